From an optimization exercise on the open Yosys and OpenROAD flow, aimed at small area; shortcuts taken in it are not production practice. Function was checked by simulation only, so behaviour that the tests miss may differ from the original. Runs are listed by start time; runs that overlapped did not see each other's results, and the first one shown may already differ from the original design. The series may have gaps, and a smaller design here may also do less where the tests do not look. No activity file was given, so power comes from the tool's default toggle rates.

==> flow/design.v <==
module usb_device_controller
(
        input clk_i,
        input reset_i,
        output usbrst_o,
        output highspeed_o,
        output suspend_o,
        output online_o,
        input  [7:0]    txdat_i  ,
        input           txval_i  ,
        input  [11:0]   txdat_len_i,
        input  [3:0]    txiso_pid_i,
        input           txcork_i ,
        output          txpop_o  ,
        output          txact_o  ,
        output [7:0]    rxdat_o  ,
        output          rxval_o  ,
        input           rxrdy_i  ,
        output          rxact_o  ,
        output          rxpktval_o,
        output          txpktfin_o,
        output          setup_o,
        output [3:0]    endpt_o  ,
        output          sof_o    ,
        input  [7:0]    inf_alter_i,
        output [7:0]    inf_alter_o,
        output [7:0]    inf_sel_o,
        output          inf_set_o,
        output [15:0]   descrom_raddr_o,
        output [7:0]    desc_index_o,
        output [7:0]    desc_type_o,
        input  [7:0]    descrom_rdata_i,
        input  [15:0]    desc_dev_addr_i,
        input  [15:0]    desc_dev_len_i,
        input  [15:0]    desc_qual_addr_i,
        input  [15:0]    desc_qual_len_i,
        input  [15:0]    desc_fscfg_addr_i,
        input  [15:0]    desc_fscfg_len_i,
        input  [15:0]    desc_hscfg_addr_i,
        input  [15:0]    desc_hscfg_len_i,
        input  [15:0]    desc_oscfg_addr_i,
        input  [15:0]    desc_strlang_addr_i,
        input  [15:0]    desc_strvendor_addr_i,
        input  [15:0]    desc_strvendor_len_i,
        input  [15:0]    desc_strproduct_addr_i,
        input  [15:0]    desc_strproduct_len_i,
        input  [15:0]    desc_strserial_addr_i,
        input  [15:0]    desc_strserial_len_i,
        input           desc_have_strings_i,
        input  [15:0]    desc_hidrpt_addr_i,
        input  [15:0]    desc_hidrpt_len_i,
        output [7:0] utmi_dataout_o   ,
        output       utmi_txvalid_o   ,
        input        utmi_txready_i   ,
        input  [7:0] utmi_datain_i    ,
        input        utmi_rxactive_i  ,
        input        utmi_rxvalid_i   ,
        input        utmi_rxerror_i   ,
        input  [1:0] utmi_linestate_i ,
        output [1:0] utmi_opmode_o    ,
        output       utmi_xcvrselect_o,
        output       utmi_termselect_o,
        output       utmi_reset_o     ,
        output       ack_timeout_o    ,
        output       ack_received_o   , 
        output       ack_bad_packet_o
        ,output wire [3:0] transact_state_o
        ,output wire [3:0] crc_dbg_dataout_o
        ,input wire clk_120
        ,output wire stuck_in_2nd_or_3rd_state_o
        ,output wire [19:0] dev_controller_dbg_o
);
    parameter ENDPT_NUM = 0; 
    localparam ST_IDLE= 0;
    localparam ST_STALL= 1;
    localparam ST_NAK= 2;
    localparam ST_INSTART= 3;
    localparam ST_INSEND= 4;
    localparam ST_INDONE= 5;
    localparam ST_OUTRECV= 6;
    localparam ST_OUTNAK = 7;
    localparam ST_SETUP= 8;
    wire [7:0] txbuf_rdat;
    wire       usbi_usbrst;
    wire       usbi_highspeed;
    wire       usbi_suspend;
    wire       usbp_chirpk;
    wire       usbp_rxact;
    wire       usbp_rxrdy;
    wire       usbp_rxfin;
    wire [7:0] usbp_rxdat;
    wire       usbp_txact;
    wire       usbp_txrdy;
    wire [7:0] usbp_txdat;
    wire       usbt_in;
    wire       usbt_out;
    wire       usbt_setup;
    wire       usbt_ping;
    wire       usbt_fin;
    wire [3:0] usbt_endpt;
    wire       usbt_nak;
    wire       usbt_stall;
    wire       usbt_nyet;
    wire       usbt_send;
    wire       usbt_isync;
    wire       usbt_osync;
    wire       usbt_rxrdy;
    wire [7:0] usbt_rxdat;
    reg  [1:0] usbt_type;
    wire       usbt_txrdy;
    wire [7:0] usbt_txdat;
    wire [6:0] usbc_addr;
    wire       usbc_confd;
    wire [1:ENDPT_NUM] usbc_clr_in;
    wire [1:ENDPT_NUM] usbc_clr_out;
    wire [1:ENDPT_NUM] usbc_sethlt_in;
    wire [1:ENDPT_NUM] usbc_sethlt_out;
    wire       usbc_dscbusy;
    wire       usbc_dscrd;
    wire [7:0] usbc_dsctyp;
    wire [7:0] usbc_dscinx;
    wire [15:0] usbc_dscoff;
    reg  [15:0] descrom_raddr;
    reg  [15:0] descrom_start;
    reg  [15:0] usbc_dsclen;
    wire       usbc_selfpowered;
    wire       usbc_in;
    wire       usbc_out;
    wire       usbc_setup;
    wire       usbc_ping;
    wire       usbc_nak;
    wire       usbc_stall;
    wire       usbc_nyet;
    wire       usbc_send;
    wire       usbc_isync;
    wire [7:0] usbc_txdat;
    reg  [3:0] cur_state;
    reg  [3:0] next_state;
    reg [1:ENDPT_NUM] isync;
    reg [1:ENDPT_NUM] osync;
    reg [1:ENDPT_NUM] halt_in;
    reg [1:ENDPT_NUM] halt_out;
    reg [11 : 0] s_txbuf_stop;
    reg [11 : 0] s_bufptr;
    reg          s_isync;
    reg          s_osync;
    reg          s_halt_in;
    reg          s_halt_out;
    reg          s_endpt_rxrdy;
    reg          s_endpt_txcork;
    reg          s_endpt_tx_en;
    reg          s_nyet;
    wire         s_reset;
    wire         q_usbrst;
    wire         q_online;
    wire         q_highspeed;
    wire       usbp_txvalid_o;
    wire [1:0] usbi_opmode;
    wire [7:0] usbp_dataout_o;
    assign utmi_opmode_o = usbi_opmode;
    assign utmi_dataout_o = usbp_dataout_o;
    assign utmi_txvalid_o = usbp_txvalid_o; 
    wire [9:0] dev_packet_dbg_o;
    wire [9:0] dev_control_dbg_o;
    wire [9:0] dev_transact_dbg_o;
    assign dev_controller_dbg_o[0]  = isync[1];
    assign dev_controller_dbg_o[1]  = osync[1];
    assign dev_controller_dbg_o[2]  = usbt_fin;
    assign dev_controller_dbg_o[3]  = usbc_clr_in[1];
    assign dev_controller_dbg_o[4]  = usbc_clr_out[1];
    assign dev_controller_dbg_o[5]  = dev_control_dbg_o[0];
    assign dev_controller_dbg_o[6]  = dev_control_dbg_o[1];
    assign dev_controller_dbg_o[7]  = 1'b0;
    assign dev_controller_dbg_o[8]  = 1'b0;
    assign dev_controller_dbg_o[9]  = 1'b0;
    assign dev_controller_dbg_o[10] = 1'b0;
    assign dev_controller_dbg_o[11] = 1'b0;
    assign dev_controller_dbg_o[12] = 1'b0;
    assign dev_controller_dbg_o[13] = 1'b0;
    assign dev_controller_dbg_o[14] = 1'b0;
    assign dev_controller_dbg_o[15] = 1'b0;
    assign dev_controller_dbg_o[16] = 1'b0;
    assign dev_controller_dbg_o[17] = 1'b0;
    assign dev_controller_dbg_o[18] = 1'b0;
    assign dev_controller_dbg_o[19] = 1'b0;
    usb_init u_usb_init (
         .CLK             (clk_i            )
        ,.RESET           (s_reset          )
        ,.I_USBRST        (usbi_usbrst      )
        ,.I_HIGHSPEED     (usbi_highspeed   )
        ,.I_SUSPEND       (usbi_suspend     )
        ,.P_CHIRPK        (usbp_chirpk      )
        ,.PHY_RESET       (utmi_reset_o     )
        ,.PHY_LINESTATE   (utmi_linestate_i )
        ,.PHY_OPMODE      (usbi_opmode      )
        ,.PHY_XCVRSELECT  (utmi_xcvrselect_o)
        ,.PHY_TERMSELECT  (utmi_termselect_o)
    );  
    usb_packet u_usb_packet(
         .CLK             (clk_i            )
        ,.RESET           (usbi_usbrst      )
        ,.P_CHIRPK        (usbp_chirpk      )
        ,.P_RXACT         (usbp_rxact       )
        ,.P_RXRDY         (usbp_rxrdy       )
        ,.P_RXFIN         (usbp_rxfin       )
        ,.P_RXDAT         (usbp_rxdat       )
        ,.P_TXACT         (usbp_txact       )
        ,.P_TXRDY         (usbp_txrdy       )
        ,.P_TXDAT         (usbp_txdat       )
        ,.PHY_DATAOUT     (usbp_dataout_o   )
        ,.PHY_TXVALID     (usbp_txvalid_o   )
        ,.PHY_TXREADY     (utmi_txready_i   )
        ,.PHY_DATAIN      (utmi_datain_i    )
        ,.PHY_RXACTIVE    (utmi_rxactive_i  )
        ,.PHY_RXVALID     (utmi_rxvalid_i   )
        ,.PHY_RXERROR     (utmi_rxerror_i   )
        ,.clk_120 (clk_120) 
        ,.crc_dbg_dataout_o () 
        ,.dev_packet_dbg_o(dev_packet_dbg_o)
    );
    usb_transact usb_transact_inst(
         .CLK             (clk_i         )
        ,.RESET           (usbi_usbrst   )
        ,.T_IN            (usbt_in       )
        ,.T_OUT           (usbt_out      )
        ,.T_SOF           (sof_o         )
        ,.T_SETUP         (usbt_setup    )
        ,.T_PING          (usbt_ping     )
        ,.T_FIN           (usbt_fin      )
        ,.T_ADDR          (usbc_addr     )
        ,.T_ENDPT         (usbt_endpt    )
        ,.T_NAK           (usbt_nak      )
        ,.T_STALL         (usbt_stall    )
        ,.T_NYET          (usbt_nyet     )
        ,.T_SEND          (usbt_send     )
        ,.T_ISYNC         (usbt_isync    )
        ,.T_OSYNC         (usbt_osync    )
        ,.T_RXRDY         (usbt_rxrdy    )
        ,.T_RXDAT         (usbt_rxdat    )
        ,.T_TYPE          (usbt_type     )
        ,.T_PID_DATA      (txiso_pid_i   )
        ,.T_TXRDY         (usbt_txrdy    )
        ,.T_TXDAT         (usbt_txdat    )
        ,.I_HIGHSPEED     (usbi_highspeed)
        ,.P_RXACT         (usbp_rxact    )
        ,.P_RXRDY         (usbp_rxrdy    )
        ,.P_RXFIN         (usbp_rxfin    )
        ,.P_RXDAT         (usbp_rxdat    )
        ,.P_TXACT         (usbp_txact    )
        ,.P_TXRDY         (usbp_txrdy    )
        ,.P_TXDAT         (usbp_txdat    )
        ,.ack_timeout_o                  (ack_timeout_o )
        ,.ack_received_o                 (ack_received_o  )
        ,.ack_bad_packet_o               (ack_bad_packet_o)
        ,.transact_state_o               (transact_state_o)
        ,.stuck_in_2nd_or_3rd_state_o    (stuck_in_2nd_or_3rd_state_o)
        ,.dev_transact_dbg_o (dev_transact_dbg_o)
    );
    usb_control #(.NENDPT(ENDPT_NUM))
    usb_control_inst (
         .CLK                    (clk_i           )
        ,.RESET                  (usbi_usbrst     )
        ,.C_ADDR                 (usbc_addr       )
        ,.C_CONFD                (usbc_confd      )
        ,.C_CLRIN                (usbc_clr_in     )
        ,.C_CLROUT               (usbc_clr_out    )
        ,.C_HLTIN                (halt_in         )
        ,.C_HLTOUT               (halt_out        )
        ,.C_SHLTIN               (usbc_sethlt_in  )
        ,.C_SHLTOUT              (usbc_sethlt_out )
        ,.C_INTERFACE_ALTER_I    (inf_alter_i     )
        ,.C_INTERFACE_ALTER_O    (inf_alter_o     )
        ,.C_INTERFACE            (inf_sel_o       )
        ,.C_INTERFACE_UPDATE     (inf_set_o       )
        ,.C_DSCBUSY              (usbc_dscbusy    )
        ,.C_DSCRD                (usbc_dscrd      )
        ,.C_DSCTYP               (usbc_dsctyp     )
        ,.C_DSCINX               (usbc_dscinx     )
        ,.C_DSCOFF               (usbc_dscoff     )
        ,.C_DSCLEN               (usbc_dsclen     )
        ,.C_SELFPOWERED          (usbc_selfpowered)
        ,.T_IN                   (usbc_in         )
        ,.T_OUT                  (usbc_out        )
        ,.T_SETUP                (usbc_setup      )
        ,.T_PING                 (usbc_ping       )
        ,.T_FIN                  (usbt_fin        )
        ,.T_NAK                  (usbc_nak        )
        ,.T_STALL                (usbc_stall      )
        ,.T_NYET                 (usbc_nyet       )
        ,.T_SEND                 (usbc_send       )
        ,.T_ISYNC                (usbc_isync      )
        ,.T_OSYNC                (usbt_osync      )
        ,.T_RXRDY                (usbt_rxrdy      )
        ,.T_RXDAT                (usbt_rxdat      )
        ,.T_TXRDY                (usbt_txrdy      )
        ,.T_TXDAT                (usbc_txdat      )
        ,.dev_control_dbg_o      (dev_control_dbg_o)
    );
    assign usbrst_o      = q_usbrst;
    assign highspeed_o   = q_highspeed;
    assign suspend_o     = usbi_suspend;
    assign online_o      = q_online;
    assign usbc_in     = (usbt_endpt == 4'b0000) ? usbt_in    : 0;
    assign usbc_out    = (usbt_endpt == 4'b0000) ? usbt_out   : 0;
    assign usbc_setup  = (usbt_endpt == 4'b0000) ? usbt_setup : 0;
    assign usbc_ping   = (usbt_endpt == 4'b0000) ? usbt_ping  : 0;
    assign usbc_selfpowered = 1'b0;
    assign usbt_nak    = (usbt_endpt == 4'b0000) ? usbc_nak : (next_state == ST_NAK) ? 1 : 0;
    assign usbt_stall  = (usbt_endpt == 4'b0000) ? usbc_stall : (next_state == ST_STALL) ? 1 : 0;
    assign usbt_nyet   = (usbt_endpt == 4'b0000) ? usbc_nyet  : s_nyet;
    assign usbt_send   = (usbt_endpt == 4'b0000) ? txval_i|usbc_send  : (cur_state == ST_INSEND) ? 1 : 0;
    assign usbt_isync  = (usbt_endpt == 4'b0000) ? endpt0_isync : s_isync;
    assign usbt_txdat  = (usbt_endpt == 4'b0000 && usbc_dscbusy == 0) ? (txval_i ? txbuf_rdat : usbc_txdat) : (usbt_endpt == 4'b0000) ? descrom_rdata_i : txbuf_rdat;
    assign s_reset     = reset_i;
    assign q_online    = usbc_confd;
    assign q_usbrst    = usbi_usbrst;
    assign q_highspeed = usbi_highspeed;
    wire [ENDPT_NUM:0] endpt_in;
    wire [ENDPT_NUM:0] endpt_out;
    genvar i;
    generate
        for(i=1;i<=ENDPT_NUM;i=i+1) begin : halt_sync
            always @(posedge clk_i) begin
                if (s_reset == 1) begin
                    halt_in[i] <= 0;
                    halt_out[i] <= 0;
                end
                else if (usbi_usbrst == 1) begin
                    halt_in[i] <= 0;
                    halt_out[i] <= 0;
                end
                else begin
                    halt_in[i] <= (halt_in[i] || usbc_sethlt_in[i]) && (~usbc_clr_in[i]);
                    halt_out[i] <= (halt_out[i] || usbc_sethlt_out[i]) && (~usbc_clr_out[i]);
                end
            end
            always @(posedge clk_i) begin
                if (s_reset == 1) begin
                    isync[i] <= 0;
                    osync[i] <= 0;
                end
                else if (usbi_usbrst == 1) begin
                    isync[i] <= 0;
                    osync[i] <= 0;
                end
                else if (cur_state == ST_IDLE) begin
                    isync[i] <= isync[i] && (~usbc_clr_in[i]);
                    osync[i] <= osync[i] && (~usbc_clr_out[i]);
                end
                else if (cur_state == ST_INDONE) begin
                    if ( (usbt_endpt == i) ) begin
                        if (usbt_type == 2'd1) begin
                            isync[i] <= 1'b0;
                        end
                        else if (usbt_fin == 1) begin
                            isync[i] <= ~isync[i];
                        end
                    end
                end
                else if (cur_state == ST_OUTRECV) begin
                    if ( (usbt_endpt == i) && (usbt_fin == 1) && (usbt_osync == osync[i])) begin
                        osync[i] <= ~osync[i];
                    end
                end
            end
        end
    endgenerate
    reg endpt0_isync;
    reg endpt0_osync;
    always @(posedge clk_i) begin
        if (s_reset == 1) begin
            endpt0_isync <= 1'b1;
            endpt0_osync <= 1'b1;
        end
        else if (usbi_usbrst == 1) begin
            endpt0_isync <= 1'b1;
            endpt0_osync <= 1'b1;
        end
        else if (cur_state == ST_SETUP) begin
            endpt0_isync <= 1'b1;
            endpt0_osync <= 1'b1;
        end
        else if (cur_state == ST_INDONE) begin
            if (usbt_endpt == 4'b0000) begin
                if (usbt_fin == 1) begin
                    endpt0_isync <= ~endpt0_isync;
                end
            end
        end
        else if (cur_state == ST_OUTRECV) begin
            if ( (usbt_endpt == 4'b0000) && (usbt_fin == 1) && (usbt_osync == endpt0_osync)) begin
                endpt0_osync <= ~endpt0_osync;
            end
        end
    end
    assign crc_dbg_dataout_o[0] = endpt0_isync; 
    assign crc_dbg_dataout_o[1] = endpt0_osync; 
    assign crc_dbg_dataout_o[2] = isync[1]; 
    assign crc_dbg_dataout_o[3] = osync[1]; 
    always @(posedge clk_i) begin
        if (s_reset == 1) begin
            s_endpt_rxrdy  <= 1'b0;
            s_endpt_txcork <= 1'b0;
            s_halt_out     <= 1'b0;
            s_halt_in      <= 1'b0;
            s_osync        <= 1'b0;
            s_isync        <= 1'b0;
        end
        else begin
            s_endpt_rxrdy  <= rxrdy_i;
            s_endpt_txcork <= txcork_i;
            s_halt_out     <= (usbt_endpt >= 1 && usbt_endpt <= ENDPT_NUM) ? halt_out[usbt_endpt] : 1'b0;
            s_halt_in      <= (usbt_endpt >= 1 && usbt_endpt <= ENDPT_NUM) ? halt_in[usbt_endpt] : 1'b0;
            s_osync        <= (usbt_endpt >= 1 && usbt_endpt <= ENDPT_NUM) ? osync[usbt_endpt] : 1'b0;
            s_isync        <= (usbt_endpt >= 1 && usbt_endpt <= ENDPT_NUM) ? isync[usbt_endpt] : 1'b0;
        end
    end
    always @(posedge clk_i) begin
        if (s_reset == 1) begin
            s_txbuf_stop   <= 12'd32;
        end
        else begin
            s_txbuf_stop <= txdat_len_i;  
        end
    end
    always @(posedge clk_i) begin
        if (s_reset == 1) begin
            usbt_type <= 2'd0;
        end
        else begin
            usbt_type <= 2'b00;  
        end
    end
    generate
       for(i=0;i<=ENDPT_NUM;i=i+1) begin : set_endpt
            assign endpt_in[i]  = (usbt_endpt == i);
            assign endpt_out[i] = (usbt_endpt == i);
        end
    endgenerate
    always @(posedge clk_i) begin
        if (s_reset == 1) begin
            cur_state <= ST_IDLE;
        end
        else begin
            cur_state <= next_state;
        end
    end
    always @(*) begin
        if (s_reset == 1) begin
            next_state = ST_IDLE;
        end
        else if (usbi_usbrst == 1) begin
            next_state  = ST_IDLE;
        end
        else begin
            case (cur_state)
                ST_IDLE : begin
                    if ((usbt_out == 1)&&(|endpt_out))begin
                        if (s_halt_out == 1) begin
                            next_state = ST_STALL;
                        end
                        else if (s_endpt_rxrdy == 1) begin
                            next_state = ST_OUTRECV;
                        end
                        else begin
                            next_state = ST_OUTNAK;
                        end
                    end
                    else if (usbt_setup == 1)begin
                        next_state = ST_SETUP;
                    end
                    else if ((usbt_in == 1)&&(|endpt_in)) begin
                        if (s_halt_in == 1)
                            next_state = ST_STALL;
                        else if (s_endpt_txcork == 0) begin
                            next_state = ST_INSTART;
                        end else begin
                            next_state = ST_NAK;
                        end
                    end
                    else if ((usbt_ping == 1) && (|endpt_out)) begin
                        if (s_endpt_rxrdy == 1) begin
                            next_state = ST_IDLE;
                        end
                        else begin
                            next_state = ST_NAK;
                        end
                    end
                    else begin
                        next_state = ST_IDLE;
                    end
                end
                ST_STALL :
                    if ((usbt_in == 0) && (usbt_out == 0) && (usbt_ping == 0)) begin
                        next_state = ST_IDLE;
                    end
                    else begin
                        next_state = ST_STALL;
                    end
                ST_NAK :
                    if ((usbt_in == 0) && (usbt_out == 0) && (usbt_ping == 0)) begin
                        next_state = ST_IDLE;
                    end
                    else begin
                        next_state = ST_NAK;
                    end
                ST_INSTART : begin
                    if (usbt_in == 0)
                        next_state = ST_IDLE;
                    else if (s_bufptr == s_txbuf_stop) begin
                        next_state = ST_INDONE;
                    end
                    else begin
                        next_state = ST_INSEND;
                    end
                end
                ST_INSEND :
                    if (usbt_in == 0) begin
                        next_state = ST_IDLE;
                    end
                     else if ( usbt_txrdy == 1) begin
                        if (s_bufptr >= s_txbuf_stop) begin
                            next_state = ST_INDONE;
                        end
                        else begin
                            next_state = ST_INSEND;
                        end
                    end
                    else begin
                        next_state = ST_INSEND;
                    end
                ST_INDONE : begin
                    if (usbt_in == 0) begin
                        next_state = ST_IDLE;
                    end
                    else if ( usbt_fin == 1) begin
                        next_state = ST_IDLE;
                    end
                    else begin
                        next_state = ST_INDONE;
                    end
                end
                ST_SETUP :
                    if (usbt_setup == 0) begin
                        next_state = ST_IDLE;
                    end
                    else begin
                        next_state = ST_SETUP;
                    end
                ST_OUTRECV :
                    if (usbt_out == 0) begin
                        next_state = ST_IDLE;
                    end
                    else begin
                        next_state = ST_OUTRECV;
                    end
                ST_OUTNAK :
                    if (usbt_out == 0) begin
                        next_state = ST_IDLE;
                    end
                    else if (usbt_rxrdy == 1) begin
                        if (usbt_type == 1'b1) begin
                            next_state = ST_IDLE;
                        end
                        else if (usbt_osync == s_osync) begin
                            next_state = ST_NAK;
                        end
                        else begin
                            next_state = ST_OUTNAK;
                        end
                    end
                    else begin
                        next_state = ST_OUTNAK;
                    end
                default: next_state  = ST_IDLE;
            endcase
        end
    end
    always @(posedge clk_i) begin
        if (s_reset == 1) begin
            s_bufptr <= 0; 
            s_endpt_tx_en <= 1'b0;
            s_nyet <= 0;
        end
        else if (usbi_usbrst == 1) begin
            s_bufptr <= 0; 
            s_endpt_tx_en <= 1'b0;
            s_nyet <= 0;
        end
        else begin
            case (cur_state)
                ST_IDLE : begin
                    s_bufptr <= 0;
                    s_nyet <= 0;
                    s_endpt_tx_en <= 1'b0;
                end
                ST_INSTART : begin
                    s_bufptr <= s_bufptr + 1'b1;
                    s_endpt_tx_en <= 1'b1;
                end
                ST_INSEND :
                     if ( usbt_txrdy == 1) begin
                    s_bufptr <= s_bufptr + 1;
                    end
                ST_OUTRECV :
                    if ( usbt_rxrdy == 1) begin
                        s_nyet <= ~s_endpt_rxrdy;
                    end
                default:;
            endcase
        end
    end
reg [7:0] rxdat_d0;
reg [7:0] rxdat_d1;
reg [7:0] rxdat_d2;
reg       rxval_d0;
reg       rxval_d1;
reg       rxval_d2;
always @ (posedge clk_i, posedge reset_i) begin
    if (reset_i) begin
        rxdat_d0 <= 8'd0;
        rxdat_d1 <= 8'd0;
        rxdat_d2 <= 8'd0;
        rxval_d0 <= 1'd0;
        rxval_d1 <= 1'd0;
        rxval_d2 <= 1'd0;
    end
    else begin
        if (cur_state == ST_OUTRECV && usbt_rxrdy == 1) begin
            rxdat_d0 <= usbt_rxdat;
            rxdat_d1 <= rxdat_d0;
            rxdat_d2 <= rxdat_d1;
            rxval_d0 <= 1'b1;
            rxval_d1 <= rxval_d0;
            rxval_d2 <= rxval_d1;
        end
        else if (cur_state == ST_SETUP && usbt_rxrdy == 1) begin
            rxdat_d0 <= usbt_rxdat;
            rxdat_d1 <= rxdat_d0;
            rxdat_d2 <= rxdat_d1;
            rxval_d0 <= 1'b1;
            rxval_d1 <= rxval_d0;
            rxval_d2 <= rxval_d1;
        end
        else if (cur_state == ST_OUTRECV && usbt_out == 0) begin
            rxdat_d0 <= 8'd0;
            rxdat_d1 <= 8'd0;
            rxdat_d2 <= 8'd0;
            rxval_d0 <= 1'd0;
            rxval_d1 <= 1'd0;
            rxval_d2 <= 1'd0;
        end
        else if (cur_state == ST_SETUP && usbt_setup == 0) begin
            rxdat_d0 <= 8'd0;
            rxdat_d1 <= 8'd0;
            rxdat_d2 <= 8'd0;
            rxval_d0 <= 1'd0;
            rxval_d1 <= 1'd0;
            rxval_d2 <= 1'd0;
        end
        else begin
            rxdat_d2 <= 8'd0;
            rxval_d2 <= 1'd0;
        end
    end
end
reg rx_packet_valid;
always @ (posedge clk_i, posedge reset_i) begin
    if (reset_i) begin
        rx_packet_valid <= 1'b0;
    end
    else begin
        if (cur_state == ST_OUTRECV) begin
            if (usbt_fin == 1) begin
                if (usbt_type == 1'b1) begin
                    rx_packet_valid <= 1'b1;
                end
                else if (usbt_osync == s_osync) begin
                    rx_packet_valid <= 1'b1;
                end
                else begin
                    rx_packet_valid <= 1'b0;
                end
            end
            else begin
                rx_packet_valid <= 1'b0;
            end
        end
        else begin
            rx_packet_valid <= 1'b0;
        end
    end
end
assign txpktfin_o = (cur_state == ST_INDONE)&(usbt_fin == 1);
assign txbuf_rdat = txdat_i;
assign rxdat_o  = ((cur_state == ST_OUTRECV)|(cur_state == ST_SETUP)) ? rxdat_d2 : 0;
assign rxval_o  = ((cur_state == ST_OUTRECV)|(cur_state == ST_SETUP)) ? rxval_d2 : 0;
assign rxact_o  = (cur_state == ST_OUTRECV);
assign rxpktval_o = rx_packet_valid;
assign setup_o = (cur_state == ST_SETUP);
assign endpt_o  = usbt_endpt;
assign txpop_o  = usbt_txrdy;
assign txact_o  = s_endpt_tx_en;
    assign desc_index_o = usbc_dscinx;
    assign desc_type_o  = usbc_dsctyp;
    always @(*)  
    begin
        descrom_start <= 0;
        usbc_dsclen <= 0;
        case (usbc_dsctyp)
            8'h01 : begin    
                descrom_start <= desc_dev_addr_i;
                usbc_dsclen   <= desc_dev_len_i;
            end
            8'h02 : begin    
                if (usbc_dscinx == 0) begin
                    descrom_start <= desc_hscfg_addr_i;
                    usbc_dsclen   <= desc_hscfg_len_i;
                end
            end
            8'h03 : begin    
                case (usbc_dscinx)
                    0: begin  
                        descrom_start <= desc_strlang_addr_i;
                        usbc_dsclen <= 4;
                    end
                    default: begin  
                        descrom_start <= desc_strvendor_addr_i;
                        usbc_dsclen <= desc_strvendor_len_i;
                    end
                endcase
            end
            8'h06 : begin    
                    descrom_start <= desc_qual_addr_i;
                    usbc_dsclen   <= desc_qual_len_i;
            end
            8'h07 : begin    
                if (usbc_dscinx == 0) begin
                    descrom_start <= desc_hscfg_addr_i;
                    usbc_dsclen   <= desc_hscfg_len_i;
                end
            end
        endcase
    end
    always @(posedge clk_i) begin
        if (s_reset == 1) begin
           descrom_raddr <= 16'd0;
        end
        else if (usbc_dscrd == 1) begin
           descrom_raddr <= descrom_start + usbc_dscoff;
       end
    end
    assign descrom_raddr_o = descrom_raddr;
endmodule
`timescale 1ns / 1ps
module usb_init #(
    parameter HSSUPPORT = 1 
)
(
    input wire CLK,
    input wire RESET,
    output wire I_USBRST,
    output wire I_HIGHSPEED,
    output wire I_SUSPEND,
    output wire P_CHIRPK,
    output wire PHY_RESET,
    input wire [1 : 0] PHY_LINESTATE,
    output wire [1 : 0] PHY_OPMODE,
    output wire         PHY_XCVRSELECT,
    output wire PHY_TERMSELECT
);
    localparam TIME_SUSPEND = 20'd180000;
    localparam TIME_RESET = 16'd10000;
    localparam TIME_SUSPRST = 20'd360000;
    localparam TIME_CHIRPK  = 20'd72000;
    localparam TIME_FILT = 8'd165;
    localparam TIME_WTFS = 20'd66000;
    localparam TIME_WTRSTHS = 20'd6000;
    localparam TIME_OVERFLOW = 20'd102000;
    localparam ST_INIT        = 4'h0;
    localparam ST_FSRESET    = 4'h1;
    localparam ST_FULLSPEED    = 4'h2;
    localparam ST_SUSPEND    = 4'h3;
    localparam ST_SUSPRESET    = 4'h4;
    localparam ST_SENDCHIRP    = 4'h5;
    localparam ST_RECVCHIRP    = 4'h6;
    localparam ST_HIGHSPEED    = 4'h7;
    localparam ST_HSREVERT    = 4'h8;
    reg [3 : 0] s_state;
    reg [15 : 0] s_timer1;
    reg [19 : 0] s_timer2;
    reg [2 : 0] s_chirpcnt;
    reg s_highspeed;
    reg s_suspend;
    reg [1 : 0] s_linestate;
    reg         s_reset;
    reg [1 : 0] s_opmode;
    reg         s_xcvrselect;
    reg         s_termselect;
    reg         s_chirpk;
    reg v_clrtimer1;
    reg v_clrtimer2;
    assign I_USBRST          = s_reset;
    assign I_HIGHSPEED       = s_highspeed;
    wire phy_linestate_rst;
    assign phy_linestate_rst =  (PHY_LINESTATE != 2'b01) ? 1'b1 : 1'b0;
    assign I_SUSPEND         = s_suspend & ~phy_linestate_rst;
    assign P_CHIRPK          = s_chirpk;
    assign PHY_RESET         = s_reset;
    assign PHY_OPMODE        = s_opmode;
    assign PHY_XCVRSELECT    = s_xcvrselect;
    assign PHY_TERMSELECT    = s_termselect;
    always@(posedge CLK) begin
        v_clrtimer1 <= 1'b0;
        v_clrtimer2 <= 1'b0;
        s_linestate <= PHY_LINESTATE;
        s_reset  <= 1'b0;
        s_chirpk <= 1'b0;
        if (RESET) begin
            s_reset      <= 1'b1;
            s_opmode     <= 2'b01;
            s_xcvrselect <= 1'b1;
            s_termselect <= 1'b1;
            v_clrtimer1  <= 1'b1;
            v_clrtimer2  <= 1'b1;
            s_highspeed  <= 1'b0;
            s_state      <= ST_INIT;
            s_timer1     <= 'h0;
            s_timer2     <= 'h0;
        end
        else begin
            case(s_state)
                ST_INIT : begin
                    s_opmode     <= 2'b01;    
                    s_xcvrselect <= 1'b1;     
                    s_termselect <= 1'b1;     
                    v_clrtimer1  <= 1'b1;
                    if(s_timer2 >= TIME_OVERFLOW) begin
                        v_clrtimer2 <= 1'b1;
                        s_state     <= ST_FULLSPEED;
                    end
                end
                ST_FSRESET : begin
                    s_highspeed  <= 1'b0;
                    s_opmode     <= 2'b00;    
                    s_xcvrselect <= 1'b1;     
                    s_termselect <= 1'b1;     
                    v_clrtimer1  <= 1'b1;
                    v_clrtimer2  <= 1'b1;
                    if(s_linestate != 2'b00) begin
                        s_state  <= ST_FULLSPEED;
                    end
                end
                ST_FULLSPEED : begin
                    s_highspeed  <= 1'b0;
                    s_opmode     <= 2'b00;    
                    s_xcvrselect <= 1'b1;     
                    s_termselect <= 1'b1;     
                    if(s_linestate != 2'b00) begin
                        v_clrtimer1 <= 1'b1;
                    end
                    if(s_linestate != 2'b01) begin
                        v_clrtimer2 <= 1'b1;
                    end
                    if(s_timer1 == TIME_RESET) begin
                        s_reset <= 1'b1;
                        s_state <= ST_SENDCHIRP;
                    end
                    else if(s_timer2 == TIME_SUSPEND) begin
                        s_state <= ST_SUSPEND;
                    end
                end
                ST_SUSPEND : begin
                    s_opmode     <= 2'b00;    
                    s_xcvrselect <= 'b1;     
                    s_termselect <= 'b1;     
                    v_clrtimer1  <= 'b1;
                    v_clrtimer2  <= 'b1;
                    if(s_linestate != 'b01) begin
                            if(s_highspeed == 1'b1) begin
                                if(s_linestate == 2'b10) begin
                                    s_state <= ST_HIGHSPEED;
                                end
                                else if(s_linestate == 2'b00) begin
                                    s_state <= ST_SUSPRESET;
                                end
                            end
                            else begin
                                s_state <= ST_FULLSPEED;
                            end
                    end
                end
                ST_SUSPRESET : begin
                    s_opmode     <= 2'b00;    
                    s_xcvrselect <= 1'b1;     
                    s_termselect <= 1'b1;     
                    if(s_linestate != 2'b00) begin
                        v_clrtimer1 <= 1'b1;
                    end
                    if(s_timer1 == TIME_RESET) begin
                        s_reset     <= 1'b1;
                        v_clrtimer2 <= 1'b1;
                        s_state     <= ST_SENDCHIRP;
                    end
                    if(s_timer2 == TIME_SUSPRST) begin
                        s_state <= ST_SUSPEND;
                    end
                end
                ST_SENDCHIRP : begin
                    s_highspeed  <= 1'b0;
                    s_opmode     <= 2'b10;    
                    s_xcvrselect <= 1'b0;     
                    s_termselect <= 1'b1;     
                    s_chirpk     <= 1'b1;     
                    v_clrtimer1  <= 1'b1;
                    if(s_timer2 == TIME_CHIRPK) begin
                        v_clrtimer2 <= 1'b1;
                        s_chirpcnt  <= 3'b000;
                        s_state     <= ST_RECVCHIRP;
                    end
                end
                ST_RECVCHIRP : begin
                    s_opmode     <= 2'b10;    
                    s_xcvrselect <= 1'b0;     
                    s_termselect <= 1'b1;     
                    if((s_chirpcnt[0] == 1'b0 && s_linestate != 2'b10) || (s_chirpcnt[0] == 1'b1 && s_linestate != 2'b01)) begin
                        v_clrtimer1 <= 1'b1;
                    end
                    if(s_timer2 == TIME_WTFS) begin
                        v_clrtimer1 <= 1'b1;
                        v_clrtimer2 <= 1'b1;
                        s_state     <= ST_FSRESET;
                    end
                    else if (s_timer1 == TIME_FILT) begin
                        if(s_chirpcnt == 5) begin
                            v_clrtimer2 <= 1'b1;
                            s_state     <= ST_HIGHSPEED;
                        end
                        s_chirpcnt  <= s_chirpcnt + 1;
                        v_clrtimer1 <= 1'b1;
                    end
                end
                ST_HIGHSPEED : begin
                    s_highspeed  <= 1'b1;
                    s_opmode     <= 2'b00;    
                    s_xcvrselect <= 1'b0;     
                    s_termselect <= 1'b0;     
                    if(s_linestate != 2'b00) begin
                        v_clrtimer2 <= 1'b1;
                    end
                    if(s_timer2 == TIME_SUSPEND) begin
                        v_clrtimer2 <= 1'b1;
                        s_state     <= ST_HSREVERT;
                    end
                end
                ST_HSREVERT : begin
                    s_opmode     <= 2'b00;    
                    s_xcvrselect <= 1'b1;     
                    s_termselect <= 1'b1;     
                    if(s_timer2 == TIME_WTRSTHS) begin
                        v_clrtimer2 <= 1'b1;
                        if(s_linestate == 2'b00) begin
                            s_reset <= 1'b1;
                            s_state <= ST_SENDCHIRP;
                        end
                        else begin
                            s_state <= ST_SUSPEND;
                        end
                    end
                end
            endcase
            if(v_clrtimer1 == 1'b1) begin
                s_timer1 <= 'h0;
            end
            else begin
                s_timer1 <= s_timer1 + 1;
            end
            if(v_clrtimer2 == 1'b1) begin
                s_timer2 <= 'h0;
            end
            else begin
                s_timer2 <= s_timer2 + 1;
            end
        end
    end
    always@(posedge CLK) begin
        if(phy_linestate_rst || RESET) begin
            s_suspend <= 1'b0;
      end
        else begin
            if (s_state == ST_SUSPEND) begin
                s_suspend   <= 1'b1;
            end
        end
    end
endmodule
module usb_transact 
#(
    parameter HSSUPPORT = 1 
)
(
        input CLK,
        input RESET,
        output T_IN,
        output T_OUT,
        output T_SOF,
        output T_SETUP,  
        output T_PING,
        output T_FIN,
        input [6:0] T_ADDR,
        output [3:0] T_ENDPT,
        input T_NAK,
        input T_STALL,
        input T_NYET,
        input T_SEND,
        input T_ISYNC,
        output T_OSYNC,
        output T_RXRDY,
        input [1:0] T_TYPE,
        input [3:0] T_PID_DATA,
        output [7:0] T_RXDAT,
        output T_TXRDY,
        input [7:0] T_TXDAT,
        input I_HIGHSPEED,
        input P_RXACT,
        input P_RXRDY,
        input P_RXFIN,
        input [7:0] P_RXDAT,
        output P_TXACT,
        input P_TXRDY,
        output [7:0] P_TXDAT,
        output reg ack_timeout_o,
        output reg ack_received_o,
        output reg ack_bad_packet_o
        ,output wire [3:0] transact_state_o
        ,output wire stuck_in_2nd_or_3rd_state_o
        ,output wire [9:0] dev_transact_dbg_o
    );
    localparam pid_out   = 4'b0001;
    localparam pid_in    = 4'b1001;
    localparam pid_sof   = 4'b0101;
    localparam pid_setup = 4'b1101;
    localparam pid_ack   = 4'b0010;
    localparam pid_nak   = 4'b1010;
    localparam pid_stall = 4'b1110;
    localparam pid_nyet  = 4'b0110;
    localparam pid_ping  = 4'b0100;
    localparam pid_data  = 3'b011;
    localparam ST_IDLE      = 16'h0000;
    localparam ST_SKIP      = 16'h0001;
    localparam ST_GETTOKEN1 = 16'h0002;
    localparam ST_GETTOKEN2 = 16'h0004;
    localparam ST_GETTOKEN3 = 16'h0008;
    localparam ST_GOTTOKEN  = 16'h0010;
    localparam ST_SENDSHAKE = 16'h0020;
    localparam ST_GETDATA   = 16'h0040;
    localparam ST_GOTDATA   = 16'h0080;
    localparam ST_SENDDATA  = 16'h0100;
    localparam ST_SENDING   = 16'h0200;
    localparam ST_WAITACK   = 16'h0400;
    localparam ST_WAITSKIP  = 16'h0800;
    localparam ST_GETACK    = 16'h1000;
    reg [15:0] s_state;
    wire s_active;
    reg [3:0] transact_state;
    always @(posedge CLK) begin
        case (s_state)
            ST_IDLE     :   begin   transact_state <= 4'd0    ;end
            ST_SKIP     :   begin   transact_state <= 4'd1    ;end  
            ST_GETTOKEN1:   begin   transact_state <= 4'd2    ;end
            ST_GETTOKEN2:   begin   transact_state <= 4'd3    ;end
            ST_GETTOKEN3:   begin   transact_state <= 4'd4    ;end
            ST_GOTTOKEN :   begin   transact_state <= 4'd5    ;end
            ST_SENDSHAKE:   begin   transact_state <= 4'd6    ;end
            ST_GETDATA  :   begin   transact_state <= 4'd7    ;end
            ST_GOTDATA  :   begin   transact_state <= 4'd8    ;end
            ST_SENDDATA :   begin   transact_state <= 4'd9    ;end
            ST_SENDING  :   begin   transact_state <= 4'd10   ;end
            ST_WAITACK  :   begin   transact_state <= 4'd11   ;end
            ST_WAITSKIP :   begin   transact_state <= 4'd12   ;end
            ST_GETACK   :   begin   transact_state <= 4'd13   ;end
            default     :   begin   transact_state <= 4'd15   ;end
        endcase
    end
    assign transact_state_o = transact_state;
    wire stuck_in_2nd_or_3rd_state;
    reg [3:0] stuck_in_2nd_or_3rd_state_counter;
    assign stuck_in_2nd_or_3rd_state = (stuck_in_2nd_or_3rd_state_counter >= 4'd10) ? 1'b1 : 1'b0;
    assign stuck_in_2nd_or_3rd_state_o = stuck_in_2nd_or_3rd_state;
    reg s_in;
    reg s_out;
    reg s_sof;
    reg s_in_valid;
    reg s_out_valid;
    reg s_sof_valid;
    reg s_setup   ;
    reg s_ping;
    reg s_finished;
    reg s_prevrxact;
    reg [3:0] s_sendpid;
    wire [7:0] s_sendpid_mirrored;
    assign s_sendpid_mirrored = {~s_sendpid, s_sendpid};
    reg [3:0] s_endpt;
    reg s_osync;
    localparam wait_timeout_ls = 16'b0001111111111111;
    localparam wait_timeout_fs = 16'b0000000111111111;
    localparam wait_timeout_hs = 16'b0000000011111111;
    localparam wait_send_fs = 16'b0000000000001110;
    localparam wait_send_ls = 16'b0000000001110000;
    localparam wait_send_hs = 16'b0000000000000010;
    reg[15:0] wait_count;
    assign T_IN    = s_in_valid & s_active;   
    assign T_OUT   = s_out_valid & s_active;  
    assign T_SOF   = s_sof_valid; 
    assign T_SETUP = s_setup & s_active;
    assign T_PING  = s_ping & s_active;
    assign T_FIN   = s_finished;   
    assign T_ENDPT = s_endpt;
    assign T_OSYNC = s_osync;
    assign T_RXRDY = (s_state == ST_GETDATA) ? P_RXRDY : 0;
    assign T_RXDAT = P_RXDAT;
    assign T_TXRDY = (s_state == ST_SENDING) ? P_TXRDY : 0;
    assign P_TXACT = (s_state == ST_SENDSHAKE || s_state == ST_SENDDATA || (s_state == ST_SENDING && T_SEND == 1)) ? 1 : 0;
    assign P_TXDAT = (s_state == ST_SENDSHAKE || s_state == ST_SENDDATA) ? s_sendpid_mirrored : T_TXDAT;
    assign s_active =
                 (s_state == ST_IDLE || s_state == ST_GOTTOKEN ||
                  s_state == ST_SENDSHAKE ||
                  s_state == ST_GETDATA || s_state == ST_GOTDATA ||
                  s_state == ST_SENDDATA || s_state == ST_SENDING ||
                  s_state == ST_WAITACK || s_state == ST_WAITSKIP || s_state == ST_GETACK);
always @(posedge CLK)
    s_prevrxact     <= P_RXACT;
always @(posedge CLK  ) begin
    if(RESET) begin
        s_state         <= ST_IDLE;
        s_in            <= 0;
        s_out           <= 0;
        s_sof           <= 0;
        s_in_valid      <= 1'b0;
        s_out_valid     <= 1'b0;
        s_sof_valid     <= 0;
        s_setup         <= 0;
        s_ping          <= 0;
        s_finished      <= 0;
        s_endpt         <= 0;
        s_osync         <= 0;
        wait_count      <= 0;
        s_sendpid       <= 0;
        ack_timeout_o   <= 1'b0;
        ack_received_o  <= 1'b0;
        ack_bad_packet_o<= 1'b0;
        stuck_in_2nd_or_3rd_state_counter <= 4'b0;
    end
    else begin
        case(s_state)
            ST_IDLE: begin
                s_in            <= 0;
                s_out           <= 0;
                s_setup         <= 0;
                s_ping          <= 0;
                s_finished      <= 0;
                s_in_valid      <= 1'b0;
                s_out_valid     <= 1'b0;
                s_sof_valid     <= 0;
                ack_timeout_o   <= 1'b0;
                ack_received_o  <= 1'b0;
                ack_bad_packet_o<= 1'b0;
                stuck_in_2nd_or_3rd_state_counter <= 4'b0;
                if(P_RXRDY == 1) begin
                    case (P_RXDAT[3:0])
                        pid_out: begin
                            s_out   <= 1;
                            s_state <= ST_GETTOKEN1;
                        end
                        pid_in: begin
                            s_in    <= 1;
                            s_state <= ST_GETTOKEN1;
                        end
                        pid_sof: begin
                            s_sof   <= 1;
                            s_state <= ST_GETTOKEN1;
                        end
                        pid_setup: begin
                            s_setup <= 1;
                            s_state <= ST_GETTOKEN1;
                        end
                        pid_ping: begin
                                s_ping  <= 1;
                                s_state <= ST_GETTOKEN1;
                        end
                        default: begin
                            s_state <= ST_SKIP;
                        end
                    endcase
                end
            end
            ST_SKIP: begin
                stuck_in_2nd_or_3rd_state_counter <= 4'b0;
                if(P_RXACT == 0) begin
                    s_state <= ST_IDLE;
                end
            end
            ST_GETTOKEN1: begin
                if(P_RXACT == 0) begin
                    s_state <= ST_IDLE;
                    s_sof <= 1'b0;
                end else if(P_RXRDY == 1) begin
                    if(s_sof == 1) begin  
                        s_state <= ST_GETTOKEN2;
                    end
                    else begin
                        s_endpt[0] <= P_RXDAT[7];
                        if ((P_RXDAT[6:0] == T_ADDR)) begin
                            s_state <= ST_GETTOKEN2;
                        end
                        else begin
                            s_state <= ST_SKIP;
                        end
                    end
                end
                if (stuck_in_2nd_or_3rd_state_counter < 4'd10) stuck_in_2nd_or_3rd_state_counter <= stuck_in_2nd_or_3rd_state_counter + 1'b1;
                else stuck_in_2nd_or_3rd_state_counter <= stuck_in_2nd_or_3rd_state_counter;
            end
            ST_GETTOKEN2: begin
                if (P_RXACT == 0) begin
                    s_state <= ST_IDLE;
                    s_sof <= 1'b0;
                end
                else if (P_RXRDY == 1) begin
                    if(s_sof == 1) begin  
                        s_state <= ST_IDLE;
                        s_sof <= 1'b0;
                        s_sof_valid <= 1;
                    end
                    else begin
                        s_endpt[3:1] <= P_RXDAT[2:0];
                        s_state <= ST_GETTOKEN3;
                    end
                end
                if (stuck_in_2nd_or_3rd_state_counter < 4'd10) stuck_in_2nd_or_3rd_state_counter <= stuck_in_2nd_or_3rd_state_counter + 1'b1;
                else stuck_in_2nd_or_3rd_state_counter <= stuck_in_2nd_or_3rd_state_counter;
            end
            ST_GETTOKEN3: begin
                stuck_in_2nd_or_3rd_state_counter <= 4'b0;
                if (P_RXFIN == 1) begin
                    s_state <= ST_GOTTOKEN;
                    if (s_in) begin
                        s_in_valid <= 1'b1;
                        s_out_valid <= 1'b0;
                    end
                    else if (s_out) begin
                        s_in_valid <= 1'b0;
                        s_out_valid <= 1'b1;
                    end
                end else if(P_RXACT == 0) begin
                    s_state <= ST_IDLE;
                end
                if (s_in == 1) begin
                   if (I_HIGHSPEED == 1)
                       wait_count <= wait_send_hs;
                   else
                       wait_count <= wait_send_fs;
                end
                else if (s_ping == 1) begin
                    if (I_HIGHSPEED == 1)
                        wait_count <= wait_send_hs;
                    else
                        wait_count <= wait_send_fs;
                end
                else begin
                   if (I_HIGHSPEED == 1)
                       wait_count <= wait_timeout_hs;
                   else
                       wait_count <= wait_timeout_fs;
                end
            end
            ST_GOTTOKEN: begin
                if (P_RXACT == 1) begin
                    if (P_RXRDY == 1) begin
                        if (((s_out == 1) || (s_setup == 1)) && (P_RXDAT[2:0] == pid_data)) begin
                            s_osync <= P_RXDAT[3];
                            s_state <= ST_GETDATA;
                        end    else begin
                            s_in_valid <= 0;
                            s_out_valid <= 0;
                            s_in    <= 0;
                            s_out   <= 0;
                            s_setup <= 0;
                            s_ping  <= 0;
                            case(P_RXDAT[3:0])
                                pid_out: begin
                                    s_out <= 1;
                                    s_state <= ST_GETTOKEN1;
                                end
                                pid_in: begin
                                    s_in <= 1;
                                    s_state <= ST_GETTOKEN1;
                                end
                                pid_setup: begin
                                    s_setup <= 1;
                                    s_state <= ST_GETTOKEN1;
                                end
                                pid_ping: begin
                                        s_ping  <= 1;
                                        s_state <= ST_GETTOKEN1;
                                end
                                default: begin
                                    s_state <= ST_SKIP;
                                end
                            endcase
                        end
                    end
                end else if (s_prevrxact == 1) begin
                    s_state <= ST_IDLE;
               end else if (s_in == 1) begin
                    if (T_STALL == 1) begin
                        s_state   <= ST_SENDSHAKE;
                        s_sendpid <= pid_stall;
                    end else if (T_NAK == 1) begin
                        s_state   <= ST_SENDSHAKE;
                        s_sendpid <= pid_nak;
                    end else begin
                        if (wait_count == 0)begin
                            s_state   <= ST_SENDDATA;
                            if (T_TYPE == 2'd1) begin  
                                s_sendpid <= T_PID_DATA;
                            end
                            else begin
                                s_sendpid <= {T_ISYNC, pid_data};
                            end
                        end
                    end
                end
                else if ((s_ping == 1)) begin
                    s_state <= ST_SENDSHAKE;
                    if (T_STALL == 1)
                        s_sendpid <= pid_stall;
                    else if (T_NAK == 1)
                        s_sendpid <= pid_nak;
                    else
                        s_sendpid <= pid_ack;
                end
                else if (wait_count == 0)begin
                    s_state <= ST_IDLE;
                end
                wait_count <= wait_count - 1;
            end
            ST_SENDSHAKE: begin
                if (P_TXRDY == 1) begin
                    s_finished <= 1;
                    s_state <= ST_IDLE;
                end
            end
            ST_GETDATA: begin
                if (P_RXFIN == 1) begin
                    s_state <= ST_GOTDATA;
                end
                else if (P_RXACT == 0) begin
                    s_state <= ST_IDLE;
                end
                if (I_HIGHSPEED == 1)
                   wait_count <= wait_send_hs;
                else
                   wait_count <= wait_send_fs;
            end
            ST_GOTDATA: begin
                if (wait_count == 0) begin
                    if (T_TYPE == 2'd1) begin  
                        s_state <= ST_IDLE;
                        s_finished <= 1;
                    end
                    else begin
                        s_state <= ST_SENDSHAKE;
                    end
                    if (T_STALL == 1) begin
                        s_sendpid <= pid_stall;
                    end else if (T_NAK == 1) begin
                        s_sendpid <= pid_nak;
                    end
                    else if ((I_HIGHSPEED == 1) && (T_NYET == 1)) begin
                        s_sendpid <= pid_nyet;
                    end
                    else begin
                        s_sendpid <= pid_ack;
                    end
                end
                else begin
                    wait_count <= wait_count - 1;
                end
            end
            ST_SENDDATA: begin
                if (P_TXRDY == 1) begin
                    s_state <= ST_SENDING;
                end
            end
            ST_SENDING: begin
                if (T_SEND == 0) begin
                    if (P_RXACT == 1) begin
                        s_state <= ST_WAITSKIP;
                    end else begin
                        if (T_TYPE == 2'd1) begin  
                            s_state <= ST_IDLE;
                            s_finished <= 1;
                        end
                        else begin
                            s_state <= ST_WAITACK;
                        end
                    end
                end
                    if (I_HIGHSPEED == 1)
                       wait_count <= wait_timeout_hs;
                    else
                       wait_count <= wait_timeout_fs;
            end
            ST_WAITACK: begin
                if (P_RXACT == 1) begin
                    if (P_RXRDY == 1) begin
                        case (P_RXDAT[3:0])
                            pid_ack: begin
                                s_state <= ST_GETACK;
                            end
                            pid_out: begin
                                s_in_valid <= 0;
                                s_in    <= 0;
                                s_out   <= 1;
                                s_state <= ST_GETTOKEN1;
                            end
                            pid_in: begin
                                s_in    <= 1;
                                s_state <= ST_GETTOKEN1;
                            end
                            pid_setup: begin
                                s_in_valid <= 0;
                                s_in    <= 0;
                                s_setup <= 1;
                                s_state <= ST_GETTOKEN1;
                            end
                            pid_ping: begin
                                        s_in_valid <= 0;
                                    s_in    <= 0;
                                    s_ping  <= 1;
                                    s_state <= ST_GETTOKEN1;
                            end
                            default: begin
                                s_state <= ST_WAITSKIP;
                            end
                        endcase
                    end
                end else if (s_prevrxact == 1) begin
                        ack_bad_packet_o <= 1'b1;
                        s_state <= ST_IDLE;
                end else if (wait_count == 0) begin
                    ack_timeout_o <= 1'b1;
                    s_state <= ST_IDLE;
                end
                    wait_count <= wait_count - 1;
            end
            ST_WAITSKIP: begin
                if (wait_count == 0) begin
                    s_state <= ST_SKIP;
                end else if (P_RXACT == 0) begin
                    if (T_TYPE == 2'd1) begin  
                        s_state <= ST_IDLE;
                        s_finished <= 1;
                    end
                    else begin
                        s_state <= ST_WAITACK;
                    end
                end
                wait_count <= wait_count - 1;
            end
            ST_GETACK: begin
                if (P_RXFIN == 1) begin
                    ack_received_o <= 1'b1;
                    s_finished <= 1;
                    s_state <= ST_IDLE;
                end
                else if (P_RXACT == 0) begin
                    s_state <= ST_IDLE;
                end
            end
        endcase
    end
end
endmodule
module usb_packet (
    input wire CLK,
    input wire RESET,
    input wire P_CHIRPK,
    output wire P_RXACT,
    output wire P_RXRDY,
    output wire P_RXFIN,
    output wire [7 : 0] P_RXDAT,
    input wire P_TXACT,
    output wire P_TXRDY,
    input wire [7 : 0] P_TXDAT,
    input wire [7 : 0] PHY_DATAIN,
    output reg [7 : 0] PHY_DATAOUT,
    output reg PHY_TXVALID,
    input wire PHY_TXREADY,
    input wire PHY_RXACTIVE,
    input PHY_RXVALID,
    input wire PHY_RXERROR
    ,input wire clk_120
    ,output reg [3:0] crc_dbg_dataout_o
    ,output wire [9 : 0] dev_packet_dbg_o
);
    localparam ST_NONE        = 12'h000;
    localparam ST_CHIRPK    = 12'h001;
    localparam ST_RWAIT        = 12'h002;
    localparam ST_RTOKEN    = 12'h004;
    localparam ST_RDATA        = 12'h008;
    localparam ST_RSHAKE    = 12'h010;
    localparam ST_TSTART    = 12'h020;
    localparam ST_TDATA        = 12'h040;
    localparam ST_TCRC1        = 12'h080;
    localparam ST_TCRC2        = 12'h100;
    reg [11 : 0] s_state;
    reg s_txfirst;
    reg s_rxactive;
    reg s_rxvalid;
    reg s_rxerror;
    reg [7 : 0] s_datain;
    reg s_txready;
    reg [7 : 0] s_dataout;
    reg s_rxgoodpacket;
    localparam crc5_gen  = 5'b00101;
    localparam crc5_res  = 5'b01100;
    localparam crc16_gen = 16'b1000000000000101;
    localparam crc16_res = 16'b1000000000001101;
    reg [4 : 0] crc5_buf ;
    reg [15 : 0]  crc16_buf;
    reg [7 : 0] v_dataout;
    reg v_txvalid;
    reg v_crc_upd;
    reg [7 : 0] v_crc_data;
    reg [4 : 0] v_crc5_new;
    reg [15 : 0] v_crc16_new;
    integer i;
    function [4 : 0] crc5_upd;
        input  [4 : 0] c;
        input  [7 : 0] b;
        reg [4 : 0] t;
        begin
             t = {b[0] ^ c[4],
                        b[1] ^ c[3],
                        b[2] ^ c[2],
                        b[3] ^ c[1],
                        b[4] ^ c[0]};
         crc5_upd = {b[5] ^ t[1] ^ t[2],
                        b[6] ^ t[0] ^ t[1] ^ t[4],
                        b[5] ^ b[7] ^ t[0] ^ t[3] ^ t[4],
                        b[6] ^ t[1] ^ t[3] ^ t[4],
                        b[7] ^ t[0] ^ t[2] ^ t[3] };
        end
    endfunction
    function [15:0] crc16_upd;
        input  [15 : 0] c;
        input  [ 7 : 0] b;
        reg [7 : 0] t;
        begin
             t = {b[0] ^ c[15],
                        b[1] ^ c[14],
                        b[2] ^ c[13],
                        b[3] ^ c[12],
                        b[4] ^ c[11],
                        b[5] ^ c[10],
                        b[6] ^ c[9],
                        b[7] ^ c[8] };
             crc16_upd = {c[7] ^ t[0] ^ t[1] ^ t[2] ^ t[3] ^ t[4] ^ t[5] ^ t[6] ^ t[7],
                        c[6], c[5], c[4], c[3], c[2],
                        c[1] ^ t[7],
                        c[0] ^ t[6] ^ t[7],
                        t[5] ^ t[6],
                        t[4] ^ t[5],
                        t[3] ^ t[4],
                        t[2] ^ t[3],
                        t[1] ^ t[2],
                        t[0] ^ t[1],
                        t[1] ^ t[2] ^ t[3] ^ t[4] ^ t[5] ^ t[6] ^ t[7],
                        t[0] ^ t[1] ^ t[2] ^ t[3] ^ t[4] ^ t[5] ^ t[6] ^ t[7] };
        end
    endfunction
    assign P_RXACT = s_rxactive;
    assign P_RXFIN = ~s_rxactive & ~s_rxerror & s_rxgoodpacket;
    assign P_RXRDY = s_rxactive & s_rxvalid;
    assign P_RXDAT = s_datain;
    assign P_TXRDY = (s_state == ST_TSTART) ? 1'b1 : ((s_state == ST_TDATA)&P_TXACT) ? (s_txfirst | s_txready) : 1'b0;
    always@(posedge CLK) begin
        v_dataout   = s_dataout;
        v_txvalid   = 1'b0;
        v_crc_upd   = 1'b0;
        v_crc_data  = 8'h00;
        v_crc5_new  = 5'h00;
        v_crc16_new = 16'h0000;
        s_txfirst <= 1'b0;
        s_rxactive <= PHY_RXACTIVE;
        s_rxvalid  <= PHY_RXVALID;
        s_rxerror  <= PHY_RXERROR;
        s_datain   <= PHY_DATAIN;
        s_txready  <= PHY_TXREADY;
        if(RESET) begin
            s_state        <= ST_NONE;
            s_rxgoodpacket <= 1'b0;
        end
        else begin
            case(s_state)
                ST_NONE : begin
                    crc5_buf       <= 5'h1F;
                    crc16_buf      <= 16'hFFFF;
                    s_rxgoodpacket <= 1'b0;
                    if(P_CHIRPK) begin
                        s_state <= ST_CHIRPK;
                    end    else if(s_rxactive) begin
                        if(s_rxerror) begin
                            s_state <= ST_RWAIT;
                        end    else if(s_rxvalid) begin
                            if (s_datain[3:0] ==  ~s_datain[7:4]) begin
                                case (s_datain[1:0])
                                    2'b01 : begin  
                                        s_state <= ST_RTOKEN;
                                    end
                                    2'b11 : begin  
                                        s_state <= ST_RDATA;
                                    end
                                    2'b10 : begin  
                                        s_state        <= ST_RSHAKE;
                                        s_rxgoodpacket <= 1'b1;
                                    end
                                    default : begin  
                                        s_state <= ST_RTOKEN;
                                    end
                                endcase
                            end    else begin
                                s_state <= ST_RWAIT;
                            end
                        end
                    end    else if (P_TXACT) begin
                        v_txvalid = 1'b1;
                        v_dataout = P_TXDAT;
                        s_state   <= ST_TSTART;
                    end
                end
                ST_CHIRPK : begin
                    if (!P_CHIRPK) begin
                        s_state <= ST_NONE;
                    end
                end
                ST_RTOKEN : begin
                    if(!s_rxactive) begin
                        s_rxgoodpacket <= 1'b0;
                        s_state        <= ST_NONE;
                    end    else if(s_rxerror) begin
                        s_rxgoodpacket <= 1'b0;
                        s_state <= ST_RWAIT;
                    end    else if(s_rxvalid) begin
                        v_crc5_new = crc5_upd(crc5_buf, s_datain);
                        crc5_buf   <= v_crc5_new;
                        if(v_crc5_new == crc5_res) begin
                            s_rxgoodpacket <= 1'b1;
                        end    else begin
                            s_rxgoodpacket <= 1'b0;
                        end
                    end
                end
                ST_RDATA : begin
                    if(!s_rxactive) begin
                        s_rxgoodpacket <= 1'b0;
                        s_state        <= ST_NONE;
                    end    else if(s_rxerror) begin
                        s_rxgoodpacket <= 1'b0;
                        s_state        <= ST_RWAIT;
                    end else if(s_rxvalid) begin
                        v_crc_upd  = 1'b1;
                        v_crc_data = s_datain;
                    end
                end
                ST_RWAIT : begin
                    if (!s_rxactive) begin
                        s_state <= ST_NONE;
                    end
                end
                ST_RSHAKE : begin
                    if(!s_rxactive) begin
                        s_rxgoodpacket <= 1'b0;
                        s_state        <= ST_NONE;
                    end    else if(s_rxerror | s_rxvalid) begin
                        s_rxgoodpacket <= 1'b0;
                        s_state        <= ST_RWAIT;
                    end
                end
                ST_TSTART : begin
                    v_txvalid = 1'b1;
                    case(P_TXDAT[1:0])
                        2'b11 : begin  
                            s_state   <= ST_TDATA;
                            s_txfirst <= 1'b1;
                        end
                        2'b10 : begin  
                            s_state <= ST_RWAIT;
                        end
                        default : begin  
                        end
                    endcase
                end
                ST_TDATA : begin
                    v_txvalid = 1'b1;
                    if(s_txready | s_txfirst) begin
                        if(!P_TXACT) begin
                            for(i=0; i<=7; i=i+1) begin
                                v_dataout[i] = ~crc16_buf[15-i];
                            end
                            s_state <= ST_TCRC1;
                        end    else begin
                            v_dataout = P_TXDAT;
                            v_crc_upd  = 1'b1;
                            v_crc_data = P_TXDAT;
                        end
                    end
                end
                ST_TCRC1 : begin
                    v_txvalid = 1'b1;
                    if(s_txready) begin
                        for(i=0; i<=7; i=i+1) begin
                            v_dataout[i] = ~crc16_buf[7-i];
                        end
                        s_state <= ST_TCRC2;
                    end
                end
                ST_TCRC2 : begin
                    if(s_txready) begin
                        s_state <= ST_RWAIT;
                    end
                    else begin
                        v_txvalid = 1'b1;
                    end
                end
            endcase
        end
        if(v_crc_upd) begin
            v_crc16_new = crc16_upd(crc16_buf, v_crc_data);
            crc16_buf   <= v_crc16_new;
            if(s_state == ST_RDATA && v_crc16_new == crc16_res) begin
                s_rxgoodpacket <= 1'b1;
            end    else begin
                s_rxgoodpacket <= 1'b0;
            end
        end
        if(RESET) begin
            PHY_TXVALID <= 1'b0;
            PHY_DATAOUT <= 8'h00;
        end    else if(s_state == ST_CHIRPK) begin
            PHY_TXVALID <= P_CHIRPK;
            PHY_DATAOUT <= 8'h00;
        end    else if((PHY_TXREADY==1'b1) || (s_state == ST_NONE && P_TXACT == 1'b1)) begin
            PHY_TXVALID <= v_txvalid;
            PHY_DATAOUT <= v_dataout;
        end
        s_dataout <= v_dataout;
    end
endmodule
`timescale 1ns / 1ps
module usb_control #(
    parameter NENDPT = 4'h0
)(
    input wire CLK,
    input wire RESET,
    output wire [6 : 0] C_ADDR,
    output wire C_CONFD,
    output reg [1 : NENDPT] C_CLRIN,
    output reg [1 : NENDPT] C_CLROUT,
    input wire [1 : NENDPT] C_HLTIN,
    input wire [1 : NENDPT] C_HLTOUT,
    output reg [1 : NENDPT] C_SHLTIN,
    output reg [1 : NENDPT] C_SHLTOUT,
    input      [7 : 0] C_INTERFACE_ALTER_I,
    output     [7 : 0] C_INTERFACE_ALTER_O,
    output     [7 : 0] C_INTERFACE,
    output             C_INTERFACE_UPDATE,
    output wire C_DSCBUSY,
    output wire C_DSCRD,
    output wire [7 : 0] C_DSCTYP,
    output wire [7 : 0] C_DSCINX,
    output wire [15 : 0] C_DSCOFF,
    input wire [15 : 0] C_DSCLEN,
    input wire C_SELFPOWERED,
    input wire T_IN,
    input wire T_OUT,
    input wire T_SETUP,
    input wire T_PING,
    input wire T_FIN,
    output wire T_NAK,
    output wire T_STALL,
    output wire T_NYET,
    output wire T_SEND,
    output wire T_ISYNC,
    input wire T_OSYNC,
    input wire T_RXRDY,
    input wire [7 : 0] T_RXDAT,
    input wire T_TXRDY,
    output wire [7 : 0] T_TXDAT
    ,output reg [9 : 0] dev_control_dbg_o
);
    localparam req_getstatus    = 4'b0000;
    localparam req_clearfeature = 4'b0001;
    localparam req_setfeature   = 4'b0011;
    localparam req_setaddress   = 4'b0101;
    localparam req_getdesc      = 4'b0110;
    localparam req_getconf      = 4'b1000;
    localparam req_setconf      = 4'b1001;
    localparam req_getiface     = 4'b1010;
    localparam req_setinterface = 4'b1011;
    localparam ST_IDLE            = 12'h000;
    localparam ST_STALL           = 12'h001;
    localparam ST_SETUP           = 12'h002;
    localparam ST_SETUPERR        = 12'h004;
    localparam ST_NONSTANDARD     = 12'h008;
    localparam ST_ENDSETUP        = 12'h010;
    localparam ST_WAITIN          = 12'h020;
    localparam ST_SENDRESP        = 12'h040;
    localparam ST_STARTDESC       = 12'h080;
    localparam ST_SENDDESC        = 12'h100;
    localparam ST_DONESEND        = 12'h200;
    reg [11 : 0] s_state;
    reg [ 3:0] s_ctlrequest;
    reg [ 7:0] s_ctlparam;
    reg [ 7:0] s_desctyp;
    reg [15:0] s_answerlen;
    reg [ 7:0] s_sendbyte;
    reg [ 7:0] s_interface_alter;
    reg [ 7:0] s_interface;
    reg        s_interface_set;
    reg [ 6:0] s_addr;
    reg        s_confd;
    reg [ 2:0] s_setupptr;
    reg [15:0] s_answerptr;
    reg        s_nak;
    assign dev_control_dbg_o[1] = T_STALL;
   assign C_INTERFACE_ALTER_O  = s_interface_alter;
   assign C_INTERFACE          = s_interface;
   assign C_INTERFACE_UPDATE  = s_interface_set;
    assign C_ADDR  = s_addr;
    assign C_CONFD = s_confd;
    assign C_DSCBUSY = (s_state == ST_WAITIN) ? T_IN : (s_state == ST_STARTDESC || s_state == ST_SENDDESC) ? 1'b1 : 1'b0;
    assign C_DSCRD   = (s_state == ST_STARTDESC) ? 1'b1 : T_TXRDY;
    assign C_DSCTYP  = s_desctyp;
    assign C_DSCINX  = s_ctlparam;
    assign C_DSCOFF  = s_answerptr;
    assign T_NAK   = 1'b0;
    assign T_STALL = (s_state == ST_STALL) ? 1'b1 : 1'b0;
    assign T_NYET  = 1'b0;
    assign T_SEND  = ((s_state == ST_SENDRESP) || (s_state == ST_SENDDESC)) ? 1'b1 : 1'b0;
        assign T_ISYNC = ~s_answerptr[6];
    assign T_TXDAT = s_sendbyte;
integer i;
    always@(posedge CLK) begin
        if(RESET) begin
            s_state <= ST_IDLE;
            s_addr  <= 'h0;
            s_confd <= 'b0;
            C_CLRIN  <= ~0;
            C_CLROUT <= ~0;
            C_SHLTIN  <= 'h0;
            C_SHLTOUT <= 'h0;
            s_interface_alter <= 'd0;
            s_interface <= 'd0;
            s_interface_set <= 'd0;
            dev_control_dbg_o[0] <= 1'b0;
        end
        else begin
            case(s_state)
                ST_IDLE : begin
                    s_answerptr <= 'h0;
                    s_interface_set <= 'd0;
                    if(T_SETUP == 1'b1) begin
                        s_state <= ST_SETUP;
                        s_setupptr <= 'h0;
                        C_CLRIN   <= 'h0;
                        C_CLROUT  <= 'h0;
                        C_SHLTIN  <= 'h0;
                        C_SHLTOUT <= 'h0;
                    end
                    dev_control_dbg_o[0] <= 1'b0;
                end
                ST_STALL : begin
                    if(T_SETUP == 1'b1) begin
                        s_state <= ST_SETUP;
                        s_setupptr <= 'h0;
                    end
                end
                ST_SETUP : begin
                    s_answerptr <= 'h0;
                    if (T_RXRDY == 1'b1) begin
                        case (s_setupptr)
                            3'b000 : begin
                                s_ctlparam <= T_RXDAT;
                                if (T_RXDAT[6:5] != 2'b00) begin
                                    s_state <= ST_NONSTANDARD;
                                end
                            end
                            3'b001 : begin
                                s_ctlrequest <= T_RXDAT[3:0];
                                if (T_RXDAT[7:4] != 4'b0000) begin
                                    s_state <= ST_SETUPERR;
                                end
                            end
                            3'b010 : begin
                                if(s_ctlrequest != req_getstatus) begin
                                    s_ctlparam <= T_RXDAT;
                                    s_interface_alter <= T_RXDAT;
                                end
                            end
                            3'b011 : begin
                                s_desctyp <= T_RXDAT[7:0];
                            end
                            3'b100 : begin
                                case (s_ctlrequest)
                                    req_clearfeature : begin
                                        if (s_ctlparam == 8'h0) begin
                                            s_ctlparam <= T_RXDAT;
                                        end
                                        else begin
                                            s_ctlparam <= 0;
                                        end
                                    end
                                    req_setfeature : begin
                                        if(s_ctlparam == 8'h0) begin
                                            s_ctlparam <= T_RXDAT;
                                        end
                                        else begin
                                            s_state <= ST_SETUPERR;
                                        end
                                    end
                                    req_getiface : begin
                                        s_interface <= T_RXDAT;
                                    end
                                    req_setinterface : begin
                                        s_interface <= T_RXDAT;
                                    end
                                    req_getstatus : begin
                                        if(s_ctlparam[1:0] == 2'b00) begin
                                            s_sendbyte <= {7'h0, C_SELFPOWERED};
                                            s_ctlparam <= 8'h0;
                                        end
                                        else if(s_ctlparam[1:0] == 2'b10) begin
                                            s_sendbyte <= 8'h0;
                                            s_ctlparam <= T_RXDAT;
                                        end
                                        else begin
                                            s_sendbyte <= 8'h0;
                                            s_ctlparam <= 8'h0;
                                        end
                                    end
                                    default : begin
                                    end
                                endcase
                            end
                            3'b101 : begin
                                if (s_ctlrequest == req_setfeature) begin
                                end
                            end
                            3'b110 : begin
                                s_answerlen[7:0] <= T_RXDAT;
                            end
                            3'b111 : begin
                                s_answerlen[15:8] <= T_RXDAT;
                                s_state <= ST_ENDSETUP;
                            end
                            default : begin
                            end
                        endcase
                        s_setupptr <= s_setupptr + 1;
                    end
                    else if(T_FIN == 1'b1) begin
                        s_state <= ST_STALL;
                    end
                    else if(T_SETUP == 1'b0) begin
                        s_state <= ST_IDLE;
                    end
                end
                ST_SETUPERR : begin
                    if(T_FIN == 1'b1) begin
                        s_state <= ST_STALL;
                    end
                    else if(T_SETUP == 1'b0) begin
                        s_state <= ST_IDLE;
                    end
                end
                ST_NONSTANDARD : begin
                    if(T_SETUP == 1'b0) begin
                        s_state <= ST_IDLE;
                    end
                end
                ST_ENDSETUP : begin
                    if(T_FIN == 1'b1) begin
                        case (s_ctlrequest)
                            req_getstatus : begin
                                for(i=1; i<=NENDPT; i=i+1) begin
                                    if(s_ctlparam[3:0] == i) begin
                                        if(s_ctlparam[7] == 1'b1) begin
                                            s_sendbyte <= {7'h0, C_HLTIN[i]};
                                        end
                                        else begin
                                            s_sendbyte <= {7'h0, C_HLTOUT[i]};
                                        end
                                    end
                                end
                               s_state <= ST_WAITIN;
                            end
                            req_clearfeature : begin
                                dev_control_dbg_o[0] <= 1'b1;
                                for(i=1; i<=NENDPT; i=i+1) begin
                                    if(s_ctlparam[3:0] == i) begin
                                        if(s_ctlparam[7] == 1'b1) begin
                                            C_CLRIN[i] <= 1'b1;
                                        end
                                        else begin
                                            C_CLROUT[i] <= 1'b1;
                                        end
                                    end
                                end
                                s_state <= ST_IDLE;
                            end
                            req_setfeature : begin
                                    for(i=1; i<=NENDPT; i=i+1) begin
                                        if(s_ctlparam[3:0] == i) begin
                                            if(s_ctlparam[7] == 1'b1) begin
                                                C_SHLTIN[i] <= 1'b1;
                                            end
                                            else begin
                                                C_SHLTOUT[i] <= 1'b1;
                                            end
                                        end
                                    end
                                    s_state <= ST_IDLE;
                            end
                            req_setinterface : begin
                                s_interface_set <= 1'b1;
                            end
                            req_setaddress : begin
                                s_state <= ST_WAITIN;
                            end
                            req_getdesc : begin
                                s_state <= ST_WAITIN;
                            end
                            req_getconf : begin
                                s_state <= ST_WAITIN;
                            end
                            req_setconf : begin
                                if(s_ctlparam[7:1] == 7'h0) begin
                                    s_confd  <= s_ctlparam[0];
                                    s_state  <= ST_IDLE;
                                    C_CLRIN  <= ~0;
                                    C_CLROUT <= ~0;
                                end
                                else begin
                                    s_state <= ST_STALL;
                                end
                            end
                            req_setinterface : begin
                                s_state <= ST_IDLE;
                            end
                            req_getiface : begin
                                s_state <= ST_WAITIN;
                            end
                            default : begin
                                s_state <= ST_STALL;
                            end
                        endcase
                    end
                    else if(T_SETUP == 1'b0) begin
                        s_state <= ST_IDLE;
                    end
                end
                ST_WAITIN : begin
                        s_answerptr[5:0] <= 6'd0;
                    if(T_SETUP == 1'b1) begin
                        s_state    <= ST_SETUP;
                        s_setupptr <= 'h0;
                    end
                    else if(T_IN == 1'b1) begin
                        case(s_ctlrequest)
                            req_getstatus : begin
                                s_state <= ST_SENDRESP;
                            end
                            req_setaddress : begin
                                s_addr  <= s_ctlparam[6:0];
                                s_state <= ST_IDLE;
                            end
                            req_getdesc : begin
                                s_state <= ST_STARTDESC;
                            end
                            req_getconf : begin
                                s_sendbyte <= {7'h0, s_confd};
                                s_state <= ST_SENDRESP;
                            end
                            req_getiface : begin
                                s_sendbyte <= C_INTERFACE_ALTER_I;
                                s_state <= ST_SENDRESP;
                            end
                            req_setfeature : begin
                                s_state <= ST_STALL;
                            end
                            default : begin
                            end
                        endcase
                    end
                end
                ST_SENDRESP : begin
                    if(T_IN == 1'b0) begin
                        s_state <= ST_WAITIN;
                    end
                    else if(T_TXRDY == 1'b1) begin
                        s_sendbyte <= 8'h0;
                        if(s_answerptr[0] | s_answerlen[0]) begin
                            s_state <= ST_DONESEND;
                        end
                            s_answerptr[5:0] <= s_answerptr[5:0] + 1'b1;
                    end
                end
                ST_STARTDESC : begin
                    if(T_IN == 1'b0) begin
                        s_state <= ST_WAITIN;
                    end
                    else if(C_DSCLEN == 'h0) begin
                        s_state <= ST_STALL;
                    end
                    else if((s_answerptr == C_DSCLEN) || (s_answerptr == s_answerlen)) begin
                        s_state <= ST_DONESEND;
                    end
                    else begin
                        s_state <= ST_SENDDESC;
                    end
                        s_answerptr[5:0] <= s_answerptr[5:0] + 1'b1;
                end
                ST_SENDDESC : begin
                    if(T_IN == 1'b0) begin
                        s_state <= ST_WAITIN;
                    end    else if(T_TXRDY == 1'b1) begin
                            if((s_answerptr[5:0] == 0) || (s_answerptr == C_DSCLEN) || (s_answerptr == s_answerlen)) begin
                            s_state <= ST_DONESEND;
                        end
                        else begin
                                s_answerptr[5:0] <= s_answerptr[5:0] + 1'b1;
                        end
                    end
                end
                ST_DONESEND : begin
                    if(T_FIN == 1'b1) begin
                            if(s_answerptr[5:0] == 0) begin
                            s_state <= ST_WAITIN;
                        end    else begin
                            s_state <= ST_IDLE;
                        end
                            s_answerptr <= s_answerptr + 64;
                    end    else if(T_IN == 1'b0) begin
                        s_state <= ST_WAITIN;
                    end
                end
            endcase
        end
    end
endmodule
module USB_Device_Controller_Top
(
    input clk_i         ,
    input reset_i       ,
    output usbrst_o      ,
    output highspeed_o   ,
    output suspend_o     ,
    output online_o      ,
    input  [7:0]    txdat_i  ,
    input           txval_i  ,
    input  [11:0]   txdat_len_i  ,
    input  [3:0]    txiso_pid_i  ,
    input           txcork_i ,
    output          txpop_o  ,
    output          txact_o  ,
    output          txpktfin_o  ,
    output [7:0]    rxdat_o  ,
    output          rxval_o  ,
    input           rxrdy_i  ,
    output          rxact_o  ,
    output          rxpktval_o  ,
    output          setup_o,
    output [3:0]    endpt_o  ,
    output          sof_o    ,
    input  [7:0]    inf_alter_i,
    output [7:0]    inf_alter_o,
    output [7:0]    inf_sel_o,
    output          inf_set_o,
    output [9:0]    descrom_raddr_o,         
    input  [7:0]    descrom_rdata_i,         
    input  [9:0]    desc_dev_addr_i,         
    input  [7:0]    desc_dev_len_i,          
    input  [9:0]    desc_qual_addr_i,        
    input  [7:0]    desc_qual_len_i,         
    input  [9:0]    desc_fscfg_addr_i,       
    input  [7:0]    desc_fscfg_len_i,        
    input  [9:0]    desc_hscfg_addr_i,       
    input  [7:0]    desc_hscfg_len_i,        
    input  [9:0]    desc_oscfg_addr_i,       
    input  [9:0]    desc_strlang_addr_i,     
    input  [9:0]    desc_strvendor_addr_i,   
    input  [7:0]    desc_strvendor_len_i,    
    input  [9:0]    desc_strproduct_addr_i,  
    input  [7:0]    desc_strproduct_len_i,   
    input  [9:0]    desc_strserial_addr_i,   
    input  [7:0]    desc_strserial_len_i,    
    input           desc_have_strings_i,     
    output [7:0] utmi_dataout_o   ,
    output       utmi_txvalid_o   ,
    input        utmi_txready_i   ,
    input  [7:0] utmi_datain_i    ,
    input        utmi_rxactive_i  ,
    input        utmi_rxvalid_i   ,
    input        utmi_rxerror_i   ,
    input  [1:0] utmi_linestate_i ,
    output [1:0] utmi_opmode_o    ,
    output       utmi_xcvrselect_o,
    output       utmi_termselect_o,
    output       utmi_reset_o
);
    usb_device_controller #(.ENDPT_NUM(1))
    u_usb_device_controller (
         .clk_i                 (clk_i               )
        ,.reset_i               (reset_i             )
        ,.usbrst_o              (usbrst_o            )
        ,.highspeed_o           (highspeed_o         )
        ,.suspend_o             (suspend_o           )
        ,.online_o              (online_o            )
        ,.txdat_i               (txdat_i             )
        ,.txval_i               (txval_i             )
        ,.txdat_len_i           (txdat_len_i         )
        ,.txiso_pid_i           (txiso_pid_i         )
        ,.txcork_i              (txcork_i            )
        ,.txpop_o               (txpop_o             )
        ,.txact_o               (txact_o             )
        ,.txpktfin_o            (txpktfin_o          )
        ,.rxdat_o               (rxdat_o             )
        ,.rxval_o               (rxval_o             )
        ,.rxact_o               (rxact_o             )
        ,.rxrdy_i               (rxrdy_i             )
        ,.rxpktval_o            (rxpktval_o          )
        ,.setup_o               (setup_o             )
        ,.endpt_o               (endpt_o             )
        ,.sof_o                 (sof_o               )
        ,.inf_alter_i           (inf_alter_i         )
        ,.inf_alter_o           (inf_alter_o         )
        ,.inf_sel_o             (inf_sel_o           )
        ,.inf_set_o             (inf_set_o           )
        ,.descrom_rdata_i       (descrom_rdata_i     )
        ,.descrom_raddr_o       (descrom_raddr_o     )
        ,.desc_dev_addr_i       (desc_dev_addr_i       )
        ,.desc_dev_len_i        (desc_dev_len_i        )
        ,.desc_qual_addr_i      (desc_qual_addr_i      )
        ,.desc_qual_len_i       (desc_qual_len_i       )
        ,.desc_fscfg_addr_i     (desc_fscfg_addr_i     )
        ,.desc_fscfg_len_i      (desc_fscfg_len_i      )
        ,.desc_hscfg_addr_i     (desc_hscfg_addr_i     )
        ,.desc_hscfg_len_i      (desc_hscfg_len_i      )
        ,.desc_oscfg_addr_i     (desc_oscfg_addr_i     )
        ,.desc_strlang_addr_i   (desc_strlang_addr_i   )
        ,.desc_strvendor_addr_i (desc_strvendor_addr_i )
        ,.desc_strvendor_len_i  (desc_strvendor_len_i  )
        ,.desc_strproduct_addr_i(desc_strproduct_addr_i)
        ,.desc_strproduct_len_i (desc_strproduct_len_i )
        ,.desc_strserial_addr_i (desc_strserial_addr_i )
        ,.desc_strserial_len_i  (desc_strserial_len_i  )
        ,.desc_have_strings_i   (desc_have_strings_i   )
        ,.utmi_dataout_o        (utmi_dataout_o      )
        ,.utmi_txvalid_o        (utmi_txvalid_o      )
        ,.utmi_txready_i        (utmi_txready_i      )
        ,.utmi_datain_i         (utmi_datain_i       )
        ,.utmi_rxactive_i       (utmi_rxactive_i     )
        ,.utmi_rxvalid_i        (utmi_rxvalid_i      )
        ,.utmi_rxerror_i        (utmi_rxerror_i      )
        ,.utmi_linestate_i      (utmi_linestate_i    )
        ,.utmi_opmode_o         (utmi_opmode_o       )
        ,.utmi_xcvrselect_o     (utmi_xcvrselect_o   )
        ,.utmi_termselect_o     (utmi_termselect_o   )
        ,.utmi_reset_o          (utmi_reset_o        )
        ,.ack_timeout_o         (                    )
        ,.ack_received_o        (                    )
        ,.ack_bad_packet_o      (                    )
        ,.transact_state_o              ()
        ,.clk_120                       (1'b0)
        ,.crc_dbg_dataout_o             ()
        ,.stuck_in_2nd_or_3rd_state_o   ()
        ,.dev_controller_dbg_o          ()
    );
endmodule
==> flow/run.sh <==
#!/bin/bash
# synth_recipe.tcl (not shown) runs the flow's synth.tcl, then flattens the netlist and writes it again
# the make line also repeats each setting of config.mk as NAME=value (left out here)
make -C /OpenROAD-flow-scripts/flow DESIGN_CONFIG=/design/flow/config.mk WORK_HOME=/design/flow/orfs CLKGATE_MAP_FILE= SYNTH_SCRIPT=/design/flow/synth_recipe.tcl finish
==> flow/config.mk <==
export PLATFORM = sky130hd
export DESIGN_NAME = USB_Device_Controller_Top
export DESIGN_NICKNAME = USB_Device_Controller_Top
export VERILOG_FILES = /design/flow/design.v
export SDC_FILE = /design/flow/constraint.sdc
export NUM_CORES = 4
export LEC_CHECK = 0
export CAP_MARGIN = 20
export CORE_MARGIN = 2
export CORE_UTILIZATION = 40
export PLACE_DENSITY = 0.6
export SLEW_MARGIN = 20
==> flow/constraint.sdc <==
create_clock -name core_clock -period 10.0 [get_ports {clk_i}]
set_input_delay 2.0000 -clock core_clock [delete_from_list [all_inputs] [get_ports {clk_i}]]
set_output_delay 2.0000 -clock core_clock [all_outputs]
set_load 0.01 [all_outputs]
==> flow_summary.json, run 1 <==
{
  "setup_viol": 0,
  "reg2reg_slack_ns": 4.78,
  "syn_area_um2": 19800,
  "relSlewSlack": 0.303,
  "grt_antenna_before_repair": 2,
  "clockBufferDepth": 3,
  "postCtsSetupRepairBufs": 0,
  "finClkSkew_ns": 0.0151,
  "cp-start-kind": "input port",
  "areaGrowthSynthToFinish_pct": 20.4,
  "synth_seq_area_share": 0.405,
  "fp.dieW_um": 227,
  "ys_seq_elements": 350,
  "finalNetCount": 2737,
  "wl_per_cell_um": 19.3,
  "required_ns": 8.00,
  "hold_viol_final": 0,
  "drcViolationCount": 0,
  "antenna_cells": 0,
  "synth_top_area_frac": 0.236,
  "drv_cap": 0,
  "firstDrtPassIters": 5,
  "fmax_ghz": 0.150,
  "initial_core_util": 0.405,
  "status": "no timing/DRC/antenna violations",
  "ctsResizeCount": 0,
  "syn_inst": 2343,
  "grt_util_all_layers": 0.235,
  "num_rows": 81,
  "dieHeight_um": 227,
  "slew_violations": 0,
  "cts_buffers": 41,
  "hp-class": "reg2reg",
  "final_core_util": 0.488,
  "powerDensity_nw_per_um2": 172,
  "ctsHoldBuffers": 0,
  "synth_largest_area_cell": "dfxtp_1",
  "dieArea_um2": 51400,
  "arrival_ns": 4.65,
  "io_buffers": 201,
  "vias_per_cell": 5.71,
  "synth_ff_type": "dfxtp_1",
  "ir_worst_vdd_v": 0.000103,
  "clk_latency_ns": 0.57,
  "finalCriticalPeriod_ns": 6.65,
  "rr_worst_depth": 13,
  "synth_area_leaders": "dfxtp_1 (24%), edfxtp_1 (13%), nor2_1 (5.8%)",
  "grt_pass1_wl_um": 95500,
  "finalCritPeriodShare": 0.665,
  "synth.avg_cell_area_um2": 8.47,
  "crit_fanout": 12,
  "yosysUniqueCellTypes": 94,
  "gp_congestion": 0.916,
  "synth_edf_count": 88,
  "hold_depth": 1,
  "cts_sinks": 350,
  "hpwl_um": 45100,
  "grt-ovfl-total": 0,
  "final_common_cell": "nor2_1",
  "rsz0062_at_grt": "false",
  "mostFrequentLayoutCells": "nor2_1 (308), nand2_1 (237), dfxtp_1 (233)",
  "crit_type": "in2out",
  "fin_cells": 3185,
  "io_pins": 271,
  "async_reset_ff_frac": 0.0800,
  "power_uw": 4100,
  "htree_levels": 2,
  "cp-end-kind": "primary output",
  "layout-drive-gt1-share": 0.0583,
  "dr.first_iter.drc_count": 1544,
  "ys_warn_count": 23,
  "cts_tree": "yes",
  "core_um2": 49000,
  "placed_cells": 3109,
  "dr_total_vias": 18200,
  "leakagePower_uw": 0.00869,
  "route.antenna.remaining_nets": 0,
  "path_clk_slew_ns": 0.06,
  "final.setup.tns_ns": 0,
  "worst_pin_slew_ns": 1.03,
  "grt_pass1_vias": 17400,
  "cts.root.buffer_cell": "clkbuf_16",
  "grt_max_degree": 42,
  "drt_wl_total_um": 61500,
  "min_to": "u_usb_device_controller.halt_in"
}
-- flip-flops by register name, indices dropped and copies added, names as in the netlist, 9 cells and up --
register / count
u_usb_device_controller.usb_transact_inst.wait_count: 16
u_usb_device_controller.usb_control_inst.s_state: 12
u_usb_device_controller.descrom_raddr: 10
u_usb_device_controller.u_usb_packet.crc16_buf: 16
u_usb_device_controller.u_usb_packet.s_state: 9
u_usb_device_controller.u_usb_init.s_timer2: 20
u_usb_device_controller.usb_control_inst.s_answerlen: 16
u_usb_device_controller.usb_control_inst.s_answerptr: 16
u_usb_device_controller.usb_transact_inst.s_state: 16
u_usb_device_controller.s_txbuf_stop: 12
u_usb_device_controller.u_usb_init.s_timer1: 16
u_usb_device_controller.s_bufptr: 12
-- worst max path at each step --
stage,slack [ns],to,startpoint,cells past startpoint
floorplan,5.20,txpop_o,txval_i,6
global placement,3.37,txpop_o,txval_i,8
detailed placement,3.32,txpop_o,txval_i,8
CTS,3.32,txpop_o,txval_i,8
global route,3.24,txpop_o,txval_i,8
finish,3.35,txpop_o,txval_i,8
-- cell type report --
cell class / instances / area, um^2
Tap cell: 664 / 831
Inverter: 74 / 278
Fill cell: 4686 / 25100
Clock inverter: 19 / 280
Sequential cell: 350 / 8030
Timing Repair Buffer: 226 / 2200
Clock buffer: 57 / 1170
Multi-Input combinational cell: 1795 / 11100
-- cell usage after synthesis, types with 9 or more instances --
master and number:
nor2_1 308, nand2_1 237, dfxtp_1 234, a21oi_1 124, o21ai_0 115, clkbuf_1 109, edfxtp_1 88, nor3_1 82
xor2_1 77, inv_1 73, xnor2_1 73, nand3_1 70, mux2i_1 64, nor2b_1 62, ha_1 42, and3_1 40
nand4_1 39, and2_1 34, nor4_1 31, dfrtp_1 28, or3_1 27, nand2b_1 26, a31oi_1 22, a211oi_1 17
a22oi_1 17, o211ai_1 16, o21a_1 14, o31ai_1 14, nor3b_1 13, mux2_2 12, a222oi_1 11, or2_2 11
a21o_1 10, a22o_1 9, and4_1 9, buf_1 9
-- routing by layer --
metal | wire [um] | global-route usage | vias up
li1 | - | - | 8698
met1 | 26700 | 0.308 | 8753
met2 | 28800 | 0.387 | 594
met3 | 3910 | 0.0390 | 136
met4 | 2080 | 0.0893 | 4
met5 | 24 | 0 | -
-- through the flow --
step | hold slack (ns) | cell area, um^2 | setup WS (ns)
final | 0.439 | 23900 | 3.35
after global routing | 0.459 | 23900 | 3.24
after CTS | 0.438 | 23900 | 3.32
after detailed placement | 0.420 | 22400 | 3.32
after global placement | 0.415 | 22400 | 3.37
after floorplan | 0.358 | 19800 | 5.20
-- where the power goes --
| group | internal [uW] | switching, uW |
|---|---|---|
| Clock | 1000 | 618 |
| Sequential | 1540 | 107 |
| Combinational | 332 | 509 |
-- critical path, stage by stage --
cell	delay, ns
clkdlybuf4s50_1	0.82
nor2_1	0.13
o31a_1	0.21
o21a_1	0.21
o21ai_1	0.31
nand2_1	0.31
inv_1	0.11
clkdlybuf4s50_1	0.53
-- logic make-up after synthesis --
| kind of cell | after synthesis | share of synthesized area |
|---|---|---|
| mux | 76 | 0.0391 |
| compound gates | 479 | 0.160 |
| flops | 350 | 0.405 |
| buf+inv | 198 | 0.0385 |
| simple gates | 1044 | 0.261 |
| fa+ha+maj | 43 | 0.0275 |
| xor+xnor | 153 | 0.0694 |
==> inputs of run 2 (changes only) <==
--- a/flow/design.v
+++ b/flow/design.v
@@ -106,7 +106,7 @@
     wire       usbt_osync;
     wire       usbt_rxrdy;
     wire [7:0] usbt_rxdat;
-    reg  [1:0] usbt_type;
+    wire [1:0] usbt_type = 2'd0;  
     wire       usbt_txrdy;
     wire [7:0] usbt_txdat;
     wire [6:0] usbc_addr;
@@ -423,14 +423,6 @@
             s_txbuf_stop <= txdat_len_i;  
         end
     end
-    always @(posedge clk_i) begin
-        if (s_reset == 1) begin
-            usbt_type <= 2'd0;
-        end
-        else begin
-            usbt_type <= 2'b00;  
-        end
-    end
     generate
        for(i=0;i<=ENDPT_NUM;i=i+1) begin : set_endpt
             assign endpt_in[i]  = (usbt_endpt == i);
@@ -703,7 +695,7 @@
 assign txact_o  = s_endpt_tx_en;
     assign desc_index_o = usbc_dscinx;
     assign desc_type_o  = usbc_dsctyp;
-    always @(*)  
+    always @(*) 
     begin
         descrom_start <= 0;
         usbc_dsclen <= 0;
@@ -787,8 +779,8 @@
     localparam ST_HIGHSPEED    = 4'h7;
     localparam ST_HSREVERT    = 4'h8;
     reg [3 : 0] s_state;
-    reg [15 : 0] s_timer1;
-    reg [19 : 0] s_timer2;
+    reg [13 : 0] s_timer1;
+    reg [18 : 0] s_timer2;
     reg [2 : 0] s_chirpcnt;
     reg s_highspeed;
     reg s_suspend;
@@ -1046,21 +1038,21 @@
     localparam pid_nyet  = 4'b0110;
     localparam pid_ping  = 4'b0100;
     localparam pid_data  = 3'b011;
-    localparam ST_IDLE      = 16'h0000;
-    localparam ST_SKIP      = 16'h0001;
-    localparam ST_GETTOKEN1 = 16'h0002;
-    localparam ST_GETTOKEN2 = 16'h0004;
-    localparam ST_GETTOKEN3 = 16'h0008;
-    localparam ST_GOTTOKEN  = 16'h0010;
-    localparam ST_SENDSHAKE = 16'h0020;
-    localparam ST_GETDATA   = 16'h0040;
-    localparam ST_GOTDATA   = 16'h0080;
-    localparam ST_SENDDATA  = 16'h0100;
-    localparam ST_SENDING   = 16'h0200;
-    localparam ST_WAITACK   = 16'h0400;
-    localparam ST_WAITSKIP  = 16'h0800;
-    localparam ST_GETACK    = 16'h1000;
-    reg [15:0] s_state;
+    localparam ST_IDLE = 4'd0;
+    localparam ST_SKIP = 4'd1;
+    localparam ST_GETTOKEN1 = 4'd2;
+    localparam ST_GETTOKEN2 = 4'd3;
+    localparam ST_GETTOKEN3 = 4'd4;
+    localparam ST_GOTTOKEN = 4'd5;
+    localparam ST_SENDSHAKE = 4'd6;
+    localparam ST_GETDATA = 4'd7;
+    localparam ST_GOTDATA = 4'd8;
+    localparam ST_SENDDATA = 4'd9;
+    localparam ST_SENDING = 4'd10;
+    localparam ST_WAITACK = 4'd11;
+    localparam ST_WAITSKIP = 4'd12;
+    localparam ST_GETACK = 4'd13;
+    reg [3:0] s_state;
     wire s_active;
     reg [3:0] transact_state;
     always @(posedge CLK) begin
@@ -1097,7 +1089,9 @@
     reg s_ping;
     reg s_finished;
     reg s_prevrxact;
-    reg [3:0] s_sendpid;
+    reg s_sendpid3;
+    reg s_sendpid2;
+    wire [3:0] s_sendpid = (s_state == ST_SENDDATA) ? {s_sendpid3, 3'b011} : {s_sendpid3, s_sendpid2, 2'b10};
     wire [7:0] s_sendpid_mirrored;
     assign s_sendpid_mirrored = {~s_sendpid, s_sendpid};
     reg [3:0] s_endpt;
@@ -1145,7 +1139,6 @@
         s_endpt         <= 0;
         s_osync         <= 0;
         wait_count      <= 0;
-        s_sendpid       <= 0;
         ack_timeout_o   <= 1'b0;
         ack_received_o  <= 1'b0;
         ack_bad_packet_o<= 1'b0;
@@ -1315,30 +1308,23 @@
                end else if (s_in == 1) begin
                     if (T_STALL == 1) begin
                         s_state   <= ST_SENDSHAKE;
-                        s_sendpid <= pid_stall;
+                        s_sendpid3 <= 1'b1;
+                        s_sendpid2 <= 1'b1;
                     end else if (T_NAK == 1) begin
                         s_state   <= ST_SENDSHAKE;
-                        s_sendpid <= pid_nak;
+                        s_sendpid3 <= 1'b1;
+                        s_sendpid2 <= 1'b0;
                     end else begin
                         if (wait_count == 0)begin
                             s_state   <= ST_SENDDATA;
-                            if (T_TYPE == 2'd1) begin  
-                                s_sendpid <= T_PID_DATA;
-                            end
-                            else begin
-                                s_sendpid <= {T_ISYNC, pid_data};
-                            end
+                            s_sendpid3 <= T_ISYNC;
                         end
                     end
                 end
                 else if ((s_ping == 1)) begin
                     s_state <= ST_SENDSHAKE;
-                    if (T_STALL == 1)
-                        s_sendpid <= pid_stall;
-                    else if (T_NAK == 1)
-                        s_sendpid <= pid_nak;
-                    else
-                        s_sendpid <= pid_ack;
+                    s_sendpid3 <= T_STALL | T_NAK;
+                    s_sendpid2 <= T_STALL;
                 end
                 else if (wait_count == 0)begin
                     s_state <= ST_IDLE;
@@ -1365,24 +1351,9 @@
             end
             ST_GOTDATA: begin
                 if (wait_count == 0) begin
-                    if (T_TYPE == 2'd1) begin  
-                        s_state <= ST_IDLE;
-                        s_finished <= 1;
-                    end
-                    else begin
-                        s_state <= ST_SENDSHAKE;
-                    end
-                    if (T_STALL == 1) begin
-                        s_sendpid <= pid_stall;
-                    end else if (T_NAK == 1) begin
-                        s_sendpid <= pid_nak;
-                    end
-                    else if ((I_HIGHSPEED == 1) && (T_NYET == 1)) begin
-                        s_sendpid <= pid_nyet;
-                    end
-                    else begin
-                        s_sendpid <= pid_ack;
-                    end
+                    s_state <= ST_SENDSHAKE;
+                    s_sendpid3 <= T_STALL | T_NAK;
+                    s_sendpid2 <= T_STALL | (~T_NAK & I_HIGHSPEED & T_NYET);
                 end
                 else begin
                     wait_count <= wait_count - 1;
@@ -1505,17 +1476,17 @@
     ,output reg [3:0] crc_dbg_dataout_o
     ,output wire [9 : 0] dev_packet_dbg_o
 );
-    localparam ST_NONE        = 12'h000;
-    localparam ST_CHIRPK    = 12'h001;
-    localparam ST_RWAIT        = 12'h002;
-    localparam ST_RTOKEN    = 12'h004;
-    localparam ST_RDATA        = 12'h008;
-    localparam ST_RSHAKE    = 12'h010;
-    localparam ST_TSTART    = 12'h020;
-    localparam ST_TDATA        = 12'h040;
-    localparam ST_TCRC1        = 12'h080;
-    localparam ST_TCRC2        = 12'h100;
-    reg [11 : 0] s_state;
+    localparam ST_NONE = 4'd0;
+    localparam ST_CHIRPK = 4'd1;
+    localparam ST_RWAIT = 4'd2;
+    localparam ST_RTOKEN = 4'd3;
+    localparam ST_RDATA = 4'd4;
+    localparam ST_RSHAKE = 4'd5;
+    localparam ST_TSTART = 4'd6;
+    localparam ST_TDATA = 4'd7;
+    localparam ST_TCRC1 = 4'd8;
+    localparam ST_TCRC2 = 4'd9;
+    reg [3 : 0] s_state;
     reg s_txfirst;
     reg s_rxactive;
     reg s_rxvalid;
@@ -1606,7 +1577,6 @@
         else begin
             case(s_state)
                 ST_NONE : begin
-                    crc5_buf       <= 5'h1F;
                     crc16_buf      <= 16'hFFFF;
                     s_rxgoodpacket <= 1'b0;
                     if(P_CHIRPK) begin
@@ -1654,8 +1624,8 @@
                         s_rxgoodpacket <= 1'b0;
                         s_state <= ST_RWAIT;
                     end    else if(s_rxvalid) begin
-                        v_crc5_new = crc5_upd(crc5_buf, s_datain);
-                        crc5_buf   <= v_crc5_new;
+                        v_crc5_new = crc5_upd(crc16_buf[4:0], s_datain);
+                        crc16_buf[4:0] <= v_crc5_new;
                         if(v_crc5_new == crc5_res) begin
                             s_rxgoodpacket <= 1'b1;
                         end    else begin
@@ -1810,18 +1780,18 @@
     localparam req_setconf      = 4'b1001;
     localparam req_getiface     = 4'b1010;
     localparam req_setinterface = 4'b1011;
-    localparam ST_IDLE            = 12'h000;
-    localparam ST_STALL           = 12'h001;
-    localparam ST_SETUP           = 12'h002;
-    localparam ST_SETUPERR        = 12'h004;
-    localparam ST_NONSTANDARD     = 12'h008;
-    localparam ST_ENDSETUP        = 12'h010;
-    localparam ST_WAITIN          = 12'h020;
-    localparam ST_SENDRESP        = 12'h040;
-    localparam ST_STARTDESC       = 12'h080;
-    localparam ST_SENDDESC        = 12'h100;
-    localparam ST_DONESEND        = 12'h200;
-    reg [11 : 0] s_state;
+    localparam ST_IDLE = 4'd0;
+    localparam ST_STALL = 4'd1;
+    localparam ST_SETUP = 4'd2;
+    localparam ST_SETUPERR = 4'd3;
+    localparam ST_NONSTANDARD = 4'd4;
+    localparam ST_ENDSETUP = 4'd5;
+    localparam ST_WAITIN = 4'd6;
+    localparam ST_SENDRESP = 4'd7;
+    localparam ST_STARTDESC = 4'd8;
+    localparam ST_SENDDESC = 4'd9;
+    localparam ST_DONESEND = 4'd10;
+    reg [3 : 0] s_state;
     reg [ 3:0] s_ctlrequest;
     reg [ 7:0] s_ctlparam;
     reg [ 7:0] s_desctyp;
==> flow/flow/run.sh (new file) <==
#!/bin/bash
# Own layout flow: the standard flow (standard.sh, unchanged synthesis) with
# plain buf_1 port buffers and a clock tree built without dummy loads.
set -uo pipefail
export BUFFER_PORTS_ARGS="-buffer_cell sky130_fd_sc_hd__buf_1"
export CTS_ARGS="-sink_clustering_enable -repair_clock_nets -dont_use_dummy_load"
bash standard.sh finish > flow_make.log 2>&1
==> flow/standard.sh (new file) <==
#!/bin/bash
# synth_recipe.tcl (not shown) runs the flow's synth.tcl, then flattens the netlist and writes it again
# the make line also repeats each setting of config.mk as NAME=value (left out here)
make -C /OpenROAD-flow-scripts/flow DESIGN_CONFIG=/design/flow/config.mk WORK_HOME=/design/flow/orfs CLKGATE_MAP_FILE= SYNTH_SCRIPT=/design/flow/synth_recipe.tcl "${@:-finish}"
removed: flow/run.sh
==> run 2 against run 1 <==
Compared with the run above:
- hold slack improved by 0.020 ns
- synthesized cell count fell by 7.4%
- combinational power rose by 43%
- global-route usage fell by 1.5 points
- register-to-register slack improved by 0.66 ns
- setup slack improved by 0.034 ns
- via count fell by 8.8%
- largest cell class unchanged
- largest power group unchanged
- highest routed layer is now met4
==> flow_summary.json, run 2 <==
{
  "drv_cap": 0,
  "firstDrtPassIters": 6,
  "vias_per_cell": 5.72,
  "crit_type": "in2out",
  "slowest_delay_ns": 0.54,
  "final.setup.tns_ns": 0,
  "synth_area_leaders": "dfxtp_1 (22%), edfxtp_1 (14%), nor2_1 (6.0%)",
  "async_reset_ff_frac": 0.0889,
  "fmax_ghz": 0.151,
  "finish.instance_area_um2": 20600,
  "relSlewSlack": 0.324,
  "syn_area_um2": 18400,
  "required_ns": 8.00,
  "finClkSkew_ns": 0.0470,
  "arrival_ns": 4.61,
  "mostFrequentLayoutCells": "nor2_1 (294), nand2_1 (203), dfxtp_1 (201)",
  "nFillCells": 4456,
  "clk_latency_ns": 0.56,
  "cts_sinks": 315,
  "endpoint": "txpop_o",
  "grt_max_degree": 54,
  "clockBufferDepth": 3,
  "fin_ws_ns": 3.39,
  "worst_pin_slew_ns": 1.01,
  "slew_violations": 0,
  "whs_ns": 0.460,
  "synth.avg_cell_area_um2": 8.48,
  "ctsHoldBuffers": 0,
  "yosysUniqueCellTypes": 111,
  "io_pins": 271,
  "grt-ovfl-total": 0,
  "synth_largest_area_cell": "dfxtp_1",
  "grt_pass1_wl_um": 84000,
  "dr.first_iter.drc_count": 1542,
  "rsz0062_at_grt": "false",
  "hpwl_um": 39200,
  "leakagePower_uw": 0.00728,
  "finalCriticalPeriod_ns": 6.61,
  "rr_worst_depth": 19,
  "grt_util_all_layers": 0.220,
  "crit_fanout": 18,
  "dieHeight_um": 218,
  "cts_buffers": 38,
  "dieArea_um2": 47700,
  "drt_wl_total_um": 54100,
  "r2r_end": "u_usb_device_controller.descrom_raddr[9]",
  "drcViolationCount": 0,
  "cp-start-kind": "input port",
  "final_common_cell": "nor2_1",
  "crit_chain": "buf_1 > or4b_1 > o32ai_2 > o21ai_4 > a21oi_1 > or2_1 > inv_1 > buf_1",
  "synth_top_area_frac": 0.220,
  "hp-class": "reg2reg",
  "fp.dieW_um": 218,
  "postCtsSetupRepairBufs": 0,
  "num_rows": 78,
  "setup_viol": 0,
  "path_clk_slew_ns": 0.04,
  "hold_viol_final": 0,
  "finalCritPeriodShare": 0.661,
  "largest-register": "u_usb_device_controller.u_usb_init.s_timer2",
  "ys_warn_count": 23,
  "synth_most_common_cell": "nor2_1",
  "synth_seq_area_share": 0.397,
  "seq_area_um2": 7300,
  "multi_input_comb_area_um2": 10400,
  "cts_tree": "yes",
  "io_buffers": 201,
  "cts.root.buffer_cell": "clkbuf_16",
  "ys_seq_elements": 315,
  "reg2reg_slack_ns": 5.44,
  "synth_edf_count": 85,
  "cp-end-kind": "primary output",
  "grt_antenna_before_repair": 0,
  "ir_worst_vdd_v": 0.0000798,
  "layout-drive-gt1-share": 0.0570,
  "largest_register_ffs": 19,
  "finalNetCount": 2552,
  "powerDensity_nw_per_um2": 192,
  "wl_per_cell_um": 18.6,
  "core_um2": 45400,
  "synthTopCellsByCount": "nor2_1 (295), nand2_1 (203), dfxtp_1 (202)",
  "placed_cells": 2862,
  "crit_top_cell": "buf_1",
  "ctsResizeCount": 0,
  "route.antenna.remaining_nets": 0,
  "syn_inst": 2169,
  "areaGrowthSynthToFinish_pct": 11.7,
  "critPathSlowestCell": "or4b_1",
  "dr_total_vias": 16600,
  "dpl_worst_slack_ns": 3.45,
  "initial_core_util": 0.405,
  "antenna_cells": 0,
  "placed_cell_area_um2": 19600,
  "grt_pass1_vias": 15700,
  "gp_congestion": 0.913,
  "htree_levels": 2,
  "synth_ff_type": "dfxtp_1",
  "fin_cells": 2900,
  "status": "no timing/DRC/antenna violations",
  "crit_start": "txval_i"
}
run 2: changes by cell type in the layout (fill, tap and decap cells not counted), moves of 12 or more:
cell	change
clkdlybuf4s50_1	-201
buf_1	+200
nand2_1	-34
dfxtp_1	-32
and3_1	-27
mux2i_1	-23
o21ai_0	-22
a21oi_1	+17
nand4_1	-17
nor2_1	-14
nor3_1	-13
a31oi_1	-12
run 2: layer usage:
layer	vias to the layer above	part of all wire	GRT usage
met5	-	0	0
met1	7891	0.43	0.280
met4	0	0.032	0.0884
met2	592	0.47	0.370
met3	90	0.065	0.0349
li1	8008	-	-
run 2: logic make-up (layout without fill, tap and decap cells):
| logic type | Yosys count | after routing | synth area share |
|---|---|---|---|
| muxes | 55 | 55 | 0.0311 |
| adders and majority gates | 44 | 44 | 0.0303 |
| AOI/OAI and AO/OA | 485 | 485 | 0.180 |
| DFF | 315 | 315 | 0.397 |
| buffers and inverters | 200 | 331 | 0.0428 |
| xor gates and xnor gates | 138 | 138 | 0.0698 |
| and+or+nand+nor | 932 | 932 | 0.249 |
run 2: where the power goes:
part / total [uW] / internal, uW / switching [uW]
logic: 1200 / 435 / 761
clock network: 1160 / 665 / 490
registers: 1600 / 1440 / 163
run 2: critical path, delay by kind of cell:
family | cells | cell delay [ns]
AND/OR/NAND/NOR | 2 | 0.98
buffers and inverters | 3 | 0.58
AO/OA/AOI/OAI | 3 | 1.05
run 2: how the worst min path moves through the flow:
stage                     slack (ns)                                             end  cells past startpoint                                             from
after floorplan                 0.40                                       flip-flop                      0  u_usb_device_controller.u_usb_packet.s_rxactive
after global placement          0.44  u_usb_device_controller.u_usb_init.s_timer2[0]                      1   u_usb_device_controller.u_usb_init.s_timer2[0]
after detailed placement        0.45                                       flip-flop                      2                                        flip-flop
after CTS                       0.46                 u_usb_device_controller.s_isync                      2                    u_usb_device_controller.isync
after global routing            0.48                 u_usb_device_controller.s_isync                      2                    u_usb_device_controller.isync
final                           0.46  u_usb_device_controller.u_usb_init.s_timer2[0]                      1   u_usb_device_controller.u_usb_init.s_timer2[0]
run 2: cell type report:
type,count,area share
clock buffer,38,0.0463
tap,600,0.0365
sequential,315,0.355
multi-input combinational,1654,0.504
inverter,66,0.0121
timing repair buffer,227,0.0463
run 2: per-stage QoR:
step	power (uW)	util
after floorplan	2470	-
after global placement	2780	0.431
after detailed placement	2800	0.431
after CTS	3970	0.452
after global routing	4180	0.453
final	3950	0.453
==> inputs of run 3 (changes only) <==
--- a/flow/design.v
+++ b/flow/design.v
@@ -62,7 +62,7 @@
         output       utmi_termselect_o,
         output       utmi_reset_o     ,
         output       ack_timeout_o    ,
-        output       ack_received_o   , 
+        output       ack_received_o   ,
         output       ack_bad_packet_o
         ,output wire [3:0] transact_state_o
         ,output wire [3:0] crc_dbg_dataout_o
@@ -70,7 +70,7 @@
         ,output wire stuck_in_2nd_or_3rd_state_o
         ,output wire [19:0] dev_controller_dbg_o
 );
-    parameter ENDPT_NUM = 0; 
+    parameter ENDPT_NUM = 0;
     localparam ST_IDLE= 0;
     localparam ST_STALL= 1;
     localparam ST_NAK= 2;
@@ -140,7 +140,6 @@
     reg [1:ENDPT_NUM] osync;
     reg [1:ENDPT_NUM] halt_in;
     reg [1:ENDPT_NUM] halt_out;
-    reg [11 : 0] s_txbuf_stop;
     reg [11 : 0] s_bufptr;
     reg          s_isync;
     reg          s_osync;
@@ -159,7 +158,7 @@
     wire [7:0] usbp_dataout_o;
     assign utmi_opmode_o = usbi_opmode;
     assign utmi_dataout_o = usbp_dataout_o;
-    assign utmi_txvalid_o = usbp_txvalid_o; 
+    assign utmi_txvalid_o = usbp_txvalid_o;
     wire [9:0] dev_packet_dbg_o;
     wire [9:0] dev_control_dbg_o;
     wire [9:0] dev_transact_dbg_o;
@@ -195,7 +194,7 @@
         ,.PHY_OPMODE      (usbi_opmode      )
         ,.PHY_XCVRSELECT  (utmi_xcvrselect_o)
         ,.PHY_TERMSELECT  (utmi_termselect_o)
-    );  
+    );
     usb_packet u_usb_packet(
          .CLK             (clk_i            )
         ,.RESET           (usbi_usbrst      )
@@ -214,7 +213,7 @@
         ,.PHY_RXACTIVE    (utmi_rxactive_i  )
         ,.PHY_RXVALID     (utmi_rxvalid_i   )
         ,.PHY_RXERROR     (utmi_rxerror_i   )
-        ,.clk_120 (clk_120) 
+        ,.clk_120 (clk_120)
         ,.crc_dbg_dataout_o () 
         ,.dev_packet_dbg_o(dev_packet_dbg_o)
     );
@@ -393,10 +392,10 @@
             end
         end
     end
-    assign crc_dbg_dataout_o[0] = endpt0_isync; 
-    assign crc_dbg_dataout_o[1] = endpt0_osync; 
-    assign crc_dbg_dataout_o[2] = isync[1]; 
-    assign crc_dbg_dataout_o[3] = osync[1]; 
+    assign crc_dbg_dataout_o[0] = endpt0_isync;
+    assign crc_dbg_dataout_o[1] = endpt0_osync;
+    assign crc_dbg_dataout_o[2] = isync[1];
+    assign crc_dbg_dataout_o[3] = osync[1];
     always @(posedge clk_i) begin
         if (s_reset == 1) begin
             s_endpt_rxrdy  <= 1'b0;
@@ -415,12 +414,26 @@
             s_isync        <= (usbt_endpt >= 1 && usbt_endpt <= ENDPT_NUM) ? isync[usbt_endpt] : 1'b0;
         end
     end
+    reg [11:0] bufptr_d;
+    always @(*) begin
+        if (s_reset == 1 || usbi_usbrst == 1 || cur_state == ST_IDLE)
+            bufptr_d = 12'd0;
+        else if (cur_state == ST_INSTART || (cur_state == ST_INSEND && usbt_txrdy == 1))
+            bufptr_d = s_bufptr + 1'b1;
+        else
+            bufptr_d = s_bufptr;
+    end
+    reg s_bufptr_eq_stop;
+    reg s_bufptr_ge_stop;
     always @(posedge clk_i) begin
+        s_bufptr <= bufptr_d;
         if (s_reset == 1) begin
-            s_txbuf_stop   <= 12'd32;
+            s_bufptr_eq_stop <= 1'b0;
+            s_bufptr_ge_stop <= 1'b0;
         end
         else begin
-            s_txbuf_stop <= txdat_len_i;  
+            s_bufptr_eq_stop <= (bufptr_d == txdat_len_i);
+            s_bufptr_ge_stop <= (bufptr_d >= txdat_len_i);
         end
     end
     generate
@@ -499,7 +512,7 @@
                 ST_INSTART : begin
                     if (usbt_in == 0)
                         next_state = ST_IDLE;
-                    else if (s_bufptr == s_txbuf_stop) begin
+                    else if (s_bufptr_eq_stop) begin
                         next_state = ST_INDONE;
                     end
                     else begin
@@ -511,7 +524,7 @@
                         next_state = ST_IDLE;
                     end
                      else if ( usbt_txrdy == 1) begin
-                        if (s_bufptr >= s_txbuf_stop) begin
+                        if (s_bufptr_ge_stop) begin
                             next_state = ST_INDONE;
                         end
                         else begin
@@ -570,30 +583,22 @@
     end
     always @(posedge clk_i) begin
         if (s_reset == 1) begin
-            s_bufptr <= 0; 
             s_endpt_tx_en <= 1'b0;
             s_nyet <= 0;
         end
         else if (usbi_usbrst == 1) begin
-            s_bufptr <= 0; 
             s_endpt_tx_en <= 1'b0;
             s_nyet <= 0;
         end
         else begin
             case (cur_state)
                 ST_IDLE : begin
-                    s_bufptr <= 0;
                     s_nyet <= 0;
                     s_endpt_tx_en <= 1'b0;
                 end
                 ST_INSTART : begin
-                    s_bufptr <= s_bufptr + 1'b1;
                     s_endpt_tx_en <= 1'b1;
                 end
-                ST_INSEND :
-                     if ( usbt_txrdy == 1) begin
-                    s_bufptr <= s_bufptr + 1;
-                    end
                 ST_OUTRECV :
                     if ( usbt_rxrdy == 1) begin
                         s_nyet <= ~s_endpt_rxrdy;
@@ -608,7 +613,7 @@
 reg       rxval_d0;
 reg       rxval_d1;
 reg       rxval_d2;
-always @ (posedge clk_i, posedge reset_i) begin
+always @ (posedge clk_i) begin
     if (reset_i) begin
         rxdat_d0 <= 8'd0;
         rxdat_d1 <= 8'd0;
@@ -657,7 +662,7 @@
     end
 end
 reg rx_packet_valid;
-always @ (posedge clk_i, posedge reset_i) begin
+always @ (posedge clk_i) begin
     if (reset_i) begin
         rx_packet_valid <= 1'b0;
     end
@@ -746,7 +751,7 @@
 endmodule
 `timescale 1ns / 1ps
 module usb_init #(
-    parameter HSSUPPORT = 1 
+    parameter HSSUPPORT = 1
 )
 (
     input wire CLK,
@@ -827,7 +832,7 @@
                     s_xcvrselect <= 1'b1;     
                     s_termselect <= 1'b1;     
                     v_clrtimer1  <= 1'b1;
-                    if(s_timer2 >= TIME_OVERFLOW) begin
+                    if(s_timer2 == TIME_OVERFLOW) begin
                         v_clrtimer2 <= 1'b1;
                         s_state     <= ST_FULLSPEED;
                     end
@@ -986,9 +991,9 @@
         end
     end
 endmodule
-module usb_transact 
+module usb_transact
 #(
-    parameter HSSUPPORT = 1 
+    parameter HSSUPPORT = 1
 )
 (
         input CLK,
@@ -996,7 +1001,7 @@
         output T_IN,
         output T_OUT,
         output T_SOF,
-        output T_SETUP,  
+        output T_SETUP,
         output T_PING,
         output T_FIN,
         input [6:0] T_ADDR,
@@ -1058,7 +1063,7 @@
     always @(posedge CLK) begin
         case (s_state)
             ST_IDLE     :   begin   transact_state <= 4'd0    ;end
-            ST_SKIP     :   begin   transact_state <= 4'd1    ;end  
+            ST_SKIP     :   begin   transact_state <= 4'd1    ;end
             ST_GETTOKEN1:   begin   transact_state <= 4'd2    ;end
             ST_GETTOKEN2:   begin   transact_state <= 4'd3    ;end
             ST_GETTOKEN3:   begin   transact_state <= 4'd4    ;end
@@ -1081,11 +1086,11 @@
     assign stuck_in_2nd_or_3rd_state_o = stuck_in_2nd_or_3rd_state;
     reg s_in;
     reg s_out;
-    reg s_sof;
+    wire s_sof = ~(s_in | s_out | s_setup | s_ping);
     reg s_in_valid;
     reg s_out_valid;
     reg s_sof_valid;
-    reg s_setup   ;
+    reg s_setup  ;
     reg s_ping;
     reg s_finished;
     reg s_prevrxact;
@@ -1124,12 +1129,11 @@
                   s_state == ST_WAITACK || s_state == ST_WAITSKIP || s_state == ST_GETACK);
 always @(posedge CLK)
     s_prevrxact     <= P_RXACT;
-always @(posedge CLK  ) begin
+always @(posedge CLK ) begin
     if(RESET) begin
         s_state         <= ST_IDLE;
         s_in            <= 0;
         s_out           <= 0;
-        s_sof           <= 0;
         s_in_valid      <= 1'b0;
         s_out_valid     <= 1'b0;
         s_sof_valid     <= 0;
@@ -1170,7 +1174,6 @@
                             s_state <= ST_GETTOKEN1;
                         end
                         pid_sof: begin
-                            s_sof   <= 1;
                             s_state <= ST_GETTOKEN1;
                         end
                         pid_setup: begin
@@ -1196,7 +1199,6 @@
             ST_GETTOKEN1: begin
                 if(P_RXACT == 0) begin
                     s_state <= ST_IDLE;
-                    s_sof <= 1'b0;
                 end else if(P_RXRDY == 1) begin
                     if(s_sof == 1) begin  
                         s_state <= ST_GETTOKEN2;
@@ -1217,12 +1219,10 @@
             ST_GETTOKEN2: begin
                 if (P_RXACT == 0) begin
                     s_state <= ST_IDLE;
-                    s_sof <= 1'b0;
                 end
                 else if (P_RXRDY == 1) begin
                     if(s_sof == 1) begin  
                         s_state <= ST_IDLE;
-                        s_sof <= 1'b0;
                         s_sof_valid <= 1;
                     end
                     else begin
==> flow/flow/run.sh (replaced) <==
#!/bin/bash
# Own layout flow: the standard flow (standard.sh, unchanged synthesis) with
#  - plain buf_1 cells as the input/output port buffers,
#  - synthesis buffers removed at floorplan instead of timing-driven placement,
#  - a clock tree of clkbuf_4 cells over clusters of at most 10 flip-flops, without dummy loads.
# All tool output goes to the ORFS logs under orfs/logs and to flow_make.log here.
set -uo pipefail
export BUFFER_PORTS_ARGS="-buffer_cell sky130_fd_sc_hd__buf_1"
export CTS_ARGS="-sink_clustering_enable -repair_clock_nets -dont_use_dummy_load -buf_list {sky130_fd_sc_hd__clkbuf_4} -sink_clustering_size 10 -sink_clustering_max_diameter 50"
export REMOVE_ABC_BUFFERS=1
bash standard.sh finish > flow_make.log 2>&1
--- a/flow/config.mk
+++ b/flow/config.mk
@@ -5,8 +5,10 @@
 export SDC_FILE = /design/flow/constraint.sdc
 export NUM_CORES = 4
 export LEC_CHECK = 0
+export ABC_AREA = 1
 export CAP_MARGIN = 20
 export CORE_MARGIN = 2
 export CORE_UTILIZATION = 40
+export GPL_TIMING_DRIVEN = 0
 export PLACE_DENSITY = 0.6
 export SLEW_MARGIN = 20
==> run 3 against run 2 <==
Compared with the run above:
- total power down 28%
- global-route usage grew 1.8 points
- synthesized cell count up 18%
- combinational power fell by 34%
- highest routed layer unchanged
- non-clock buffer count decreased by 21
- area after synthesis down 2.4%
- still clean on timing, DRC and antenna
- critical path depth up 2
==> flow_summary.json, run 3 <==
{
  "synthTopCellsByCount": "nand2_1 (476), nor2_1 (371), inv_1 (349)",
  "grt_use_met1": 0.310,
  "syn_area_um2": 18000,
  "ctsHoldBuffers": 0,
  "worst_pin_slew_ns": 1.18,
  "synth_ff_type": "dfxtp_1",
  "synth_most_common_cell": "nand2_1",
  "drv_cap": 0,
  "clockBufferDepth": 3,
  "largest-register": "u_usb_device_controller.u_usb_init.s_timer2",
  "finalCriticalPeriod_ns": 5.76,
  "synth.avg_cell_area_um2": 7.02,
  "leakagePower_uw": 0.00764,
  "hp-class": "reg2reg",
  "fp.dieW_um": 216,
  "grt_util_all_layers": 0.238,
  "hpwl_um": 43500,
  "ctsResizeCount": 0,
  "synth_edf_count": 85,
  "mostFrequentLayoutCells": "nand2_1 (476), nor2_1 (371), inv_1 (348)",
  "syn_inst": 2559,
  "cts.root.buffer_cell": "clkbuf_4",
  "dr_total_vias": 18000,
  "use_met2": 0.393,
  "route.antenna.remaining_nets": 0,
  "gp_congestion": 0.939,
  "ys_warn_count": 23,
  "dr.first_iter.drc_count": 1347,
  "fin_ws_ns": 4.24,
  "async_reset_ff_frac": 0,
  "cp-end-kind": "primary output",
  "firstDrtPassIters": 6,
  "grt_pass1_vias": 16700,
  "vias_per_cell": 5.38,
  "synth_area_leaders": "dfxtp_1 (24%), edfxtp_1 (14%), nand2_1 (9.9%)",
  "crit_type": "in2out",
  "num_rows": 77,
  "final_core_util": 0.443,
  "whs_ns": 0.432,
  "synth_top_area_frac": 0.244,
  "powerDensity_nw_per_um2": 145,
  "dieHeight_um": 216,
  "cts_sinks": 304,
  "setup_viol": 0,
  "finClkSkew_ns": 0.131,
  "grt_max_degree": 68,
  "slew_violations": 0,
  "use_met3": 0.0471,
  "ir_worst_vdd_v": 0.0000554,
  "yosysUniqueCellTypes": 70,
  "dieArea_um2": 46600,
  "finalNetCount": 3005,
  "top_usage_layer": "met2",
  "grt_pass1_wl_um": 88700,
  "areaGrowthSynthToFinish_pct": 9.41,
  "synth_seq_area_share": 0.386,
  "final.setup.tns_ns": 0,
  "final_common_cell": "nand2_1",
  "crit_fanout": 15,
  "cts_tree": "yes",
  "ys_seq_elements": 304,
  "core_um2": 44300,
  "io_pins": 271,
  "arrival_ns": 3.76,
  "layout-drive-gt1-share": 0.0545,
  "required_ns": 8.00,
  "initial_core_util": 0.405,
  "cts_buffers": 43,
  "grt-ovfl-total": 0,
  "hold_viol_final": 0,
  "path_clk_slew_ns": 0.10,
  "dpl_worst_slack_ns": 4.26,
  "rsz0062_at_grt": "false",
  "synth_largest_area_cell": "dfxtp_1",
  "postCtsSetupRepairBufs": 0,
  "wl_per_cell_um": 17.1,
  "cp-start-kind": "input port",
  "fmax_ghz": 0.173,
  "relSlewSlack": 0.209,
  "htree_levels": 2,
  "clk_latency_ns": 0.80,
  "drt_wl_total_um": 57100,
  "grt_antenna_before_repair": 1,
  "status": "no timing/DRC/antenna violations",
  "finalCritPeriodShare": 0.576,
  "largest_register_ffs": 19,
  "io_buffers": 201,
  "drcViolationCount": 0
}
-- run 3: final cells by class --
type                       count  area, um^2
antenna                        1        2.50
clock buffer                  43         323
fill                        4752       24700
inverter                     376        1410
multi-input combinational   1825        9430
sequential                   304        6940
tap                          592         741
timing repair buffer         206         811
-- run 3: kinds of logic (layout without fill, tap and decap cells) --
logic type,after synthesis,after routing,synth area share
simple gates,1205,1205,0.295
flops,304,304,0.386
compound gates,511,511,0.165
fa+ha+maj,43,43,0.0304
other cells,0,1,0
xor+xnor,66,66,0.0322
buf+inv,430,625,0.0914
-- run 3: report_power, final --
part	switching [uW]	total [uW]	leakage, uW	internal, uW
Sequential	88.4	1440	0.00252	1350
Combinational	553	794	0.00492	241
Clock	424	621	0.000198	197
Total	1070	2860	0.00764	1790
-- run 3: layer usage --
layer | part of all wire | vias to the layer above
li1 | - | 8918
met5 | 0 | -
met2 | 0.46 | 643
met4 | 0.032 | 0
met3 | 0.069 | 97
met1 | 0.44 | 8335
-- run 3: metrics by stage --
stage	instance area, um^2	instances	total power, uW
floorplan	17700	2505	1990
global placement	19200	3298	2230
detailed placement	19300	3303	2240
CTS	19600	3346	2870
global route	19700	3347	3040
finish	19700	3347	2860
-- run 3: path summary, 6_finish.rpt --
check	startpoint	endpoint	slack (ns)	cells past startpoint
max	txval_i	txpop_o	4.24	10
max reg2reg	flip-flop	u_usb_device_controller.s_bufptr_ge_stop	5.26	25
min reg2reg	u_usb_device_controller.rxdat_d1[6]	u_usb_device_controller.rxdat_d2[6]	0.43	2
min	u_usb_device_controller.rxdat_d1[6]	u_usb_device_controller.rxdat_d2[6]	0.43	2
-- run 3: worst max-delay path, cell delays in order --
cell     delay [ns]
buf_1          0.45
nor2_1         0.14
nand2_1        0.13
nand2_2        0.08
nand2_4        0.19
nand3_4        0.12
nand2_2        0.11
inv_2          0.05
nor2_4         0.27
buf_1          0.20
==> inputs of run 4 (changes only) <==
--- a/flow/design.v
+++ b/flow/design.v
@@ -613,52 +613,33 @@
 reg       rxval_d0;
 reg       rxval_d1;
 reg       rxval_d2;
+wire rx_shift = (cur_state == ST_OUTRECV || cur_state == ST_SETUP) && usbt_rxrdy == 1;
+wire rx_clear = (cur_state == ST_OUTRECV && usbt_out == 0) || (cur_state == ST_SETUP && usbt_setup == 0);
+always @ (posedge clk_i) begin
+    if (rx_shift) begin
+        rxdat_d0 <= usbt_rxdat;
+        rxdat_d1 <= rxdat_d0;
+    end
+    rxdat_d2 <= (rx_shift && rxval_d1) ? rxdat_d1 : 8'd0;
+end
 always @ (posedge clk_i) begin
     if (reset_i) begin
-        rxdat_d0 <= 8'd0;
-        rxdat_d1 <= 8'd0;
-        rxdat_d2 <= 8'd0;
+        rxval_d0 <= 1'd0;
+        rxval_d1 <= 1'd0;
+        rxval_d2 <= 1'd0;
+    end
+    else if (rx_shift) begin
+        rxval_d0 <= 1'b1;
+        rxval_d1 <= rxval_d0;
+        rxval_d2 <= rxval_d1;
+    end
+    else if (rx_clear) begin
         rxval_d0 <= 1'd0;
         rxval_d1 <= 1'd0;
         rxval_d2 <= 1'd0;
     end
     else begin
-        if (cur_state == ST_OUTRECV && usbt_rxrdy == 1) begin
-            rxdat_d0 <= usbt_rxdat;
-            rxdat_d1 <= rxdat_d0;
-            rxdat_d2 <= rxdat_d1;
-            rxval_d0 <= 1'b1;
-            rxval_d1 <= rxval_d0;
-            rxval_d2 <= rxval_d1;
-        end
-        else if (cur_state == ST_SETUP && usbt_rxrdy == 1) begin
-            rxdat_d0 <= usbt_rxdat;
-            rxdat_d1 <= rxdat_d0;
-            rxdat_d2 <= rxdat_d1;
-            rxval_d0 <= 1'b1;
-            rxval_d1 <= rxval_d0;
-            rxval_d2 <= rxval_d1;
-        end
-        else if (cur_state == ST_OUTRECV && usbt_out == 0) begin
-            rxdat_d0 <= 8'd0;
-            rxdat_d1 <= 8'd0;
-            rxdat_d2 <= 8'd0;
-            rxval_d0 <= 1'd0;
-            rxval_d1 <= 1'd0;
-            rxval_d2 <= 1'd0;
-        end
-        else if (cur_state == ST_SETUP && usbt_setup == 0) begin
-            rxdat_d0 <= 8'd0;
-            rxdat_d1 <= 8'd0;
-            rxdat_d2 <= 8'd0;
-            rxval_d0 <= 1'd0;
-            rxval_d1 <= 1'd0;
-            rxval_d2 <= 1'd0;
-        end
-        else begin
-            rxdat_d2 <= 8'd0;
-            rxval_d2 <= 1'd0;
-        end
+        rxval_d2 <= 1'd0;
     end
 end
 reg rx_packet_valid;
@@ -766,14 +747,14 @@
     output wire         PHY_XCVRSELECT,
     output wire PHY_TERMSELECT
 );
-    localparam TIME_SUSPEND = 20'd180000;
-    localparam TIME_RESET = 16'd10000;
-    localparam TIME_SUSPRST = 20'd360000;
-    localparam TIME_CHIRPK  = 20'd72000;
-    localparam TIME_FILT = 8'd165;
-    localparam TIME_WTFS = 20'd66000;
-    localparam TIME_WTRSTHS = 20'd6000;
-    localparam TIME_OVERFLOW = 20'd102000;
+    localparam TIME_SUSPEND = 19'h5d54d;  
+    localparam TIME_RESET = 16'hebdd;  
+    localparam TIME_SUSPRST = 19'h7870c;  
+    localparam TIME_CHIRPK  = 19'h53159;  
+    localparam TIME_FILT = 16'h7570;  
+    localparam TIME_WTFS = 19'h38e7d;  
+    localparam TIME_WTRSTHS = 19'h08ae4;  
+    localparam TIME_OVERFLOW = 19'h1b637;  
     localparam ST_INIT        = 4'h0;
     localparam ST_FSRESET    = 4'h1;
     localparam ST_FULLSPEED    = 4'h2;
@@ -784,8 +765,10 @@
     localparam ST_HIGHSPEED    = 4'h7;
     localparam ST_HSREVERT    = 4'h8;
     reg [3 : 0] s_state;
-    reg [13 : 0] s_timer1;
+    reg [15 : 0] s_timer1;
     reg [18 : 0] s_timer2;
+    wire [15 : 0] timer1_step = {s_timer1[14:0], s_timer1[15] ^ s_timer1[13] ^ s_timer1[12] ^ s_timer1[10] ^ (s_timer1[14:0] == 15'd0)};
+    wire [18 : 0] timer2_step = {s_timer2[17:0], ~(s_timer2[18] ^ s_timer2[17] ^ s_timer2[16] ^ s_timer2[13])};
     reg [2 : 0] s_chirpcnt;
     reg s_highspeed;
     reg s_suspend;
@@ -970,13 +953,13 @@
                 s_timer1 <= 'h0;
             end
             else begin
-                s_timer1 <= s_timer1 + 1;
+                s_timer1 <= timer1_step;
             end
             if(v_clrtimer2 == 1'b1) begin
                 s_timer2 <= 'h0;
             end
             else begin
-                s_timer2 <= s_timer2 + 1;
+                s_timer2 <= timer2_step;
             end
         end
     end
@@ -1101,13 +1084,12 @@
     assign s_sendpid_mirrored = {~s_sendpid, s_sendpid};
     reg [3:0] s_endpt;
     reg s_osync;
-    localparam wait_timeout_ls = 16'b0001111111111111;
-    localparam wait_timeout_fs = 16'b0000000111111111;
-    localparam wait_timeout_hs = 16'b0000000011111111;
-    localparam wait_send_fs = 16'b0000000000001110;
-    localparam wait_send_ls = 16'b0000000001110000;
-    localparam wait_send_hs = 16'b0000000000000010;
+    localparam wait_timeout_fs = 16'd511;  
+    localparam wait_timeout_hs = 16'd255;  
+    localparam wait_send_fs = 16'd14;  
+    localparam wait_send_hs = 16'd2;  
     reg[15:0] wait_count;
+    wire [15:0] wait_count_dec = wait_count - 1'b1;
     assign T_IN    = s_in_valid & s_active;   
     assign T_OUT   = s_out_valid & s_active;  
     assign T_SOF   = s_sof_valid; 
@@ -1329,7 +1311,7 @@
                 else if (wait_count == 0)begin
                     s_state <= ST_IDLE;
                 end
-                wait_count <= wait_count - 1;
+                wait_count <= wait_count_dec;
             end
             ST_SENDSHAKE: begin
                 if (P_TXRDY == 1) begin
@@ -1356,7 +1338,7 @@
                     s_sendpid2 <= T_STALL | (~T_NAK & I_HIGHSPEED & T_NYET);
                 end
                 else begin
-                    wait_count <= wait_count - 1;
+                    wait_count <= wait_count_dec;
                 end
             end
             ST_SENDDATA: begin
@@ -1424,7 +1406,7 @@
                     ack_timeout_o <= 1'b1;
                     s_state <= ST_IDLE;
                 end
-                    wait_count <= wait_count - 1;
+                    wait_count <= wait_count_dec;
             end
             ST_WAITSKIP: begin
                 if (wait_count == 0) begin
@@ -1438,7 +1420,7 @@
                         s_state <= ST_WAITACK;
                     end
                 end
-                wait_count <= wait_count - 1;
+                wait_count <= wait_count_dec;
             end
             ST_GETACK: begin
                 if (P_RXFIN == 1) begin
==> run 4 against run 3 <==
Compared with the run above:
- cell count decreased by 2.7%
- largest cell class unchanged
- via count decreased by 4.9%
- combinational power decreased by 0.5%
- hold slack got worse by 0.062 ns
- largest power group unchanged
- sequential cell count increased by 2
- still clean on timing, DRC and antenna
- clock power increased by 0.6%
- synthesized cell count decreased by 3.4%
- sequential power about the same
- total power increased by 1.1%
- die area decreased by 1.8%
- global-route usage decreased by 0.64 points
- clock skew decreased by 0.044 ns
==> flow_summary.json, run 4 <==
{
  "initial_core_util": 0.407,
  "finalCritPeriodShare": 0.592,
  "seq_area_um2": 7140,
  "synth_largest_area_cell": "dfxtp_1",
  "wl_met1_um": 23400,
  "leakagePower_uw": 0.00794,
  "fmax_ghz": 0.169,
  "cts.root.buffer_cell": "clkbuf_4",
  "cp-end-kind": "primary output",
  "grt_pass1_wl_um": 85600,
  "slowest_delay_ns": 0.37,
  "hp-class": "reg2reg",
  "finalCriticalPeriod_ns": 5.92,
  "final.setup.tns_ns": 0,
  "syn_area_um2": 17600,
  "num_rows": 76,
  "wl_per_cell_um": 16.7,
  "rsz0062_at_grt": "false",
  "synthTopCellsByCount": "nand2_1 (458), nor2_1 (377), inv_1 (376)",
  "drv_cap": 0,
  "crit_fanout": 13,
  "crit_chain": "buf_1 > inv_1 > nand3_1 > nand2_1 > nand2_4 > nand3_4 > nand2_2 > inv_2 > nor2_4 > buf_1",
  "wl_met3_um": 3200,
  "powerDensity_nw_per_um2": 149,
  "cp-start-kind": "input port",
  "wl_met2_um": 26000,
  "worst_pin_slew_ns": 0.979,
  "cts_sinks": 306,
  "clk_latency_ns": 0.79,
  "cts_buffers": 45,
  "ir_worst_vdd_v": 0.000104,
  "postCtsSetupRepairBufs": 0,
  "synth_top_area_frac": 0.233,
  "syn_inst": 2471,
  "path_clk_slew_ns": 0.10,
  "status": "no timing/DRC/antenna violations",
  "largest-register": "u_usb_device_controller.u_usb_init.s_timer2",
  "final_common_cell": "nand2_1",
  "hpwl_um": 41700,
  "ctsHoldBuffers": 0,
  "whs_ns": 0.369,
  "grt_pass1_vias": 16600,
  "dr_total_vias": 17100,
  "areaGrowthSynthToFinish_pct": 9.78,
  "grt_util_all_layers": 0.231,
  "firstDrtPassIters": 6,
  "synth_edf_count": 101,
  "layout-drive-gt1-share": 0.0491,
  "cts_tree": "yes",
  "grt_max_degree": 74,
  "required_ns": 8.00,
  "relSlewSlack": 0.330,
  "htree_levels": 2,
  "vias_per_cell": 5.26,
  "io_buffers": 201,
  "multi_input_comb_area_um2": 8810,
  "dr.first_iter.drc_count": 1296,
  "grt_antenna_before_repair": 2,
  "synth_seq_area_share": 0.405,
  "largest_register_ffs": 19,
  "synth_area_leaders": "dfxtp_1 (23%), edfxtp_1 (17%), nand2_1 (9.8%)",
  "slew_violations": 0,
  "grt-ovfl-total": 0,
  "fp.dieW_um": 214,
  "drt_wl_total_um": 54300,
  "clockBufferDepth": 3,
  "mostFrequentLayoutCells": "nand2_1 (458), inv_1 (376), nor2_1 (375)",
  "gp_congestion": 0.931,
  "synth_most_common_cell": "nand2_1",
  "placed_cells": 3208,
  "fin_cells": 3255,
  "synth.avg_cell_area_um2": 7.13,
  "ctsResizeCount": 0,
  "synth_ff_type": "dfxtp_1",
  "route.antenna.remaining_nets": 0,
  "arrival_ns": 3.92,
  "hold_viol_final": 0,
  "drcViolationCount": 0,
  "dieArea_um2": 45800,
  "critPathSlowestCell": "buf_1",
  "crit_top_cell": "buf_1",
  "async_reset_ff_frac": 0,
  "nFillCells": 4539,
  "core_um2": 43300,
  "crit_type": "in2out",
  "yosysUniqueCellTypes": 69,
  "dieHeight_um": 214,
  "ys_seq_elements": 306,
  "io_pins": 271,
  "top_layer": "met4",
  "setup_viol": 0,
  "finClkSkew_ns": 0.0867,
  "finalNetCount": 2914,
  "ys_warn_count": 23
}
## run 4: changes by cell type in the layout (fill, tap and decap cells not counted), sizes merged, moves of 7 or more
cell    before  now
edfxtp      85  101
a22oi        3   10
nand2      494  470
dfxtp      219  205
o21ai      195  177
a21oi      181  171
nor3        81   58
o32ai        9    1
xnor2       30   22
o211ai       9   16
a31oi       24   17
inv        366  392
nand3      132   93
nand4       37   56
## run 4: path summary, 6_finish.rpt
check	start	depth (start not counted)	slack, ns	to
max reg2reg	flip-flop	23	4.55	u_usb_device_controller.descrom_raddr[9]
min reg2reg	u_usb_device_controller.rxdat_d0[2]	0	0.37	u_usb_device_controller.rxdat_d1[2]
min	u_usb_device_controller.rxdat_d0[2]	0	0.37	u_usb_device_controller.rxdat_d1[2]
max	txval_i	10	4.08	txpop_o
## run 4: layout make-up
cell class / count / share of cell area
multi-input combinational: 1709 / 0.455
sequential: 306 / 0.369
inverter: 401 / 0.0779
timing repair buffer: 207 / 0.0427
tap: 585 / 0.0378
clock buffer: 45 / 0.0175
antenna: 2 / 0.000259
## run 4: cells by family after synthesis
group / count (synthesis) / share of synthesized area
muxes: 3 / 0.00170
buffers and inverters: 456 / 0.0984
DFF: 306 / 0.405
and+or+nand+nor: 1126 / 0.279
AOI/OAI and AO/OA: 482 / 0.159
adders and majority gates: 38 / 0.0274
xor gates and xnor gates: 60 / 0.0298
## run 4: critical path, delay by kind of cell
kind,cells,cell delay (ns)
simple gates,6,1.04
buf+inv,4,0.85
## run 4: stage by stage
step / power, uW / cell area, um^2 / setup WS, ns / util
floorplan: 2030 / 17400 / 5.27 / -
global placement: 2270 / 18900 / 3.33 / 0.436
detailed placement: 2280 / 19000 / 3.98 / 0.439
CTS: 2920 / 19300 / 4.10 / 0.447
global route: 3090 / 19400 / 3.98 / 0.447
finish: 2890 / 19400 / 4.08 / 0.447
## run 4: power by group
group,switching [uW],internal [uW],total (uW)
Clock,419,206,625
Combinational,537,252,790
Sequential,93.0,1380,1470
Total,1050,1840,2890
## run 4: layer usage
| metal | global-route usage | up-vias |
|---|---|---|
| li1 | - | 8570 |
| met1 | 0.281 | 7917 |
| met2 | 0.404 | 520 |
| met3 | 0.0471 | 112 |
| met4 | 0.0846 | 0 |
| met5 | 0 | - |
==> inputs of run 5 (changes only) <==
--- a/flow/design.v
+++ b/flow/design.v
@@ -397,15 +397,7 @@
     assign crc_dbg_dataout_o[2] = isync[1];
     assign crc_dbg_dataout_o[3] = osync[1];
     always @(posedge clk_i) begin
-        if (s_reset == 1) begin
-            s_endpt_rxrdy  <= 1'b0;
-            s_endpt_txcork <= 1'b0;
-            s_halt_out     <= 1'b0;
-            s_halt_in      <= 1'b0;
-            s_osync        <= 1'b0;
-            s_isync        <= 1'b0;
-        end
-        else begin
+        begin
             s_endpt_rxrdy  <= rxrdy_i;
             s_endpt_txcork <= txcork_i;
             s_halt_out     <= (usbt_endpt >= 1 && usbt_endpt <= ENDPT_NUM) ? halt_out[usbt_endpt] : 1'b0;
@@ -427,12 +419,11 @@
     reg s_bufptr_ge_stop;
     always @(posedge clk_i) begin
         s_bufptr <= bufptr_d;
+        s_bufptr_eq_stop <= (txdat_len_i == 12'd0);
         if (s_reset == 1) begin
-            s_bufptr_eq_stop <= 1'b0;
             s_bufptr_ge_stop <= 1'b0;
         end
         else begin
-            s_bufptr_eq_stop <= (bufptr_d == txdat_len_i);
             s_bufptr_ge_stop <= (bufptr_d >= txdat_len_i);
         end
     end
@@ -644,10 +635,7 @@
 end
 reg rx_packet_valid;
 always @ (posedge clk_i) begin
-    if (reset_i) begin
-        rx_packet_valid <= 1'b0;
-    end
-    else begin
+    begin
         if (cur_state == ST_OUTRECV) begin
             if (usbt_fin == 1) begin
                 if (usbt_type == 1'b1) begin
@@ -1476,13 +1464,15 @@
     reg [7 : 0] s_datain;
     reg s_txready;
     reg [7 : 0] s_dataout;
-    reg s_rxgoodpacket;
     localparam crc5_gen  = 5'b00101;
     localparam crc5_res  = 5'b01100;
     localparam crc16_gen = 16'b1000000000000101;
     localparam crc16_res = 16'b1000000000001101;
     reg [4 : 0] crc5_buf ;
     reg [15 : 0]  crc16_buf;
+    wire s_rxgoodpacket = (s_state == ST_RSHAKE)
+                        | (s_state == ST_RTOKEN && crc16_buf[4:0] == crc5_res)
+                        | (s_state == ST_RDATA && crc16_buf == crc16_res);
     reg [7 : 0] v_dataout;
     reg v_txvalid;
     reg v_crc_upd;
@@ -1554,13 +1544,11 @@
         s_txready  <= PHY_TXREADY;
         if(RESET) begin
             s_state        <= ST_NONE;
-            s_rxgoodpacket <= 1'b0;
         end
         else begin
             case(s_state)
                 ST_NONE : begin
                     crc16_buf      <= 16'hFFFF;
-                    s_rxgoodpacket <= 1'b0;
                     if(P_CHIRPK) begin
                         s_state <= ST_CHIRPK;
                     end    else if(s_rxactive) begin
@@ -1577,7 +1565,6 @@
                                     end
                                     2'b10 : begin  
                                         s_state        <= ST_RSHAKE;
-                                        s_rxgoodpacket <= 1'b1;
                                     end
                                     default : begin  
                                         s_state <= ST_RTOKEN;
@@ -1600,27 +1587,18 @@
                 end
                 ST_RTOKEN : begin
                     if(!s_rxactive) begin
-                        s_rxgoodpacket <= 1'b0;
                         s_state        <= ST_NONE;
                     end    else if(s_rxerror) begin
-                        s_rxgoodpacket <= 1'b0;
                         s_state <= ST_RWAIT;
                     end    else if(s_rxvalid) begin
                         v_crc5_new = crc5_upd(crc16_buf[4:0], s_datain);
                         crc16_buf[4:0] <= v_crc5_new;
-                        if(v_crc5_new == crc5_res) begin
-                            s_rxgoodpacket <= 1'b1;
-                        end    else begin
-                            s_rxgoodpacket <= 1'b0;
-                        end
                     end
                 end
                 ST_RDATA : begin
                     if(!s_rxactive) begin
-                        s_rxgoodpacket <= 1'b0;
                         s_state        <= ST_NONE;
                     end    else if(s_rxerror) begin
-                        s_rxgoodpacket <= 1'b0;
                         s_state        <= ST_RWAIT;
                     end else if(s_rxvalid) begin
                         v_crc_upd  = 1'b1;
@@ -1634,10 +1612,8 @@
                 end
                 ST_RSHAKE : begin
                     if(!s_rxactive) begin
-                        s_rxgoodpacket <= 1'b0;
                         s_state        <= ST_NONE;
                     end    else if(s_rxerror | s_rxvalid) begin
-                        s_rxgoodpacket <= 1'b0;
                         s_state        <= ST_RWAIT;
                     end
                 end
@@ -1692,11 +1668,6 @@
         if(v_crc_upd) begin
             v_crc16_new = crc16_upd(crc16_buf, v_crc_data);
             crc16_buf   <= v_crc16_new;
-            if(s_state == ST_RDATA && v_crc16_new == crc16_res) begin
-                s_rxgoodpacket <= 1'b1;
-            end    else begin
-                s_rxgoodpacket <= 1'b0;
-            end
         end
         if(RESET) begin
             PHY_TXVALID <= 1'b0;
--- a/flow/config.mk
+++ b/flow/config.mk
@@ -5,7 +5,6 @@
 export SDC_FILE = /design/flow/constraint.sdc
 export NUM_CORES = 4
 export LEC_CHECK = 0
-export ABC_AREA = 1
 export CAP_MARGIN = 20
 export CORE_MARGIN = 2
 export CORE_UTILIZATION = 40
==> run 5 against run 4 <==
Compared with the run above:
- final area is 2.6% lower
- count of clock-buffer cells in the layout is 2 lower
- maximum frequency is 8.5% lower
- register-to-register slack worse by 0.37 ns
- hold slack better by 0.059 ns
- via count is 9.6% lower
- critical path type unchanged
- critical endpoint unchanged
==> flow_summary.json, run 5 <==
{
  "hpwl_um": 37500,
  "route.antenna.remaining_nets": 0,
  "areaGrowthSynthToFinish_pct": 9.03,
  "num_rows": 76,
  "grt_util_all_layers": 0.225,
  "synth_top_area_frac": 0.237,
  "postCtsSetupRepairBufs": 0,
  "relSlewSlack": 0.187,
  "synthTopCellsByCount": "nor2_1 (256), dfxtp_1 (205), nand2_1 (164)",
  "syn_area_um2": 17300,
  "crit_buf_inv": 3,
  "layout-drive-gt1-share": 0.0549,
  "fmax_ghz": 0.155,
  "hp-class": "reg2reg",
  "worst_pin_slew_ns": 1.22,
  "crit_fanout": 10,
  "syn_inst": 2007,
  "critPathSlowestCell": "or4b_1",
  "switchingPower_uw": 1050,
  "drv_cap": 0,
  "synth_edf_count": 100,
  "vias_per_cell": 5.66,
  "yosysUniqueCellTypes": 98,
  "cts.root.buffer_cell": "clkbuf_4",
  "multi_input_comb_area_um2": 9540,
  "grt_pass1_wl_um": 79900,
  "cp-start-kind": "input port",
  "ctsHoldBuffers": 0,
  "finalCritPeriodShare": 0.647,
  "ctsResizeCount": 0,
  "grt_antenna_before_repair": 1,
  "firstDrtPassIters": 6,
  "setup_viol": 0,
  "path_delay_family": "compound AO/OA/AOI/OAI gates",
  "dieArea_um2": 44900,
  "core_um2": 42900,
  "grt_pass1_vias": 14800,
  "cts_buffers": 43,
  "required_ns": 8.00,
  "mostFrequentLayoutCells": "nor2_1 (253), buf_1 (200), dfxtp_1 (199)",
  "finalCriticalPeriod_ns": 6.47,
  "io_buffers": 201,
  "arrival_ns": 4.47,
  "cts_tree": "yes",
  "crit_type": "in2out",
  "finClkSkew_ns": 0.0620,
  "initial_core_util": 0.403,
  "clkPwrFrac": 0.211,
  "largest_register_ffs": 19,
  "status": "no timing/DRC/antenna violations",
  "seq_power_share": 0.524,
  "swShare": 0.364,
  "internal_power_uw": 1840,
  "powerDensity_nw_per_um2": 154,
  "finish.instance_area_um2": 18900,
  "grt-ovfl-total": 0,
  "synth_area_leaders": "dfxtp_1 (24%), edfxtp_1 (17%), nor2_1 (5.6%)",
  "p_comb_frac": 0.265,
  "ys_warn_count": 23,
  "crit_top_cell": "buf_1",
  "gp_congestion": 0.891,
  "drt_wl_total_um": 51200,
  "dr_total_vias": 15500,
  "dr.first_iter.drc_count": 1416,
  "clk_latency_ns": 0.76,
  "dieHeight_um": 212,
  "synth_largest_area_cell": "dfxtp_1",
  "seq_area_um2": 7120,
  "wl_per_cell_um": 18.7,
  "synth_ff_type": "dfxtp_1",
  "drcViolationCount": 0,
  "cp-end-kind": "primary output",
  "power_uw": 2900,
  "slew_violations": 0,
  "grt_max_degree": 50,
  "cts_sinks": 305,
  "io_pins": 271,
  "leakagePower_uw": 0.00674,
  "async_reset_ff_frac": 0,
  "final_core_util": 0.440,
  "clockBufferDepth": 3,
  "synth.avg_cell_area_um2": 8.62,
  "final.setup.tns_ns": 0,
  "finalNetCount": 2395,
  "fp.dieW_um": 212,
  "largest-register": "u_usb_device_controller.u_usb_init.s_timer2",
  "nFillCells": 4345,
  "htree_levels": 2,
  "crit_chain": "buf_1 > or4b_1 > o32ai_1 > o21a_1 > o21ai_1 > nand2_1 > inv_2 > buf_1",
  "ir_worst_vdd_v": 0.0000559,
  "final_common_cell": "nor2_1",
  "synth_most_common_cell": "nor2_1",
  "slowest_delay_ns": 0.57,
  "ys_seq_elements": 305,
  "hold_viol_final": 0,
  "rsz0062_at_grt": "false",
  "synth_seq_area_share": 0.411,
  "path_clk_slew_ns": 0.10,
  "placed_cell_area_um2": 18500
}
[run 5: changes by cell type in the layout (fill, tap and decap cells not counted), moves of 37 or more]
cell     change
nor2b_1     +44
inv_1      -312
and2_1      +45
a21oi_1     -46
nand2_1    -294
mux2i_1     +50
o21ai_0     -91
nor2_1     -122
xnor2_1     +37
[run 5: area by class of cell]
| cell class | instances | share of cell area |
|---|---|---|
| antenna | 3 | 0.000398 |
| sequential | 305 | 0.377 |
| inverter | 67 | 0.0133 |
| timing repair buffer | 214 | 0.0469 |
| tap | 585 | 0.0388 |
| clock buffer | 43 | 0.0171 |
| multi-input combinational | 1519 | 0.506 |
[run 5: kinds of logic (layout without fill, tap and decap cells)]
logic type | Yosys count | in the layout | share of synthesized area
adder cells (fa/ha/maj) | 39 | 39 | 0.0286
multiplexers | 66 | 66 | 0.0391
AND/OR/NAND/NOR | 855 | 855 | 0.247
buffers and inverters | 183 | 324 | 0.0416
other | 0 | 3 | 0
flip-flops | 305 | 305 | 0.411
XOR/XNOR | 120 | 120 | 0.0629
AO/OA/AOI/OAI | 439 | 439 | 0.170
[run 5: through the flow]
step / std cells / setup slack [ns] / hold WS [ns]
after floorplan: 1891 / 4.40 / 0.397
after global placement: 2677 / 2.93 / 0.401
after detailed placement: 2689 / 3.03 / 0.405
after CTS: 2732 / 3.55 / 0.429
after global routing: 2734 / 3.43 / 0.450
final: 2736 / 3.53 / 0.428
[run 5: worst paths after layout]
path                                                          start                                  endpoint  slack (ns)  cells past startpoint
worst min-delay path            u_usb_device_controller.rxdat_d0[2]       u_usb_device_controller.rxdat_d1[2]        0.43                      0
worst max-delay path                                        txval_i                                   txpop_o        3.53                      8
worst min register to register  u_usb_device_controller.rxdat_d0[2]       u_usb_device_controller.rxdat_d1[2]        0.43                      0
worst max register to register                            flip-flop  u_usb_device_controller.s_bufptr_ge_stop        4.18                     22
[run 5: layer usage]
layer,vias up,GRT usage,part of all wire
met4,0,0.0983,0.040
met2,570,0.356,0.44
met5,-,0,0
met3,106,0.0522,0.078
li1,7518,-,-
met1,7290,0.295,0.44
[run 5: power groups by stage]
stage | clock [uW] | sequential, uW | combinational [uW]
finish | 610 | 1520 | 768
global route | 688 | 1540 | 862
CTS | 644 | 1520 | 761
detailed placement | 0 | 1540 | 757
global placement | 0 | 1550 | 741
floorplan | 0 | 1490 | 549
==> inputs of run 6 (changes only) <==
--- a/flow/design.v
+++ b/flow/design.v
@@ -320,11 +320,7 @@
     generate
         for(i=1;i<=ENDPT_NUM;i=i+1) begin : halt_sync
             always @(posedge clk_i) begin
-                if (s_reset == 1) begin
-                    halt_in[i] <= 0;
-                    halt_out[i] <= 0;
-                end
-                else if (usbi_usbrst == 1) begin
+                if (usbi_usbrst == 1) begin
                     halt_in[i] <= 0;
                     halt_out[i] <= 0;
                 end
@@ -334,11 +330,7 @@
                 end
             end
             always @(posedge clk_i) begin
-                if (s_reset == 1) begin
-                    isync[i] <= 0;
-                    osync[i] <= 0;
-                end
-                else if (usbi_usbrst == 1) begin
+                if (usbi_usbrst == 1) begin
                     isync[i] <= 0;
                     osync[i] <= 0;
                 end
@@ -367,11 +359,7 @@
     reg endpt0_isync;
     reg endpt0_osync;
     always @(posedge clk_i) begin
-        if (s_reset == 1) begin
-            endpt0_isync <= 1'b1;
-            endpt0_osync <= 1'b1;
-        end
-        else if (usbi_usbrst == 1) begin
+        if (usbi_usbrst == 1) begin
             endpt0_isync <= 1'b1;
             endpt0_osync <= 1'b1;
         end
@@ -408,7 +396,7 @@
     end
     reg [11:0] bufptr_d;
     always @(*) begin
-        if (s_reset == 1 || usbi_usbrst == 1 || cur_state == ST_IDLE)
+        if (cur_state == ST_IDLE)
             bufptr_d = 12'd0;
         else if (cur_state == ST_INSTART || (cur_state == ST_INSEND && usbt_txrdy == 1))
             bufptr_d = s_bufptr + 1'b1;
@@ -420,12 +408,7 @@
     always @(posedge clk_i) begin
         s_bufptr <= bufptr_d;
         s_bufptr_eq_stop <= (txdat_len_i == 12'd0);
-        if (s_reset == 1) begin
-            s_bufptr_ge_stop <= 1'b0;
-        end
-        else begin
-            s_bufptr_ge_stop <= (bufptr_d >= txdat_len_i);
-        end
+        s_bufptr_ge_stop <= (bufptr_d >= txdat_len_i);
     end
     generate
        for(i=0;i<=ENDPT_NUM;i=i+1) begin : set_endpt
@@ -434,18 +417,10 @@
         end
     endgenerate
     always @(posedge clk_i) begin
-        if (s_reset == 1) begin
-            cur_state <= ST_IDLE;
-        end
-        else begin
-            cur_state <= next_state;
-        end
+        cur_state <= next_state;
     end
     always @(*) begin
-        if (s_reset == 1) begin
-            next_state = ST_IDLE;
-        end
-        else if (usbi_usbrst == 1) begin
+        if (usbi_usbrst == 1) begin
             next_state  = ST_IDLE;
         end
         else begin
@@ -573,11 +548,7 @@
         end
     end
     always @(posedge clk_i) begin
-        if (s_reset == 1) begin
-            s_endpt_tx_en <= 1'b0;
-            s_nyet <= 0;
-        end
-        else if (usbi_usbrst == 1) begin
+        if (usbi_usbrst == 1) begin
             s_endpt_tx_en <= 1'b0;
             s_nyet <= 0;
         end
@@ -1058,8 +1029,9 @@
     reg s_in;
     reg s_out;
     wire s_sof = ~(s_in | s_out | s_setup | s_ping);
-    reg s_in_valid;
-    reg s_out_valid;
+    reg s_tok_valid;
+    wire s_in_valid  = s_in & s_tok_valid;
+    wire s_out_valid = s_out & s_tok_valid;
     reg s_sof_valid;
     reg s_setup  ;
     reg s_ping;
@@ -1104,8 +1076,7 @@
         s_state         <= ST_IDLE;
         s_in            <= 0;
         s_out           <= 0;
-        s_in_valid      <= 1'b0;
-        s_out_valid     <= 1'b0;
+        s_tok_valid     <= 1'b0;
         s_sof_valid     <= 0;
         s_setup         <= 0;
         s_ping          <= 0;
@@ -1126,8 +1097,7 @@
                 s_setup         <= 0;
                 s_ping          <= 0;
                 s_finished      <= 0;
-                s_in_valid      <= 1'b0;
-                s_out_valid     <= 1'b0;
+                s_tok_valid     <= 1'b0;
                 s_sof_valid     <= 0;
                 ack_timeout_o   <= 1'b0;
                 ack_received_o  <= 1'b0;
@@ -1207,13 +1177,8 @@
                 stuck_in_2nd_or_3rd_state_counter <= 4'b0;
                 if (P_RXFIN == 1) begin
                     s_state <= ST_GOTTOKEN;
-                    if (s_in) begin
-                        s_in_valid <= 1'b1;
-                        s_out_valid <= 1'b0;
-                    end
-                    else if (s_out) begin
-                        s_in_valid <= 1'b0;
-                        s_out_valid <= 1'b1;
+                    if (s_in | s_out) begin
+                        s_tok_valid <= 1'b1;
                     end
                 end else if(P_RXACT == 0) begin
                     s_state <= ST_IDLE;
@@ -1244,8 +1209,7 @@
                             s_osync <= P_RXDAT[3];
                             s_state <= ST_GETDATA;
                         end    else begin
-                            s_in_valid <= 0;
-                            s_out_valid <= 0;
+                            s_tok_valid <= 0;
                             s_in    <= 0;
                             s_out   <= 0;
                             s_setup <= 0;
@@ -1361,7 +1325,7 @@
                                 s_state <= ST_GETACK;
                             end
                             pid_out: begin
-                                s_in_valid <= 0;
+                                s_tok_valid <= 0;
                                 s_in    <= 0;
                                 s_out   <= 1;
                                 s_state <= ST_GETTOKEN1;
@@ -1371,13 +1335,13 @@
                                 s_state <= ST_GETTOKEN1;
                             end
                             pid_setup: begin
-                                s_in_valid <= 0;
+                                s_tok_valid <= 0;
                                 s_in    <= 0;
                                 s_setup <= 1;
                                 s_state <= ST_GETTOKEN1;
                             end
                             pid_ping: begin
-                                        s_in_valid <= 0;
+                                        s_tok_valid <= 0;
                                     s_in    <= 0;
                                     s_ping  <= 1;
                                     s_state <= ST_GETTOKEN1;
==> run 6 against run 5 <==
Compared with the run above:
- via count is 1.1% lower
- highest routed layer unchanged
- global-route usage is 0.53 points lower
- cell count is 4.3% lower
- maximum frequency is 5.3% lower
- first-iteration DRC count is 3.0% lower
- critical path type unchanged
- routed wire length is 2.5% lower
- area after synthesis is 1.7% lower
- critical path depth stayed put
==> flow_summary.json, run 6 <==
{
  "crit_top_cell": "buf_1",
  "synth_largest_area_cell": "dfxtp_1",
  "ctsResizeCount": 0,
  "synth_area_leaders": "dfxtp_1 (24%), edfxtp_1 (18%), nor2_1 (5.4%)",
  "clockBufferDepth": 3,
  "finalCritPeriodShare": 0.683,
  "dieArea_um2": 44200,
  "drt_wl_total_um": 49900,
  "areaGrowthSynthToFinish_pct": 8.56,
  "grt_util_all_layers": 0.220,
  "grt_antenna_before_repair": 2,
  "htree_levels": 2,
  "crit_chain": "buf_1 > nor4b_1 > a32o_1 > o21a_1 > nor2_1 > o21ai_0 > inv_1 > buf_1",
  "firstDrtPassIters": 8,
  "async_reset_ff_frac": 0,
  "initial_core_util": 0.405,
  "mostFrequentLayoutCells": "nor2_1 (241), buf_1 (200), dfxtp_1 (200)",
  "arrival_ns": 4.83,
  "synth_seq_area_share": 0.417,
  "vias_per_cell": 5.85,
  "io_buffers": 201,
  "syn_inst": 1935,
  "ys_seq_elements": 304,
  "drv_cap": 0,
  "grt_pass1_wl_um": 77800,
  "clk_latency_ns": 0.77,
  "slowest_delay_ns": 0.77,
  "min_to": "u_usb_device_controller.rxdat_d1[6]",
  "num_rows": 75,
  "grt_pass1_vias": 14400,
  "status": "no timing/DRC/antenna violations",
  "final_common_cell": "nor2_1",
  "path_clk_slew_ns": 0.10,
  "powerDensity_nw_per_um2": 162,
  "min-delay-start": "u_usb_device_controller.rxdat_d0[6]",
  "synth_ff_type": "dfxtp_1",
  "finClkSkew_ns": 0.0959,
  "postCtsSetupRepairBufs": 0,
  "route.antenna.remaining_nets": 0,
  "r2r_end": "u_usb_device_controller.s_bufptr_ge_stop",
  "setup_viol": 0,
  "critPathSlowestCell": "o21ai_0",
  "synth_top_area_frac": 0.240,
  "grt-ovfl-total": 0,
  "top_usage_layer": "met2",
  "yosysUniqueCellTypes": 91,
  "required_ns": 8.00,
  "hp-class": "reg2reg",
  "final.setup.tns_ns": 0,
  "largest_register_ffs": 19,
  "synth_most_common_cell": "nor2_1",
  "hold_viol_final": 0,
  "syn_area_um2": 17000,
  "relSlewSlack": 0.175,
  "use_met2": 0.355,
  "layout-drive-gt1-share": 0.0481,
  "ys_warn_count": 23,
  "reg2reg_slack_ns": 4.09,
  "cp-start-kind": "input port",
  "dieHeight_um": 210,
  "fmax_ghz": 0.146,
  "worst_pin_slew_ns": 1.23,
  "cts.root.buffer_cell": "clkbuf_4",
  "slew_violations": 0,
  "fp.dieW_um": 210,
  "io_pins": 271,
  "dr.first_iter.drc_count": 1374,
  "rr_worst_depth": 20,
  "final_core_util": 0.440,
  "gp_congestion": 0.936,
  "grt_use_met1": 0.296,
  "rsz0062_at_grt": "false",
  "synth_edf_count": 100,
  "nFillCells": 4186,
  "use_met3": 0.0445,
  "ctsHoldBuffers": 0,
  "finalNetCount": 2323,
  "cts_sinks": 304,
  "hpwl_um": 36100,
  "crit_fanout": 10,
  "finalCriticalPeriod_ns": 6.83,
  "hold_depth": 0,
  "largest-register": "u_usb_device_controller.u_usb_init.s_timer2",
  "drcViolationCount": 0,
  "grt_max_degree": 54,
  "ir_worst_vdd_v": 0.0000641,
  "dr_total_vias": 15300,
  "synthTopCellsByCount": "nor2_1 (243), dfxtp_1 (204), nand2_1 (161)",
  "path_delay_family": "compound AO/OA/AOI/OAI gates",
  "cts_tree": "yes",
  "cp-end-kind": "primary output",
  "crit_type": "in2out",
  "wl_per_cell_um": 19.1,
  "core_um2": 41900,
  "leakagePower_uw": 0.00669,
  "cts_buffers": 43,
  "crit_buf_inv": 3,
  "synth.avg_cell_area_um2": 8.79
}
run 6: cells by family after synthesis:
kind of cell / after synthesis / synth area share
buffers and inverters: 165 / 0.0383
and+or+nand+nor: 804 / 0.239
adders and majority gates: 38 / 0.0284
muxes: 61 / 0.0364
AOI/OAI and AO/OA: 444 / 0.176
DFF: 304 / 0.417
xor gates and xnor gates: 119 / 0.0659
run 6: final cells by class:
| type | instances | area [um^2] | share of cell area |
|---|---|---|---|
| Antenna cell | 2 | 5.00 | 0.000271 |
| Clock buffer | 43 | 323 | 0.0175 |
| Tap cell | 539 | 674 | 0.0365 |
| Timing Repair Buffer | 205 | 808 | 0.0438 |
| Sequential cell | 304 | 7090 | 0.384 |
| Multi-Input combinational cell | 1466 | 9340 | 0.506 |
| Inverter | 59 | 221 | 0.0120 |
run 6: stage by stage:
stage / setup slack [ns] / power [uW] / hold slack [ns] / area, um^2 / instances
final: 3.17 / 2990 / 0.424 / 18500 / 2618
after global placement: 2.85 / 2360 / 0.401 / 18000 / 2569
after global routing: 3.06 / 3180 / 0.441 / 18500 / 2618
after CTS: 3.13 / 3000 / 0.426 / 18400 / 2616
after floorplan: 4.64 / 2110 / 0.397 / 16600 / 1829
after detailed placement: 2.84 / 2380 / 0.405 / 18100 / 2573
run 6: power by group:
group | total, uW | switching [uW] | internal (uW)
clock network | 615 | 417 | 197
registers | 1560 | 191 | 1370
logic | 819 | 502 | 318
run 6: worst max path at each step:
stage / endpoint / startpoint / cells past startpoint / slack, ns
after floorplan: u_usb_device_controller.s_bufptr_ge_stop / txval_i / 20 / 4.64
after global placement: u_usb_device_controller.s_bufptr_ge_stop / txval_i / 21 / 2.85
after detailed placement: u_usb_device_controller.s_bufptr_ge_stop / txval_i / 21 / 2.84
after CTS: txpop_o / txval_i / 8 / 3.13
after global routing: txpop_o / txval_i / 8 / 3.06
final: txpop_o / txval_i / 8 / 3.17
run 6: per-layer routing:
metal	routed length, um	share of wire	vias up
met3	3750	0.075	116
met5	0	0	-
met4	1620	0.032	0
met1	22200	0.44	7261
met2	22400	0.45	634
li1	-	-	7301
==> inputs of run 7 (changes only) <==
--- a/flow/config.mk
+++ b/flow/config.mk
@@ -5,9 +5,9 @@
 export SDC_FILE = /design/flow/constraint.sdc
 export NUM_CORES = 4
 export LEC_CHECK = 0
-export CAP_MARGIN = 20
+export CAP_MARGIN = 0
 export CORE_MARGIN = 2
 export CORE_UTILIZATION = 40
 export GPL_TIMING_DRIVEN = 0
 export PLACE_DENSITY = 0.6
-export SLEW_MARGIN = 20
+export SLEW_MARGIN = 0
==> run 7 against run 6 <==
Compared with the run above:
- register-to-register slack worse by 0.15 ns
- clock power about the same
- combinational power decreased by 1%
- non-clock buffer count unchanged
- total power shrank 0.49%
- first-iteration DRC count decreased by 8.4%
- via count decreased by 0.57%
- synthesized cell count unchanged
- die area did not move
==> flow_summary.json, run 7 <==
{
  "status": "no timing/DRC/antenna violations",
  "crit_chain": "buf_1 > nor4b_1 > a32o_1 > o21a_1 > nor2_1 > o21ai_0 > inv_1 > buf_1",
  "p_comb_frac": 0.271,
  "grt_pass1_vias": 14400,
  "path_delay_family": "compound AO/OA/AOI/OAI gates",
  "synth_edf_count": 100,
  "num_rows": 75,
  "io_pins": 271,
  "clockBufferDepth": 3,
  "firstDrtPassIters": 6,
  "synth_ff_type": "dfxtp_1",
  "grt_pass1_wl_um": 78300,
  "setup_viol": 0,
  "critPathSlowestCell": "o21ai_0",
  "synth_top_area_frac": 0.240,
  "grt_antenna_before_repair": 1,
  "crit_buf_inv": 3,
  "yosysUniqueCellTypes": 91,
  "finalCriticalPeriod_ns": 6.87,
  "cp-start-kind": "input port",
  "cts.root.buffer_cell": "clkbuf_4",
  "slowest_delay_ns": 0.82,
  "core_um2": 41900,
  "relSlewSlack": 0.0716,
  "grt_max_degree": 54,
  "internal_power_uw": 1880,
  "powerDensity_nw_per_um2": 162,
  "fmax_ghz": 0.146,
  "crit_fanout": 10,
  "largest-register": "u_usb_device_controller.u_usb_init.s_timer2",
  "wl_per_cell_um": 19.1,
  "layout-drive-gt1-share": 0.0424,
  "async_reset_ff_frac": 0,
  "seq_power_share": 0.523,
  "required_ns": 8.00,
  "swShare": 0.368,
  "hold_viol_final": 0,
  "postCtsSetupRepairBufs": 0,
  "syn_area_um2": 17000,
  "hp-class": "reg2reg",
  "synth_largest_area_cell": "dfxtp_1",
  "dieArea_um2": 44200,
  "drt_wl_total_um": 49900,
  "initial_core_util": 0.405,
  "vias_per_cell": 5.82,
  "final.setup.tns_ns": 0,
  "gp_congestion": 0.936,
  "finClkSkew_ns": 0.0955,
  "leakagePower_uw": 0.00668,
  "cp-end-kind": "primary output",
  "arrival_ns": 4.87,
  "nFillCells": 4198,
  "power_uw": 2980,
  "ys_warn_count": 23,
  "ir_worst_vdd_v": 0.0000552,
  "dpl_worst_slack_ns": 2.82,
  "htree_levels": 2,
  "areaGrowthSynthToFinish_pct": 8.31,
  "synth_area_leaders": "dfxtp_1 (24%), edfxtp_1 (18%), nor2_1 (5.4%)",
  "synthTopCellsByCount": "nor2_1 (243), dfxtp_1 (204), nand2_1 (161)",
  "clkPwrFrac": 0.206,
  "cts_buffers": 43,
  "path_clk_slew_ns": 0.11,
  "dr_total_vias": 15200,
  "mostFrequentLayoutCells": "nor2_1 (242), dfxtp_1 (203), buf_1 (200)",
  "crit_top_cell": "buf_1",
  "switchingPower_uw": 1100,
  "syn_inst": 1935,
  "grt-ovfl-total": 0,
  "ys_seq_elements": 304,
  "synth.avg_cell_area_um2": 8.79,
  "cts_tree": "yes",
  "grt_util_all_layers": 0.221,
  "finalNetCount": 2323,
  "dr.first_iter.drc_count": 1259,
  "slew_violations": 0,
  "fin_ws_ns": 3.13,
  "worst_pin_slew_ns": 1.39,
  "finalCritPeriodShare": 0.687,
  "cts_sinks": 304,
  "drcViolationCount": 0,
  "drv_cap": 0,
  "io_buffers": 201,
  "synth_seq_area_share": 0.417,
  "largest_register_ffs": 19,
  "rsz0062_at_grt": "false",
  "hpwl_um": 36100,
  "ctsHoldBuffers": 0,
  "route.antenna.remaining_nets": 0,
  "final_common_cell": "nor2_1",
  "crit_type": "in2out",
  "fp.dieW_um": 210,
  "clk_latency_ns": 0.77,
  "dieHeight_um": 210,
  "ctsResizeCount": 0,
  "synth_most_common_cell": "nor2_1"
}
## run 7: cell counts after synthesis
No cell type changed its count.
## run 7: logic make-up (layout without fill, tap and decap cells)
logic type / after synthesis / in the layout / synth area share
xor gates and xnor gates: 119 / 119 / 0.0659
adders and majority gates: 38 / 38 / 0.0284
DFF: 304 / 304 / 0.417
AOI/OAI and AO/OA: 444 / 444 / 0.176
muxes: 61 / 61 / 0.0364
and+or+nand+nor: 804 / 804 / 0.239
buffers and inverters: 165 / 307 / 0.0383
other: 0 / 2 / 0
## run 7: path summary, 6_finish.rpt
path                                            start                                  endpoint  slack (ns)  cells after the start
hold reg to reg   u_usb_device_controller.rxdat_d0[6]       u_usb_device_controller.rxdat_d1[6]        0.42                      0
setup / recovery                              txval_i                                   txpop_o        3.13                      8
setup reg to reg                            flip-flop  u_usb_device_controller.s_bufptr_ge_stop        3.94                     20
hold / removal    u_usb_device_controller.rxdat_d0[6]       u_usb_device_controller.rxdat_d1[6]        0.42                      0
## run 7: per-layer routing
metal  global-route usage  up-vias  routed length, um
li1                     -     7295                  -
met3               0.0399       95               3460
met4               0.0783        0               1550
met2                0.353      544              22500
met5                    0        -                  0
met1                0.301     7291              22400
## run 7: cell type report
| class | count | area, um^2 | area share |
|---|---|---|---|
| well taps | 539 | 674 | 0.0366 |
| diodes | 2 | 5.00 | 0.000272 |
| clock buffers | 43 | 323 | 0.0175 |
| inverters | 59 | 221 | 0.0120 |
| flip-flops and latches | 304 | 7090 | 0.385 |
| multi-input cells | 1466 | 9290 | 0.504 |
| repair buffers | 205 | 813 | 0.0442 |
## run 7: worst register-to-register path, stage by stage, from the launching register on
cell	delay (ns)
dfxtp_1	1.12
nor4bb_1	0.30
a31oi_2	0.51
o21a_1	0.45
nor2_1	0.19
o21ai_0	0.82
o21ai_1	0.39
xor2_1	0.22
nand2_1	0.11
ha_1	0.29
nand2b_1	0.13
a21o_1	0.17
a21o_1	0.19
a21o_1	0.17
a21o_1	0.17
a21o_1	0.17
a21oi_1	0.14
nor2b_1	0.06
o21ai_0	0.14
o2bb2ai_1	0.14
o21ai_0	0.12
## run 7: power groups by stage
stage | sequential [uW] | combinational [uW] | clock, uW
finish | 1560 | 808 | 613
detailed placement | 1580 | 792 | 0
global route | 1580 | 900 | 691
global placement | 1590 | 776 | 0
CTS | 1550 | 798 | 647
floorplan | 1530 | 581 | 0
## run 7: metrics by stage
| step | instances | instance area (um^2) | hold WS, ns | utilization |
|---|---|---|---|---|
| final | 2618 | 18400 | 0.417 | 0.439 |
| after global placement | 2569 | 18000 | 0.401 | 0.429 |
| after floorplan | 1829 | 16600 | 0.397 | - |
| after detailed placement | 2573 | 18100 | 0.405 | 0.431 |
| after global routing | 2617 | 18400 | 0.441 | 0.439 |
| after CTS | 2616 | 18400 | 0.424 | 0.439 |

re-timing with driven ports:
In the flow no input, the clock included, has a driving cell. The finished layouts below were timed again as built, in two steps.
Step 1, drivers: a clkbuf_16 drives clk_i and a buf_2 each remaining input, both assumed.
Step 2 moves the port delays by t, midway between the first and last clock arrival at a register: inputs arrive t later, outputs are due t later. That takes back most of the time a late clock gives input paths.
a / b / c = ideal / step 1 / step 2; a / b = the first two.
run | t, ns | setup slack, ns | pins driven straight from the clock port
run 1 | 0.623 | 3.351 / 3.243 / 3.243 | 1
run 2 | 0.589 | 3.385 / 3.321 / 3.321 | 1
run 3 | 0.787 | 4.236 / 4.211 / 4.211 | 1
run 4 | 0.798 | 4.081 / 4.044 / 3.933 | 1
run 5 | 0.785 | 3.533 / 3.474 / 2.994 | 1
run 6 | 0.773 | 3.170 / 3.147 / 2.897 | 1
run 7 | 0.769 | 3.133 / 3.109 / 2.854 | 1
After both steps every run listed still meets setup and hold. The setup slack of run 5, which loses most, moves by -0.059 ns with the drivers and by -0.539 ns with both steps.
